Source: an optimization exercise on an open RTL-to-GDS flow (aim: small area). Production flows keep margins and buffers that such runs may drop.
Function was checked by simulation only, so behaviour that the tests miss may differ from the original.
Runs are listed by start time; runs that overlapped did not see each other's results, and the first one shown may already differ from the original design.
The series may have gaps, and a smaller design here may also do less where the tests do not look.
No driver is modelled on the clock port, so clocking that relies on it looks cheaper here than on a real chip.
Power is estimated from default activity; no workload was simulated.

File: flow/run.sh
#!/bin/bash
# synth_recipe.tcl (not shown) runs the flow's synth.tcl, then flattens the netlist and writes it again
# the make line also repeats each setting of config.mk as NAME=value (left out here)
make -C /OpenROAD-flow-scripts/flow DESIGN_CONFIG=/design/flow/config.mk WORK_HOME=/design/flow/orfs CLKGATE_MAP_FILE= SYNTH_SCRIPT=/design/flow/synth_recipe.tcl finish
File: flow/config.mk
export PLATFORM = sky130hd
export DESIGN_NAME = xst
export DESIGN_NICKNAME = xst
export VERILOG_FILES = /design/flow/design.v
export SDC_FILE = /design/flow/constraint.sdc
export NUM_CORES = 4
export LEC_CHECK = 0
export ABC_AREA = 1
export CAP_MARGIN = 20
export CORE_MARGIN = 2
export CORE_UTILIZATION = 40
export SLEW_MARGIN = 20
File: flow/constraint.sdc
create_clock -name core_clock -period 5.0 [get_ports {clk_i}]
set_input_delay 1.0000 -clock core_clock [delete_from_list [all_inputs] [get_ports {clk_i}]]
set_output_delay 1.0000 -clock core_clock [all_outputs]
set_load 0.01 [all_outputs]
File: flow/design.v
`timescale 1ns / 1ps
module xst(
	input		clk_i,
	input		reset_i,
	input		rxd_i,
	input	[63:0]	dat_i,
	input		txreg_we_i,
	input		txregr_we_i,
	input		txreg_oe_i,
	input		txregr_oe_i,
	input	[15:0]	txbaud_i,
	input	[5:0]	bits_i,
	output		txd_o,
	output reg	txc_o,
	output		idle_o,
	output reg [15:0] brg_o,
	output reg [5:0] bits_o,
	output	[63:0]	dat_o
);
	reg	[63:0]	shift_register;
	assign		txd_o = shift_register[0];
	assign		idle_o = ~|bits_o;
	wire		txreg_shift = ~|brg_o;
	wire	[15:1]	halfbit = txbaud_i[15:1];
	wire	[63:0]	shift_reg_rev = {
				shift_register[0],
				shift_register[1],
				shift_register[2],
				shift_register[3],
				shift_register[4],
				shift_register[5],
				shift_register[6],
				shift_register[7],
				shift_register[8],
				shift_register[9],
				shift_register[10],
				shift_register[11],
				shift_register[12],
				shift_register[13],
				shift_register[14],
				shift_register[15],
				shift_register[16],
				shift_register[17],
				shift_register[18],
				shift_register[19],
				shift_register[20],
				shift_register[21],
				shift_register[22],
				shift_register[23],
				shift_register[24],
				shift_register[25],
				shift_register[26],
				shift_register[27],
				shift_register[28],
				shift_register[29],
				shift_register[30],
				shift_register[31],
				shift_register[32],
				shift_register[33],
				shift_register[34],
				shift_register[35],
				shift_register[36],
				shift_register[37],
				shift_register[38],
				shift_register[39],
				shift_register[40],
				shift_register[41],
				shift_register[42],
				shift_register[43],
				shift_register[44],
				shift_register[45],
				shift_register[46],
				shift_register[47],
				shift_register[48],
				shift_register[49],
				shift_register[50],
				shift_register[51],
				shift_register[52],
				shift_register[53],
				shift_register[54],
				shift_register[55],
				shift_register[56],
				shift_register[57],
				shift_register[58],
				shift_register[59],
				shift_register[60],
				shift_register[61],
				shift_register[62],
				shift_register[63]
			};
	assign		dat_o =
			  (txreg_oe_i ? shift_register : 0)
			| (txregr_oe_i ? shift_reg_rev : 0);
	always @(posedge clk_i) begin
		shift_register <= shift_register;
		brg_o <= brg_o;
		txc_o <= txc_o;
		bits_o <= bits_o;
		if(reset_i) begin
			shift_register <= ~(64'd0);
			brg_o <= 0;
			txc_o <= 0;
			bits_o <= 0;
		end
		else if(txreg_we_i) begin
			brg_o <= txbaud_i;
			txc_o <= 1;
			shift_register <= dat_i;
			bits_o <= bits_i;
		end
		else if(txregr_we_i) begin
			brg_o <= txbaud_i;
			txc_o <= 1;
			shift_register <= {
				dat_i[0], dat_i[1], dat_i[2], dat_i[3],
				dat_i[4], dat_i[5], dat_i[6], dat_i[7],
				dat_i[8], dat_i[9],
				dat_i[10], dat_i[11], dat_i[12], dat_i[13],
				dat_i[14], dat_i[15], dat_i[16], dat_i[17],
				dat_i[18], dat_i[19],
				dat_i[20], dat_i[21], dat_i[22], dat_i[23],
				dat_i[24], dat_i[25], dat_i[26], dat_i[27],
				dat_i[28], dat_i[29],
				dat_i[30], dat_i[31], dat_i[32], dat_i[33],
				dat_i[34], dat_i[35], dat_i[36], dat_i[37],
				dat_i[38], dat_i[39],
				dat_i[40], dat_i[41], dat_i[42], dat_i[43],
				dat_i[44], dat_i[45], dat_i[46], dat_i[47],
				dat_i[48], dat_i[49],
				dat_i[50], dat_i[51], dat_i[52], dat_i[53],
				dat_i[54], dat_i[55], dat_i[56], dat_i[57],
				dat_i[58], dat_i[59],
				dat_i[60], dat_i[61], dat_i[62], dat_i[63]
			};
			bits_o <= bits_i;
		end
		else begin
			if(txreg_shift & ~idle_o) begin
				brg_o <= txbaud_i;
				txc_o <= (bits_o != 6'd1);
				shift_register <= {rxd_i, shift_register[63:1]};
				bits_o <= bits_o - 1;
			end
			else if(~txreg_shift & ~idle_o) begin
				brg_o <= brg_o - 1;
			end
		end
		if(brg_o == {1'b0, halfbit}) begin
			txc_o <= 0;
		end
	end
endmodule
==> flow_summary.toml, run 1 <==
[critical_path]
worstPathRequired_ns = 4.00
arrival_ns = 3.00
cp.buffers_inverters = 4
path_cells = "clkdlybuf4s50_1 -> inv_2 -> buf_4 -> o22ai_1 -> clkdlybuf4s50_1"
path_class = "input port to output port"
crit-reg2reg-capture = "shift_register[3]$_SDFFE_PP1P_"
crit_family = "buffers and inverters"
path_max_fanout = 38
critical_path_depth = 5
critPathLaunchType = "input port"
crit_start = "txreg_oe_i"
crit_top_cell = "clkdlybuf4s50_1"
worst_r2r_path_depth = 10
crit-reg2reg-launch = "bits_o[0]$_SDFFE_PP0P_"
cpPeakStageDelay_ns = 0.54
r2r_setup_slack_ns = 2.43
cp_slowest_cell = "clkdlybuf4s50_1"
crit_end = "dat_o[31]"
endpoint_kind = "output port"

[clocking]
clock-sinks = 87
cts-root-buf = "clkbuf_16"
postCtsSetupBuffers = 0
cts_hold_buf = 0
cts.clk_slew.worst_paths_ns = 0.06
post_cts_resized = 0
tritoncts = "yes"
clockBufferDepth = 2
h-tree-depth = 3
clk_latency_ns = 0.35
cts_made_buffers = 9

[yosys]
synth_xor_area_frac = 0.0148
synth_cell_types = 31
yosys_most_used_dff = "dfxtp_1"
ys_seq_area_frac = 0.294
syn_inst = 962
synth_edf_count = 0
synthesis.nets = 1058
yosys_warnings = 1
syn_avg_cell_area_um2 = 6.15
synth-compound-area-share = 0.336
synth_mux_area_frac = 0
ys_seq_elements = 87
synth_top_area_share = 0.294
synth_largest_area_cell = "dfxtp_1"
synth_top_family_by_area = "compound AO/OA/AOI/OAI gates"
syn_area_um2 = 5920
synthArstFlopShare = 0
synthAdderAreaFrac = 0.00635
synth_commonest_cells = "155 x nand2_1, 138 x inv_1, 117 x o21ai_0"
synthSimpleGateAreaFrac = 0.198
yosysMostFrequentCell = "nand2_1"
ys_top_cells_by_area = "dfxtp_1 29%, o21ai_0 9.9%, nand2_1 9.8%"

[final_layout]
diodes = 0
areaGrowthSynthToFinish_pct = 34.1
drive_above_1_share = 0.0375
fill_cells = 1522
layout.nets = 1185

[run]
cap_violations = 0

[pwr]
max-vdd-ir-drop_mv = 0.181
p_total_mw = 2.14
p_leak_nw = 3.61
power_density_nw_per_um2 = 269

[die]
dieArea_um2 = 15800
start_util = 0.409
pin_count = 182
core_um2 = 14500
die_w_um = 126
dieHeight_um = 126
core.rowCount = 44

[detailed_routing]
drt-total-wl_mm = 17.7
firstDrtPassIters = 5
route.detailed.drc = 0
wl_per_cell_um = 13.8
ant_nets = 0
drt_iter0_drc = 391
viasPerCell = 5.08
via_count = 6481

[worst_hold_path]
hold_class = "flip-flop to flip-flop"
worstHoldStart = "shift_register[62]$_SDFFE_PP1P_"

[global_route]
grt_pass1_vias = 5849
track_usage = 0.221
grt_pass1_wl_mm = 29.0
globalRouteOverflowTotal = 0
grt_max_degree = 108
antenna_found_initial = 0

[timing]
fin_crit_ns = 4.00
setup_viol = 0
fin_tns_setup_ns = 0
worst_pin_slew_ns = 1.06
max_freq_ghz = 0.250
slew_headroom = 0.295
rsz0062_at_grt = "false"
hold_viol = 0
worst_clock_skew_ns = 0.00970
slew_viol_final = 0
period_share = 0.799

[outcome]
status = "no timing/DRC/antenna violations"

[place]
hpwl_mm = 12.3
io_buffers = 181
gp_congestion = 0.819
kinds of logic (layout without fill, tap and decap cells):
family                     count (synthesis)  in the layout
adders and majority gates                  3              3
buffers and inverters                    214            345
xor gates and xnor gates                  10             10
DFF                                       87             87
AOI/OAI and AO/OA                        363            363
and+or+nand+nor                          285            285
final cells by class:
class,count,area (um^2),share of cell area
tap,184,230,0.0290
multi-input combinational,661,3290,0.414
timing repair buffer,187,1850,0.233
sequential,87,1740,0.219
clock inverter,2,13.8,0.00173
clock buffer,13,280,0.0353
inverter,143,537,0.0676
power breakdown:
part / leakage, nW / switching, mW / internal (mW) / total [mW]
logic: 2.73 / 0.351 / 0.317 / 0.668
clock network: 0.148 / 0.282 / 0.389 / 0.671
registers: 0.726 / 0.0431 / 0.755 / 0.798
total: 3.61 / 0.677 / 1.46 / 2.14
worst reg2reg max path, stage by stage (launching register included):
cell     delay (ns)
dfxtp_1        0.37
inv_1          0.09
ha_1           0.21
nand2_1        0.11
nor2_2         0.05
nand2_2        0.14
nand3_4        0.12
nand2_4        0.70
buf_4          0.46
a21oi_1        0.13
o21ai_0        0.11
metrics by stage:
stage	util	hold slack (ns)	setup slack (ns)	std cells	instance area [um^2]
2_1_floorplan	-	0.467	2.47	962	5920
3_3_place_gp	0.528	0.497	1.03	1262	7640
3_5_place_dp	0.528	0.495	1.02	1262	7640
4_1_cts	0.548	0.505	1.02	1277	7940
5_1_grt	0.548	0.525	0.884	1277	7940
6_report	0.548	0.501	1.00	1277	7940
cells in the final DEF, fill, tap and decap left out, drive strengths merged:
cell / netlist / routed
xnor2: 6 / 6
a211oi: 33 / 33
o22ai: 64 / 64
nand4: 7 / 7
buf: 32 / 9
nand2: 158 / 158
clkinv: 0 / 2
ha: 3 / 3
clkdlybuf4s50: 0 / 178
o21ai: 152 / 152
or2: 1 / 1
o31ai: 1 / 1
dfxtp: 87 / 87
nand3: 20 / 20
a31oi: 1 / 1
nor2: 95 / 95
xor2: 4 / 4
nor3: 3 / 3
clkbuf: 39 / 13
nor3b: 1 / 1
a21oi: 112 / 112
inv: 143 / 143
worst min path at each step:
| stage | end | slack [ns] | cells after the start |
|---|---|---|---|
| global route | shift_register[62]$_SDFFE_PP1P_ | 0.53 | 2 |
| CTS | shift_register[62]$_SDFFE_PP1P_ | 0.50 | 2 |
| finish | shift_register[62]$_SDFFE_PP1P_ | 0.50 | 2 |
| global placement | shift_register[25]$_SDFFE_PP1P_ | 0.50 | 2 |
| floorplan | shift_register[19]$_SDFFE_PP1P_ | 0.47 | 2 |
| detailed placement | shift_register[62]$_SDFFE_PP1P_ | 0.49 | 2 |
per-layer routing:
| layer | global-route usage | vias to the layer above | wire (um) |
|---|---|---|---|
| met5 | 0 | - | 0 |
| met4 | 0.0627 | 0 | 185 |
| met3 | 0.0484 | 10 | 870 |
| met2 | 0.342 | 140 | 7920 |
| met1 | 0.312 | 2857 | 8710 |
| li1 | - | 3474 | - |
sequential cells by signal, summed over array words and instances (netlist names):
name and count:
bits_o 6, brg_o 16, shift_register 64, txc_o 1
==> inputs of run 2 (changes only) <==
==> flow/design.v (replaced) <==
`timescale 1ns / 1ps
module xst(
	input		clk_i,
	input		reset_i,
	input		rxd_i,
	input	[63:0]	dat_i,
	input		txreg_we_i,
	input		txregr_we_i,
	input		txreg_oe_i,
	input		txregr_oe_i,
	input	[15:0]	txbaud_i,
	input	[5:0]	bits_i,
	output		txd_o,
	output reg	txc_o,
	output		idle_o,
	output reg [15:0] brg_o,
	output reg [5:0] bits_o,
	output	[63:0]	dat_o
);
	reg	[63:0]	srn;
	wire		ld = txreg_we_i | txregr_we_i;
	wire		active = |bits_o;
	wire		z = ~|brg_o;
	wire		sh = active & z;
	wire		sel_d = ~reset_i & txreg_we_i;
	wire		sel_r = ~reset_i & ~txreg_we_i & txregr_we_i;
	wire		shn = ld | ~sh;		 
	wire		hldn = ld | sh;		 
	wire	[64:0]	srn_up = {~rxd_i, srn};
	genvar i;
	generate
		for (i = 0; i < 64; i = i + 1) begin : g_sr
			wire x = ~((shn | srn_up[i+1]) & (hldn | srn[i]) & ~reset_i);
			always @(posedge clk_i)
				srn[i] <= ~((sel_d & dat_i[i]) | (sel_r & dat_i[63-i]) | x);
			assign dat_o[i] = ~((~txreg_oe_i | srn[i]) & (~txregr_oe_i | srn[63-i]));
		end
	endgenerate
	assign		txd_o = ~srn[0];
	assign		idle_o = ~active;
	always @(posedge clk_i) begin
		if (reset_i) begin
			brg_o <= 0;
			bits_o <= 0;
		end else if (ld) begin
			brg_o <= txbaud_i;
			bits_o <= bits_i;
		end else if (sh) begin
			brg_o <= txbaud_i;
			bits_o <= bits_o - 1;
		end else if (active) begin
			brg_o <= brg_o - 1;
		end
	end
	always @(posedge clk_i) begin
		if (brg_o == {1'b0, txbaud_i[15:1]})
			txc_o <= 0;
		else if (reset_i)
			txc_o <= 0;
		else if (ld)
			txc_o <= 1;
		else if (sh)
			txc_o <= (bits_o != 6'd1);
	end
endmodule
==> flow/flow/run.sh (new file) <==
#!/bin/bash
# Own layout flow: the standard synthesis, then the combinational logic re-mapped for area
# (flip-flops untouched), then the standard layout with the smallest plain buffer on each port.
set -euo pipefail
W=$PWD
F=$W/flow
R=$W/orfs/results/$FLOW_PLATFORM/xst/base
# 1. standard synthesis, unchanged
bash standard.sh synth > synth.log 2>&1
cp $R/1_2_yosys.v $W/standard_synth.v
# 2. re-map the logic
export REMAP_LIB=$FLOW_HOME/platforms/$FLOW_PLATFORM/lib/sky130_fd_sc_hd__tt_025C_1v80.lib
export REMAP_NETLIST=$R/1_2_yosys.v
export REMAP_ABC=$F/nf.abc
export REMAP_DONT_USE="$(grep -o 'sky130_fd_sc_hd__\(probe\|lpflow\)[a-z0-9_]*' $FLOW_HOME/platforms/$FLOW_PLATFORM/config.mk | sort -u | tr '\n' ' ')"
yosys -c $F/remap.tcl > remap.log 2>&1
rm -f $R/1_synth.odb $R/1_synth.sdc
# 3. the rest of the standard layout
export BUFFER_PORTS_ARGS="-buffer_cell sky130_fd_sc_hd__buf_1"
if [[ -f $F/cts_args ]]; then export CTS_ARGS="$(cat $F/cts_args)"; fi
bash standard.sh > layout.log 2>&1
==> flow/flow/nf.abc (new file) <==
strash
&get -n
&dch -f
&nf -R 1000
&put
==> flow/flow/remap.tcl (new file) <==
# Re-map the combinational logic of the standard synthesis netlist for area.
# The flip-flops are kept as they are (same instances, names and cell types).
set lib $::env(REMAP_LIB)
set net $::env(REMAP_NETLIST)
set dont_use {}
foreach c $::env(REMAP_DONT_USE) { lappend dont_use -dont_use $c }
yosys read_liberty -ignore_miss_func $lib
yosys read_verilog $net
yosys hierarchy -top $::env(FLOW_TOP)
yosys blackbox sky130_fd_sc_hd__dfxtp_1
yosys flatten
yosys opt_clean
yosys rename -hide w:*.*
yosys tee -o remap_pre.stat stat -liberty $lib
yosys abc -script $::env(REMAP_ABC) -liberty $lib {*}$dont_use
yosys opt_clean -purge
yosys hilomap -singleton -hicell sky130_fd_sc_hd__conb_1 HI -locell sky130_fd_sc_hd__conb_1 LO
yosys splitnets
yosys opt_clean -purge
yosys tee -o remap_post.stat stat -liberty $lib
yosys write_verilog -noattr -noexpr -nohex -nodec $net
==> flow/standard.sh (new file) <==
#!/bin/bash
# synth_recipe.tcl (not shown) runs the flow's synth.tcl, then flattens the netlist and writes it again
# the make line also repeats each setting of config.mk as NAME=value (left out here)
make -C /OpenROAD-flow-scripts/flow DESIGN_CONFIG=/design/flow/config.mk WORK_HOME=/design/flow/orfs CLKGATE_MAP_FILE= SYNTH_SCRIPT=/design/flow/synth_recipe.tcl "${@:-finish}"
removed: flow/run.sh
==> flow_summary.toml, run 2 <==
[timing]
fin_tns_setup_ns = 0
slew_viol_final = 0
worst_clock_skew_ns = 0.0145
timing.hold.ws_ns = 0.507
worst_pin_slew_ns = 1.10
setup_viol = 0
slew_headroom = 0.261
rsz0062_at_grt = "false"
fin_crit_ns = 3.94
max_freq_ghz = 0.254
hold_viol = 0
period_share = 0.788

[run]
cap_violations = 0

[critical_path]
r2r_setup_slack_ns = 1.06
worst_r2r_path_depth = 14
crit-reg2reg-capture = "srn[58]$_DFF_P_"
crit_top_cell = "nor2_1"
cp_slowest_cell = "nand2_2"
path_cells = "nor3_1 -> nand2b_1 -> nand2b_1 -> or3_1 -> nor2_1 -> nand2_1 -> or3_1 -> or2_0 -> nor2_1 -> nand2_1 -> nand2_2 -> buf_4 -> o21ai_0 -> nor2_1"
path_class = "flip-flop to flip-flop"
path_max_fanout = 33
cpPeakStageDelay_ns = 0.44
arrival_ns = 4.22
endpoint_kind = "flip-flop"
worstPathRequired_ns = 5.28
crit-reg2reg-launch = "brg_o[0]$_SDFFE_PP0P_"
critPathLaunchType = "flip-flop"

[clocking]
clockBufferDepth = 2
clock-sinks = 87
postCtsSetupBuffers = 0
tritoncts = "yes"
cts_hold_buf = 0
cts.clk_slew.worst_paths_ns = 0.09
clk_latency_ns = 0.35
h-tree-depth = 3
cts_made_buffers = 9
post_cts_resized = 0
cts-root-buf = "clkbuf_8"

[detailed_routing]
route.detailed.drc = 0
ant_nets = 0
wl_per_cell_um = 16.4
drt-total-wl_mm = 15.0
firstDrtPassIters = 5
viasPerCell = 5.89
drt_iter0_drc = 419
via_count = 5376

[pwr]
power_density_nw_per_um2 = 309
p_total_mw = 1.72
p_leak_nw = 1.98
max-vdd-ir-drop_mv = 0.134

[die]
core_um2 = 10800
core.rowCount = 38
dieArea_um2 = 11900
start_util = 0.408
pin_count = 182
die_w_um = 109
dieHeight_um = 109

[worst_hold_path]
whs_path_depth = 2
worstHoldStart = "bits_o[5]$_SDFFE_PP0P_"
hold_end = "bits_o[5]$_SDFFE_PP0P_"
hold_class = "flip-flop to flip-flop"

[global_route]
grt_pass1_vias = 4765
grt_max_degree = 67
globalRouteOverflowTotal = 0
antenna_found_initial = 0
grt_pass1_wl_mm = 23.2
track_usage = 0.241

[final_layout]
drive_above_1_share = 0.0375
largest_register = "srn"
reg.largest.list = "srn x64, brg_o x16, bits_o x6"
areaGrowthSynthToFinish_pct = 26.3
final_cell_mix = "179 x buf_1, 153 x nor2_1, 87 x dfxtp_1"
fill_cells = 1130
largest_reg_flops = 64
layout_commonest_cell = "buf_1"
multi_input_area_um2 = 2630
seqCellArea_um2 = 1740
diodes = 0
layout.nets = 862

[outcome]
status = "no timing/DRC/antenna violations"

[yosys]
yosys_warnings = 1
synthesis.nets = 661
syn_inst = 568
syn_area_um2 = 4400
syn_avg_cell_area_um2 = 7.75

[place]
io_buffers = 181
hpwl_mm = 10.2
gp_congestion = 0.857
## run 2: cell count changes in the layout (fill, tap and decap cells not counted), sizes merged, moves of 8 or more
cell,delta
clkinv,+8
nand3,-20
o21ai,-68
clkdlybuf4s50,-178
a21oi,-89
inv,-141
a211oi,-22
nand2,-138
buf,+180
a221oi,+64
nor2,+58
## run 2: routing by layer
metal,share of wire,up-vias,GRT usage
met1,0.45,2539,0.325
met2,0.47,187,0.402
met3,0.062,21,0.0365
li1,-,2629,-
met5,0,-,0
met4,0.013,0,0.0614
## run 2: per-stage QoR
stage / cells / worst slack [ns] / util / cell area (um^2)
5_1_grt: 913 / 0.666 / 0.515 / 5560
2_1_floorplan: 568 / 1.04 / - / 4400
4_1_cts: 912 / 1.10 / 0.513 / 5540
3_3_place_gp: 897 / 1.30 / 0.494 / 5330
6_report: 913 / 1.06 / 0.515 / 5560
3_5_place_dp: 897 / 1.10 / 0.494 / 5330
## run 2: cell type report
type | instances | area share
Clock inverter | 5 | 0.0146
Timing Repair Buffer | 190 | 0.137
Clock buffer | 10 | 0.0230
Sequential cell | 87 | 0.313
Tap cell | 140 | 0.0315
Multi-Input combinational cell | 471 | 0.474
Inverter | 10 | 0.00675
## run 2: worst max path at each step
stage,depth (start not counted),to,start,slack [ns]
floorplan,15,brg_o[5]$_SDFFE_PP0P_,brg_o[0]$_SDFFE_PP0P_,1.04
global placement,14,srn[55]$_DFF_P_,brg_o[0]$_SDFFE_PP0P_,1.30
detailed placement,14,srn[58]$_DFF_P_,brg_o[0]$_SDFFE_PP0P_,1.10
CTS,14,srn[58]$_DFF_P_,brg_o[0]$_SDFFE_PP0P_,1.10
global route,14,srn[58]$_DFF_P_,brg_o[1]$_SDFFE_PP0P_,0.67
finish,14,srn[58]$_DFF_P_,brg_o[0]$_SDFFE_PP0P_,1.06
## run 2: critical path, delay by kind of cell, from the launching register on
family | cells | cell delay [ns]
AO/OA/AOI/OAI | 1 | 0.14
buffers and inverters | 1 | 0.38
flip-flops | 1 | 0.39
AND/OR/NAND/NOR | 12 | 2.97
## run 2: where the power goes
group	leakage [nW]	internal [mW]	switching [mW]
registers	0.726	0.751	0.0671
clock network	0.103	0.280	0.253
logic	1.15	0.145	0.223
total	1.98	1.18	0.543
==> inputs of run 3 (changes only) <==
==> flow/flow/cts_args (new file) <==
-sink_clustering_enable -repair_clock_nets -buf_list sky130_fd_sc_hd__clkbuf_8 -dont_use_dummy_load
==> flow_summary.toml, run 3 <==
[final_layout]
fill_cells = 1130
reg.largest.list = "srn x64, brg_o x16, bits_o x6"
final_cell_mix = "179 x buf_1, 153 x nor2_1, 87 x dfxtp_1"
multi_input_area_um2 = 2630
seqCellArea_um2 = 1740
diodes = 0
areaGrowthSynthToFinish_pct = 24.4
finalNonFillerCells = 907
layout_commonest_cell = "buf_1"
largest_register = "srn"
drive_above_1_share = 0.0313
final_area_um2 = 5470
layout.nets = 862
largest_reg_flops = 64

[clocking]
clockBufferDepth = 2
postCtsSetupBuffers = 0
cts_hold_buf = 0
tritoncts = "yes"
h-tree-depth = 3
cts_made_buffers = 9
cts.clk_slew.worst_paths_ns = 0.09
clock-sinks = 87
cts-root-buf = "clkbuf_8"
post_cts_resized = 0
clk_latency_ns = 0.34

[outcome]
status = "no timing/DRC/antenna violations"

[global_route]
top_usage_layer = "met2"
grt_pass1_wl_mm = 23.2
grtUsageMet3 = 0.0365
gr-usage-met1 = 0.323
met2_usage = 0.405
grt_max_degree = 67
track_usage = 0.241
grt_pass1_vias = 4771
antenna_found_initial = 0
globalRouteOverflowTotal = 0

[timing]
period_share = 0.780
fin_crit_ns = 3.90
rsz0062_at_grt = "false"
slew_headroom = 0.259
worst_clock_skew_ns = 0.0320
setup_viol = 0
hold_viol = 0
worst_slack_ns = 1.10
slew_viol_final = 0
worst_pin_slew_ns = 1.11
fin_tns_setup_ns = 0
max_freq_ghz = 0.256

[detailed_routing]
wl_per_cell_um = 16.5
drt_iter0_drc = 389
viasPerCell = 5.94
via_count = 5384
drt-total-wl_mm = 14.9
ant_nets = 0
route.detailed.drc = 0
firstDrtPassIters = 5

[worst_hold_path]
whs_path_depth = 2
hold_class = "flip-flop to flip-flop"

[critical_path]
worst_r2r_path_depth = 14
endpoint_kind = "flip-flop"
worstPathRequired_ns = 5.28
path_max_fanout = 33
critPathLaunchType = "flip-flop"
arrival_ns = 4.18
path_class = "flip-flop to flip-flop"

[pwr]
internal_power_mw = 1.06
switching_share = 0.326
clkPwrFrac = 0.245
max-vdd-ir-drop_mv = 0.134
pwr-share-seq = 0.521
combPwrFrac = 0.234
p_total_mw = 1.57
p_leak_nw = 1.94
p_sw_uw = 512
power_density_nw_per_um2 = 287

[die]
core.rowCount = 38
die_w_um = 109
core_um2 = 10800
dieHeight_um = 109
pin_count = 182
start_util = 0.408
dieArea_um2 = 11900

[yosys]
syn_area_um2 = 4400
syn_inst = 568
yosys_warnings = 1
syn_avg_cell_area_um2 = 7.75
synthesis.nets = 661

[run]
cap_violations = 0

[place]
pre_cts_ws_ns = 1.10
gp_congestion = 0.857
dp.cells = 897
hpwl_mm = 10.2
io_buffers = 181
place_area_um2 = 5330
[run 3: through the flow]
| stage | utilization | hold slack (ns) |
|---|---|---|
| 2_1_floorplan | - | 0.481 |
| 3_3_place_gp | 0.494 | 0.467 |
| 3_5_place_dp | 0.494 | 0.491 |
| 4_1_cts | 0.505 | 0.499 |
| 5_1_grt | 0.507 | 0.530 |
| 6_report | 0.507 | 0.501 |
[run 3: layout make-up]
cell class	instances	area share
Clock buffer	9	0.0226
Sequential cell	87	0.318
Tap cell	140	0.0320
Multi-Input combinational cell	471	0.481
Timing Repair Buffer	190	0.139
Inverter	10	0.00686
[run 3: power groups by stage]
stage          logic (mW)  clock network (mW)  registers [mW]
2_1_floorplan       0.209                   0           0.822
3_3_place_gp        0.358                   0           0.829
3_5_place_dp        0.364                   0           0.832
4_1_cts             0.366               0.391           0.816
5_1_grt             0.410               0.428           0.828
6_report            0.367               0.384           0.819
[run 3: per-layer routing]
layer,wire (um),share of wire
met1,6700,0.45
met2,7040,0.47
met3,1010,0.068
met4,190,0.013
met5,0,0
[run 3: final timing paths]
check | from | slack, ns | to
max | brg_o[1]$_SDFFE_PP0P_ | 1.10 | srn[58]$_DFF_P_
min | srn[61]$_DFF_P_ | 0.50 | srn[60]$_DFF_P_
max reg2reg | brg_o[1]$_SDFFE_PP0P_ | 1.10 | srn[58]$_DFF_P_
min reg2reg | srn[61]$_DFF_P_ | 0.50 | srn[60]$_DFF_P_
[run 3: critical path, stage by stage, from the launching register on]
cell      delay (ns)
dfxtp_1         0.36
nor3_1          0.31
nand2b_1        0.12
nand2b_1        0.18
or3_1           0.34
nor2_1          0.25
nand2_1         0.22
or3_1           0.43
or2_0           0.26
nor2_1          0.18
nand2_1         0.09
nand2_2         0.43
buf_4           0.38
o21ai_0         0.14
nor2_1          0.14
==> inputs of run 4 (changes only) <==
==> flow/design.v (replaced) <==
`timescale 1ns / 1ps
module xst(
	input		clk_i,
	input		reset_i,
	input		rxd_i,
	input	[63:0]	dat_i,
	input		txreg_we_i,
	input		txregr_we_i,
	input		txreg_oe_i,
	input		txregr_oe_i,
	input	[15:0]	txbaud_i,
	input	[5:0]	bits_i,
	output		txd_o,
	output reg	txc_o,
	output		idle_o,
	output reg [15:0] brg_o,
	output reg [5:0] bits_o,
	output	[63:0]	dat_o
);
	reg	[63:0]	srn;
	wire		rstn = ~reset_i;
	wire		ld = txreg_we_i | txregr_we_i;
	wire		active = |bits_o;
	wire	[16:0]	t;
	assign		t[0] = active;
	genvar k;
	generate
		for (k = 0; k < 16; k = k + 1) begin : g_t
			assign t[k+1] = t[k] & ~brg_o[k];
		end
	endgenerate
	wire		sh = t[16];		 
	wire		sel_d = rstn & txreg_we_i;
	wire		sel_r = rstn & ~txreg_we_i & txregr_we_i;
	wire		shn = ld | ~sh;		 
	wire		hldn = ld | sh;		 
	wire	[64:0]	srn_up = {~rxd_i, srn};
	genvar i;
	generate
		for (i = 0; i < 64; i = i + 1) begin : g_sr
			wire x = ~((shn | srn_up[i+1]) & (hldn | srn[i]) & rstn);
			always @(posedge clk_i)
				srn[i] <= ~((sel_d & dat_i[i]) | (sel_r & dat_i[63-i]) | x);
			assign dat_o[i] = ~((~txreg_oe_i | srn[i]) & (~txregr_oe_i | srn[63-i]));
		end
	endgenerate
	assign		txd_o = ~srn[0];
	assign		idle_o = ~active;
	wire		brg_ld = rstn & (ld | sh);
	wire		brg_kp = rstn & ~(ld | sh);
	always @(posedge clk_i)
		brg_o <= ({16{brg_ld}} & txbaud_i) | ({16{brg_kp}} & (brg_o ^ t[15:0]));
	wire	[6:0]	u;
	assign		u[0] = sh;
	generate
		for (k = 0; k < 6; k = k + 1) begin : g_u
			assign u[k+1] = u[k] & ~bits_o[k];
		end
	endgenerate
	wire		bits_ld = rstn & ld;
	wire		bits_kp = rstn & ~ld;
	always @(posedge clk_i)
		bits_o <= ({6{bits_ld}} & bits_i) | ({6{bits_kp}} & (bits_o ^ u[5:0]));
	wire		half = (brg_o == {1'b0, txbaud_i[15:1]});
	wire		one = (bits_o == 6'd1);
	always @(posedge clk_i)
		txc_o <= ~half & rstn & (ld | (sh ? ~one : txc_o));
endmodule
==> flow_summary.toml, run 4 <==
[clocking]
cts_hold_buf = 0
cts_made_buffers = 9
h-tree-depth = 3
clock-sinks = 87
tritoncts = "yes"
cts-root-buf = "clkbuf_8"
clk_latency_ns = 0.35
clockBufferDepth = 2
cts.clk_slew.worst_paths_ns = 0.08

[critical_path]
worst_r2r_path_depth = 15
path_max_fanout = 65
crit-reg2reg-capture = "srn[41]$_DFF_P_"
critPathLaunchType = "flip-flop"
cp_slowest_cell = "or3_2"
crit-reg2reg-launch = "bits_o[2]$_DFF_P_"
path_cells = "or3_1 -> nor4_1 -> nor4_2 -> nand2b_1 -> nor3_1 -> nand2_1 -> nor3_2 -> nand2b_1 -> nor3_1 -> nand2_1 -> or3_1 -> or2_0 -> or3_2 -> buf_4 -> o221a_1"
worstPathRequired_ns = 5.21
crit_start = "bits_o[2]$_DFF_P_"
arrival_ns = 4.57
cpPeakStageDelay_ns = 0.42
r2r_setup_slack_ns = 0.65
endpoint_kind = "flip-flop"
crit_end = "srn[41]$_DFF_P_"
path_class = "flip-flop to flip-flop"

[die]
die_w_um = 106
core_um2 = 10200
dieHeight_um = 106
start_util = 0.407
dieArea_um2 = 11200
pin_count = 182
core.rowCount = 37

[timing]
rsz0062_at_grt = "false"
fin_crit_ns = 4.35
slew_viol_final = 0
worst_clock_skew_ns = 0.0247
worst_pin_slew_ns = 0.885
max_freq_ghz = 0.230
setup_viol = 0
hold_viol = 0
period_share = 0.871
fin_tns_setup_ns = 0
slew_headroom = 0.410

[detailed_routing]
wl_per_cell_um = 17.9
viasPerCell = 6.23
via_count = 4641
drt-total-wl_mm = 13.3
ant_nets = 0
drt_iter0_drc = 328
firstDrtPassIters = 5
route.detailed.drc = 0

[place]
place_area_um2 = 5090
io_buffers = 181
gp_congestion = 0.911
hpwl_mm = 8.80

[final_layout]
final_cell_mix = "179 x buf_1, 87 x dfxtp_1, 66 x o22ai_1, 66 x a221oi_1, 64 x o221a_1"
drive_above_1_share = 0.0443
reg.largest.list = "srn x64, brg_o x16, bits_o x6"
layout.nets = 704
largest_register = "srn"
layout_commonest_cell = "buf_1"
diodes = 0
largest_reg_flops = 64
final_area_um2 = 5240
areaGrowthSynthToFinish_pct = 26.0

[pwr]
p_leak_nw = 1.65
max-vdd-ir-drop_mv = 0.152
power_density_nw_per_um2 = 296

[yosys]
syn_avg_cell_area_um2 = 10.1
yosys_warnings = 1
syn_inst = 410
syn_area_um2 = 4160
synthesis.nets = 503

[global_route]
antenna_found_initial = 0
globalRouteOverflowTotal = 0
track_usage = 0.225
grt_pass1_vias = 4090
grt_max_degree = 70
grt_pass1_wl_mm = 20.6

[worst_hold_path]
hold_class = "flip-flop to flip-flop"
whs_path_depth = 2

[run]
cap_violations = 0

[outcome]
status = "no timing/DRC/antenna violations"
-- run 4: cell count changes in the layout (fill, tap and decap cells not counted), sizes merged, moves of 7 or more --
| cell | change |
|---|---|
| o21ai | -61 |
| a21oi | -20 |
| o221a | +63 |
| nor2 | -143 |
| nand2 | +7 |
| a211oi | -11 |
-- run 4: where the power goes --
part	leakage, nW	switching, mW	internal (mW)
Clock	0.0647	0.218	0.162
Sequential	0.726	0.0672	0.751
Combinational	0.858	0.200	0.153
-- run 4: repair_timing --
action / in CTS / in global routing
setup endpoints to repair: 0 / 65
resized for setup: 0 / 2
setup buffers: 0 / 0
-- run 4: routing by layer --
metal	wire, um	GRT usage	vias to the layer above
met5	0	0	-
met4	222	0.0742	0
met3	925	0.0472	14
met2	5940	0.339	209
met1	6230	0.321	2187
li1	-	-	2231
-- run 4: worst min path at each step --
stage                     slack, ns               from           endpoint
after floorplan                0.51  bits_o[5]$_DFF_P_  bits_o[5]$_DFF_P_
after global placement         0.51  bits_o[5]$_DFF_P_  bits_o[5]$_DFF_P_
after detailed placement       0.51  bits_o[5]$_DFF_P_  bits_o[5]$_DFF_P_
after CTS                      0.53  bits_o[5]$_DFF_P_  bits_o[5]$_DFF_P_
after global routing           0.57  bits_o[5]$_DFF_P_  bits_o[5]$_DFF_P_
final                          0.53  bits_o[5]$_DFF_P_  bits_o[5]$_DFF_P_
-- run 4: area by class of cell --
type                       count  area [um^2]
clock buffer                   9          124
fill                         980         4990
inverter                      12         46.3
multi-input combinational    311         2400
sequential                    87         1740
tap                          136          170
timing repair buffer         190          762
-- run 4: metrics by stage --
stage	total power, mW	hold slack [ns]	worst slack [ns]	std cells	util
floorplan	1.03	0.511	0.284	410	-
global placement	1.17	0.514	0.552	735	0.497
detailed placement	1.18	0.510	0.334	735	0.497
CTS	1.56	0.526	0.305	744	0.509
global route	1.63	0.572	0.149	745	0.513
finish	1.55	0.531	0.647	745	0.513
-- run 4: critical path, delay by kind of cell (launching register included) --
family                 cells  cell delay (ns)
DFF                        1             0.41
AOI/OAI and AO/OA          1             0.31
buffers and inverters      1             0.33
and+or+nand+nor           13             3.14
==> inputs of run 5 (changes only) <==
==> flow/flow/cts_args (replaced) <==
-sink_clustering_enable -repair_clock_nets -buf_list sky130_fd_sc_hd__clkbuf_8 -sink_clustering_size 30 -sink_clustering_max_diameter 120 -dont_use_dummy_load
==> flow_summary.toml, run 5 <==
[yosys]
syn_avg_cell_area_um2 = 10.1
syn_area_um2 = 4160
synthesis.nets = 503
yosys_warnings = 1
syn_inst = 410

[die]
die_w_um = 106
dieArea_um2 = 11200
core_um2 = 10200
core.rowCount = 37
start_util = 0.407
pin_count = 182
dieHeight_um = 106

[final_layout]
areaGrowthSynthToFinish_pct = 26.0
layout_commonest_cell = "buf_1"
largest_register = "srn"
seqCellArea_um2 = 1740
reg.largest.list = "srn x64, brg_o x16, bits_o x6"
largest_reg_flops = 64
multi_input_area_um2 = 2400
final_cell_mix = "179 x buf_1, 87 x dfxtp_1, 66 x o22ai_1, 66 x a221oi_1, 64 x o221a_1"
diodes = 0
drive_above_1_share = 0.0443
fill_cells = 980
layout.nets = 704

[pwr]
power_density_nw_per_um2 = 296
p_total_mw = 1.55
p_leak_nw = 1.65
max-vdd-ir-drop_mv = 0.152

[timing]
max_freq_ghz = 0.230
setup_viol = 0
slew_viol_final = 0
slew_headroom = 0.410
fin_tns_setup_ns = 0
worst_pin_slew_ns = 0.885
hold_viol = 0
rsz0062_at_grt = "false"
fin_crit_ns = 4.35
period_share = 0.871
worst_clock_skew_ns = 0.0247

[detailed_routing]
ant_nets = 0
via_count = 4641
route.detailed.drc = 0
viasPerCell = 6.23
firstDrtPassIters = 5
drt-total-wl_mm = 13.3
drt_iter0_drc = 328
wl_per_cell_um = 17.9

[outcome]
status = "no timing/DRC/antenna violations"

[clocking]
cts-root-buf = "clkbuf_8"
clock-sinks = 87
tritoncts = "yes"
h-tree-depth = 3
clk_latency_ns = 0.35
postCtsSetupBuffers = 0
cts_made_buffers = 9
cts.clk_slew.worst_paths_ns = 0.08
clockBufferDepth = 2

[global_route]
grt_max_degree = 70
globalRouteOverflowTotal = 0
antenna_found_initial = 0
grt_pass1_vias = 4090
track_usage = 0.225
grt_pass1_wl_mm = 20.6

[critical_path]
cpPeakStageDelay_ns = 0.42
path_max_fanout = 65
worstPathRequired_ns = 5.21
path_cells = "or3_1 -> nor4_1 -> nor4_2 -> nand2b_1 -> nor3_1 -> nand2_1 -> nor3_2 -> nand2b_1 -> nor3_1 -> nand2_1 -> or3_1 -> or2_0 -> or3_2 -> buf_4 -> o221a_1"
cp_slowest_cell = "or3_2"
critPathLaunchType = "flip-flop"
endpoint_kind = "flip-flop"
path_class = "flip-flop to flip-flop"
arrival_ns = 4.57

[worst_hold_path]
hold_class = "flip-flop to flip-flop"

[place]
hpwl_mm = 8.80
gp_congestion = 0.911
io_buffers = 181

[run]
cap_violations = 0
==> run 5: what timing repair did <==
| action | CTS | global route |
|---|---|---|
| endpoints found under the setup margin | 0 | 65 |
| gates resized for setup | 0 | 2 |
| hold buffers | 0 | 0 |
==> run 5: power breakdown <==
part	switching (mW)	leakage [nW]	total, mW	internal, mW
Combinational	0.200	0.858	0.353	0.153
Sequential	0.0672	0.726	0.818	0.751
Clock	0.218	0.0647	0.380	0.162
==> run 5: path summary, 6_finish.rpt <==
path / start / to / slack (ns) / cells after the start
worst max-delay path: bits_o[2]$_DFF_P_ / srn[41]$_DFF_P_ / 0.65 / 15
worst min-delay path: bits_o[5]$_DFF_P_ / bits_o[5]$_DFF_P_ / 0.53 / 2
worst max register to register: bits_o[2]$_DFF_P_ / srn[41]$_DFF_P_ / 0.65 / 15
worst min register to register: bits_o[5]$_DFF_P_ / bits_o[5]$_DFF_P_ / 0.53 / 2
==> run 5: final cells by class <==
cell class | count | area share
clock buffer | 9 | 0.0236
multi-input combinational | 311 | 0.458
sequential | 87 | 0.332
inverter | 12 | 0.00883
tap | 136 | 0.0325
timing repair buffer | 190 | 0.145
==> run 5: metrics by stage <==
stage,utilization,area (um^2),setup slack [ns],cells,hold slack (ns)
global placement,0.497,5090,0.552,735,0.514
finish,0.513,5240,0.647,745,0.531
detailed placement,0.497,5090,0.334,735,0.510
CTS,0.509,5210,0.305,744,0.526
floorplan,-,4170,0.284,410,0.511
global route,0.513,5240,0.149,745,0.572
==> run 5: worst max-delay path: cells and delay by family, from the launching register on <==
family                 cells  cell delay [ns]
flip-flops                 1             0.41
AO/OA/AOI/OAI              1             0.31
buffers and inverters      1             0.33
AND/OR/NAND/NOR           13             3.14
==> run 5: routing by layer <==
layer / track usage / vias up / part of all wire
li1: - / 2231 / -
met1: 0.321 / 2187 / 0.47
met2: 0.339 / 209 / 0.45
met3: 0.0472 / 14 / 0.069
met4: 0.0742 / 0 / 0.017
met5: 0 / - / 0
==> inputs of run 6 (changes only) <==
==> flow/flow/run.sh (replaced) <==
#!/bin/bash
# Own layout flow: the standard synthesis, then the logic replaced by a hand-mapped netlist
# that keeps the standard synthesis's flip-flops (same instance names and cell type), then the standard flow's
# standard layout with the smallest plain buffer on each port and a leaner clock tree.
set -euo pipefail
W=$PWD
F=$W/flow
R=$W/orfs/results/$FLOW_PLATFORM/xst/base
# 1. standard synthesis, unchanged
bash standard.sh synth > synth.log 2>&1
cp $R/1_2_yosys.v $W/standard_synth.v
# 2. hand-mapped logic around the standard flip-flops
python3 $F/handmap.py $W/standard_synth.v $W/hand.v > handmap.log 2>&1
cp $W/hand.v $R/1_2_yosys.v
rm -f $R/1_synth.odb $R/1_synth.sdc
# 3. the rest of the standard layout
export BUFFER_PORTS_ARGS="-buffer_cell sky130_fd_sc_hd__buf_1"
if [[ -f $F/cts_args ]]; then export CTS_ARGS="$(cat $F/cts_args)"; fi
bash standard.sh > layout.log 2>&1
==> flow/flow/cts_args (replaced) <==
-sink_clustering_enable -repair_clock_nets -buf_list sky130_fd_sc_hd__clkbuf_8 -dont_use_dummy_load
==> flow/flow/handmap.py (new file) <==
#!/usr/bin/env python3
"""Write a hand-mapped sky130hd netlist of xst (the logic of rtl/xst.v, gate by gate).

usage: handmap.py STANDARD_NETLIST OUT
The flip-flops keep the instance names the standard synthesis gave them (found by the net on
their Q pin); the script fails if any expected flip-flop is missing there."""
import re
import sys

std = open(sys.argv[1]).read()
flops = {}
for name, body in re.findall(r'sky130_fd_sc_hd__dfxtp_1\s+(\S+)\s*\((.*?)\);', std, re.S):
    pins = {p: v.strip() for p, v in re.findall(r'\.(\w+)\(([^)]*)\)', body)}
    flops[pins['Q'].lstrip('\\').strip()] = name

cells = []
wires = set()
n = [0]


def w(name):
    wires.add(name)
    return name


def cell(typ, out, **pins):
    n[0] += 1
    conns = ', '.join(f'.{p}({v})' for p, v in pins.items())
    cells.append(f'  sky130_fd_sc_hd__{typ} h{n[0]} ({conns}, {out});')


def g(typ, y, **pins):
    cell(typ, f'.Y({y})', **pins)


def gx(typ, x, **pins):
    cell(typ, f'.X({x})', **pins)


used = set()


def ff(q, qnet, d):
    inst = flops[q]
    used.add(q)
    cells.append(f'  sky130_fd_sc_hd__dfxtp_1 {inst} (.CLK(clk_i), .D({d}), .Q({qnet}));')


def srn(i):
    return f'srn_{i}'


# shared control
g('inv_1', w('rstn'), A='reset_i')
g('nor2_1', w('ld_n'), A='txreg_we_i', B='txregr_we_i')
g('nor2b_1', w('sel_d'), A='reset_i', B_N='txreg_we_i')
g('nor3b_1', w('sel_r'), A='reset_i', B='txreg_we_i', C_N='txregr_we_i')
g('inv_1', w('oen'), A='txreg_oe_i')
g('inv_1', w('roen'), A='txregr_oe_i')
g('inv_1', w('srn_64'), A='rxd_i')
g('inv_1', 'txd_o', A=srn(0))

# bit counter: idle
g('nor3_1', w('bz_lo'), A='bits_o[0]', B='bits_o[1]', C='bits_o[2]')
g('nor3_1', w('bz_hi'), A='bits_o[3]', B='bits_o[4]', C='bits_o[5]')
gx('and2_0', 'idle_o', A='bz_lo', B='bz_hi')

# bit-rate counter borrow chain: t[k] = active & brg[k-1:0] == 0, kept as t or ~t by parity
# even k: tn_k = ~t[k]; odd k: t_k = t[k]
prev = 'idle_o'
for k in range(16):
    b = f'brg_o[{k}]'
    if k % 2 == 0:
        g('xnor2_1', w(f'by_{k}'), A=b, B=prev)
        g('nor2_1', w(f't_{k+1}'), A=prev, B=b)
        prev = f't_{k+1}'
    else:
        gx('xor2_1', w(f'by_{k}'), A=b, B=prev)
        g('nand2b_1', w(f'tn_{k+1}'), A_N=b, B=prev)
        prev = f'tn_{k+1}'
# prev = tn_16 = ~sh
g('nand2b_1', w('shn'), A_N='tn_16', B='ld_n')      # 0: shift
g('nand2_1', w('hldn'), A='ld_n', B='tn_16')        # 0: hold
g('a21oi_1', w('brg_ld'), A1='ld_n', A2='tn_16', B1='reset_i')
g('nor2_1', w('brg_kp'), A='reset_i', B='hldn')
for k in range(16):
    gx('a22o_1', w(f'brg_d_{k}'), A1='brg_ld', A2=f'txbaud_i[{k}]', B1='brg_kp', B2=f'by_{k}')
    ff(f'brg_o[{k}]', f'brg_o[{k}]', f'brg_d_{k}')

# bit counter: borrow chain started by sh
prev = 'tn_16'
for k in range(6):
    b = f'bits_o[{k}]'
    if k % 2 == 0:
        g('xnor2_1', w(f'uy_{k}'), A=b, B=prev)
        if k < 5:
            g('nor2_1', w(f'u_{k+1}'), A=prev, B=b)
            prev = f'u_{k+1}'
    else:
        gx('xor2_1', w(f'uy_{k}'), A=b, B=prev)
        if k < 5:
            g('nand2b_1', w(f'un_{k+1}'), A_N=b, B=prev)
            prev = f'un_{k+1}'
g('nor2_1', w('bits_ld'), A='reset_i', B='ld_n')
g('nor2b_1', w('bits_kp'), A='reset_i', B_N='ld_n')
for k in range(6):
    gx('a22o_1', w(f'bits_d_{k}'), A1='bits_ld', A2=f'bits_i[{k}]', B1='bits_kp', B2=f'uy_{k}')
    ff(f'bits_o[{k}]', f'bits_o[{k}]', f'bits_d_{k}')

# half-bit compare: brg_o == {1'b0, txbaud_i[15:1]}
for k in range(15):
    gx('xor2_1', w(f'ne_{k}'), A=f'brg_o[{k}]', B=f'txbaud_i[{k+1}]')
g('nor4_1', w('eq_0'), A='ne_0', B='ne_1', C='ne_2', D='ne_3')
g('nor4_1', w('eq_1'), A='ne_4', B='ne_5', C='ne_6', D='ne_7')
g('nor4_1', w('eq_2'), A='ne_8', B='ne_9', C='ne_10', D='ne_11')
g('nor4_1', w('eq_3'), A='ne_12', B='ne_13', C='ne_14', D='brg_o[15]')
gx('and4_1', w('half'), A='eq_0', B='eq_1', C='eq_2', D='eq_3')

# txc
g('nor2_1', w('b12z'), A='bits_o[1]', B='bits_o[2]')
g('nand3_1', w('onen'), A='bits_o[0]', B='b12z', C='bz_hi')   # bits_o != 1
g('mux2i_1', w('txc_mn'), A0='onen', A1='txc_o', S='tn_16')    # ~(sh ? bits_o != 1 : txc_o)
g('a211oi_1', w('txc_d'), A1='ld_n', A2='txc_mn', B1='half', C1='reset_i')
ff('txc_o', 'txc_o', 'txc_d')

# shift register, kept inverted
for i in range(64):
    w(srn(i))
    g('o221ai_1', w(f'x_{i}'), A1='shn', A2=srn(i + 1), B1='hldn', B2=srn(i), C1='rstn')
    g('a221oi_1', w(f'sr_d_{i}'), A1='sel_d', A2=f'dat_i[{i}]', B1='sel_r', B2=f'dat_i[{63 - i}]', C1=f'x_{i}')
    ff(f'srn[{i}]', srn(i), f'sr_d_{i}')
    g('o22ai_1', f'dat_o[{i}]', A1='oen', A2=srn(i), B1='roen', B2=srn(63 - i))

missing = set(flops) - used
if missing or len(used) != 87:
    sys.exit(f'flip-flops not matched: {sorted(missing)} / used {len(used)}')

out = ['module xst(clk_i, reset_i, rxd_i, dat_i, txreg_we_i, txregr_we_i, txreg_oe_i, txregr_oe_i,'
       ' txbaud_i, bits_i, txd_o, txc_o, idle_o, brg_o, bits_o, dat_o);',
       '  input clk_i; input reset_i; input rxd_i; input [63:0] dat_i;',
       '  input txreg_we_i; input txregr_we_i; input txreg_oe_i; input txregr_oe_i;',
       '  input [15:0] txbaud_i; input [5:0] bits_i;',
       '  output txd_o; output txc_o; output idle_o; output [15:0] brg_o; output [5:0] bits_o;',
       '  output [63:0] dat_o;']
out += [f'  wire {x};' for x in sorted(wires)]
out += cells
out.append('endmodule')
open(sys.argv[2], 'w').write('\n'.join(out) + '\n')
removed: flow/flow/nf.abc
removed: flow/flow/remap.tcl
==> flow_summary.toml, run 6 <==
[global_route]
antenna_found_initial = 0
grt_max_degree = 65
track_usage = 0.231
grt_pass1_wl_mm = 21.1
globalRouteOverflowTotal = 0
grt_pass1_vias = 4098

[die]
core_um2 = 9770
dieArea_um2 = 10900
dieHeight_um = 104
die_w_um = 104
core.rowCount = 36
pin_count = 182
start_util = 0.412

[outcome]
status = "no timing/DRC/antenna violations"

[final_layout]
final_cell_mix = "181 x buf_1, 87 x dfxtp_1, 64 x o221ai_1, 64 x a221oi_1, 64 x o22ai_1"
reg.largest.list = "srn x64, brg_o x16, bits_o x6"
largest_register = "srn"
layout.nets = 676
layout_commonest_cell = "buf_1"
diodes = 0
areaGrowthSynthToFinish_pct = 26.5
drive_above_1_share = 0.0396
largest_reg_flops = 64

[clocking]
clk_latency_ns = 0.35
cts-root-buf = "clkbuf_8"
post_cts_resized = 0
clock-sinks = 87
cts_made_buffers = 9
tritoncts = "yes"
clockBufferDepth = 2
cts.clk_slew.worst_paths_ns = 0.08
postCtsSetupBuffers = 0
h-tree-depth = 3
cts_hold_buf = 0

[pwr]
max-vdd-ir-drop_mv = 0.159
power_density_nw_per_um2 = 306
combPwrFrac = 0.226
clkPwrFrac = 0.245
internal_power_mw = 1.06
pwr-share-seq = 0.529
p_leak_nw = 1.72
switching_share = 0.316
p_sw_uw = 492

[critical_path]
path_class = "flip-flop to flip-flop"
critPathLaunchType = "flip-flop"
crit_start = "bits_o[4]$_DFF_P_"
endpoint_kind = "flip-flop"
cp_slowest_cell = "dfxtp_1"
path_cells = "nor3_1 -> and2_0 -> nor2_1 -> nand2b_1 -> nor2_1 -> nand2b_1 -> nor2_1 -> nand2b_1 -> nor2_1 -> nand2b_1 -> nor2_1 -> nand2b_1 -> nor2_1 -> nand2b_1 -> nor2_1 -> nand2b_1 -> nor2_1 -> nand2b_1 -> nand2_2 -> buf_12 -> o221ai_1 -> a221oi_1"
path_max_fanout = 46
arrival_ns = 4.57
cpPeakStageDelay_ns = 0.39
worstPathRequired_ns = 5.23
crit-reg2reg-launch = "bits_o[4]$_DFF_P_"

[timing]
worst_slack_ns = 0.661
fin_crit_ns = 4.34
hold_viol = 0
worst_pin_slew_ns = 1.07
timing.hold.ws_ns = 0.584
fin_tns_setup_ns = 0
worst_clock_skew_ns = 0.0255
slew_headroom = 0.288
setup_viol = 0
max_freq_ghz = 0.230
period_share = 0.868
rsz0062_at_grt = "false"
slew_viol_final = 0

[yosys]
syn_avg_cell_area_um2 = 10.5
syn_area_um2 = 4030
syn_inst = 385
synthesis.nets = 478
yosys_warnings = 1

[place]
pre_cts_ws_ns = 0.691
hpwl_mm = 8.65
gp_congestion = 0.805
io_buffers = 181

[detailed_routing]
ant_nets = 0
viasPerCell = 6.35
drt-met1-wl_mm = 5.74
dr_wl_met2_mm = 6.05
dr.max_layer_used = "met4"
routed-wl-met3_mm = 1.21
route.detailed.drc = 0
drt-total-wl_mm = 13.2
firstDrtPassIters = 5
drt_iter0_drc = 306
via_count = 4537
wl_per_cell_um = 18.4

[worst_hold_path]
worstHoldStart = "txc_o$_DFF_P_"
hold_class = "flip-flop to flip-flop"

[run]
cap_violations = 0
[run 6: power groups by stage]
stage	combinational [mW]	sequential, mW	clock (mW)
after global placement	0.343	0.835	0
after CTS	0.349	0.822	0.396
after global routing	0.387	0.832	0.414
after detailed placement	0.346	0.838	0
after floorplan	0.211	0.827	0
final	0.352	0.824	0.381
[run 6: final timing paths]
path	endpoint	slack, ns	depth (start not counted)
min	txc_o$_DFF_P_	0.58	2
min reg2reg	txc_o$_DFF_P_	0.58	2
max	srn[21]$_DFF_P_	0.66	22
max reg2reg	srn[21]$_DFF_P_	0.66	22
[run 6: routing by layer]
layer | track usage | vias up
met1 | 0.319 | 2192
met4 | 0.0589 | 0
met2 | 0.351 | 203
li1 | - | 2130
met3 | 0.0733 | 12
met5 | 0 | -
[run 6: area by class of cell]
cell class | instances | area [um^2]
Clock buffer | 9 | 124
Fill cell | 951 | 4680
Inverter | 5 | 18.8
Multi-Input combinational cell | 293 | 2280
Sequential cell | 87 | 1740
Tap cell | 133 | 166
Timing Repair Buffer | 187 | 757
[run 6: stage by stage]
stage	utilization	power, mW	std cells	cell area [um^2]
2_1_floorplan	-	1.04	385	4030
3_3_place_gp	0.505	1.18	704	4940
3_5_place_dp	0.505	1.18	704	4940
4_1_cts	0.518	1.57	713	5060
5_1_grt	0.521	1.63	714	5090
6_report	0.521	1.56	714	5090
[run 6: worst max-delay path, delay by kind of cell (launching register included)]
kind	cells	cell delay, ns
and+or+nand+nor	19	3.10
AOI/OAI and AO/OA	2	0.46
DFF	1	0.39
buffers and inverters	1	0.28
==> inputs of run 7 (changes only) <==
==> flow/flow/cts_args (replaced) <==
-buf_list sky130_fd_sc_hd__clkbuf_16 -sink_clustering_enable -sink_clustering_size 50 -sink_clustering_max_diameter 300 -dont_use_dummy_load -repair_clock_nets
==> flow_summary.toml, run 7 <==
[yosys]
yosys_warnings = 1
synthesis.nets = 478
syn_avg_cell_area_um2 = 10.5
syn_inst = 385
syn_area_um2 = 4030

[final_layout]
reg.largest.list = "srn x64, brg_o x16, bits_o x6"
layout_commonest_cell = "buf_1"
largest_reg_flops = 64
layout.nets = 676
drive_above_1_share = 0.0396
multi_input_area_um2 = 2280
areaGrowthSynthToFinish_pct = 29.0
final_cell_mix = "181 x buf_1, 87 x dfxtp_1, 64 x o221ai_1, 64 x a221oi_1, 64 x o22ai_1"
diodes = 0
seqCellArea_um2 = 1740
largest_register = "srn"
fill_cells = 945

[clocking]
postCtsSetupBuffers = 0
clock-sinks = 87
cts_made_buffers = 9
cts.clk_slew.worst_paths_ns = 0.06
clk_latency_ns = 0.33
post_cts_resized = 0
tritoncts = "yes"
clockBufferDepth = 2
h-tree-depth = 3
cts_hold_buf = 0
cts-root-buf = "clkbuf_16"

[timing]
fin_tns_setup_ns = 0
slew_headroom = 0.283
max_freq_ghz = 0.232
rsz0062_at_grt = "false"
worst_pin_slew_ns = 1.07
worst_slack_ns = 0.683
period_share = 0.863
setup_viol = 0
fin_crit_ns = 4.32
hold_viol = 0
slew_viol_final = 0
worst_clock_skew_ns = 0.0141

[die]
dieHeight_um = 104
core.rowCount = 36
die_w_um = 104
pin_count = 182
start_util = 0.412
core_um2 = 9770
dieArea_um2 = 10900

[critical_path]
path_cells = "nor3_1 -> and2_0 -> nor2_1 -> nand2b_1 -> nor2_1 -> nand2b_1 -> nor2_1 -> nand2b_1 -> nor2_1 -> nand2b_1 -> nor2_1 -> nand2b_1 -> nor2_1 -> nand2b_1 -> nor2_1 -> nand2b_1 -> nor2_1 -> nand2b_1 -> nand2_2 -> buf_12 -> o221ai_1 -> a221oi_1"
arrival_ns = 4.53
cp.buffers_inverters = 1
critPathLaunchType = "flip-flop"
path_class = "flip-flop to flip-flop"
cp_slowest_cell = "nand2_2"
path_max_fanout = 46
crit_family = "simple AND/OR/NAND/NOR gates"
worstPathRequired_ns = 5.21
endpoint_kind = "flip-flop"
cpPeakStageDelay_ns = 0.39

[pwr]
max-vdd-ir-drop_mv = 0.173
power_density_nw_per_um2 = 334
p_leak_nw = 1.77

[detailed_routing]
drt-total-wl_mm = 13.2
ant_nets = 0
viasPerCell = 6.38
route.detailed.drc = 0
firstDrtPassIters = 5
wl_per_cell_um = 18.5
via_count = 4555
drt_iter0_drc = 341

[global_route]
globalRouteOverflowTotal = 0
grt_pass1_wl_mm = 21.1
grt_pass1_vias = 4109
antenna_found_initial = 0
grt_max_degree = 65
track_usage = 0.232

[place]
pre_cts_ws_ns = 0.691
io_buffers = 181
hpwl_mm = 8.65
gp_congestion = 0.805

[worst_hold_path]
hold_class = "flip-flop to flip-flop"

[outcome]
status = "no timing/DRC/antenna violations"

[run]
cap_violations = 0
==> run 7: worst register-to-register path: cells and delay by family, from the launching register on <==
kind,cells,cell delay [ns]
and+or+nand+nor,19,3.08
AOI/OAI and AO/OA,2,0.48
DFF,1,0.38
buffers and inverters,1,0.28
==> run 7: path summary, 6_finish.rpt <==
kind	to	slack (ns)	depth (start not counted)	start
worst max-delay path	srn[21]$_DFF_P_	0.68	22	bits_o[4]$_DFF_P_
worst min-delay path	txc_o$_DFF_P_	0.58	2	txc_o$_DFF_P_
worst max register to register	srn[21]$_DFF_P_	0.68	22	bits_o[4]$_DFF_P_
worst min register to register	txc_o$_DFF_P_	0.58	2	txc_o$_DFF_P_
==> run 7: cell type report <==
class                   instances  area share
clock buffers                   9      0.0434
inverters                       5     0.00361
multi-input cells             293       0.440
flip-flops and latches         87       0.335
well taps                     133      0.0320
repair buffers                187       0.146
==> run 7: where the power goes <==
part / leakage, nW / internal [mW] / total (mW) / switching, mW
Sequential: 0.729 / 0.755 / 0.825 / 0.0701
Combinational: 0.929 / 0.149 / 0.352 / 0.203
Clock: 0.111 / 0.317 / 0.557 / 0.240
==> run 7: layer usage <==
| metal | global-route usage | vias up | wire length (um) |
|---|---|---|---|
| met1 | 0.318 | 2204 | 5840 |
| met3 | 0.0733 | 15 | 1200 |
| met5 | 0 | - | 0 |
| met2 | 0.352 | 208 | 6060 |
| li1 | - | 2128 | - |
| met4 | 0.0589 | 0 | 144 |
==> run 7: per-stage QoR <==
stage / power [mW] / area (um^2) / cells / hold slack, ns / utilization
3_5_place_dp: 1.18 / 4940 / 704 / 0.557 / 0.505
4_1_cts: 1.74 / 5160 / 713 / 0.573 / 0.528
6_report: 1.73 / 5190 / 714 / 0.582 / 0.531
2_1_floorplan: 1.04 / 4030 / 385 / 0.562 / -
5_1_grt: 1.82 / 5190 / 714 / 0.618 / 0.531
3_3_place_gp: 1.18 / 4940 / 704 / 0.546 / 0.505
==> inputs of run 8 (changes only) <==
==> flow/flow/cts_args (replaced) <==
-buf_list {sky130_fd_sc_hd__clkbuf_4 sky130_fd_sc_hd__clkbuf_8 sky130_fd_sc_hd__clkbuf_16} -sink_clustering_enable -repair_clock_nets -dont_use_dummy_load
==> flow_summary.toml, run 8 <==
[critical_path]
r2r_setup_slack_ns = 0.66
worstPathRequired_ns = 5.23
crit-reg2reg-launch = "bits_o[4]$_DFF_P_"
endpoint_kind = "flip-flop"
cpPeakStageDelay_ns = 0.39
worst_r2r_path_depth = 22
crit_family = "simple AND/OR/NAND/NOR gates"
cp.buffers_inverters = 1
crit-reg2reg-capture = "srn[21]$_DFF_P_"
path_max_fanout = 46
path_class = "flip-flop to flip-flop"
arrival_ns = 4.57
critPathLaunchType = "flip-flop"
cp_slowest_cell = "dfxtp_1"
path_cells = "nor3_1 -> and2_0 -> nor2_1 -> nand2b_1 -> nor2_1 -> nand2b_1 -> nor2_1 -> nand2b_1 -> nor2_1 -> nand2b_1 -> nor2_1 -> nand2b_1 -> nor2_1 -> nand2b_1 -> nor2_1 -> nand2b_1 -> nor2_1 -> nand2b_1 -> nand2_2 -> buf_12 -> o221ai_1 -> a221oi_1"

[detailed_routing]
firstDrtPassIters = 5
viasPerCell = 6.35
via_count = 4537
route.detailed.drc = 0
wl_per_cell_um = 18.4
ant_nets = 0
drt-total-wl_mm = 13.2
drt_iter0_drc = 306

[pwr]
p_sw_uw = 492
p_leak_nw = 1.72
internal_power_mw = 1.06
power_density_nw_per_um2 = 306
combPwrFrac = 0.226
pwr-share-seq = 0.529
clkPwrFrac = 0.245
switching_share = 0.316
max-vdd-ir-drop_mv = 0.159

[final_layout]
multi_input_area_um2 = 2280
areaGrowthSynthToFinish_pct = 26.5
fin_util = 0.521
finalNonFillerCells = 714
final_area_um2 = 5090
layout_commonest_cell = "buf_1"
diodes = 0
layout.nets = 676
reg.largest.list = "srn x64, brg_o x16, bits_o x6"
drive_above_1_share = 0.0396
seqCellArea_um2 = 1740
fill_cells = 951
largest_register = "srn"
final_cell_mix = "181 x buf_1, 87 x dfxtp_1, 64 x o221ai_1, 64 x a221oi_1, 64 x o22ai_1"
largest_reg_flops = 64

[clocking]
cts-root-buf = "clkbuf_8"
post_cts_resized = 0
postCtsSetupBuffers = 0
cts_made_buffers = 9
clock-sinks = 87
cts.clk_slew.worst_paths_ns = 0.08
tritoncts = "yes"
clk_latency_ns = 0.35
clockBufferDepth = 2
cts_hold_buf = 0
h-tree-depth = 3

[timing]
rsz0062_at_grt = "false"
period_share = 0.868
hold_viol = 0
slew_viol_final = 0
max_freq_ghz = 0.230
slew_headroom = 0.288
setup_viol = 0
worst_clock_skew_ns = 0.0255
worst_pin_slew_ns = 1.07
fin_crit_ns = 4.34
fin_tns_setup_ns = 0

[die]
start_util = 0.412
pin_count = 182
die_w_um = 104
core_um2 = 9770
dieHeight_um = 104
dieArea_um2 = 10900
core.rowCount = 36

[worst_hold_path]
hold_class = "flip-flop to flip-flop"
whs_path_depth = 2
worstHoldStart = "txc_o$_DFF_P_"
hold_end = "txc_o$_DFF_P_"

[yosys]
syn_area_um2 = 4030
yosys_warnings = 1
syn_avg_cell_area_um2 = 10.5
synthesis.nets = 478
syn_inst = 385

[place]
place_area_um2 = 4940
hpwl_mm = 8.65
dp.cells = 704
gp_congestion = 0.805
io_buffers = 181

[global_route]
grt_max_degree = 65
globalRouteOverflowTotal = 0
grt_pass1_vias = 4098
grt_pass1_wl_mm = 21.1
track_usage = 0.231
antenna_found_initial = 0

[outcome]
status = "no timing/DRC/antenna violations"

[run]
cap_violations = 0
run 8: per-stage QoR:
stage	setup WS, ns	hold WS (ns)	power (mW)
2_1_floorplan	0.00780	0.562	1.04
3_3_place_gp	0.863	0.546	1.18
3_5_place_dp	0.691	0.557	1.18
4_1_cts	0.664	0.577	1.57
5_1_grt	0.128	0.622	1.63
6_report	0.661	0.584	1.56
run 8: layout make-up:
| type | instances | area share |
|---|---|---|
| clock buffers | 9 | 0.0243 |
| inverters | 5 | 0.00369 |
| multi-input cells | 293 | 0.449 |
| flip-flops and latches | 87 | 0.342 |
| well taps | 133 | 0.0327 |
| repair buffers | 187 | 0.149 |
run 8: tightest hold or removal path: cells and delay by family, from the launching register on:
kind / cells / cell delay (ns)
mux: 1 / 0.13
flops: 1 / 0.32
compound gates: 1 / 0.08
run 8: how the worst max path moves through the flow:
stage	startpoint	endpoint	cells past startpoint
floorplan	reset_i	srn[0]$_DFF_P_	2
global placement	bits_o[4]$_DFF_P_	srn[6]$_DFF_P_	22
detailed placement	bits_o[4]$_DFF_P_	srn[21]$_DFF_P_	22
CTS	bits_o[4]$_DFF_P_	srn[21]$_DFF_P_	22
global route	bits_o[3]$_DFF_P_	srn[21]$_DFF_P_	22
finish	bits_o[4]$_DFF_P_	srn[21]$_DFF_P_	22
run 8: power by group through the flow:
stage	Clock, mW	Combinational (mW)	Sequential (mW)
6_report	0.381	0.352	0.824
5_1_grt	0.414	0.387	0.832
4_1_cts	0.396	0.349	0.822
3_5_place_dp	0	0.346	0.838
3_3_place_gp	0	0.343	0.835
2_1_floorplan	0	0.211	0.827
run 8: routing by layer:
layer  track usage  vias up  part of all wire
met1         0.319     2192              0.44
met4        0.0589        0             0.011
met2         0.351      203              0.46
met3        0.0733       12             0.092
met5             0        -                 0
li1              -     2130                 -
==> inputs of run 9 (changes only) <==
==> flow/flow/cts_args (replaced) <==
-buf_list sky130_fd_sc_hd__clkbuf_8 -repair_clock_nets -dont_use_dummy_load
==> flow_summary.toml, run 9 <==
[critical_path]
path_max_fanout = 46
path_class = "flip-flop to flip-flop"
cp_slowest_cell = "dfxtp_1"
worstPathRequired_ns = 5.23
path_cells = "nor3_1 -> and2_0 -> nor2_1 -> nand2b_1 -> nor2_1 -> nand2b_1 -> nor2_1 -> nand2b_1 -> nor2_1 -> nand2b_1 -> nor2_1 -> nand2b_1 -> nor2_1 -> nand2b_1 -> nor2_1 -> nand2b_1 -> nor2_1 -> nand2b_1 -> nand2_2 -> buf_12 -> o221ai_1 -> a221oi_1"
arrival_ns = 4.57
critPathLaunchType = "flip-flop"
endpoint_kind = "flip-flop"
cpPeakStageDelay_ns = 0.39
crit_family = "simple AND/OR/NAND/NOR gates"
cp.buffers_inverters = 1

[die]
dieHeight_um = 104
core.rowCount = 36
die_w_um = 104
core_um2 = 9770
dieArea_um2 = 10900
pin_count = 182
start_util = 0.412

[global_route]
grt_max_degree = 65
grt_pass1_wl_mm = 21.1
track_usage = 0.231
antenna_found_initial = 0
grt_pass1_vias = 4098
globalRouteOverflowTotal = 0

[yosys]
syn_inst = 385
syn_avg_cell_area_um2 = 10.5
synthesis.nets = 478
syn_area_um2 = 4030
yosys_warnings = 1

[pwr]
p_leak_nw = 1.72
max-vdd-ir-drop_mv = 0.159
p_sw_uw = 492
switching_share = 0.316
clkPwrFrac = 0.245
pwr-share-seq = 0.529
internal_power_mw = 1.06
combPwrFrac = 0.226
power_density_nw_per_um2 = 306

[detailed_routing]
firstDrtPassIters = 5
ant_nets = 0
drt_iter0_drc = 306
wl_per_cell_um = 18.4
via_count = 4537
viasPerCell = 6.35
route.detailed.drc = 0
drt-total-wl_mm = 13.2

[timing]
setup_viol = 0
slew_viol_final = 0
fin_tns_setup_ns = 0
rsz0062_at_grt = "false"
slew_headroom = 0.288
period_share = 0.868
worst_pin_slew_ns = 1.07
worst_clock_skew_ns = 0.0255
max_freq_ghz = 0.230
fin_crit_ns = 4.34
hold_viol = 0

[final_layout]
largest_register = "srn"
multi_input_area_um2 = 2280
reg.largest.list = "srn x64, brg_o x16, bits_o x6"
layout.nets = 676
final_cell_mix = "181 x buf_1, 87 x dfxtp_1, 64 x o221ai_1, 64 x a221oi_1, 64 x o22ai_1"
largest_reg_flops = 64
areaGrowthSynthToFinish_pct = 26.5
seqCellArea_um2 = 1740
layout_commonest_cell = "buf_1"
drive_above_1_share = 0.0396
fill_cells = 951
final_area_um2 = 5090
diodes = 0

[clocking]
cts-root-buf = "clkbuf_8"
clk_latency_ns = 0.35
cts_hold_buf = 0
post_cts_resized = 0
clock-sinks = 87
cts.clk_slew.worst_paths_ns = 0.08
tritoncts = "yes"
cts_made_buffers = 9
clockBufferDepth = 2
h-tree-depth = 3
postCtsSetupBuffers = 0

[place]
io_buffers = 181
gp_congestion = 0.805
place_area_um2 = 4940
hpwl_mm = 8.65

[run]
cap_violations = 0

[outcome]
status = "no timing/DRC/antenna violations"

[worst_hold_path]
hold_class = "flip-flop to flip-flop"
[run 9: tightest hold or removal path: cells and delay by family, from the launching register on]
kind / cells / cell delay (ns)
flops: 1 / 0.32
mux: 1 / 0.13
compound gates: 1 / 0.08
[run 9: final timing paths]
path                                        end         startpoint  slack (ns)  cells past startpoint
worst max-delay path            srn[21]$_DFF_P_  bits_o[4]$_DFF_P_        0.66                     22
worst min-delay path              txc_o$_DFF_P_      txc_o$_DFF_P_        0.58                      2
worst min register to register    txc_o$_DFF_P_      txc_o$_DFF_P_        0.58                      2
worst max register to register  srn[21]$_DFF_P_  bits_o[4]$_DFF_P_        0.66                     22
[run 9: stage by stage]
step	utilization	total power [mW]	hold slack (ns)	setup WS, ns	cells
global placement	0.505	1.18	0.546	0.863	704
floorplan	-	1.04	0.562	0.00780	385
CTS	0.518	1.57	0.577	0.664	713
finish	0.521	1.56	0.584	0.661	714
global route	0.521	1.63	0.622	0.128	714
detailed placement	0.505	1.18	0.557	0.691	704
[run 9: routing by layer]
metal,track usage,vias up,share of wire
li1,-,2130,-
met1,0.319,2192,0.44
met2,0.351,203,0.46
met3,0.0733,12,0.092
met4,0.0589,0,0.011
met5,0,-,0
[run 9: power by group through the flow]
| stage | clock, mW | sequential (mW) | combinational (mW) |
|---|---|---|---|
| 2_1_floorplan | 0 | 0.827 | 0.211 |
| 3_3_place_gp | 0 | 0.835 | 0.343 |
| 3_5_place_dp | 0 | 0.838 | 0.346 |
| 4_1_cts | 0.396 | 0.822 | 0.349 |
| 5_1_grt | 0.414 | 0.832 | 0.387 |
| 6_report | 0.381 | 0.824 | 0.352 |
[run 9: area by class of cell]
class	instances	share of cell area
multi-input cells	293	0.449
flip-flops and latches	87	0.342
repair buffers	187	0.149
well taps	133	0.0327
clock buffers	9	0.0243
inverters	5	0.00369
==> inputs of run 10 (changes only) <==
==> flow/flow/cts_args (replaced) <==
-root_buf sky130_fd_sc_hd__clkbuf_8 -buf_list sky130_fd_sc_hd__clkbuf_4 -sink_clustering_enable -repair_clock_nets -dont_use_dummy_load
==> flow_summary.toml, run 10 <==
[clocking]
post_cts_resized = 0
postCtsSetupBuffers = 0
clockBufferDepth = 2
tritoncts = "yes"
cts-root-buf = "clkbuf_8"
h-tree-depth = 3
clock-sinks = 87
cts.clk_slew.worst_paths_ns = 0.08
cts_hold_buf = 0
clk_latency_ns = 0.35
cts_made_buffers = 9

[final_layout]
fin_util = 0.521
reg.largest.list = "srn x64, brg_o x16, bits_o x6"
final_cell_mix = "181 x buf_1, 87 x dfxtp_1, 64 x o221ai_1, 64 x a221oi_1, 64 x o22ai_1"
layout_commonest_cell = "buf_1"
largest_register = "srn"
drive_above_1_share = 0.0396
layout.nets = 676
areaGrowthSynthToFinish_pct = 26.5
largest_reg_flops = 64
diodes = 0

[critical_path]
path_max_fanout = 46
arrival_ns = 4.57
cp.buffers_inverters = 1
cpPeakStageDelay_ns = 0.39
path_class = "flip-flop to flip-flop"
cp_slowest_cell = "dfxtp_1"
endpoint_kind = "flip-flop"
critPathLaunchType = "flip-flop"
worstPathRequired_ns = 5.23
path_cells = "nor3_1 -> and2_0 -> nor2_1 -> nand2b_1 -> nor2_1 -> nand2b_1 -> nor2_1 -> nand2b_1 -> nor2_1 -> nand2b_1 -> nor2_1 -> nand2b_1 -> nor2_1 -> nand2b_1 -> nor2_1 -> nand2b_1 -> nor2_1 -> nand2b_1 -> nand2_2 -> buf_12 -> o221ai_1 -> a221oi_1"
crit_family = "simple AND/OR/NAND/NOR gates"

[timing]
fin_crit_ns = 4.34
slew_headroom = 0.288
period_share = 0.868
rsz0062_at_grt = "false"
worst_slack_ns = 0.661
worst_clock_skew_ns = 0.0255
hold_viol = 0
setup_viol = 0
worst_pin_slew_ns = 1.07
fin_tns_setup_ns = 0
max_freq_ghz = 0.230
slew_viol_final = 0

[global_route]
grt_max_degree = 65
grt_pass1_vias = 4098
antenna_found_initial = 0
track_usage = 0.231
globalRouteOverflowTotal = 0
grt_pass1_wl_mm = 21.1

[pwr]
power_density_nw_per_um2 = 306
p_total_mw = 1.56
max-vdd-ir-drop_mv = 0.159
p_leak_nw = 1.72

[yosys]
syn_area_um2 = 4030
yosys_warnings = 1
syn_avg_cell_area_um2 = 10.5
synthesis.nets = 478
syn_inst = 385

[detailed_routing]
wl_per_cell_um = 18.4
drt_iter0_drc = 306
firstDrtPassIters = 5
drt-total-wl_mm = 13.2
via_count = 4537
route.detailed.drc = 0
viasPerCell = 6.35
ant_nets = 0

[die]
dieArea_um2 = 10900
core_um2 = 9770
core.rowCount = 36
start_util = 0.412
dieHeight_um = 104
pin_count = 182
die_w_um = 104

[place]
hpwl_mm = 8.65
io_buffers = 181
pre_cts_ws_ns = 0.691
gp_congestion = 0.805

[run]
cap_violations = 0

[outcome]
status = "no timing/DRC/antenna violations"

[worst_hold_path]
hold_class = "flip-flop to flip-flop"
run 10: path summary, 6_finish.rpt:
kind	startpoint	end	slack [ns]	cells past startpoint
hold reg to reg	txc_o$_DFF_P_	txc_o$_DFF_P_	0.58	2
setup reg to reg	bits_o[4]$_DFF_P_	srn[21]$_DFF_P_	0.66	22
hold / removal	txc_o$_DFF_P_	txc_o$_DFF_P_	0.58	2
setup / recovery	bits_o[4]$_DFF_P_	srn[21]$_DFF_P_	0.66	22
run 10: per-stage QoR:
| stage | hold slack [ns] | area, um^2 | std cells |
|---|---|---|---|
| 6_report | 0.584 | 5090 | 714 |
| 5_1_grt | 0.622 | 5090 | 714 |
| 4_1_cts | 0.577 | 5060 | 713 |
| 3_5_place_dp | 0.557 | 4940 | 704 |
| 3_3_place_gp | 0.546 | 4940 | 704 |
| 2_1_floorplan | 0.562 | 4030 | 385 |
run 10: metal layers:
metal / global-route usage / share of wire / up-vias
met3: 0.0733 / 0.092 / 12
li1: - / - / 2130
met5: 0 / 0 / -
met1: 0.319 / 0.44 / 2192
met4: 0.0589 / 0.011 / 0
met2: 0.351 / 0.46 / 203
run 10: power by group:
part	switching [mW]	total [mW]	internal (mW)
combinational	0.203	0.352	0.149
clock	0.219	0.381	0.162
sequential	0.0698	0.824	0.754
total	0.492	1.56	1.06
run 10: cell type report:
cell class	instances	area, um^2
tap	133	166
multi-input combinational	293	2280
clock buffer	9	124
sequential	87	1740
fill	951	4680
inverter	5	18.8
timing repair buffer	187	757
run 10: worst min-delay path, cell delays in order (launching register included):
cell and delay [ns]:
dfxtp_1 0.32, mux2i_1 0.13, a211oi_1 0.08
==> inputs of run 11 (changes only) <==
==> flow/flow/cts_args (replaced) <==
-sink_clustering_enable -repair_clock_nets -buf_list sky130_fd_sc_hd__clkbuf_8 -dont_use_dummy_load
--- a/flow/config.mk
+++ b/flow/config.mk
@@ -8,5 +8,5 @@
 export ABC_AREA = 1
 export CAP_MARGIN = 20
 export CORE_MARGIN = 2
-export CORE_UTILIZATION = 40
+export CORE_UTILIZATION = 65
 export SLEW_MARGIN = 20
==> flow_summary.toml, run 11 <==
[outcome]
status = "no timing/DRC/antenna violations"

[critical_path]
r2r_setup_slack_ns = 0.40
path_max_fanout = 6
critPathLaunchType = "flip-flop"
worst_r2r_path_depth = 25
cp_slowest_cell = "dfxtp_1"
path_class = "flip-flop to flip-flop"
cp.buffers_inverters = 0
crit_top_cell = "nor2_1"
endpoint_kind = "flip-flop"
worstPathRequired_ns = 5.26
crit-reg2reg-capture = "bits_o[5]$_DFF_P_"
cpPeakStageDelay_ns = 0.42
crit-reg2reg-launch = "bits_o[4]$_DFF_P_"
crit_family = "simple AND/OR/NAND/NOR gates"
arrival_ns = 4.86

[timing]
timing.hold.ws_ns = 0.596
max_freq_ghz = 0.217
setup_viol = 0
worst_clock_skew_ns = 0.0158
fin_crit_ns = 4.60
fin_tns_setup_ns = 0
slew_headroom = 0.291
worst_pin_slew_ns = 1.06
period_share = 0.920
hold_viol = 0
slew_viol_final = 0

[detailed_routing]
route.detailed.drc = 0
via_count = 4837
routed-wl-met3_mm = 1.29
firstDrtPassIters = 6
viasPerCell = 7.37
dr_wl_met2_mm = 6.29
drt-total-wl_mm = 13.0
wl_per_cell_um = 19.8
dr.max_layer_used = "met4"
drt_iter0_drc = 507
drt-met1-wl_mm = 5.01
ant_nets = 0

[global_route]
grt_pass1_wl_mm = 19.6
globalRouteOverflowTotal = 0
antenna_found_initial = 0
track_usage = 0.364
grt_pass1_vias = 4145
grt_max_degree = 65

[place]
hpwl_mm = 8.26
gp_congestion = 0.851
place_area_um2 = 4870
io_buffers = 181

[clocking]
cts.clk_slew.worst_paths_ns = 0.08
h-tree-depth = 3
clk_latency_ns = 0.36
tritoncts = "yes"
cts-root-buf = "clkbuf_8"
clock-sinks = 87
postCtsSetupBuffers = 0
cts_made_buffers = 9
clockBufferDepth = 2

[die]
pin_count = 182
core_um2 = 5960
dieArea_um2 = 6840
core.rowCount = 28
start_util = 0.676
dieHeight_um = 82.7
die_w_um = 82.7

[final_layout]
areaGrowthSynthToFinish_pct = 24.6
largest_reg_flops = 64
fill_cells = 365
largest_register = "srn"
final_cell_mix = "181 x buf_1, 87 x dfxtp_1, 64 x o221ai_1, 64 x a221oi_1, 64 x o22ai_1"
layout_commonest_cell = "buf_1"
fin_util = 0.842
drive_above_1_share = 0.0413
diodes = 0
reg.largest.list = "srn x64, brg_o x16, bits_o x6"
final_area_um2 = 5010
layout.nets = 676

[yosys]
syn_inst = 385
syn_area_um2 = 4030
synthesis.nets = 478
syn_avg_cell_area_um2 = 10.5
yosys_warnings = 1

[worst_hold_path]
hold_class = "flip-flop to flip-flop"
worstHoldStart = "txc_o$_DFF_P_"
hold_end = "txc_o$_DFF_P_"
whs_path_depth = 2

[pwr]
max-vdd-ir-drop_mv = 0.233
power_density_nw_per_um2 = 310
p_leak_nw = 1.72

[run]
cap_violations = 0
==> run 11: metrics by stage <==
| stage | instances | total power [mW] | worst slack [ns] |
|---|---|---|---|
| CTS | 656 | 1.55 | 0.334 |
| detailed placement | 647 | 1.18 | 0.401 |
| global route | 656 | 1.63 | -0.00764 |
| finish | 656 | 1.56 | 0.398 |
| floorplan | 385 | 1.04 | 0.00780 |
| global placement | 647 | 1.17 | 0.689 |
==> run 11: per-layer routing <==
| layer | global-route usage | vias up |
|---|---|---|
| li1 | - | 2147 |
| met1 | 0.459 | 2321 |
| met2 | 0.584 | 325 |
| met3 | 0.0870 | 44 |
| met4 | 0.179 | 0 |
| met5 | 0 | - |
==> run 11: how the worst max path moves through the flow <==
stage	slack [ns]	endpoint	from	cells after the start
after floorplan	0.008	srn[0]$_DFF_P_	reset_i	2
after global placement	0.69	srn[47]$_DFF_P_	bits_o[3]$_DFF_P_	22
after detailed placement	0.40	srn[6]$_DFF_P_	bits_o[4]$_DFF_P_	22
after CTS	0.33	srn[7]$_DFF_P_	bits_o[3]$_DFF_P_	22
after global routing	-0.008	bits_o[5]$_DFF_P_	bits_o[4]$_DFF_P_	25
final	0.40	bits_o[5]$_DFF_P_	bits_o[4]$_DFF_P_	25
==> run 11: worst min-delay path, delay by kind of cell, from the launching register on <==
family / cells / cell delay (ns)
flops: 1 / 0.32
mux: 1 / 0.15
compound gates: 1 / 0.09
==> run 11: area by class of cell <==
class | count | area (um^2) | area share
Tap cell | 75 | 93.8 | 0.0187
Clock buffer | 9 | 124 | 0.0247
Sequential cell | 87 | 1740 | 0.347
Inverter | 5 | 18.8 | 0.00374
Timing Repair Buffer | 187 | 737 | 0.147
Multi-Input combinational cell | 293 | 2300 | 0.459
==> run 11: timing repair <==
action                     CTS  global route
setup endpoints to repair    0            36
gates resized for setup      0             4
hold buffers                 0             0
==> run 11: report_power, final <==
| part | leakage, nW | total, mW | internal (mW) | switching, mW |
|---|---|---|---|---|
| sequential | 0.729 | 0.826 | 0.754 | 0.0716 |
| clock | 0.0647 | 0.376 | 0.161 | 0.215 |
| combinational | 0.928 | 0.355 | 0.147 | 0.207 |
| total | 1.72 | 1.56 | 1.06 | 0.494 |
==> inputs of run 12 (changes only) <==
--- a/flow/config.mk
+++ b/flow/config.mk
@@ -6,7 +6,8 @@
 export NUM_CORES = 4
 export LEC_CHECK = 0
 export ABC_AREA = 1
-export CAP_MARGIN = 20
+export CAP_MARGIN = 0
 export CORE_MARGIN = 2
 export CORE_UTILIZATION = 65
-export SLEW_MARGIN = 20
+export PLACE_DENSITY = 0.8
+export SLEW_MARGIN = 0
==> flow_summary.toml, run 12 <==
[outcome]
status = "no timing/DRC/antenna violations"

[global_route]
grt_pass1_wl_mm = 18.8
track_usage = 0.353
globalRouteOverflowTotal = 0
antenna_found_initial = 0
grt_pass1_vias = 4019
grt_max_degree = 66

[detailed_routing]
route.detailed.drc = 0
via_count = 4757
firstDrtPassIters = 5
drt-total-wl_mm = 12.9
ant_nets = 0
wl_per_cell_um = 19.7
viasPerCell = 7.25
drt_iter0_drc = 493

[clocking]
clock-sinks = 87
h-tree-depth = 3
clk_latency_ns = 0.35
clockBufferDepth = 2
post_cts_resized = 0
cts.clk_slew.worst_paths_ns = 0.09
cts-root-buf = "clkbuf_8"
cts_hold_buf = 0
postCtsSetupBuffers = 0
cts_made_buffers = 9
tritoncts = "yes"

[die]
dieArea_um2 = 6840
core.rowCount = 28
start_util = 0.676
core_um2 = 5960
die_w_um = 82.7
pin_count = 182
dieHeight_um = 82.7

[timing]
fin_crit_ns = 4.53
period_share = 0.905
slew_headroom = 0.273
worst_clock_skew_ns = 0.0239
hold_viol = 0
rsz0062_at_grt = "false"
timing.hold.ws_ns = 0.599
setup_viol = 0
max_freq_ghz = 0.221
worst_pin_slew_ns = 1.09
fin_tns_setup_ns = 0
slew_viol_final = 0

[critical_path]
crit-reg2reg-launch = "bits_o[3]$_DFF_P_"
crit_top_cell = "nor2_1"
arrival_ns = 4.78
worstPathRequired_ns = 5.26
endpoint_kind = "flip-flop"
cpPeakStageDelay_ns = 0.40
worst_r2r_path_depth = 25
cp_slowest_cell = "dfxtp_1"
crit-reg2reg-capture = "bits_o[5]$_DFF_P_"
crit_start = "bits_o[3]$_DFF_P_"
r2r_setup_slack_ns = 0.47
path_class = "flip-flop to flip-flop"
path_max_fanout = 6
crit_end = "bits_o[5]$_DFF_P_"
critPathLaunchType = "flip-flop"

[pwr]
power_density_nw_per_um2 = 312
p_leak_nw = 1.71
max-vdd-ir-drop_mv = 0.253

[final_layout]
largest_register = "srn"
largest_reg_flops = 64
diodes = 0
layout_commonest_cell = "buf_1"
areaGrowthSynthToFinish_pct = 24.2
layout.nets = 676
drive_above_1_share = 0.0361
reg.largest.list = "srn x64, brg_o x16, bits_o x6"
final_cell_mix = "181 x buf_1, 87 x dfxtp_1, 64 x o221ai_1, 64 x a221oi_1, 64 x o22ai_1"

[run]
cap_violations = 0

[place]
hpwl_mm = 8.09
gp_congestion = 0.824
io_buffers = 181

[yosys]
syn_area_um2 = 4030
syn_avg_cell_area_um2 = 10.5
yosys_warnings = 1
synthesis.nets = 478
syn_inst = 385

[worst_hold_path]
hold_class = "flip-flop to flip-flop"
whs_path_depth = 2
run 12: routing by layer:
metal	GRT usage	up-vias	part of all wire
met5	0	-	0
met3	0.103	39	0.10
met1	0.416	2267	0.38
met4	0.143	0	0.023
met2	0.602	308	0.49
li1	-	2143	-
run 12: worst min-delay path by stage:
stage | startpoint | slack [ns] | end
global route | srn[36]$_DFF_P_ | 0.62 | srn[35]$_DFF_P_
detailed placement | srn[62]$_DFF_P_ | 0.58 | srn[62]$_DFF_P_
CTS | srn[62]$_DFF_P_ | 0.59 | srn[62]$_DFF_P_
floorplan | srn[63]$_DFF_P_ | 0.56 | srn[63]$_DFF_P_
finish | srn[17]$_DFF_P_ | 0.60 | srn[17]$_DFF_P_
global placement | txc_o$_DFF_P_ | 0.55 | txc_o$_DFF_P_
run 12: metrics by stage:
step                std cells  instance area, um^2  power (mW)  utilization  setup WS [ns]
floorplan                 385                 4030        1.04            -        0.00780
global placement          647                 4870        1.17        0.818          0.958
detailed placement        647                 4870        1.18        0.818          0.603
CTS                       656                 5000        1.55        0.839          0.563
global route              656                 5000        1.62        0.839         0.0557
finish                    656                 5000        1.56        0.839          0.475
run 12: critical path, delay by kind of cell (launching register included):
| family | cells | cell delay (ns) |
|---|---|---|
| DFF | 1 | 0.40 |
| AOI/OAI and AO/OA | 1 | 0.19 |
| and+or+nand+nor | 23 | 3.78 |
| xor gates and xnor gates | 1 | 0.07 |
run 12: layout make-up:
cell class	count	area, um^2
Timing Repair Buffer	187	737
Clock buffer	9	124
Fill cell	377	958
Multi-Input combinational cell	293	2280
Tap cell	75	93.8
Inverter	5	18.8
Sequential cell	87	1740
run 12: where the power goes:
group	internal, mW	total [mW]	switching, mW
combinational	0.147	0.352	0.205
sequential	0.754	0.824	0.0706
clock	0.162	0.382	0.221
==> inputs of run 13 (changes only) <==
--- a/flow/flow/run.sh
+++ b/flow/flow/run.sh
@@ -10,7 +10,7 @@
 bash standard.sh synth > synth.log 2>&1
 cp $R/1_2_yosys.v $W/standard_synth.v
 # 2. hand-mapped logic around the standard flip-flops
-python3 $F/handmap.py $W/standard_synth.v $W/hand.v > handmap.log 2>&1
+python3 $F/handmap.py $W/standard_synth.v $W/hand.v 2 > handmap.log 2>&1
 cp $W/hand.v $R/1_2_yosys.v
 rm -f $R/1_synth.odb $R/1_synth.sdc
 # 3. the rest of the standard layout
--- a/flow/flow/handmap.py
+++ b/flow/flow/handmap.py
@@ -1,7 +1,7 @@
 #!/usr/bin/env python3
 """Write a hand-mapped sky130hd netlist of xst (the logic of rtl/xst.v, gate by gate).
 
-usage: handmap.py STANDARD_NETLIST OUT
+usage: handmap.py STANDARD_NETLIST OUT [NDUP]
 The flip-flops keep the instance names the standard synthesis gave them (found by the net on
 their Q pin); the script fails if any expected flip-flop is missing there."""
 import re
@@ -51,12 +51,22 @@
 
 
 # shared control
-g('inv_1', w('rstn'), A='reset_i')
+# The selects of the shift register fan out to every bit; each is made NDUP times, one copy per
+# group of bits.
+NDUP = int(sys.argv[3]) if len(sys.argv) > 3 else 1
+
+
+def grp(i):
+    return i * NDUP // 64
+
+
 g('nor2_1', w('ld_n'), A='txreg_we_i', B='txregr_we_i')
-g('nor2b_1', w('sel_d'), A='reset_i', B_N='txreg_we_i')
-g('nor3b_1', w('sel_r'), A='reset_i', B='txreg_we_i', C_N='txregr_we_i')
-g('inv_1', w('oen'), A='txreg_oe_i')
-g('inv_1', w('roen'), A='txregr_oe_i')
+for j in range(NDUP):
+    g('inv_1', w(f'rstn_{j}'), A='reset_i')
+    g('nor2b_1', w(f'sel_d_{j}'), A='reset_i', B_N='txreg_we_i')
+    g('nor3b_1', w(f'sel_r_{j}'), A='reset_i', B='txreg_we_i', C_N='txregr_we_i')
+    g('inv_1', w(f'oen_{j}'), A='txreg_oe_i')
+    g('inv_1', w(f'roen_{j}'), A='txregr_oe_i')
 g('inv_1', w('srn_64'), A='rxd_i')
 g('inv_1', 'txd_o', A=srn(0))
 
@@ -79,10 +89,11 @@
         g('nand2b_1', w(f'tn_{k+1}'), A_N=b, B=prev)
         prev = f'tn_{k+1}'
 # prev = tn_16 = ~sh
-g('nand2b_1', w('shn'), A_N='tn_16', B='ld_n')      # 0: shift
-g('nand2_1', w('hldn'), A='ld_n', B='tn_16')        # 0: hold
+for j in range(NDUP):
+    g('nand2b_1', w(f'shn_{j}'), A_N='tn_16', B='ld_n')      # 0: shift
+    g('nand2_1', w(f'hldn_{j}'), A='ld_n', B='tn_16')        # 0: hold
 g('a21oi_1', w('brg_ld'), A1='ld_n', A2='tn_16', B1='reset_i')
-g('nor2_1', w('brg_kp'), A='reset_i', B='hldn')
+g('nor2_1', w('brg_kp'), A='reset_i', B='hldn_0')
 for k in range(16):
     gx('a22o_1', w(f'brg_d_{k}'), A1='brg_ld', A2=f'txbaud_i[{k}]', B1='brg_kp', B2=f'by_{k}')
     ff(f'brg_o[{k}]', f'brg_o[{k}]', f'brg_d_{k}')
@@ -126,10 +137,11 @@
 # shift register, kept inverted
 for i in range(64):
     w(srn(i))
-    g('o221ai_1', w(f'x_{i}'), A1='shn', A2=srn(i + 1), B1='hldn', B2=srn(i), C1='rstn')
-    g('a221oi_1', w(f'sr_d_{i}'), A1='sel_d', A2=f'dat_i[{i}]', B1='sel_r', B2=f'dat_i[{63 - i}]', C1=f'x_{i}')
+    j = grp(i)
+    g('o221ai_1', w(f'x_{i}'), A1=f'shn_{j}', A2=srn(i + 1), B1=f'hldn_{j}', B2=srn(i), C1=f'rstn_{j}')
+    g('a221oi_1', w(f'sr_d_{i}'), A1=f'sel_d_{j}', A2=f'dat_i[{i}]', B1=f'sel_r_{j}', B2=f'dat_i[{63 - i}]', C1=f'x_{i}')
     ff(f'srn[{i}]', srn(i), f'sr_d_{i}')
-    g('o22ai_1', f'dat_o[{i}]', A1='oen', A2=srn(i), B1='roen', B2=srn(63 - i))
+    g('o22ai_1', f'dat_o[{i}]', A1=f'oen_{j}', A2=srn(i), B1=f'roen_{j}', B2=srn(63 - i))
 
 missing = set(flops) - used
 if missing or len(used) != 87:
--- a/flow/config.mk
+++ b/flow/config.mk
@@ -6,8 +6,8 @@
 export NUM_CORES = 4
 export LEC_CHECK = 0
 export ABC_AREA = 1
-export CAP_MARGIN = 0
+export CAP_MARGIN = 20
 export CORE_MARGIN = 2
 export CORE_UTILIZATION = 65
 export PLACE_DENSITY = 0.8
-export SLEW_MARGIN = 0
+export SLEW_MARGIN = 20
==> flow_summary.toml, run 13 <==
[clocking]
tritoncts = "yes"
post_cts_resized = 0
cts-root-buf = "clkbuf_8"
h-tree-depth = 3
cts_made_buffers = 9
cts_hold_buf = 0
clockBufferDepth = 2
clock-sinks = 87
postCtsSetupBuffers = 0
clk_latency_ns = 0.37
cts.clk_slew.worst_paths_ns = 0.08

[critical_path]
arrival_ns = 4.84
path_class = "flip-flop to flip-flop"
r2r_setup_slack_ns = 0.39
cpPeakStageDelay_ns = 0.40
cp_slowest_cell = "dfxtp_1"
endpoint_kind = "flip-flop"
worst_r2r_path_depth = 22
crit_start = "bits_o[4]$_DFF_P_"
crit-reg2reg-launch = "bits_o[4]$_DFF_P_"
path_max_fanout = 32
worstPathRequired_ns = 5.24
path_cells = "nor3_1 -> and2_0 -> nor2_1 -> nand2b_1 -> nor2_1 -> nand2b_1 -> nor2_1 -> nand2b_1 -> nor2_1 -> nand2b_1 -> nor2_1 -> nand2b_1 -> nor2_1 -> nand2b_1 -> nor2_1 -> nand2b_1 -> nor2_1 -> nand2b_1 -> nand2_1 -> buf_4 -> o221ai_1 -> a221oi_1"
critPathLaunchType = "flip-flop"
crit-reg2reg-capture = "srn[38]$_DFF_P_"
crit_end = "srn[38]$_DFF_P_"

[worst_hold_path]
hold_class = "flip-flop to flip-flop"
whs_path_depth = 2

[global_route]
grt_pass1_vias = 4527
grt_pass1_wl_mm = 23.1
grt_max_degree = 34
track_usage = 0.405
antenna_found_initial = 0
globalRouteOverflowTotal = 0

[die]
die_w_um = 83.0
core.rowCount = 28
dieArea_um2 = 6890
dieHeight_um = 83.0
core_um2 = 5990
pin_count = 182
start_util = 0.678

[final_layout]
diodes = 0
reg.largest.list = "srn x64, brg_o x16, bits_o x6"
final_area_um2 = 5040
multi_input_area_um2 = 2300
fin_util = 0.841
layout.nets = 686
largest_register = "srn"
final_cell_mix = "181 x buf_1, 87 x dfxtp_1, 64 x o221ai_1, 64 x a221oi_1, 64 x o22ai_1"
drive_above_1_share = 0.0372
seqCellArea_um2 = 1740
finalNonFillerCells = 666
layout_commonest_cell = "buf_1"
fill_cells = 371
areaGrowthSynthToFinish_pct = 24.1
largest_reg_flops = 64

[yosys]
syn_avg_cell_area_um2 = 10.4
syn_area_um2 = 4060
yosys_warnings = 1
syn_inst = 392
synthesis.nets = 485

[detailed_routing]
firstDrtPassIters = 7
ant_nets = 0
drt-total-wl_mm = 14.8
wl_per_cell_um = 22.2
via_count = 5100
drt_iter0_drc = 749
route.detailed.drc = 0
viasPerCell = 7.66

[timing]
hold_viol = 0
rsz0062_at_grt = "false"
slew_headroom = 0.254
fin_tns_setup_ns = 0
worst_clock_skew_ns = 0.0239
fin_crit_ns = 4.61
worst_slack_ns = 0.393
setup_viol = 0
max_freq_ghz = 0.217
period_share = 0.921
slew_viol_final = 0
worst_pin_slew_ns = 1.12

[run]
cap_violations = 0

[pwr]
power_density_nw_per_um2 = 314
max-vdd-ir-drop_mv = 0.236
p_leak_nw = 1.74

[place]
pre_cts_ws_ns = 0.606
dp.cells = 657
place_area_um2 = 4920
io_buffers = 181
hpwl_mm = 8.93
gp_congestion = 0.833

[outcome]
status = "no timing/DRC/antenna violations"
run 13: final cells by class:
cell class	count	area share
multi-input combinational	297	0.457
sequential	87	0.346
timing repair buffer	190	0.148
clock buffer	9	0.0246
tap	75	0.0186
inverter	8	0.00596
run 13: per-layer routing:
metal / up-vias / global-route usage / share of wire / routed length (um)
met3: 65 / 0.0795 / 0.12 / 1820
met5: - / 0 / 0 / 0
met4: 0 / 0.158 / 0.033 / 487
met2: 511 / 0.686 / 0.49 / 7210
li1: 2166 / - / - / -
met1: 2358 / 0.507 / 0.36 / 5280
run 13: metrics by stage:
stage / hold WS, ns / power, mW
global route: 0.625 / 1.64
finish: 0.609 / 1.58
floorplan: 0.560 / 1.04
CTS: 0.591 / 1.56
global placement: 0.553 / 1.17
detailed placement: 0.563 / 1.19
run 13: power breakdown:
part / total (mW) / internal [mW] / leakage [nW] / switching [mW]
combinational: 0.368 / 0.148 / 0.946 / 0.220
sequential: 0.826 / 0.754 / 0.729 / 0.0718
clock: 0.391 / 0.162 / 0.0647 / 0.230
run 13: how the worst min path moves through the flow:
| stage | from | end | slack, ns |
|---|---|---|---|
| 2_1_floorplan | srn[10]$_DFF_P_ | srn[10]$_DFF_P_ | 0.56 |
| 3_3_place_gp | txc_o$_DFF_P_ | txc_o$_DFF_P_ | 0.55 |
| 3_5_place_dp | txc_o$_DFF_P_ | txc_o$_DFF_P_ | 0.56 |
| 4_1_cts | txc_o$_DFF_P_ | txc_o$_DFF_P_ | 0.59 |
| 5_1_grt | srn[42]$_DFF_P_ | srn[42]$_DFF_P_ | 0.63 |
| 6_report | srn[39]$_DFF_P_ | srn[39]$_DFF_P_ | 0.61 |
run 13: worst max-delay path, delay by kind of cell (launching register included):
family | cells | cell delay, ns
AOI/OAI and AO/OA | 2 | 0.62
buffers and inverters | 1 | 0.35
DFF | 1 | 0.40
and+or+nand+nor | 19 | 3.09
==> inputs of run 14 (changes only) <==
--- a/flow/flow/run.sh
+++ b/flow/flow/run.sh
@@ -10,7 +10,7 @@
 bash standard.sh synth > synth.log 2>&1
 cp $R/1_2_yosys.v $W/standard_synth.v
 # 2. hand-mapped logic around the standard flip-flops
-python3 $F/handmap.py $W/standard_synth.v $W/hand.v 2 > handmap.log 2>&1
+python3 $F/handmap.py $W/standard_synth.v $W/hand.v > handmap.log 2>&1
 cp $W/hand.v $R/1_2_yosys.v
 rm -f $R/1_synth.odb $R/1_synth.sdc
 # 3. the rest of the standard layout
==> flow/flow/handmap.py: back to that of run 6 <==
==> flow_summary.toml, run 14 <==
[outcome]
status = "no timing/DRC/antenna violations"

[die]
core_um2 = 5960
core.rowCount = 28
start_util = 0.676
dieHeight_um = 82.7
die_w_um = 82.7
pin_count = 182
dieArea_um2 = 6840

[detailed_routing]
route.detailed.drc = 0
via_count = 4757
drt_iter0_drc = 493
drt-total-wl_mm = 12.9
firstDrtPassIters = 5
wl_per_cell_um = 19.7
ant_nets = 0
viasPerCell = 7.25

[timing]
timing.hold.ws_ns = 0.599
max_freq_ghz = 0.221
period_share = 0.905
worst_clock_skew_ns = 0.0239
worst_pin_slew_ns = 1.09
fin_crit_ns = 4.53
slew_headroom = 0.273
rsz0062_at_grt = "false"
setup_viol = 0
slew_viol_final = 0
hold_viol = 0
fin_tns_setup_ns = 0

[clocking]
postCtsSetupBuffers = 0
post_cts_resized = 0
cts_hold_buf = 0
clk_latency_ns = 0.35
tritoncts = "yes"
clockBufferDepth = 2
cts-root-buf = "clkbuf_8"
cts_made_buffers = 9
clock-sinks = 87
cts.clk_slew.worst_paths_ns = 0.09
h-tree-depth = 3

[global_route]
track_usage = 0.353
grt_max_degree = 66
grt_pass1_wl_mm = 18.8
antenna_found_initial = 0
grt_pass1_vias = 4019
globalRouteOverflowTotal = 0

[final_layout]
layout_commonest_cell = "buf_1"
largest_reg_flops = 64
fin_util = 0.839
areaGrowthSynthToFinish_pct = 24.2
multi_input_area_um2 = 2280
seqCellArea_um2 = 1740
layout.nets = 676
final_area_um2 = 5000
final_cell_mix = "181 x buf_1, 87 x dfxtp_1, 64 x o221ai_1, 64 x a221oi_1, 64 x o22ai_1"
fill_cells = 377
diodes = 0
largest_register = "srn"
drive_above_1_share = 0.0361
reg.largest.list = "srn x64, brg_o x16, bits_o x6"

[critical_path]
worstPathRequired_ns = 5.26
arrival_ns = 4.78
path_max_fanout = 6
r2r_setup_slack_ns = 0.47
path_class = "flip-flop to flip-flop"
endpoint_kind = "flip-flop"
critPathLaunchType = "flip-flop"

[pwr]
power_density_nw_per_um2 = 312
internal_power_mw = 1.06
combPwrFrac = 0.226
p_leak_nw = 1.71
pwr-share-seq = 0.529
p_sw_uw = 497
p_total_mw = 1.56
max-vdd-ir-drop_mv = 0.253
clkPwrFrac = 0.245
switching_share = 0.319

[worst_hold_path]
hold_class = "flip-flop to flip-flop"

[yosys]
synthesis.nets = 478
syn_avg_cell_area_um2 = 10.5
syn_inst = 385
syn_area_um2 = 4030
yosys_warnings = 1

[run]
cap_violations = 0

[place]
gp_congestion = 0.824
io_buffers = 181
hpwl_mm = 8.09
place_area_um2 = 4870
[run 14: changes by cell type in the layout (fill, tap and decap cells not counted), sizes merged]
cell    change
clkinv      -1
nand2b      -1
buf         -3
inv         -2
nor2b       -1
nor3b       -1
nand2       -1
[run 14: final cells by class]
type	instances	area share
Clock buffer	9	0.0248
Sequential cell	87	0.349
Inverter	5	0.00376
Timing Repair Buffer	187	0.147
Tap cell	75	0.0188
Multi-Input combinational cell	293	0.457
[run 14: per-layer routing]
metal / global-route usage / vias up / share of wire
met3: 0.103 / 39 / 0.10
met4: 0.143 / 0 / 0.023
li1: - / 2143 / -
met5: 0 / - / 0
met1: 0.416 / 2267 / 0.38
met2: 0.602 / 308 / 0.49
[run 14: final timing paths]
check,cells past startpoint,startpoint,to
worst max-delay path,25,bits_o[3]$_DFF_P_,bits_o[5]$_DFF_P_
worst min register to register,2,srn[17]$_DFF_P_,srn[17]$_DFF_P_
worst min-delay path,2,srn[17]$_DFF_P_,srn[17]$_DFF_P_
worst max register to register,25,bits_o[3]$_DFF_P_,bits_o[5]$_DFF_P_
[run 14: power groups by stage]
stage / Clock (mW) / Combinational, mW / Sequential [mW]
after global routing: 0.405 / 0.386 / 0.831
after floorplan: 0 / 0.211 / 0.827
after global placement: 0 / 0.334 / 0.832
after detailed placement: 0 / 0.342 / 0.836
after CTS: 0.384 / 0.347 / 0.821
final: 0.382 / 0.352 / 0.824
[run 14: worst max-delay path, cell delays in order, from the launching register on]
cell and delay (ns):
dfxtp_1 0.40, nor3_1 0.12, and2_0 0.24, nor2_1 0.18, nand2b_1 0.11, nor2_1 0.18, nand2b_1 0.11, nor2_1 0.18
nand2b_1 0.11, nor2_1 0.20, nand2b_1 0.13, nor2_1 0.19, nand2b_1 0.12, nor2_1 0.18, nand2b_1 0.11, nor2_1 0.17
nand2b_1 0.13, nor2_1 0.21, nand2b_1 0.21, nor2_1 0.24, nand2b_1 0.15, nor2_1 0.22, nand2b_1 0.14, nor2_1 0.15
xor2_1 0.07, a22o_1 0.19
[run 14: through the flow]
step / cells / setup WS, ns
after floorplan: 385 / 0.00780
after global placement: 647 / 0.958
after detailed placement: 647 / 0.603
after CTS: 656 / 0.563
after global routing: 656 / 0.0557
final: 656 / 0.475
==> inputs of run 15 (changes only) <==
--- a/flow/flow/handmap.py
+++ b/flow/flow/handmap.py
@@ -50,13 +50,15 @@
     return f'srn_{i}'
 
 
-# shared control
-g('inv_1', w('rstn'), A='reset_i')
+g('inv_2', w('rstn'), A='reset_i')
 g('nor2_1', w('ld_n'), A='txreg_we_i', B='txregr_we_i')
-g('nor2b_1', w('sel_d'), A='reset_i', B_N='txreg_we_i')
-g('nor3b_1', w('sel_r'), A='reset_i', B='txreg_we_i', C_N='txregr_we_i')
-g('inv_1', w('oen'), A='txreg_oe_i')
-g('inv_1', w('roen'), A='txregr_oe_i')
+g('nand2b_1', w('sel_dn'), A_N='reset_i', B='txreg_we_i')
+g('inv_2', w('sel_d'), A='sel_dn')
+g('nor2_1', w('rw_n'), A='reset_i', B='txreg_we_i')
+g('nand2_1', w('sel_rn'), A='rw_n', B='txregr_we_i')
+g('inv_2', w('sel_r'), A='sel_rn')
+g('inv_2', w('oen'), A='txreg_oe_i')
+g('inv_2', w('roen'), A='txregr_oe_i')
 g('inv_1', w('srn_64'), A='rxd_i')
 g('inv_1', 'txd_o', A=srn(0))
 
@@ -79,10 +81,12 @@
         g('nand2b_1', w(f'tn_{k+1}'), A_N=b, B=prev)
         prev = f'tn_{k+1}'
 # prev = tn_16 = ~sh
-g('nand2b_1', w('shn'), A_N='tn_16', B='ld_n')      # 0: shift
-g('nand2_1', w('hldn'), A='ld_n', B='tn_16')        # 0: hold
-g('a21oi_1', w('brg_ld'), A1='ld_n', A2='tn_16', B1='reset_i')
-g('nor2_1', w('brg_kp'), A='reset_i', B='hldn')
+g('nor2b_1', w('sh_only'), A='tn_16', B_N='ld_n')    # shift, no load
+g('inv_2', w('shn'), A='sh_only')                     # 0: shift
+gx('and2_0', w('hold'), A='ld_n', B='tn_16')          # hold (no load, no shift)
+g('inv_2', w('hldn'), A='hold')                       # 0: hold
+g('nor2_2', w('brg_ld'), A='reset_i', B='hold')
+g('nor2_2', w('brg_kp'), A='reset_i', B='hldn')
 for k in range(16):
     gx('a22o_1', w(f'brg_d_{k}'), A1='brg_ld', A2=f'txbaud_i[{k}]', B1='brg_kp', B2=f'by_{k}')
     ff(f'brg_o[{k}]', f'brg_o[{k}]', f'brg_d_{k}')
==> flow_summary.toml, run 15 <==
[outcome]
status = "no timing/DRC/antenna violations"

[critical_path]
critPathLaunchType = "flip-flop"
worstPathRequired_ns = 5.16
path_max_fanout = 64
endpoint_kind = "flip-flop"
arrival_ns = 4.68
path_class = "flip-flop to flip-flop"

[pwr]
pwr-share-seq = 0.530
p_leak_nw = 1.70
switching_share = 0.318
max-vdd-ir-drop_mv = 0.218
internal_power_mw = 1.06
clkPwrFrac = 0.246
combPwrFrac = 0.224
power_density_nw_per_um2 = 314
p_sw_uw = 496

[die]
pin_count = 182
die_w_um = 82.9
dieArea_um2 = 6870
core.rowCount = 28
core_um2 = 5960
start_util = 0.679
dieHeight_um = 82.9

[clocking]
cts_made_buffers = 9
cts-root-buf = "clkbuf_8"
cts.clk_slew.worst_paths_ns = 0.09
cts_hold_buf = 0
clock-sinks = 87
clockBufferDepth = 2
postCtsSetupBuffers = 0
tritoncts = "yes"
h-tree-depth = 3
post_cts_resized = 0
clk_latency_ns = 0.35

[final_layout]
reg.largest.list = "srn x64, brg_o x16, bits_o x6"
layout_commonest_cell = "buf_1"
drive_above_1_share = 0.0327
layout.nets = 676
diodes = 0
final_cell_mix = "181 x buf_1, 87 x dfxtp_1, 64 x o221ai_1, 64 x a221oi_1, 64 x o22ai_1"
final_area_um2 = 4960
largest_reg_flops = 64
fin_util = 0.833
fill_cells = 387
largest_register = "srn"
areaGrowthSynthToFinish_pct = 22.7

[detailed_routing]
drt-total-wl_mm = 12.6
drt_iter0_drc = 772
via_count = 4748
viasPerCell = 7.24
drt-met1-wl_mm = 4.72
dr_wl_met2_mm = 6.13
firstDrtPassIters = 6
ant_nets = 0
dr.max_layer_used = "met4"
route.detailed.drc = 0
wl_per_cell_um = 19.2
routed-wl-met3_mm = 1.44

[timing]
rsz0062_at_grt = "false"
setup_viol = 0
slew_viol_final = 0
slew_headroom = 0.255
worst_pin_slew_ns = 1.12
max_freq_ghz = 0.221
hold_viol = 0
period_share = 0.904
worst_clock_skew_ns = 0.0177
fin_crit_ns = 4.52
fin_tns_setup_ns = 0

[global_route]
track_usage = 0.343
grt_pass1_wl_mm = 20.0
antenna_found_initial = 0
grt_max_degree = 65
grt_pass1_vias = 4191
globalRouteOverflowTotal = 0

[yosys]
syn_avg_cell_area_um2 = 10.4
synthesis.nets = 483
syn_area_um2 = 4050
syn_inst = 390
yosys_warnings = 1

[worst_hold_path]
hold_class = "flip-flop to flip-flop"

[place]
io_buffers = 181
place_area_um2 = 4840
gp_congestion = 0.877
hpwl_mm = 8.02

[run]
cap_violations = 0
==> run 15: path summary, 6_finish.rpt <==
path / cells past startpoint / start / slack, ns / end
worst max-delay path: 22 / bits_o[0]$_DFF_P_ / 0.48 / srn[28]$_DFF_P_
worst min-delay path: 2 / srn[58]$_DFF_P_ / 0.60 / srn[58]$_DFF_P_
worst min register to register: 2 / srn[58]$_DFF_P_ / 0.60 / srn[58]$_DFF_P_
worst max register to register: 22 / bits_o[0]$_DFF_P_ / 0.48 / srn[28]$_DFF_P_
==> run 15: routing by layer <==
metal	up-vias	track usage
met3	39	0.0795
met4	0	0.133
li1	2138	-
met5	-	0
met2	347	0.566
met1	2224	0.437
==> run 15: cell type report <==
cell class	count	area, um^2	share of cell area
Clock buffer	9	124	0.0250
Sequential cell	87	1740	0.351
Multi-Input combinational cell	294	2270	0.458
Inverter	9	33.8	0.00681
Timing Repair Buffer	182	699	0.141
Tap cell	75	93.8	0.0189
==> run 15: critical path: stages (launching register included) <==
cell and delay, ns:
dfxtp_1 0.42, nor3_1 0.09, and2_0 0.18, nor2_1 0.20, nand2b_1 0.12, nor2_1 0.18
nand2b_1 0.11, nor2_1 0.19, nand2b_1 0.13, nor2_1 0.19, nand2b_1 0.11, nor2_1 0.18
nand2b_1 0.13, nor2_1 0.18, nand2b_1 0.11, nor2_1 0.17, nand2b_1 0.12, nor2_1 0.19
nand2b_1 0.17, nor2b_1 0.19, inv_2 0.41, o221ai_1 0.40, a221oi_1 0.09
==> run 15: stage by stage <==
step / total power, mW / instances / hold WS (ns) / setup slack [ns]
floorplan: 1.04 / 390 / 0.560 / 0.839
global placement: 1.16 / 647 / 0.555 / 0.888
detailed placement: 1.18 / 647 / 0.587 / 0.665
CTS: 1.54 / 656 / 0.602 / 0.596
global route: 1.62 / 656 / 0.629 / 0.111
finish: 1.56 / 656 / 0.605 / 0.480
==> run 15: power by group through the flow <==
| stage | logic, mW | registers (mW) | clock network, mW |
|---|---|---|---|
| 2_1_floorplan | 0.210 | 0.826 | 0 |
| 3_3_place_gp | 0.330 | 0.832 | 0 |
| 3_5_place_dp | 0.342 | 0.836 | 0 |
| 4_1_cts | 0.344 | 0.821 | 0.379 |
| 5_1_grt | 0.379 | 0.832 | 0.411 |
| 6_report | 0.349 | 0.824 | 0.383 |
==> inputs of run 16 (changes only) <==
==> flow/flow/run.sh (replaced) <==
#!/bin/bash
# Own layout flow: the standard synthesis, then the logic replaced by a hand-mapped netlist
# that keeps the standard synthesis's flip-flops (same instance names and cell type), then the standard flow's
# standard layout with the smallest plain buffer on each port, a leaner clock tree, and clock
# buffers shrunk where the clock slew allows.
set -euo pipefail
W=$PWD
F=$W/flow
R=$W/orfs/results/$FLOW_PLATFORM/xst/base
# 1. standard synthesis, unchanged
bash standard.sh synth > synth.log 2>&1
cp $R/1_2_yosys.v $W/standard_synth.v
# 2. hand-mapped logic around the standard flip-flops
python3 $F/handmap.py $W/standard_synth.v $W/hand.v > handmap.log 2>&1
cp $W/hand.v $R/1_2_yosys.v
rm -f $R/1_synth.odb $R/1_synth.sdc
# 3. the standard layout up to clock tree synthesis
export BUFFER_PORTS_ARGS="-buffer_cell sky130_fd_sc_hd__buf_1"
if [[ -f $F/cts_args ]]; then export CTS_ARGS="$(cat $F/cts_args)"; fi
bash standard.sh cts > layout_cts.log 2>&1
# 4. shrink clock buffers where the slew allows
CLKDOWN_RESULTS=$R CLKDOWN_LIMIT=0.110 openroad -no_init -exit $F/clkdown.tcl > clkdown.log 2>&1
cp $R/4_1_cts.odb $R/4_cts.odb
# 5. the rest of the standard layout
bash standard.sh > layout.log 2>&1
==> flow/flow/clkdown.tcl (new file) <==
set P $::env(FLOW_HOME)/platforms/$::env(FLOW_PLATFORM)
set R $::env(CLKDOWN_RESULTS)
read_liberty $P/lib/sky130_fd_sc_hd__tt_025C_1v80.lib
read_db $R/4_1_cts.odb
read_sdc $R/4_cts.sdc
source $P/setRC.tcl
set_propagated_clock [all_clocks]
proc worst_clk_slew {} {
  estimate_parasitics -placement
  set worst 0
  foreach pin [get_pins -hierarchical */CLK] {
    set s [get_property $pin slew_max]
    if {$s > $worst} { set worst $s }
  }
  return $worst
}
puts "clock slew before: [worst_clk_slew]"
set limit $::env(CLKDOWN_LIMIT)
foreach inst [get_cells clkbuf_*] {
  set old [get_property [get_property $inst liberty_cell] name]
  if {$old eq "sky130_fd_sc_hd__clkbuf_4"} continue
  replace_cell $inst sky130_fd_sc_hd__clkbuf_4
  set w [worst_clk_slew]
  if {$w > $limit} {
    replace_cell $inst $old
    puts "[get_full_name $inst]: keep $old ($w)"
  } else {
    puts "[get_full_name $inst]: clkbuf_4 ($w)"
  }
}
puts "clock slew after: [worst_clk_slew]"
check_placement -verbose
report_clock_skew
report_checks -path_delay min_max -format end -group_path_count 3
write_db $R/4_1_cts.odb
==> flow_summary.toml, run 16 <==
[die]
die_w_um = 82.9
pin_count = 182
core_um2 = 5960
start_util = 0.679
core.rowCount = 28
dieHeight_um = 82.9
dieArea_um2 = 6870

[critical_path]
cpPeakStageDelay_ns = 0.42
worstPathRequired_ns = 5.20
path_cells = "nor3_1 -> and2_0 -> nor2_1 -> nand2b_1 -> nor2_1 -> nand2b_1 -> nor2_1 -> nand2b_1 -> nor2_1 -> nand2b_1 -> nor2_1 -> nand2b_1 -> nor2_1 -> nand2b_1 -> nor2_1 -> nand2b_1 -> nor2_1 -> nand2b_1 -> nor2b_1 -> inv_2 -> o221ai_1 -> a221oi_1"
critical_path_depth = 22
crit-reg2reg-launch = "bits_o[0]$_DFF_P_"
worst_r2r_path_depth = 22
endpoint_kind = "flip-flop"
path_class = "flip-flop to flip-flop"
cp.buffers_inverters = 1
arrival_ns = 4.69
critPathLaunchType = "flip-flop"
crit_start = "bits_o[0]$_DFF_P_"
crit_family = "simple AND/OR/NAND/NOR gates"
cp_slowest_cell = "dfxtp_1"
path_max_fanout = 64

[final_layout]
reg.largest.list = "srn x64, brg_o x16, bits_o x6"
largest_register = "srn"
largest_reg_flops = 64
layout_commonest_cell = "buf_1"
final_cell_mix = "181 x buf_1, 87 x dfxtp_1, 64 x o221ai_1, 64 x a221oi_1, 64 x o22ai_1"
areaGrowthSynthToFinish_pct = 21.9
drive_above_1_share = 0.0327
fill_cells = 394
seqCellArea_um2 = 1740
diodes = 0
multi_input_area_um2 = 2270
fin_util = 0.828
final_area_um2 = 4930
layout.nets = 676

[detailed_routing]
viasPerCell = 7.30
drt-total-wl_mm = 12.6
ant_nets = 0
wl_per_cell_um = 19.3
route.detailed.drc = 0
via_count = 4787
firstDrtPassIters = 5
drt_iter0_drc = 721

[place]
io_buffers = 181
gp_congestion = 0.877
hpwl_mm = 8.02
place_area_um2 = 4840

[clocking]
clockBufferDepth = 2
h-tree-depth = 3
tritoncts = "yes"
cts_made_buffers = 9
clk_latency_ns = 0.42
postCtsSetupBuffers = 0
clock-sinks = 87
cts_hold_buf = 0
cts.clk_slew.worst_paths_ns = 0.09
cts-root-buf = "clkbuf_8"
post_cts_resized = 0

[timing]
fin_tns_setup_ns = 0
setup_viol = 0
slew_headroom = 0.264
worst_pin_slew_ns = 1.10
slew_viol_final = 0
worst_clock_skew_ns = 0.0336
fin_crit_ns = 4.49
rsz0062_at_grt = "false"
hold_viol = 0
period_share = 0.898
max_freq_ghz = 0.223

[yosys]
synthesis.nets = 483
yosys_warnings = 1
syn_avg_cell_area_um2 = 10.4
syn_area_um2 = 4050
syn_inst = 390

[worst_hold_path]
worstHoldStart = "txc_o$_DFF_P_"
hold_class = "flip-flop to flip-flop"
whs_path_depth = 2

[pwr]
p_leak_nw = 1.69
power_density_nw_per_um2 = 305
p_total_mw = 1.50
max-vdd-ir-drop_mv = 0.216

[global_route]
grt_pass1_wl_mm = 20.0
grt_max_degree = 65
antenna_found_initial = 0
globalRouteOverflowTotal = 0
track_usage = 0.344
grt_pass1_vias = 4178

[run]
cap_violations = 0

[outcome]
status = "no timing/DRC/antenna violations"
==> run 16: path summary, 6_finish.rpt <==
path,end,slack (ns)
max,srn[28]$_DFF_P_,0.51
min reg2reg,txc_o$_DFF_P_,0.61
min,txc_o$_DFF_P_,0.61
max reg2reg,srn[28]$_DFF_P_,0.51
==> run 16: metal layers <==
| layer | wire, um | GRT usage | up-vias |
|---|---|---|---|
| met3 | 1420 | 0.0815 | 34 |
| met5 | 0 | 0 | - |
| li1 | - | - | 2138 |
| met4 | 289 | 0.124 | 0 |
| met1 | 4770 | 0.439 | 2270 |
| met2 | 6170 | 0.567 | 345 |
==> run 16: tightest hold or removal path, cell delays in order (launching register included) <==
cell      delay (ns)
dfxtp_1         0.34
mux2i_1         0.13
a211oi_1        0.10
==> run 16: where the power goes <==
group / switching [mW] / internal [mW]
Sequential: 0.0707 / 0.754
Clock: 0.213 / 0.118
Combinational: 0.203 / 0.145
==> run 16: layout make-up <==
class,count,share of cell area
Clock buffer,9,0.0188
Inverter,9,0.00685
Multi-Input combinational cell,294,0.460
Sequential cell,87,0.353
Tap cell,75,0.0190
Timing Repair Buffer,182,0.142
==> run 16: metrics by stage <==
step	worst slack, ns	hold slack, ns	instances
final	0.512	0.607	656
after global routing	0.140	0.619	656
after CTS	0.596	0.602	656
after detailed placement	0.665	0.587	647
after global placement	0.888	0.555	647
after floorplan	0.839	0.560	390
==> inputs of run 17 (changes only) <==
--- a/flow/flow/handmap.py
+++ b/flow/flow/handmap.py
@@ -84,7 +84,7 @@
 g('nor2b_1', w('sh_only'), A='tn_16', B_N='ld_n')    # shift, no load
 g('inv_2', w('shn'), A='sh_only')                     # 0: shift
 gx('and2_0', w('hold'), A='ld_n', B='tn_16')          # hold (no load, no shift)
-g('inv_2', w('hldn'), A='hold')                       # 0: hold
+g('inv_4', w('hldn'), A='hold')                       # 0: hold
 g('nor2_2', w('brg_ld'), A='reset_i', B='hold')
 g('nor2_2', w('brg_kp'), A='reset_i', B='hldn')
 for k in range(16):
==> flow_summary.toml, run 17 <==
[outcome]
status = "no timing/DRC/antenna violations"

[timing]
fin_tns_setup_ns = 0
worst_pin_slew_ns = 1.10
fin_crit_ns = 4.59
setup_viol = 0
worst_clock_skew_ns = 0.0301
timing.hold.ws_ns = 0.586
hold_viol = 0
period_share = 0.917
rsz0062_at_grt = "false"
slew_headroom = 0.263
slew_viol_final = 0
max_freq_ghz = 0.218

[detailed_routing]
firstDrtPassIters = 6
via_count = 4643
wl_per_cell_um = 18.8
ant_nets = 0
viasPerCell = 7.09
drt_iter0_drc = 410
drt-total-wl_mm = 12.3
route.detailed.drc = 0

[clocking]
tritoncts = "yes"
cts_made_buffers = 9
clockBufferDepth = 2
clock-sinks = 87
postCtsSetupBuffers = 0
clk_latency_ns = 0.41
cts-root-buf = "clkbuf_8"
h-tree-depth = 3
cts.clk_slew.worst_paths_ns = 0.11

[yosys]
synthesis.nets = 483
yosys_warnings = 1
syn_avg_cell_area_um2 = 10.4
syn_inst = 390
syn_area_um2 = 4050

[die]
die_w_um = 82.9
core.rowCount = 28
pin_count = 182
dieArea_um2 = 6880
start_util = 0.680
dieHeight_um = 82.9
core_um2 = 5960

[global_route]
track_usage = 0.335
antenna_found_initial = 0
grt_max_degree = 66
globalRouteOverflowTotal = 0
grt_pass1_vias = 4120
grt_pass1_wl_mm = 19.6

[pwr]
combPwrFrac = 0.230
p_sw_uw = 484
pwr-share-seq = 0.549
p_leak_nw = 1.68
max-vdd-ir-drop_mv = 0.229
internal_power_mw = 1.02
switching_share = 0.323
clkPwrFrac = 0.220
power_density_nw_per_um2 = 305

[place]
hpwl_mm = 7.85
gp_congestion = 0.873
io_buffers = 181
place_area_um2 = 4820

[final_layout]
fin_util = 0.826
final_cell_mix = "181 x buf_1, 87 x dfxtp_1, 64 x o221ai_1, 64 x a221oi_1, 64 x o22ai_1"
seqCellArea_um2 = 1740
largest_reg_flops = 64
layout_commonest_cell = "buf_1"
final_area_um2 = 4920
drive_above_1_share = 0.0310
diodes = 0
fill_cells = 403
layout.nets = 675
reg.largest.list = "srn x64, brg_o x16, bits_o x6"
areaGrowthSynthToFinish_pct = 21.4
multi_input_area_um2 = 2270
largest_register = "srn"

[critical_path]
endpoint_kind = "flip-flop"
path_class = "flip-flop to flip-flop"
critPathLaunchType = "flip-flop"
worstPathRequired_ns = 5.30
arrival_ns = 4.88
path_max_fanout = 65

[run]
cap_violations = 0

[worst_hold_path]
hold_class = "flip-flop to flip-flop"
## run 17: cell type report
cell class / count / share of cell area
well taps: 75 / 0.0191
multi-input cells: 294 / 0.462
repair buffers: 181 / 0.138
flip-flops and latches: 87 / 0.354
inverters: 9 / 0.00789
clock buffers: 9 / 0.0188
## run 17: final timing paths
kind                                   startpoint               to  slack [ns]  cells past startpoint
worst max-delay path            bits_o[4]$_DFF_P_  srn[19]$_DFF_P_        0.41                     22
worst min-delay path                txc_o$_DFF_P_    txc_o$_DFF_P_        0.59                      2
worst max register to register  bits_o[4]$_DFF_P_  srn[19]$_DFF_P_        0.41                     22
worst min register to register      txc_o$_DFF_P_    txc_o$_DFF_P_        0.59                      2
## run 17: repair_timing
item | CTS | global route
hold buffers | 0 | 0
resized for setup | 0 | 2
endpoints found under the setup margin | 0 | 45
endpoints found under the hold margin | 0 | 0
## run 17: stage by stage
step | worst slack, ns | std cells | power [mW]
4_1_cts | 0.384 | 655 | 1.54
5_1_grt | 0.0287 | 655 | 1.56
6_report | 0.414 | 655 | 1.50
2_1_floorplan | 1.06 | 390 | 1.04
3_5_place_dp | 0.510 | 646 | 1.17
3_3_place_gp | 0.701 | 646 | 1.16
## run 17: power by group through the flow
stage | Clock (mW) | Combinational [mW] | Sequential (mW)
after floorplan | 0 | 0.211 | 0.826
after global placement | 0 | 0.330 | 0.833
after detailed placement | 0 | 0.339 | 0.836
after CTS | 0.380 | 0.342 | 0.820
after global routing | 0.358 | 0.375 | 0.831
final | 0.330 | 0.345 | 0.823
## run 17: critical path, cell delays in order (launching register included)
cell and delay, ns:
dfxtp_1 0.40, nor3_1 0.09, and2_0 0.21, nor2_1 0.21, nand2b_1 0.11, nor2_1 0.17
nand2b_1 0.11, nor2_1 0.18, nand2b_1 0.12, nor2_1 0.19, nand2b_1 0.11, nor2_1 0.18
nand2b_1 0.11, nor2_1 0.19, nand2b_1 0.12, nor2_1 0.20, nand2b_1 0.13, nor2_1 0.19
nand2b_1 0.18, and2_0 0.28, clkinv_4 0.36, o221ai_1 0.24, a221oi_1 0.38
## run 17: routing by layer
| layer | wire (um) | GRT usage | up-vias |
|---|---|---|---|
| met2 | 5970 | 0.548 | 276 |
| met3 | 1120 | 0.0736 | 29 |
| met1 | 4890 | 0.429 | 2199 |
| met4 | 306 | 0.139 | 0 |
| li1 | - | - | 2139 |
| met5 | 0 | 0 | - |
==> inputs of run 18 (changes only) <==
--- a/flow/config.mk
+++ b/flow/config.mk
@@ -8,6 +8,6 @@
 export ABC_AREA = 1
 export CAP_MARGIN = 20
 export CORE_MARGIN = 2
-export CORE_UTILIZATION = 65
-export PLACE_DENSITY = 0.8
+export CORE_UTILIZATION = 70
+export PLACE_DENSITY = 0.85
 export SLEW_MARGIN = 20
==> flow_summary.toml, run 18 <==
[outcome]
status = "complete, but fails checks"
so.violations = "setup timing"

[critical_path]
path_class = "flip-flop to flip-flop"
critPathLaunchType = "flip-flop"
path_cells = "nor3_1 -> and2_0 -> nor2_1 -> nand2b_1 -> nor2_1 -> nand2b_1 -> nor2_1 -> nand2b_1 -> nor2_1 -> nand2b_1 -> nor2_1 -> nand2b_1 -> nor2_1 -> nand2b_1 -> nor2_1 -> nand2b_1 -> nor2_1 -> nand2b_1 -> and2_1 -> bufinv_16 -> o221ai_1 -> a221oi_1"
crit-reg2reg-launch = "bits_o[0]$_DFF_P_"
endpoint_kind = "flip-flop"
worst_r2r_path_depth = 22
worstPathRequired_ns = 5.28
crit-reg2reg-capture = "srn[30]$_DFF_P_"
arrival_ns = 5.59
cp_slowest_cell = "dfxtp_1"
cpPeakStageDelay_ns = 0.50
r2r_setup_slack_ns = -0.31
path_max_fanout = 33

[timing]
worst_pin_slew_ns = 1.14
slew_headroom = 0.238
period_share = 1.06
rsz0062_at_grt = "true"
slew_viol_final = 0
fin_tns_setup_ns = -1.13
max_freq_ghz = 0.188
setup_viol = 19
fin_crit_ns = 5.31
worst_clock_skew_ns = 0.0393
timing.hold.ws_ns = 0.611
worst_slack_ns = -0.313
hold_viol = 0

[final_layout]
largest_reg_flops = 64
diodes = 0
layout_commonest_cell = "buf_1"
final_area_um2 = 4950
layout.nets = 676
drive_above_1_share = 0.0344
reg.largest.list = "srn x64, brg_o x16, bits_o x6"
final_cell_mix = "181 x buf_1, 87 x dfxtp_1, 64 x o221ai_1, 64 x a221oi_1, 64 x o22ai_1"
largest_register = "srn"
fill_cells = 267
areaGrowthSynthToFinish_pct = 22.4
finalNonFillerCells = 653

[die]
pin_count = 182
start_util = 0.731
dieHeight_um = 80.1
die_w_um = 80.1
core_um2 = 5540
dieArea_um2 = 6410
core.rowCount = 27

[clocking]
clockBufferDepth = 2
clk_latency_ns = 0.44
cts.clk_slew.worst_paths_ns = 0.09
h-tree-depth = 3
tritoncts = "yes"
cts_made_buffers = 9
clock-sinks = 87
cts-root-buf = "clkbuf_8"
cts_hold_buf = 0

[detailed_routing]
firstDrtPassIters = 7
ant_nets = 0
drt_iter0_drc = 942
via_count = 5209
wl_per_cell_um = 23.7
viasPerCell = 7.98
route.detailed.drc = 0
drt-total-wl_mm = 15.5

[global_route]
grt_max_degree = 66
antenna_found_initial = 0
grt_pass1_wl_mm = 21.4
track_usage = 0.423
globalRouteOverflowTotal = 0
grt_pass1_vias = 4337

[place]
hpwl_mm = 8.77
dp.cells = 643
gp_congestion = 0.834
io_buffers = 181
place_area_um2 = 4820

[yosys]
syn_inst = 390
yosys_warnings = 1
syn_area_um2 = 4050
synthesis.nets = 483
syn_avg_cell_area_um2 = 10.4

[pwr]
power_density_nw_per_um2 = 314
p_leak_nw = 1.70
p_total_mw = 1.56
max-vdd-ir-drop_mv = 0.221

[worst_hold_path]
hold_class = "flip-flop to flip-flop"
whs_path_depth = 2
worstHoldStart = "srn[1]$_DFF_P_"
hold_end = "srn[1]$_DFF_P_"

[run]
cap_violations = 0
run 18: changes by cell type in the layout (fill, tap and decap cells not counted), sizes merged:
| cell | delta |
|---|---|
| clkinv | -1 |
| inv | +1 |
| bufinv | +1 |
run 18: worst max-delay path by stage:
stage,from,to,slack (ns),depth (start not counted)
2_1_floorplan,bits_o[4]$_DFF_P_,brg_o[0]$_DFF_P_,1.06,22
3_3_place_gp,bits_o[4]$_DFF_P_,brg_o[8]$_DFF_P_,0.72,22
3_5_place_dp,bits_o[0]$_DFF_P_,srn[30]$_DFF_P_,0.29,22
4_1_cts,bits_o[0]$_DFF_P_,srn[30]$_DFF_P_,0.06,22
5_1_grt,bits_o[3]$_DFF_P_,srn[30]$_DFF_P_,-0.38,22
6_report,bits_o[0]$_DFF_P_,srn[30]$_DFF_P_,-0.31,22
run 18: layer usage:
metal / GRT usage / wire [um] / share of wire
met3: 0.109 / 2130 / 0.14
met5: 0 / 0 / 0
met4: 0.254 / 1110 / 0.072
met1: 0.522 / 5160 / 0.33
met2: 0.664 / 7080 / 0.46
run 18: through the flow:
step | utilization | setup slack (ns)
6_report | 0.894 | -0.313
3_5_place_dp | 0.870 | 0.288
4_1_cts | 0.892 | 0.0599
2_1_floorplan | - | 1.06
3_3_place_gp | 0.870 | 0.725
5_1_grt | 0.894 | -0.376
run 18: what timing repair did:
action / 4_1_cts / 5_1_grt
endpoints found under the hold margin: 0 / 0
resized for setup: 0 / 8
endpoints found under the setup margin: 0 / 81
setup buffers: 0 / 0
run 18: layout make-up:
class	count	area (um^2)	share of cell area
timing repair inverter	1	8.76	0.00177
multi-input combinational	294	2270	0.459
tap	72	90.1	0.0182
sequential	87	1740	0.352
inverter	9	62.6	0.0126
clock buffer	9	98.8	0.0199
timing repair buffer	181	679	0.137
run 18: where the power goes:
| part | total, mW | leakage (nW) | switching [mW] | internal, mW |
|---|---|---|---|---|
| Combinational | 0.371 | 0.913 | 0.224 | 0.147 |
| Sequential | 0.831 | 0.729 | 0.0768 | 0.754 |
| Clock | 0.356 | 0.0544 | 0.229 | 0.126 |
run 18: worst max-delay path, delay by kind of cell, from the launching register on:
family / cells / cell delay [ns]
AOI/OAI and AO/OA: 2 / 0.72
buffers and inverters: 1 / 0.33
DFF: 1 / 0.50
and+or+nand+nor: 19 / 3.62
==> inputs of run 19 (changes only) <==
--- a/flow/config.mk
+++ b/flow/config.mk
@@ -8,6 +8,6 @@
 export ABC_AREA = 1
 export CAP_MARGIN = 20
 export CORE_MARGIN = 2
-export CORE_UTILIZATION = 70
-export PLACE_DENSITY = 0.85
+export CORE_UTILIZATION = 60
+export PLACE_DENSITY = 0.7
 export SLEW_MARGIN = 20
==> flow_summary.toml, run 19 <==
[global_route]
grt_max_degree = 66
grt_pass1_vias = 4066
track_usage = 0.309
antenna_found_initial = 0
globalRouteOverflowTotal = 0
grt_pass1_wl_mm = 18.8

[critical_path]
path_cells = "nor3_1 -> and2_0 -> nor2_1 -> nand2b_1 -> nor2_1 -> nand2b_1 -> nor2_1 -> nand2b_1 -> nor2_1 -> nand2b_1 -> nor2_1 -> nand2b_1 -> nor2_1 -> nand2b_1 -> nor2_1 -> nand2b_1 -> nor2_1 -> nand2b_1 -> and2_0 -> inv_4 -> nor2_2 -> a22o_1"
path_class = "flip-flop to flip-flop"
crit-reg2reg-launch = "bits_o[3]$_DFF_P_"
endpoint_kind = "flip-flop"
crit-reg2reg-capture = "brg_o[1]$_DFF_P_"
arrival_ns = 4.84
worstPathRequired_ns = 5.30
r2r_setup_slack_ns = 0.46
cp_slowest_cell = "inv_4"
worst_r2r_path_depth = 22
critPathLaunchType = "flip-flop"
cpPeakStageDelay_ns = 0.49
path_max_fanout = 65

[clocking]
tritoncts = "yes"
cts-root-buf = "clkbuf_8"
clk_latency_ns = 0.43
h-tree-depth = 3
post_cts_resized = 0
cts_made_buffers = 9
cts_hold_buf = 0
clockBufferDepth = 2
clock-sinks = 87
postCtsSetupBuffers = 0
cts.clk_slew.worst_paths_ns = 0.10

[timing]
fin_crit_ns = 4.54
worst_pin_slew_ns = 1.08
rsz0062_at_grt = "false"
fin_tns_setup_ns = 0
setup_viol = 0
hold_viol = 0
slew_viol_final = 0
slew_headroom = 0.280
period_share = 0.908
max_freq_ghz = 0.220
timing.hold.ws_ns = 0.601
worst_clock_skew_ns = 0.0296
worst_slack_ns = 0.461

[detailed_routing]
route.detailed.drc = 0
viasPerCell = 7.02
wl_per_cell_um = 18.3
drt-total-wl_mm = 12.0
via_count = 4609
drt_iter0_drc = 351
ant_nets = 0
firstDrtPassIters = 5

[yosys]
yosys_warnings = 1
synthesis.nets = 483
syn_inst = 390
syn_avg_cell_area_um2 = 10.4
syn_area_um2 = 4050

[final_layout]
layout_commonest_cell = "buf_1"
diodes = 0
largest_reg_flops = 64
final_cell_mix = "181 x buf_1, 87 x dfxtp_1, 64 x o221ai_1, 64 x a221oi_1, 64 x o22ai_1"
largest_register = "srn"
reg.largest.list = "srn x64, brg_o x16, bits_o x6"
fin_util = 0.767
layout.nets = 675
areaGrowthSynthToFinish_pct = 21.6
fill_cells = 516
drive_above_1_share = 0.0310

[die]
core.rowCount = 29
dieArea_um2 = 7420
pin_count = 182
start_util = 0.630
core_um2 = 6420
dieHeight_um = 86.1
die_w_um = 86.1

[pwr]
power_density_nw_per_um2 = 305
p_total_mw = 1.50
max-vdd-ir-drop_mv = 0.191
p_leak_nw = 1.68

[place]
io_buffers = 181
hpwl_mm = 7.85
pre_cts_ws_ns = 0.536
gp_congestion = 0.839

[outcome]
status = "no timing/DRC/antenna violations"

[worst_hold_path]
hold_class = "flip-flop to flip-flop"
worstHoldStart = "txc_o$_DFF_P_"
hold_end = "txc_o$_DFF_P_"
whs_path_depth = 2

[run]
cap_violations = 0
-- run 19: critical path: cells and delay by family (launching register included) --
family,cells,cell delay (ns)
simple gates,20,3.32
flops,1,0.38
compound gates,1,0.25
buf+inv,1,0.49
-- run 19: routing by layer --
| layer | wire [um] | up-vias | GRT usage |
|---|---|---|---|
| li1 | - | 2133 | - |
| met5 | 0 | - | 0 |
| met3 | 1190 | 28 | 0.0828 |
| met1 | 4750 | 2204 | 0.386 |
| met2 | 5800 | 244 | 0.502 |
| met4 | 300 | 0 | 0.134 |
-- run 19: worst max path at each step --
stage / start / endpoint / slack [ns]
after global placement: bits_o[4]$_DFF_P_ / brg_o[7]$_DFF_P_ / 0.68
after global routing: bits_o[4]$_DFF_P_ / srn[2]$_DFF_P_ / 0.02
after floorplan: bits_o[4]$_DFF_P_ / brg_o[0]$_DFF_P_ / 1.06
after CTS: bits_o[2]$_DFF_P_ / srn[32]$_DFF_P_ / 0.48
after detailed placement: bits_o[4]$_DFF_P_ / brg_o[1]$_DFF_P_ / 0.54
final: bits_o[3]$_DFF_P_ / brg_o[1]$_DFF_P_ / 0.46
-- run 19: report_power, final --
| group | internal, mW | switching, mW |
|---|---|---|
| registers | 0.754 | 0.0685 |
| clock network | 0.126 | 0.211 |
| logic | 0.143 | 0.199 |
| total | 1.02 | 0.478 |
-- run 19: metrics by stage --
step / instances / instance area, um^2
floorplan: 390 / 4050
global route: 657 / 4920
CTS: 657 / 4950
global placement: 648 / 4820
detailed placement: 648 / 4820
finish: 657 / 4920
-- run 19: layout make-up --
type,count,area [um^2],area share
clock buffer,9,98.8,0.0201
inverter,9,36.3,0.00737
multi-input combinational,294,2270,0.461
sequential,87,1740,0.354
tap,77,96.3,0.0196
timing repair buffer,181,679,0.138
==> inputs of run 20 (changes only) <==
--- a/flow/config.mk
+++ b/flow/config.mk
@@ -8,6 +8,6 @@
 export ABC_AREA = 1
 export CAP_MARGIN = 20
 export CORE_MARGIN = 2
-export CORE_UTILIZATION = 60
-export PLACE_DENSITY = 0.7
+export CORE_UTILIZATION = 65
+export PLACE_DENSITY = 0.9
 export SLEW_MARGIN = 20
==> flow_summary.toml, run 20 <==
[outcome]
status = "no timing/DRC/antenna violations"

[timing]
setup_viol = 0
worst_clock_skew_ns = 0.0340
fin_tns_setup_ns = 0
hold_viol = 0
max_freq_ghz = 0.216
worst_pin_slew_ns = 1.12
rsz0062_at_grt = "false"
slew_headroom = 0.255
slew_viol_final = 0
period_share = 0.926
fin_crit_ns = 4.63
timing.hold.ws_ns = 0.593

[final_layout]
layout_commonest_cell = "buf_1"
final_cell_mix = "181 x buf_1, 87 x dfxtp_1, 64 x o221ai_1, 64 x a221oi_1, 64 x o22ai_1"
diodes = 0
areaGrowthSynthToFinish_pct = 21.4
largest_register = "srn"
reg.largest.list = "srn x64, brg_o x16, bits_o x6"
layout.nets = 675
drive_above_1_share = 0.0310
largest_reg_flops = 64

[clocking]
clockBufferDepth = 2
cts.clk_slew.worst_paths_ns = 0.09
tritoncts = "yes"
clk_latency_ns = 0.42
clock-sinks = 87
h-tree-depth = 3
cts-root-buf = "clkbuf_8"
postCtsSetupBuffers = 0
cts_hold_buf = 0
cts_made_buffers = 9

[detailed_routing]
dr_wl_met2_mm = 6.18
routed-wl-met3_mm = 1.21
viasPerCell = 7.20
drt-met1-wl_mm = 5.02
ant_nets = 0
wl_per_cell_um = 19.4
drt_iter0_drc = 460
via_count = 4716
route.detailed.drc = 0
dr.max_layer_used = "met4"
firstDrtPassIters = 5
drt-total-wl_mm = 12.7

[critical_path]
endpoint_kind = "flip-flop"
path_max_fanout = 65
crit-reg2reg-launch = "bits_o[4]$_DFF_P_"
crit-reg2reg-capture = "srn[37]$_DFF_P_"
worst_r2r_path_depth = 22
critPathLaunchType = "flip-flop"
r2r_setup_slack_ns = 0.37
worstPathRequired_ns = 5.29
arrival_ns = 4.92
path_class = "flip-flop to flip-flop"
crit_start = "bits_o[4]$_DFF_P_"
crit_end = "srn[37]$_DFF_P_"

[die]
core_um2 = 5960
core.rowCount = 28
start_util = 0.680
pin_count = 182
dieHeight_um = 82.9
die_w_um = 82.9
dieArea_um2 = 6880

[pwr]
p_sw_uw = 488
internal_power_mw = 1.02
p_leak_nw = 1.68
max-vdd-ir-drop_mv = 0.193
switching_share = 0.325
power_density_nw_per_um2 = 306
pwr-share-seq = 0.548
combPwrFrac = 0.232
clkPwrFrac = 0.220

[yosys]
syn_avg_cell_area_um2 = 10.4
syn_area_um2 = 4050
syn_inst = 390
synthesis.nets = 483
yosys_warnings = 1

[worst_hold_path]
hold_class = "flip-flop to flip-flop"

[global_route]
grt_pass1_wl_mm = 20.2
globalRouteOverflowTotal = 0
track_usage = 0.347
grt_max_degree = 66
grt_pass1_vias = 4163
antenna_found_initial = 0

[place]
io_buffers = 181
gp_congestion = 0.863
hpwl_mm = 8.13

[run]
cap_violations = 0
-- run 20: changes by cell type in the layout (fill, tap and decap cells not counted) --
cell | previous run | this run
clkbuf_4 | 4 | 5
clkbuf_8 | 5 | 4
inv_4 | 1 | 0
inv_6 | 0 | 1
-- run 20: stage by stage --
step	cells	setup WS, ns	util	total power, mW	cell area (um^2)
finish	655	0.369	0.826	1.50	4920
global route	655	0.0194	0.826	1.57	4920
CTS	655	0.422	0.830	1.54	4950
detailed placement	646	0.511	0.810	1.18	4820
global placement	646	0.715	0.810	1.16	4820
floorplan	390	1.06	-	1.04	4050
-- run 20: timing repair --
item | 4_1_cts | 5_1_grt
gates resized for setup | 0 | 1
endpoints found under the setup margin | 0 | 62
endpoints found under the hold margin | 0 | 0
-- run 20: worst min-delay path by stage --
stage                    start         endpoint  slack (ns)  cells past startpoint
2_1_floorplan  srn[10]$_DFF_P_  srn[10]$_DFF_P_        0.56                      2
3_3_place_gp     txc_o$_DFF_P_    txc_o$_DFF_P_        0.56                      2
3_5_place_dp     txc_o$_DFF_P_    txc_o$_DFF_P_        0.58                      2
4_1_cts          txc_o$_DFF_P_    txc_o$_DFF_P_        0.59                      2
5_1_grt        srn[32]$_DFF_P_  srn[32]$_DFF_P_        0.63                      2
6_report         txc_o$_DFF_P_    txc_o$_DFF_P_        0.59                      2
-- run 20: final cells by class --
class / instances / area [um^2]
timing repair buffer: 181 / 679
tap: 75 / 93.8
fill: 392 / 1040
sequential: 87 / 1740
clock buffer: 9 / 92.6
inverter: 9 / 38.8
multi-input combinational: 294 / 2270
-- run 20: power by group through the flow --
| stage | clock (mW) | sequential [mW] | combinational [mW] |
|---|---|---|---|
| 2_1_floorplan | 0 | 0.826 | 0.211 |
| 3_3_place_gp | 0 | 0.834 | 0.330 |
| 3_5_place_dp | 0 | 0.836 | 0.340 |
| 4_1_cts | 0.380 | 0.821 | 0.343 |
| 5_1_grt | 0.363 | 0.831 | 0.378 |
| 6_report | 0.331 | 0.824 | 0.348 |
-- run 20: worst max-delay path, stage by stage (launching register included) --
cell and delay [ns]:
dfxtp_1 0.39, nor3_1 0.09, and2_0 0.21, nor2_1 0.19, nand2b_1 0.12, nor2_1 0.18, nand2b_1 0.12, nor2_1 0.18
nand2b_1 0.13, nor2_1 0.21, nand2b_1 0.12, nor2_1 0.20, nand2b_1 0.14, nor2_1 0.19, nand2b_1 0.12, nor2_1 0.18
nand2b_1 0.12, nor2_1 0.19, nand2b_1 0.18, and2_0 0.29, inv_6 0.39, o221ai_1 0.25, a221oi_1 0.32
-- run 20: routing by layer --
| metal | GRT usage | vias up |
|---|---|---|
| met5 | 0 | - |
| met4 | 0.134 | 0 |
| met2 | 0.560 | 344 |
| met3 | 0.0577 | 35 |
| li1 | - | 2132 |
| met1 | 0.467 | 2205 |
==> inputs of run 21 (changes only) <==
--- a/flow/config.mk
+++ b/flow/config.mk
@@ -9,5 +9,6 @@
 export CAP_MARGIN = 20
 export CORE_MARGIN = 2
 export CORE_UTILIZATION = 65
-export PLACE_DENSITY = 0.9
+export GPL_TIMING_DRIVEN = 0
+export PLACE_DENSITY = 0.8
 export SLEW_MARGIN = 20
==> flow_summary.toml, run 21 <==
[pwr]
p_total_mw = 1.51
pwr-share-seq = 0.545
p_sw_uw = 485
p_leak_nw = 1.68
power_density_nw_per_um2 = 306
max-vdd-ir-drop_mv = 0.218
switching_share = 0.322
internal_power_mw = 1.02
combPwrFrac = 0.228
clkPwrFrac = 0.226

[die]
dieHeight_um = 82.9
die_w_um = 82.9
core_um2 = 5960
dieArea_um2 = 6880
start_util = 0.680
core.rowCount = 28
pin_count = 182

[detailed_routing]
via_count = 4607
viasPerCell = 7.03
ant_nets = 0
wl_per_cell_um = 18.7
firstDrtPassIters = 6
route.detailed.drc = 0
drt-total-wl_mm = 12.2
drt_iter0_drc = 548

[final_layout]
layout_commonest_cell = "buf_1"
fill_cells = 402
largest_register = "srn"
final_cell_mix = "181 x buf_1, 87 x dfxtp_1, 64 x o221ai_1, 64 x a221oi_1, 64 x o22ai_1"
areaGrowthSynthToFinish_pct = 21.6
layout.nets = 675
diodes = 0
largest_reg_flops = 64
reg.largest.list = "srn x64, brg_o x16, bits_o x6"
drive_above_1_share = 0.0310
final_area_um2 = 4920

[critical_path]
crit-reg2reg-launch = "bits_o[4]$_DFF_P_"
cp.buffers_inverters = 1
worst_r2r_path_depth = 22
endpoint_kind = "flip-flop"
arrival_ns = 4.94
crit_family = "simple AND/OR/NAND/NOR gates"
worstPathRequired_ns = 5.30
path_class = "flip-flop to flip-flop"
path_cells = "nor3_1 -> and2_0 -> nor2_1 -> nand2b_1 -> nor2_1 -> nand2b_1 -> nor2_1 -> nand2b_1 -> nor2_1 -> nand2b_1 -> nor2_1 -> nand2b_1 -> nor2_1 -> nand2b_1 -> nor2_1 -> nand2b_1 -> nor2_1 -> nand2b_1 -> and2_0 -> inv_6 -> o221ai_1 -> a221oi_1"
critPathLaunchType = "flip-flop"
cpPeakStageDelay_ns = 0.40
path_max_fanout = 65
r2r_setup_slack_ns = 0.36
cp_slowest_cell = "dfxtp_1"
crit-reg2reg-capture = "srn[6]$_DFF_P_"

[timing]
max_freq_ghz = 0.215
rsz0062_at_grt = "false"
slew_viol_final = 0
fin_tns_setup_ns = 0
worst_clock_skew_ns = 0.0312
setup_viol = 0
period_share = 0.929
hold_viol = 0
slew_headroom = 0.270
worst_pin_slew_ns = 1.09
fin_crit_ns = 4.64

[global_route]
grt_pass1_vias = 4150
grt_pass1_wl_mm = 19.9
antenna_found_initial = 0
track_usage = 0.339
grt_max_degree = 66
globalRouteOverflowTotal = 0

[yosys]
syn_area_um2 = 4050
syn_inst = 390
syn_avg_cell_area_um2 = 10.4
synthesis.nets = 483
yosys_warnings = 1

[place]
io_buffers = 181
hpwl_mm = 7.93
place_area_um2 = 4820
gp_congestion = 0.894

[worst_hold_path]
whs_path_depth = 2
hold_class = "flip-flop to flip-flop"
worstHoldStart = "txc_o$_DFF_P_"
hold_end = "txc_o$_DFF_P_"

[clocking]
clockBufferDepth = 2
cts.clk_slew.worst_paths_ns = 0.11
cts_hold_buf = 0
tritoncts = "yes"
clk_latency_ns = 0.43
cts-root-buf = "clkbuf_8"
clock-sinks = 87
h-tree-depth = 3
cts_made_buffers = 9

[outcome]
status = "no timing/DRC/antenna violations"

[run]
cap_violations = 0
run 21: changes by cell type in the layout (fill, tap and decap cells not counted):
cell,delta
clkbuf_8,+1
clkbuf_4,-1
run 21: worst min-delay path, stage by stage (launching register included):
cell and delay [ns]:
dfxtp_1 0.33, mux2i_1 0.13, a211oi_1 0.08
run 21: layout make-up:
type	count	area [um^2]	area share
multi-input combinational	294	2270	0.461
clock buffer	9	98.8	0.0201
timing repair buffer	181	679	0.138
inverter	9	38.8	0.00788
sequential	87	1740	0.354
tap	75	93.8	0.0191
run 21: worst max path at each step:
stage / start / endpoint / slack, ns / cells after the start
final: bits_o[4]$_DFF_P_ / srn[6]$_DFF_P_ / 0.36 / 22
after global routing: bits_o[4]$_DFF_P_ / srn[0]$_DFF_P_ / 0.04 / 22
after CTS: bits_o[4]$_DFF_P_ / brg_o[3]$_DFF_P_ / 0.36 / 22
after detailed placement: bits_o[4]$_DFF_P_ / brg_o[1]$_DFF_P_ / 0.42 / 22
after global placement: bits_o[4]$_DFF_P_ / brg_o[8]$_DFF_P_ / 0.60 / 22
after floorplan: bits_o[4]$_DFF_P_ / brg_o[0]$_DFF_P_ / 1.06 / 22
run 21: repair_timing:
item / 4_1_cts / 5_1_grt
setup buffers: 0 / 0
gates resized for setup: 0 / 1
endpoints found under the setup margin: 0 / 9
run 21: metal layers:
layer  GRT usage  part of all wire
met5           0                 0
met4       0.122             0.027
met3      0.0835             0.090
met2       0.547              0.49
met1       0.444              0.40
run 21: per-stage QoR:
| step | worst slack (ns) | hold WS (ns) | util | instances |
|---|---|---|---|---|
| 2_1_floorplan | 1.06 | 0.560 | - | 390 |
| 3_3_place_gp | 0.605 | 0.554 | 0.810 | 646 |
| 3_5_place_dp | 0.417 | 0.566 | 0.810 | 646 |
| 4_1_cts | 0.362 | 0.580 | 0.830 | 655 |
| 5_1_grt | 0.0375 | 0.627 | 0.827 | 655 |
| 6_report | 0.357 | 0.587 | 0.827 | 655 |
run 21: power groups by stage:
stage / Clock [mW] / Combinational [mW] / Sequential [mW]
finish: 0.342 / 0.344 / 0.823
global route: 0.366 / 0.375 / 0.831
CTS: 0.378 / 0.341 / 0.820
detailed placement: 0 / 0.339 / 0.836
global placement: 0 / 0.329 / 0.832
floorplan: 0 / 0.211 / 0.826
==> inputs of run 22 (changes only) <==
--- a/flow/flow/handmap.py
+++ b/flow/flow/handmap.py
@@ -85,8 +85,8 @@
 g('inv_2', w('shn'), A='sh_only')                     # 0: shift
 gx('and2_0', w('hold'), A='ld_n', B='tn_16')          # hold (no load, no shift)
 g('inv_4', w('hldn'), A='hold')                       # 0: hold
-g('nor2_2', w('brg_ld'), A='reset_i', B='hold')
-g('nor2_2', w('brg_kp'), A='reset_i', B='hldn')
+g('nor2_1', w('brg_ld'), A='reset_i', B='hold')
+g('nor2_1', w('brg_kp'), A='reset_i', B='hldn')
 for k in range(16):
     gx('a22o_1', w(f'brg_d_{k}'), A1='brg_ld', A2=f'txbaud_i[{k}]', B1='brg_kp', B2=f'by_{k}')
     ff(f'brg_o[{k}]', f'brg_o[{k}]', f'brg_d_{k}')
--- a/flow/config.mk
+++ b/flow/config.mk
@@ -9,6 +9,5 @@
 export CAP_MARGIN = 20
 export CORE_MARGIN = 2
 export CORE_UTILIZATION = 65
-export GPL_TIMING_DRIVEN = 0
 export PLACE_DENSITY = 0.8
 export SLEW_MARGIN = 20
==> flow_summary.toml, run 22 <==
[outcome]
status = "no timing/DRC/antenna violations"

[timing]
setup_viol = 0
slew_headroom = 0.253
max_freq_ghz = 0.212
fin_tns_setup_ns = 0
hold_viol = 0
fin_crit_ns = 4.72
rsz0062_at_grt = "false"
worst_clock_skew_ns = 0.0325
worst_pin_slew_ns = 1.12
slew_viol_final = 0
period_share = 0.945

[pwr]
power_density_nw_per_um2 = 306
pwr-share-seq = 0.543
p_sw_uw = 492
switching_share = 0.324
combPwrFrac = 0.233
max-vdd-ir-drop_mv = 0.221
internal_power_mw = 1.03
clkPwrFrac = 0.224
p_total_mw = 1.52
p_leak_nw = 1.71

[die]
pin_count = 182
dieArea_um2 = 6870
dieHeight_um = 82.9
core.rowCount = 28
core_um2 = 5960
die_w_um = 82.9
start_util = 0.679

[critical_path]
cp.buffers_inverters = 2
endpoint_kind = "flip-flop"
crit_top_cell = "nand2b_1"
worst_r2r_path_depth = 23
critical_path_depth = 23
path_max_fanout = 21
cpPeakStageDelay_ns = 0.44
r2r_setup_slack_ns = 0.28
path_class = "flip-flop to flip-flop"
worstPathRequired_ns = 5.34
critPathLaunchType = "flip-flop"
path_cells = "nor3_1 -> and2_0 -> nor2_1 -> nand2b_1 -> nor2_1 -> nand2b_1 -> nor2_1 -> nand2b_1 -> nor2_1 -> nand2b_1 -> nor2_1 -> nand2b_1 -> nor2_2 -> nand2b_1 -> nor2_1 -> nand2b_1 -> nor2_1 -> nand2b_1 -> and2_0 -> bufinv_8 -> buf_4 -> o221ai_1 -> a221oi_1"
crit-reg2reg-capture = "srn[8]$_DFF_P_"
cp_slowest_cell = "dfxtp_1"
crit-reg2reg-launch = "bits_o[0]$_DFF_P_"
arrival_ns = 5.06
crit_family = "simple AND/OR/NAND/NOR gates"

[clocking]
cts_hold_buf = 0
cts_made_buffers = 9
cts-root-buf = "clkbuf_8"
cts.clk_slew.worst_paths_ns = 0.11
clk_latency_ns = 0.44
clock-sinks = 87
tritoncts = "yes"
clockBufferDepth = 2
h-tree-depth = 3

[place]
dp.cells = 649
gp_congestion = 0.826
hpwl_mm = 8.25
io_buffers = 181

[final_layout]
largest_reg_flops = 64
reg.largest.list = "srn x64, brg_o x16, bits_o x6"
layout_commonest_cell = "buf_1"
areaGrowthSynthToFinish_pct = 22.8
drive_above_1_share = 0.0376
diodes = 0
final_cell_mix = "181 x buf_1, 87 x dfxtp_1, 64 x o221ai_1, 64 x a221oi_1, 64 x o22ai_1"
layout.nets = 680
finalNonFillerCells = 660
largest_register = "srn"
fill_cells = 392

[run]
cap_violations = 0

[detailed_routing]
via_count = 4798
route.detailed.drc = 0
viasPerCell = 7.27
firstDrtPassIters = 8
drt-total-wl_mm = 13.1
wl_per_cell_um = 19.9
ant_nets = 0
drt_iter0_drc = 560

[yosys]
syn_area_um2 = 4040
synthesis.nets = 483
syn_inst = 390
yosys_warnings = 1
syn_avg_cell_area_um2 = 10.4

[worst_hold_path]
worstHoldStart = "srn[21]$_DFF_P_"
hold_end = "srn[21]$_DFF_P_"
hold_class = "flip-flop to flip-flop"
whs_path_depth = 2

[global_route]
grt_max_degree = 65
grt_pass1_wl_mm = 20.7
track_usage = 0.357
antenna_found_initial = 0
grt_pass1_vias = 4301
globalRouteOverflowTotal = 0
-- run 22: worst reg2reg max path, delay by kind of cell (launching register included) --
kind | cells | cell delay, ns
simple gates | 19 | 3.19
buf+inv | 2 | 0.53
compound gates | 2 | 0.49
flops | 1 | 0.44
-- run 22: through the flow --
step / util / cell area, um^2 / setup slack, ns / hold WS, ns
after floorplan: - / 4040 / 0.972 / 0.560
after global placement: 0.813 / 4840 / 0.750 / 0.555
after detailed placement: 0.813 / 4840 / 0.364 / 0.591
after CTS: 0.833 / 4960 / 0.215 / 0.607
after global routing: 0.834 / 4970 / 0.0422 / 0.623
final: 0.834 / 4970 / 0.276 / 0.613
-- run 22: worst max path at each step --
| stage | startpoint | endpoint | slack [ns] |
|---|---|---|---|
| after floorplan | bits_o[4]$_DFF_P_ | brg_o[0]$_DFF_P_ | 0.97 |
| after global placement | bits_o[4]$_DFF_P_ | srn[48]$_DFF_P_ | 0.75 |
| after detailed placement | bits_o[0]$_DFF_P_ | srn[12]$_DFF_P_ | 0.36 |
| after CTS | bits_o[0]$_DFF_P_ | srn[8]$_DFF_P_ | 0.22 |
| after global routing | bits_o[0]$_DFF_P_ | srn[10]$_DFF_P_ | 0.04 |
| final | bits_o[0]$_DFF_P_ | srn[8]$_DFF_P_ | 0.28 |
-- run 22: layer usage --
layer / up-vias / GRT usage / routed length, um
li1: 2151 / - / -
met1: 2265 / 0.456 / 4910
met2: 334 / 0.586 / 6450
met3: 48 / 0.0944 / 1390
met4: 0 / 0.125 / 373
met5: - / 0 / 0
-- run 22: timing repair --
item | 4_1_cts | 5_1_grt
gates resized for setup | 0 | 6
setup endpoints to repair | 0 | 78
setup buffers | 0 | 1
-- run 22: area by class of cell --
cell class	count	area (um^2)	share of cell area
Inverter	9	50.0	0.0101
Clock buffer	9	98.8	0.0199
Timing Repair inverter	1	5.00	0.00101
Tap cell	75	93.8	0.0189
Timing Repair Buffer	185	709	0.143
Sequential cell	87	1740	0.351
Multi-Input combinational cell	294	2270	0.457
-- run 22: power by group through the flow --
stage	combinational, mW	sequential, mW	clock [mW]
after global routing	0.382	0.834	0.371
final	0.354	0.825	0.340
after global placement	0.331	0.833	0
after detailed placement	0.342	0.837	0
after CTS	0.345	0.822	0.382
after floorplan	0.211	0.826	0

re-timing with driven ports:
The flow's constraints put no driver on any port. The routed layouts listed below were extracted and timed again, unchanged, in two steps. Step 1 (the two cells are an assumption about what drives the block):
set clk [get_ports {clk_i}]
set_driving_cell -lib_cell sky130_fd_sc_hd__clkbuf_16 $clk
set_driving_cell -lib_cell sky130_fd_sc_hd__buf_2 [delete_from_list [all_inputs] $clk]
Step 2 moves the port delays by t, midway between the first and last clock arrival at a register: inputs arrive t later, outputs are due t later. That takes back most of the time a late clock gives input paths. a / b / c = ideal / step 1 / step 2; a / b = the first two.
run | t, ns | setup slack, ns | worst setup path at the end | clock arrival spread, ns
run 1 | 0.386 | 1.004 / 0.981 / 0.981 | input to output | 0.009 / 0.010
run 2 | 0.371 | 1.060 / 1.060 / 1.060 | register to register | 0.015 / 0.015
run 3 | 0.360 | 1.100 / 1.100 / 1.100 | register to register | 0.032 / 0.032
run 4 | 0.372 | 0.647 / 0.647 / 0.647 | register to register | 0.031 / 0.031
run 5 | 0.372 | 0.647 / 0.647 / 0.647 | register to register | 0.031 / 0.031
run 6 | 0.375 | 0.661 / 0.661 / 0.661 | register to register | 0.026 / 0.026
run 7 | 0.363 | 0.683 / 0.683 / 0.683 | register to register | 0.014 / 0.015
run 8 | 0.375 | 0.661 / 0.661 / 0.661 | register to register | 0.026 / 0.026
run 9 | 0.375 | 0.661 / 0.661 / 0.661 | register to register | 0.026 / 0.026
run 10 | 0.375 | 0.661 / 0.661 / 0.661 | register to register | 0.026 / 0.026
run 11 | 0.382 | 0.398 / 0.398 / 0.398 | register to register | 0.016 / 0.015
run 12 | 0.374 | 0.475 / 0.475 / 0.475 | register to register | 0.024 / 0.024
run 13 | 0.387 | 0.393 / 0.393 / 0.393 | register to register | 0.024 / 0.024
run 14 | 0.374 | 0.475 / 0.475 / 0.475 | register to register | 0.024 / 0.024
run 15 | 0.372 | 0.480 / 0.480 / 0.480 | register to register | 0.018 / 0.018
run 16 | 0.436 | 0.512 / 0.512 / 0.512 | register to register | 0.034 / 0.033
run 17 | 0.430 | 0.414 / 0.414 / 0.414 | register to register | 0.030 / 0.031
run 18 | 0.454 | -0.313 / -0.313 / -0.313 | register to register | 0.039 / 0.040
run 19 | 0.446 | 0.461 / 0.461 / 0.461 | register to register | 0.031 / 0.031
run 20 | 0.435 | 0.369 / 0.369 / 0.369 | register to register | 0.034 / 0.035
run 21 | 0.442 | 0.357 / 0.357 / 0.357 | register to register | 0.032 / 0.031
run 22 | 0.449 | 0.276 / 0.276 / 0.276 | register to register | 0.033 / 0.033
The setup slack of run 1, which loses most, moves by -0.023 ns with the drivers and by -0.023 ns with both steps.
